This design comes from an exercise in tuning for small area on the open sky130 flow, not from production work. Only simulation tests tie the RTL to the original design; equivalence was not proved. Order is by start time. A run may have started before the one above it ended, and the first run may already hold edits. Not every run is shown, and edits may drop behaviour that the tests do not exercise. Power is estimated from default activity; no workload was simulated.

==> design/flow/design.v <==
module SIGNAL_GENERATOR_ANALYZER_ONE_WIRE
(
	input CLK_100MHz,
	input rst,
	input  	MUAFR_MISO_P,
	input  	MUAFR_MISO_N,
	input 	enable_generate,
	output logic [11: 0] test_cnt_1,
	output logic [11: 0] test_cnt_0
);
localparam ITERATION = 1004; 
logic [3: 0] prev_MUAFR_MISO_P;
logic [3: 0] prev_MUAFR_MISO_N;
always @(posedge CLK_100MHz)
begin
	if (rst)
	begin
		prev_MUAFR_MISO_P <= 4'h0;
		prev_MUAFR_MISO_N <= 4'h0;
	end else
	begin
	prev_MUAFR_MISO_P[3] <= prev_MUAFR_MISO_P[2];
	prev_MUAFR_MISO_P[2] <= prev_MUAFR_MISO_P[1];
	prev_MUAFR_MISO_P[1] <= prev_MUAFR_MISO_P[0];
	prev_MUAFR_MISO_P[0] <= MUAFR_MISO_P;
	prev_MUAFR_MISO_N[3] <= prev_MUAFR_MISO_N[2];
	prev_MUAFR_MISO_N[2] <= prev_MUAFR_MISO_N[1];
	prev_MUAFR_MISO_N[1] <= prev_MUAFR_MISO_N[0];
	prev_MUAFR_MISO_N[0] <= MUAFR_MISO_N;
	end
end
logic [15: 0] cnt_analyzer;
logic [11: 0] cnt_skew_P;
logic [11: 0] cnt_skew_N;
always @(posedge CLK_100MHz)
begin
	if (rst)
	begin
		cnt_skew_P <= 0;
		cnt_skew_N <= 0;
		cnt_analyzer <= 0;
		test_cnt_1 <= 0;
		test_cnt_0 <= 0;
	end else
	if (enable_generate == 0)
		begin
			if ((~prev_MUAFR_MISO_P[2] & MUAFR_MISO_P) | (prev_MUAFR_MISO_P[2] & ~MUAFR_MISO_P))
				cnt_skew_P <= cnt_skew_P + 1;
			if ((~prev_MUAFR_MISO_N[2] & MUAFR_MISO_N) | (prev_MUAFR_MISO_N[2] & ~MUAFR_MISO_N))
				cnt_skew_N <= cnt_skew_N + 1;
			if (cnt_analyzer == (ITERATION - 2))
			begin
				cnt_skew_N <= 0;
				cnt_skew_P <= 0;
				test_cnt_1 <= cnt_skew_P;
				test_cnt_0 <= cnt_skew_N;
			end
			if (cnt_analyzer == ITERATION)
				cnt_analyzer <= 0;
			else
				cnt_analyzer <= cnt_analyzer + 1;
		end else
		begin
			cnt_skew_P <= 0;
			cnt_skew_N <= 0;
			cnt_analyzer <= 0;
		end
end
endmodule
module SIGNAL_GENERATOR_ANALYZER
(
	input CLK_100MHz,
	input rst,
	output logic [15:0] MUAFR_MOSI_P,
	output [15:0] MUAFR_MOSI_N,
	input  logic [15:0] MUAFR_MISO_P,
	input  logic [15:0] MUAFR_MISO_N,
	input enable_generate,
	output logic [15:0] status_wire,
	output [15:0] status_gen
);
logic kz;
logic kz_P;
logic kz_N;
logic [15: 0] status_gen_P;
logic [15: 0] status_gen_N;
assign status_gen [15: 0] = status_gen_P [15: 0] & status_gen_N [15: 0];
assign kz = kz_N & kz_P;
localparam cnt_ETALON_GEN_min = 20;
localparam cnt_ETALON_GEN_max = 250;
assign MUAFR_MOSI_N [15: 0]  = ~ MUAFR_MOSI_P [15: 0];
localparam ITERATION = 102;
logic [2: 0] prev_flag_signal_P;
logic [7: 0] cnt_kz_signal_P;
logic [7: 0] cnt_kz_signal_N;
logic [15: 0] fail;
logic [3: 0] j;
logic flag_signal_P;
logic [9: 0] cnt_true_channel [15: 0];
logic [9: 0] cnt_status_true;
wire [8:0] test_cnt_1 [15: 0];
wire [8:0] test_cnt_0 [15: 0];
genvar i;
generate
	for (i = 0; i < 16; i = i + 1)
	begin : generator
		wire [11:0] full_cnt_1;
		wire [11:0] full_cnt_0;
		SIGNAL_GENERATOR_ANALYZER_ONE_WIRE signal_generator_analyzer_one_wire
		(
			.CLK_100MHz(CLK_100MHz),
			.rst(rst),
			.enable_generate(enable_generate),
			.MUAFR_MISO_P(MUAFR_MISO_P[i]),
			.MUAFR_MISO_N(MUAFR_MISO_N[i]),
			.test_cnt_1(full_cnt_1),
			.test_cnt_0(full_cnt_0)
		);
		assign test_cnt_1[i] = full_cnt_1[8:0];
		assign test_cnt_0[i] = full_cnt_0[8:0];
	always @(posedge CLK_100MHz)
	if (rst)
		status_gen_P [i] <= 0;
	else if (enable_generate == 0)
		if ((test_cnt_1 [i] > cnt_ETALON_GEN_min - 1) & (test_cnt_1 [i] < cnt_ETALON_GEN_max + 1))
			status_gen_P [i] <= 1;
		else
			status_gen_P [i] <= 0;
	always @(posedge CLK_100MHz)
	if (rst)
		status_gen_N [i] <= 0;
	else if (enable_generate == 0)
		if ((test_cnt_0 [i] > cnt_ETALON_GEN_min - 1) & (test_cnt_0 [i] < cnt_ETALON_GEN_max + 1))
			status_gen_N [i] <= 1;
		else
			status_gen_N [i] <= 0;
	end
endgenerate
integer k;
always @(posedge CLK_100MHz)
begin
	if (rst)
	begin
		MUAFR_MOSI_P <= 16'h0;
		prev_flag_signal_P <= 3'b0;
		cnt_kz_signal_P <= 0;
		cnt_kz_signal_N <= 0;
		kz_P <= 0;
		kz_N <= 0;
		fail <= 16'hFFFF;
		j <= 0;
		flag_signal_P <= 1;
		for (k = 0; k < 16; k = k + 1)
			cnt_true_channel [k] <= 0;
		cnt_status_true <= 0;
		status_wire <= 16'h0;
	end else
	if (enable_generate == 1)
	begin
		if (flag_signal_P == 1)		 
		begin
			if (prev_flag_signal_P [0] != flag_signal_P)
			begin
				MUAFR_MOSI_P [15: 0] <= 16'h0;
			end else
			begin
				MUAFR_MOSI_P [j] <= ((cnt_status_true  < (ITERATION - 6)) & (cnt_status_true >= 0)) ? 1 : 0;
			end
		end	else
		begin
			if (prev_flag_signal_P [0] != flag_signal_P)
			begin
				MUAFR_MOSI_P [15: 0] <= 16'hFFFF;
			end else
			begin
				MUAFR_MOSI_P [j] <= ((cnt_status_true  < (ITERATION - 6)) & (cnt_status_true >= 0)) ? 0 : 1;
			end
		end
		prev_flag_signal_P [2] <= prev_flag_signal_P [1];
		prev_flag_signal_P [1] <= prev_flag_signal_P [0];
		prev_flag_signal_P [0] <= flag_signal_P;
		if (cnt_status_true  == (ITERATION - 3))  
		begin
			j <= j + 1;
			cnt_status_true <= 0;
			if (j == 15)
				flag_signal_P <= flag_signal_P + 1;
			if (fail[j] == 0)
				status_wire [j] <= 1;
			else
				status_wire [j] <= 0;
		end else
			cnt_status_true <= cnt_status_true + 1;
		if ((cnt_status_true  == (ITERATION - 4)) & (flag_signal_P == 0))  
			if ((cnt_true_channel [j] > (ITERATION >> 1)) & (cnt_true_channel [j] < (ITERATION << 1)) & (kz == 1))
				fail[j] <= 0;
			else
				fail[j] <= 1;
		if ((cnt_status_true  > (ITERATION - 7)) & (flag_signal_P == 0))  
			if (cnt_kz_signal_P > (ITERATION - 15))
				kz_P <= 1;
			else
				kz_P <= 0;
		if ((cnt_status_true  > (ITERATION - 7)) & (flag_signal_P == 0))	 
			if (cnt_kz_signal_N > (ITERATION - 15))
				kz_N <= 1;
			else
				kz_N <= 0;
		if (cnt_status_true  == (ITERATION - 4))  
			cnt_true_channel [j] <= 0;
		else
			if ((MUAFR_MISO_P [j] == flag_signal_P) & (MUAFR_MISO_N [j] != flag_signal_P))
				cnt_true_channel [j] <= cnt_true_channel [j] + 1;
		if (cnt_status_true  == (ITERATION - 4))  
			cnt_kz_signal_P <= 0;
		else
			if (((MUAFR_MISO_P [0] == MUAFR_MISO_P [j]) + (MUAFR_MISO_P [1] == MUAFR_MISO_P [j]) + (MUAFR_MISO_P [2] == MUAFR_MISO_P [j]) + (MUAFR_MISO_P [3] == MUAFR_MISO_P [j]) + (MUAFR_MISO_P [4] == MUAFR_MISO_P [j]) + (MUAFR_MISO_P [5] == MUAFR_MISO_P [j]) + (MUAFR_MISO_P [6] == MUAFR_MISO_P [j]) + (MUAFR_MISO_P [7] == MUAFR_MISO_P [j]) + (MUAFR_MISO_P [8] == MUAFR_MISO_P [j]) + (MUAFR_MISO_P [9] == MUAFR_MISO_P [j]) + (MUAFR_MISO_P [10] == MUAFR_MISO_P [j]) + (MUAFR_MISO_P [11] == MUAFR_MISO_P [j]) + (MUAFR_MISO_P [12] == MUAFR_MISO_P [j]) + (MUAFR_MISO_P [13] == MUAFR_MISO_P [j])) == 1)
				cnt_kz_signal_P <= cnt_kz_signal_P + 1;
		if (cnt_status_true  == (ITERATION - 3)) 
			cnt_kz_signal_N <= 0;
		else
			if (((MUAFR_MISO_N [0] == MUAFR_MISO_N [j]) + (MUAFR_MISO_N [1] == MUAFR_MISO_N [j]) + (MUAFR_MISO_N [2] == MUAFR_MISO_N [j]) + (MUAFR_MISO_N [3] == MUAFR_MISO_N [j]) + (MUAFR_MISO_N [4] == MUAFR_MISO_N [j]) + (MUAFR_MISO_N [5] == MUAFR_MISO_N [j]) + (MUAFR_MISO_N [6] == MUAFR_MISO_N [j]) + (MUAFR_MISO_N [7] == MUAFR_MISO_N [j]) + (MUAFR_MISO_N [8] == MUAFR_MISO_N [j]) + (MUAFR_MISO_N [9] == MUAFR_MISO_N [j]) + (MUAFR_MISO_N [10] == MUAFR_MISO_N [j]) + (MUAFR_MISO_N [11] == MUAFR_MISO_N [j]) + (MUAFR_MISO_N [12] == MUAFR_MISO_N [j]) + (MUAFR_MISO_N [13] == MUAFR_MISO_N [j])) > 13)
				cnt_kz_signal_N <= cnt_kz_signal_N + 1;
		end else
		begin
			j <= 0;
			cnt_true_channel [j] <= 0;
			cnt_status_true <= 0;
			flag_signal_P <= 0;
			MUAFR_MOSI_P <= 16'h0;
		end
end
endmodule
==> design/flow/run.sh <==
#!/bin/bash
# synth_recipe.tcl (not shown) runs the flow's synth.tcl, then flattens the netlist and writes it again
# the make line also repeats each setting of config.mk as NAME=value (left out here)
make -C /OpenROAD-flow-scripts/flow DESIGN_CONFIG=/design/flow/config.mk WORK_HOME=/design/flow/orfs CLKGATE_MAP_FILE= SYNTH_SCRIPT=/design/flow/synth_recipe.tcl finish
==> design/flow/config.mk <==
export PLATFORM = sky130hd
export DESIGN_NAME = SIGNAL_GENERATOR_ANALYZER
export DESIGN_NICKNAME = SIGNAL_GENERATOR_ANALYZER
export VERILOG_FILES = /design/flow/design.v
export SDC_FILE = /design/flow/constraint.sdc
export NUM_CORES = 4
export LEC_CHECK = 0
export CAP_MARGIN = 20
export CORE_MARGIN = 2
export CORE_UTILIZATION = 40
export SLEW_MARGIN = 20
==> design/flow/constraint.sdc <==
create_clock -name core_clock -period 10.0 [get_ports {CLK_100MHz}]
set_input_delay 2.0000 -clock core_clock [delete_from_list [all_inputs] [get_ports {CLK_100MHz}]]
set_output_delay 2.0000 -clock core_clock [all_outputs]
set_load 0.01 [all_outputs]
==> impl_results.md, run 1 <==
* Worst Skew at 0.0264 ns
* Worst slack, placed at 1.25 ns
* Reg2reg setup slack at 2.96 ns
* H-tree lvl count at 4
* PostCTS Resize Cnt at 0
* First-pass GRT wire length at 184000 um
* DR vias/cell at a little over 5
* GRT Total Usage at approximately 17%
* Worst R2R End: cnt_kz_signal_N[0]$_SDFFE_PP0P_
* Max-Cap Viols at 0
* Switching power at about 2.4 mW
* Commonest register cell after synthesis: dfxtp_1
* Worst reg-to-reg path cell count at 16
* Post-synthesis net count at approximately 5500
* WP data required at ~11 ns
* Yosys reg bits at around 1200
* Nets at approximately 5600
* Fin. Hold Viols at 0
* Wire length per cell at 15.7 um
* Remaining DRCs at 0
* Post-DP HPWL at about 75000 um
* Pin count of the biggest net entering global routing at approximately 230
* Clock Latency Late Sink at between 0.7 and 0.8 ns
* CTS tree: built
* Global route total overflow at 0
* Synthesized instance count at 5344
* Setup crit end kind: flip-flop
* Ys Warns at 2
* Clock period minus worst slack at between 8 and 9 ns
* Drt first pass iters at 5
* Drt first-iter violations at 2316
* CP startpoint kind: primary input
* Count of cell types in the netlist at between 70 and 80
* Routed met1 length at 54400 um
* DR WL met2 at 49900 um
* Clock Path Buffers at 3
* GPL Wtd Cong at between 0.8 and 0.9
* WL final at roughly 110000 um
* Static Leak at slightly below 20 nW
* Fin util at between 40% and 50%
* Initial Util at around two fifths
* Slew Viols, Final at 0
* Sum Neg Setup Slack at 0 ns
* Synth area leaders: dfxtp_1 (41%), edfxtp_1 (9.4%), nor2_1 (7.8%), xor2_1 (6.0%), mux2i_1 (5.5%)
* Leading cell type by number of instances after synthesis: nor2_1
* Port Buffers at 98
* Vias in the first global route at approximately 35000
* Rel. slew slack at 21.2%
* CTS Root Buffer Type: clkbuf_16
* Initial antenna violation count at 2
* Area Growth Syn to Fin at 14.3%
* IR drop worst, VDD at between 100 and 150 uV
* Asr flop ratio synth at 0%
* Sequential power share at between 40% and 50%
* FF-to-FF Start: j[2]$_SDFFE_PP0N_
* Die height at about 360 um
* Pwr Total at between 10 and 15 mW
* Number of enable flip-flop cells after synthesis at between 150 and 200
* Dominant cell type by area after synthesis: dfxtp_1
* Share of the clock period used by the worst path at roughly four fifths
* Fraction of layout cells with a size suffix above 1 at 6.99%
* Most frequent cells after synthesis: nor2_1 (1059), dfxtp_1 (1046), nand2_1 (485)
* CTS Hold Bufs at 0
* Avg Cell Area, Syn at approximately 9.5 um^2
* Post-Syn Area at about 50000 um^2
* Final worst setup slack at ~1.8 ns
* Final setup viols at 0
* Die W at approximately 360 um
* Tightest Hold Check Type: reg2reg
* Slew @ Worst Pin at 1.18 ns
* CP Class: in2reg
* IO Pins at 99
* Max Used Layer: met4
* Fmax at 0.123 GHz
* Seq/Total Area, Yosys at between 50 and 60%
* CORE AREA at ~130000 um^2
* Share of the synthesized area in the top cell type at 41.1%
* Setup repair bufs after CTS at 0
* Worst-path clk slew at ~0.060 ns
* Combinational power share at between 4 and 5%
* Die area at ~130000 um^2
* CP Data Arrival Time at 8.84 ns
* Via count at between 30000 and 40000
* Worst Setup SP: MUAFR_MISO_N[12]
* Status: complete, no violations
* Crit-path max FO at 11
* Row count at 130
* Worst setup endpoint: cnt_kz_signal_N[0]$_SDFFE_PP0P_
* RSZ-0062 raised after global routing: no
* Cell internal pwr at approximately 8 mW
* Power Density at 181 nW/um^2
* Clock share of power at 47.6%
* CTS buffer count at roughly 130
* Switching share of power at a little under a quarter
* ANT nets after route at 0
* Met3 routed WL at approximately 6300 um
* CTS sink cnt at around 1200
* Inserted Diodes at 0
worst min path at each step:
stage | startpoint | end | slack (ns) | cells after the start
2_1_floorplan | flip-flop | flip-flop | 0.41 | 1
3_3_place_gp | flip-flop | flip-flop | 0.42 | 1
3_5_place_dp | flip-flop | flip-flop | 0.42 | 1
4_1_cts | flip-flop | flip-flop | 0.42 | 1
5_1_grt | flip-flop | flip-flop | 0.45 | 1
6_report | flip-flop | flip-flop | 0.42 | 1
through the flow:
stage	instances	hold WS, ns	area (um^2)
floorplan	5344	0.414	50900
global placement	6940	0.416	53600
detailed placement	6942	0.421	53700
CTS	7175	0.423	58200
global route	7176	0.451	58200
finish	7176	0.418	58200
power groups by stage:
stage | clock (mW) | sequential (mW) | combinational [mW]
after global routing | 5.35 | 5.01 | 0.582
after detailed placement | 0 | 5.11 | 0.521
after CTS | 5.16 | 5.01 | 0.525
final | 5.02 | 5.01 | 0.520
after global placement | 0 | 5.11 | 0.512
after floorplan | 0 | 5.10 | 0.364
critical path, stage by stage:
cell	delay [ns]
clkdlybuf4s50_1	0.80
mux4_2	0.63
a22oi_1	0.62
nand2_1	0.52
xnor2_1	0.27
ha_1	0.31
inv_1	0.05
fa_1	0.51
fa_1	0.52
fa_1	0.53
nand2b_1	0.18
fa_1	0.42
nand2b_1	0.19
or4_1	0.59
a21oi_1	0.44
mux2_2	0.24
kinds of logic (layout without fill, tap and decap cells):
group	after synthesis	after routing	share of synthesized area (%)
fa+ha+maj	119	119	3.08
buf+inv	291	473	2.29
flops	1206	1206	50.5
mux	350	350	8.35
xor+xnor	534	534	9.18
simple gates	2438	2438	21.8
compound gates	406	406	4.78
cell type report:
cell class | instances | area [um^2]
flip-flops and latches | 1206 | 25700
fillers | 11800 | 67800
clock inverters | 45 | 649
inverters | 98 | 368
repair buffers | 142 | 1350
well taps | 1650 | 2060
multi-input cells | 3847 | 24200
clock buffers | 188 | 3890
layout by cell type (no fill, tap or decap), types with 38 or more instances in the layout:
cell type           n
a21oi_1           216
and3_1            124
buf_4              39
clkbuf_16         135
clkdlybuf4s50_1    96
dfxtp_1          1043
edfxtp_1          160
ha_1              103
inv_1              97
mux2i_1           281
mux4_2             59
nand2_1           485
nand3_1           177
nand4_1           107
nor2_1           1047
nor2b_1           110
nor3_1            180
o21ai_0            70
or3_1              38
xnor2_1           180
xor2_1            351
metal layers:
layer / global-route usage (%) / up-vias
li1: - / 18400
met1: 23.9 / 17400
met2: 27.0 / 683
met3: 3.45 / 162
met4: 4.90 / 0
met5: 0 / -
==> run 2: changes to the inputs <==
==> design/flow/design.v (replaced) <==
module SIGNAL_GENERATOR_ANALYZER_ONE_WIRE
(
	input CLK_100MHz,
	input rst,
	input  	MUAFR_MISO_P,
	input  	MUAFR_MISO_N,
	input 	enable_generate,
	input 	hist_valid,	 
	input 	win_end,	 
	output logic status_gen
);
logic [2: 0] hist_P;
logic [2: 0] hist_N;
always @(posedge CLK_100MHz)
begin
	hist_P <= {hist_P[1: 0], MUAFR_MISO_P};
	hist_N <= {hist_N[1: 0], MUAFR_MISO_N};
end
wire inc_P = MUAFR_MISO_P ^ (hist_P[2] & hist_valid);
wire inc_N = MUAFR_MISO_N ^ (hist_N[2] & hist_valid);
logic [8: 0] cnt_P;
logic [8: 0] cnt_N;
wire clr = rst | enable_generate | win_end;
always @(posedge CLK_100MHz)
begin
	if (clr)
	begin
		cnt_P <= 9'd5;
		cnt_N <= 9'd5;
	end else
	begin
		cnt_P <= cnt_P + inc_P;
		cnt_N <= cnt_N + inc_N;
	end
end
wire ok_P = ~cnt_P[8] & (cnt_P[7: 0] >= 8'd25);
wire ok_N = ~cnt_N[8] & (cnt_N[7: 0] >= 8'd25);
logic verdict;
always @(posedge CLK_100MHz)
	if (rst)
		verdict <= 0;
	else if (~enable_generate & win_end)
		verdict <= ok_P & ok_N;
always @(posedge CLK_100MHz)
	if (rst)
		status_gen <= 0;
	else if (~enable_generate)
		status_gen <= verdict;
endmodule
module SIGNAL_GENERATOR_ANALYZER
(
	input CLK_100MHz,
	input rst,
	output logic [15:0] MUAFR_MOSI_P,
	output [15:0] MUAFR_MOSI_N,
	input  logic [15:0] MUAFR_MISO_P,
	input  logic [15:0] MUAFR_MISO_N,
	input enable_generate,
	output logic [15:0] status_wire,
	output [15:0] status_gen
);
wire en = enable_generate;
logic [2: 0] rst_hist;
always @(posedge CLK_100MHz)
	rst_hist <= {rst_hist[1: 0], rst};
wire hist_valid = ~|rst_hist;
logic [9: 0] win_cnt;
wire win_end  = (&win_cnt[9: 5]) & win_cnt[3] & ~win_cnt[2] & win_cnt[1] & ~win_cnt[0];	 
wire win_wrap = (&win_cnt[9: 5]) & win_cnt[3] & win_cnt[2];						 
always @(posedge CLK_100MHz)
	if (rst | en | win_wrap)
		win_cnt <= 0;
	else
		win_cnt <= win_cnt + 1'b1;
genvar i;
generate
	for (i = 0; i < 16; i = i + 1)
	begin : generator
		SIGNAL_GENERATOR_ANALYZER_ONE_WIRE signal_generator_analyzer_one_wire
		(
			.CLK_100MHz(CLK_100MHz),
			.rst(rst),
			.enable_generate(en),
			.MUAFR_MISO_P(MUAFR_MISO_P[i]),
			.MUAFR_MISO_N(MUAFR_MISO_N[i]),
			.hist_valid(hist_valid),
			.win_end(win_end),
			.status_gen(status_gen[i])
		);
	end
endgenerate
logic [6: 0] slot_cnt;		 
logic [3: 0] j;			 
logic flag;			 
logic prev_flag;		 
logic mosi_up;			 
logic mosi_cur;			 
wire slot_end = (slot_cnt == 7'd99);
always @(posedge CLK_100MHz)
	if (rst)
	begin
		slot_cnt <= 0;
		j <= 0;
		flag <= 1;
		prev_flag <= 0;
	end else if (~en)
	begin
		slot_cnt <= 0;
		j <= 0;
		flag <= 0;
	end else
	begin
		prev_flag <= flag;
		if (slot_end)
		begin
			slot_cnt <= 0;
			j <= j + 1'b1;
			if (j == 4'd15)
				flag <= ~flag;
		end else
			slot_cnt <= slot_cnt + 1'b1;
	end
always @(posedge CLK_100MHz)
	if (rst | ~en)
	begin
		mosi_up <= 0;
		mosi_cur <= 0;
	end else if (prev_flag != flag)
	begin
		mosi_up <= ~flag;
		mosi_cur <= ~flag;
	end else if (slot_end)
	begin
		if (j == 4'd15)
		begin
			mosi_up <= ~flag;
			mosi_cur <= ~flag;
		end else
			mosi_cur <= mosi_up;
	end else
		mosi_cur <= (slot_cnt < 7'd96) ? flag : ~flag;
integer k;
always @*
	for (k = 0; k < 16; k = k + 1)
		MUAFR_MOSI_P[k] = (k < j) ? ~flag : (k == j) ? mosi_cur : mosi_up;
assign MUAFR_MOSI_N = ~MUAFR_MOSI_P;
wire miso_p_j = MUAFR_MISO_P[j];
wire miso_n_j = MUAFR_MISO_N[j];
wire match = (miso_p_j == flag) & (miso_n_j != flag);
logic [6: 0] match_cnt;
logic [15: 0] left;
always @(posedge CLK_100MHz)
	if (rst | ~en | slot_end)
		match_cnt <= 0;
	else if (match)
		match_cnt <= match_cnt + 1'b1;
always @(posedge CLK_100MHz)
	if (rst)
		left <= 0;
	else if (~en)
		left[j] <= 0;
	else if (slot_end)
		left[j] <= match;
logic seen, multi;
always @*
begin
	seen = 0;
	multi = 0;
	for (k = 0; k < 14; k = k + 1)
	begin
		multi = multi | (seen & (MUAFR_MISO_P[k] == miso_p_j));
		seen = seen | (MUAFR_MISO_P[k] == miso_p_j);
	end
end
wire short_P = seen & ~multi;
wire short_N = miso_n_j ? (&MUAFR_MISO_N[13: 0]) : ~(|MUAFR_MISO_N[13: 0]);
logic [7: 0] cnt_kz_P;
logic [7: 0] cnt_kz_N;
always @(posedge CLK_100MHz)
	if (rst)
	begin
		cnt_kz_P <= 0;
		cnt_kz_N <= 0;
	end else if (en)
	begin
		if (slot_cnt == 7'd98)
			cnt_kz_P <= 0;
		else if (short_P)
			cnt_kz_P <= cnt_kz_P + 1'b1;
		if (slot_end)
			cnt_kz_N <= 0;
		else if (short_N)
			cnt_kz_N <= cnt_kz_N + 1'b1;
	end
logic verdict;
always @(posedge CLK_100MHz)
	if (slot_cnt == 7'd97)
		verdict <= (cnt_kz_P > 8'd87) & (cnt_kz_N > 8'd87);
	else if (slot_cnt == 7'd98)
		verdict <= verdict & ((match_cnt > 7'd51) | ((match_cnt == 7'd51) & left[j]));
always @(posedge CLK_100MHz)
	if (rst)
		status_wire <= 0;
	else if (en & slot_end & ~flag)
		status_wire[j] <= verdict;
endmodule
==> impl_results.md, run 2 <==
* Status: complete, no violations
* Worst path max stage delay at 1.02 ns (+0.22 ns)
* Via count at 15100 (-59%)
* Crit path buf inv count at 2 (unchanged)
* Leading cell type by number of instances after synthesis: dfxtp_1
* Remaining DRCs at 0 (unchanged)
* WL final at 44800 um (-60%)
* Vias in the first global route at 14600 (-58%)
* Rel. slew slack at 27.6% (+6.4 points)
* CP Class: reg2out
* Max Used Layer: met5
* Area occupied by multi-input gates at 10000 um^2 (-59%)
* Clock period minus worst slack at 5.55 ns (-2.61 ns)
* CTS Hold Bufs at 0 (unchanged)
* GRT Total Usage at 16.9% (-0.25 points)
* Sum Neg Setup Slack at 0 ns (unchanged)
* Post-Syn Area at 20600 um^2 (-60%)
* Slew @ Worst Pin at 1.08 ns (-0.102 ns)
* Final setup viols at 0 (unchanged)
* Share of the clock period used by the worst path at 55.5% (-26 points)
* Global route total overflow at 0 (unchanged)
* Crit-path max FO at 25 (+14)
* Initial antenna violation count at 2 (unchanged)
* Post-DP HPWL at 30300 um (-60%)
* Power Density at 178 nW/um^2 (-1.5%)
* Drt first pass iters at 5 (unchanged)
* Count of cell types in the netlist at 68 (-8.1%)
* CTS tree: built
* Worst reg-to-reg path cell count at 8 (-8)
* Dominant cell type by area after synthesis: dfxtp_1
* Row count at 83 (-36%)
* Finished Layout Cells at 3011 (-58%)
* Dpl cells at 2916 (-58%)
* Routed met1 length at 21200 um (-61%)
* Die height at 231 um (-36%)
* CP Data Arrival Time at 3.55 ns (-5.29 ns)
* IR drop worst, VDD at 108 uV (-26%)
* Crit path cell chain: inv_1, ha_1, nand2_1, o21ai_0, a211oi_1, clkdlybuf4s50_1
* ANT nets after route at 0 (unchanged)
* Asr flop ratio synth at 0% (unchanged)
* Pin count of the biggest net entering global routing at 78 (-65%)
* Worst-path clk slew at 0.06 ns (about the same)
* Post-synthesis net count at 2337 (-57%)
* Slew Viols, Final at 0 (unchanged)
* Most frequent cells after synthesis: dfxtp_1 (499), nor2_1 (356), nand2_1 (251)
* WP data required at 8.00 ns (-2.69 ns)
* Initial Util at 40.2% (-0.17 points)
* Share of the synthesized area in the top cell type at 48.6% (+7.5 points)
* Commonest non-fill, non-tap cell in the layout: dfxtp_1
* Reg2reg setup slack at 6.10 ns (+3.14 ns)
* Met3 routed WL at 2080 um (-67%)
* FF-to-FF Start: win_cnt[5]$_SDFF_PP0_
* Wire length per cell at 14.9 um (-5.4%)
* First-pass GRT wire length at 73600 um (-60%)
* CTS buffer count at 52 (-61%)
* Fraction of layout cells with a size suffix above 1 at 5.66% (-1.3 points)
* Clock Path Buffers at 3 (unchanged)
* Die area at 53200 um^2 (-59%)
* PostCTS Resize Cnt at 0 (unchanged)
* CP startpoint kind: flip-flop
* Ys Warns at 2 (unchanged)
* Synthesized instance count at 2225 (-58%)
* Static Leak at 8.47 nW (-57%)
* Storage cell area at 10000 um^2 (-61%)
* CTS Root Buffer Type: clkbuf_16
* # fillers at 4860 (-59%)
* Port Buffers at 98 (unchanged)
* Die W at 231 um (-36%)
* RSZ-0062 raised after global routing: no
* Largest registers: generator.signal_generator_analyzer_one_wire.cnt_N: 144 flops, generator.signal_generator_analyzer_one_wire.cnt_P: 144 flops
* Avg Cell Area, Syn at 9.24 um^2 (-3.1%)
* Slowest CP cell: dfxtp_1
* H-tree lvl count at 2 (-2)
* Commonest register cell after synthesis: dfxtp_1
* Seq/Total Area, Yosys at 48.7% (-1.8 points)
* Max-Cap Viols at 0 (unchanged)
* Synth area leaders: dfxtp_1 (49%), xor2_1 (6.9%), nor2_1 (6.5%), xnor2_1 (5.2%), ha_1 (4.7%)
* Nets at 2402 (-57%)
* Inserted Diodes at 0 (unchanged)
* Tightest Hold Check Type: reg2reg
* DR vias/cell at 5.02 (-1.7%)
* IO Pins at 99 (unchanged)
* Fmax at 0.180 GHz (+47%)
* CTS sink cnt at 500 (-59%)
* Family with the most delay on the worst path: flip-flops
* Clock Latency Late Sink at 0.58 ns (-0.17 ns)
* Setup crit end kind: output port
* GPL Wtd Cong at 0.838 (+0.13%)
* DR WL met2 at 20300 um (-59%)
* Area Growth Syn to Fin at 15.9%
* Fin. Hold Viols at 0 (unchanged)
* Hold path depth at 0 (-1)
* Worst Skew at 0.0152 ns (-0.0112 ns)
* Yosys reg bits at 500 (-59%)
* Setup repair bufs after CTS at 0 (unchanged)
* Number of enable flip-flop cells after synthesis at 1 (-99%)
* CORE AREA at 51100 um^2 (-59%)
* Commonest cells after routing, fill and taps aside: dfxtp_1 (499), nor2_1 (356), nand2_1 (251), xor2_1 (163), nand3_1 (138)
* Drt first-iter violations at 689 (-70%)
run 2: cell families after synthesis:
kind of cell	count (synthesis)	share of synthesized area, %
AOI/OAI and AO/OA	156	5.22
muxes	49	3.05
adders and majority gates	80	4.83
xor gates and xnor gates	286	12.2
buffers and inverters	125	2.71
DFF	500	48.7
and+or+nand+nor	1029	23.3
run 2: worst reg2reg max path: stages (launching register included):
cell and delay (ns):
dfxtp_1 0.38, and3_1 0.19, nand2_1 0.08, nor2_1 0.13
nor4bb_1 0.71, or3_4 0.68, buf_4 0.64, buf_4 0.79
nor2_1 0.16
run 2: how the worst max path moves through the flow:
stage | start | to | cells past startpoint
floorplan | MUAFR_MISO_P[6] | cnt_kz_P[4]$_SDFFE_PP0P_ | 9
global placement | MUAFR_MISO_P[1] | cnt_kz_P[6]$_SDFFE_PP0P_ | 9
detailed placement | MUAFR_MISO_P[1] | cnt_kz_P[6]$_SDFFE_PP0P_ | 9
CTS | j[1]$_SDFFE_PP0P_ | MUAFR_MOSI_P[4] | 6
global route | j[1]$_SDFFE_PP0P_ | MUAFR_MOSI_P[4] | 6
finish | j[1]$_SDFFE_PP0P_ | MUAFR_MOSI_P[4] | 6
run 2: where the power goes:
part | total (mW) | switching (mW) | internal [mW]
combinational | 0.180 | 0.107 | 0.0736
clock | 2.00 | 0.788 | 1.22
sequential | 2.06 | 0.0273 | 2.04
total | 4.25 | 0.922 | 3.33
run 2: routing by layer:
layer	global-route usage, %	vias to the layer above
li1	-	7644
met3	2.88	69
met1	22.3	7095
met4	6.25	2
met5	0	-
met2	27.9	301
run 2: layout make-up:
type / count / share of cell area, %
flip-flops and latches: 500 / 42.1
multi-input cells: 1600 / 42.0
clock buffers: 73 / 6.39
repair buffers: 108 / 4.39
well taps: 680 / 3.57
clock inverters: 22 / 1.18
inverters: 28 / 0.441
run 2: stage by stage:
| step | total power [mW] | utilization [%] | hold slack, ns | area (um^2) | setup slack (ns) |
|---|---|---|---|---|---|
| detailed placement | 2.29 | 43.1 | 0.312 | 22000 | 4.73 |
| finish | 4.25 | 46.6 | 0.318 | 23800 | 4.45 |
| global route | 4.41 | 46.6 | 0.324 | 23800 | 4.24 |
| global placement | 2.28 | 43.1 | 0.310 | 22000 | 4.72 |
| CTS | 4.31 | 46.6 | 0.320 | 23800 | 4.42 |
| floorplan | 2.22 | - | 0.310 | 20600 | 5.81 |
==> run 3: changes to the inputs <==
==> design/flow/flow/run.sh (new file) <==
#!/bin/bash
set -e
cp standard.sh flow/standard.sh.seen 2>/dev/null || true
export BUFFER_PORTS_ARGS="-buffer_cell sky130_fd_sc_hd__buf_1"
export CTS_ARGS="-sink_clustering_enable -repair_clock_nets -dont_use_dummy_load"
bash standard.sh > standard.log 2>&1
==> design/flow/flow/standard.sh.seen (new file) <==
#!/bin/bash
# The standard flow's own layout of this design, on the ORFS make targets given (by default finish). After
# finish it leaves the final layout's DEF at /design/flow/out/final.def.
set -euo pipefail
make -C /OpenROAD-flow-scripts/flow DESIGN_CONFIG=/design/flow/config.mk WORK_HOME=/design/flow/orfs CLKGATE_MAP_FILE= SYNTH_SCRIPT=/design/flow/synth_recipe.tcl CAP_MARGIN=20 CORE_MARGIN=2 CORE_UTILIZATION=40 SLEW_MARGIN=20 "${@:-finish}"
if [[ -f /design/flow/orfs/results/sky130hd/SIGNAL_GENERATOR_ANALYZER/base/6_final.odb ]]; then
  : # left out here: write the final layout as DEF
fi
==> design/flow/standard.sh (new file) <==
#!/bin/bash
# synth_recipe.tcl (not shown) runs the flow's synth.tcl, then flattens the netlist and writes it again
# the make line also repeats each setting of config.mk as NAME=value (left out here)
make -C /OpenROAD-flow-scripts/flow DESIGN_CONFIG=/design/flow/config.mk WORK_HOME=/design/flow/orfs CLKGATE_MAP_FILE= SYNTH_SCRIPT=/design/flow/synth_recipe.tcl "${@:-finish}"
removed: design/flow/run.sh
==> impl_results.md, run 3 <==
* # fillers at 4913 (+1.1%)
* Most frequent cells after synthesis: dfxtp_1 (499), nor2_1 (356), nand2_1 (251)
* Slew @ Worst Pin at 1.05 ns (-0.0311 ns)
* Max-Cap Viols at 0 (unchanged)
* Global route total overflow at 0 (unchanged)
* Post-Syn Area at 20600 um^2 (unchanged)
* CP Class: reg2out
* Static Leak at 7.97 nW (-5.9%)
* Switching share of power at 21.8% (+0.096 points)
* Tightest Hold Check Type: reg2reg
* Commonest cells after routing, fill and taps aside: dfxtp_1 (499), nor2_1 (356), nand2_1 (251), xor2_1 (163), nand3_1 (138)
* Avg Cell Area, Syn at 9.24 um^2 (unchanged)
* FF-to-FF Start: win_cnt[5]$_SDFF_PP0_
* Via count at 15000 (-0.79%)
* Met1 GRT Util at 21.7% (-0.65 points)
* Share of the clock period used by the worst path at 45.5% (-9.9 points)
* Synth area leaders: dfxtp_1 (49%), xor2_1 (6.9%), nor2_1 (6.5%), xnor2_1 (5.2%), ha_1 (4.7%)
* Yosys reg bits at 500 (unchanged)
* Remaining DRCs at 0 (unchanged)
* CTS buffer count at 51 (-1.9%)
* Nets at 2403 (+0.042%)
* Drt first pass iters at 5 (unchanged)
* GR peak layer: met2
* WL final at 44300 um (-1.2%)
* CTS tree: built
* Storage cell area at 10000 um^2 (unchanged)
* Die area at 53200 um^2 (unchanged)
* Worst setup endpoint: MUAFR_MOSI_N[4]
* CP Data Arrival Time at 2.55 ns (-1.00 ns)
* Clock period minus worst slack at 4.55 ns (-0.994 ns)
* CTS Hold Bufs at 0 (unchanged)
* Clock Latency Late Sink at 0.58 ns (about the same)
* CTS sink cnt at 500 (unchanged)
* Final setup viols at 0 (unchanged)
* WP data required at 8.00 ns (about the same)
* Drt first-iter violations at 837 (+21%)
* Row count at 83 (unchanged)
* Synthesized instance count at 2225 (unchanged)
* H-tree lvl count at 2 (unchanged)
* Rel. slew slack at 30.3% (+2.7 points)
* Worst Skew at 0.0247 ns (+0.00955 ns)
* Cell internal pwr at 2.99 mW (-10%)
* Worst-path clk slew at 0.06 ns (about the same)
* Power Density at 168 nW/um^2 (-5.6%)
* IR drop worst, VDD at 96.4 uV (-10%)
* Worst slack, placed at 4.90 ns (+0.174 ns)
* Initial Util at 40.2% (unchanged)
* Crit-path max FO at 10 (-60%)
* Combinational power share at 4.4% (+0.2 points)
* Grt met3 use at 3.46% (+0.58 points)
* Clock share of power at 41.6% (-5.6 points)
* ANT nets after route at 0 (unchanged)
* Leading cell type by number of instances after synthesis: dfxtp_1
* Fin. Hold Viols at 0 (unchanged)
* IO Pins at 99 (unchanged)
* Reg2reg setup slack at 6.61 ns (+0.51 ns)
* Clock Path Buffers at 3 (unchanged)
* Dominant cell type by area after synthesis: dfxtp_1
* Fraction of layout cells with a size suffix above 1 at 4.28% (-1.4 points)
* Die W at 231 um (unchanged)
* Count of cell types in the netlist at 68 (unchanged)
* Sequential power share at 54.0% (+5.4 points)
* CP startpoint kind: flip-flop
* Fmax at 0.220 GHz (+22%)
* Ys Warns at 2 (unchanged)
* Setup repair bufs after CTS at 0 (unchanged)
* Sum Neg Setup Slack at 0 ns (unchanged)
* Post-DP HPWL at 30000 um (-0.94%)
* Commonest register cell after synthesis: dfxtp_1
* Worst reg-to-reg path cell count at 9 (+1)
* Worst Setup SP: j[0]$_SDFFE_PP0P_
* Commonest non-fill, non-tap cell in the layout: dfxtp_1
* Switching power at 0.833 mW (-9.6%)
* Met2 usage at 26.9% (-0.92 points)
* Status: complete, no violations
* GRT Total Usage at 16.6% (-0.38 points)
* Asr flop ratio synth at 0% (unchanged)
* Area Growth Syn to Fin at 10.5%
* Largest registers: generator.signal_generator_analyzer_one_wire.cnt_N: 144 flops, generator.signal_generator_analyzer_one_wire.cnt_P: 144 flops
* Number of enable flip-flop cells after synthesis at 1 (unchanged)
* Vias in the first global route at 14500 (-0.78%)
* RSZ-0062 raised after global routing: no
* Port Buffers at 98 (unchanged)
* CORE AREA at 51100 um^2 (unchanged)
* Seq/Total Area, Yosys at 48.7% (unchanged)
* First-pass GRT wire length at 72000 um (-2.1%)
* GPL Wtd Cong at 0.858 (+2.3%)
* Final worst setup slack at 5.45 ns (+0.994 ns)
* Post-synthesis net count at 2337 (unchanged)
* Slew Viols, Final at 0 (unchanged)
* DR vias/cell at 5.05 (+0.58%)
* Setup crit end kind: output port
* CTS Root Buffer Type: clkbuf_16
* Area occupied by multi-input gates at 10000 um^2 (unchanged)
* Die height at 231 um (unchanged)
* Pin count of the biggest net entering global routing at 100 (+28%)
* PostCTS Resize Cnt at 0 (unchanged)
* WHS at 0.316 ns (-0.00273 ns)
* Share of the synthesized area in the top cell type at 48.6% (unchanged)
* Wire length per cell at 14.9 um (+0.12%)
* Initial antenna violation count at 4 (+2)
[run 3: changes by cell type in the layout (fill, tap and decap cells not counted), moves of 3 or more]
cell / previous run / this run
clkdlybuf4s50_1: 96 / 0
clkinv_2: 10 / 0
inv_6: 3 / 0
buf_1: 0 / 96
clkbuf_8: 12 / 0
clkbuf_1: 8 / 0
bufinv_16: 6 / 0
[run 3: how the worst min path moves through the flow]
stage	startpoint	to	slack [ns]	cells past startpoint
3_3_place_gp	flip-flop	flip-flop	0.31	0
5_1_grt	flip-flop	flip-flop	0.32	0
3_5_place_dp	flip-flop	flip-flop	0.31	0
2_1_floorplan	flip-flop	flip-flop	0.31	0
6_report	flip-flop	flip-flop	0.32	0
4_1_cts	flip-flop	flip-flop	0.32	0
[run 3: logic make-up after synthesis]
| kind of cell | share of synthesized area, % |
|---|---|
| AOI/OAI and AO/OA | 5.22 |
| xor gates and xnor gates | 12.2 |
| adders and majority gates | 4.83 |
| buffers and inverters | 2.71 |
| DFF | 48.7 |
| muxes | 3.05 |
| and+or+nand+nor | 23.3 |
[run 3: layout make-up]
type,instances,area share (%)
sequential,500,44.1
multi-input combinational,1600,44.0
clock buffer,51,5.62
tap,680,3.75
timing repair buffer,110,2.03
inverter,28,0.463
antenna,1,0.0110
[run 3: critical path: stages, from the launching register on]
cell and delay [ns]:
dfxtp_1 0.33, clkinv_1 0.38, ha_1 0.55, nand2_1 0.10
o21ai_0 0.08, a211oi_1 0.34, inv_1 0.07, buf_1 0.13
[run 3: power groups by stage]
stage          Clock, mW  Sequential [mW]  Combinational [mW]
2_1_floorplan          0             2.10               0.121
3_3_place_gp           0             2.11               0.165
3_5_place_dp           0             2.11               0.168
4_1_cts             1.65             2.07               0.170
5_1_grt             1.71             2.07               0.192
6_report            1.59             2.07               0.167
[run 3: layer usage]
| metal | share of wire (%) | routed length (um) |
|---|---|---|
| met3 | 4.8 | 2130 |
| met5 | 0.086 | 38 |
| met4 | 2.6 | 1160 |
| met1 | 47 | 21000 |
| met2 | 45 | 19900 |
[run 3: through the flow]
stage | power (mW) | instances | instance area, um^2 | util, %
finish | 3.82 | 2970 | 22700 | 44.4
global route | 3.98 | 2969 | 22700 | 44.4
CTS | 3.88 | 2969 | 22700 | 44.4
detailed placement | 2.28 | 2918 | 21400 | 41.9
global placement | 2.27 | 2918 | 21400 | 41.9
floorplan | 2.22 | 2225 | 20600 | -
==> run 4: changes to the inputs <==
--- a/design/flow/design.v
+++ b/design/flow/design.v
@@ -8,4 +8,5 @@
 	input 	hist_valid,	 
 	input 	win_end,	 
+	input 	pending,	 
 	output logic status_gen
 );
@@ -22,29 +23,24 @@
 logic [8: 0] cnt_N;
 wire clr = rst | enable_generate | win_end;
+wire ok_P = ~cnt_P[8] & (cnt_P[7: 0] >= 8'd25);
+wire ok_N = ~cnt_N[8] & (cnt_N[7: 0] >= 8'd25);
+wire [8: 0] cnt_P_val = {cnt_P[8: 2], cnt_P[1] & ~pending, cnt_P[0]};
 always @(posedge CLK_100MHz)
 begin
 	if (clr)
-	begin
-		cnt_P <= 9'd5;
+		cnt_P <= {7'd1, (win_end & ~rst & ~enable_generate) ? ok_P & ok_N :
+				(enable_generate & ~rst & pending) ? cnt_P[1] : 1'b0, 1'b1};
+	else
+		cnt_P <= cnt_P_val + inc_P;
+	if (clr)
 		cnt_N <= 9'd5;
-	end else
-	begin
-		cnt_P <= cnt_P + inc_P;
+	else
 		cnt_N <= cnt_N + inc_N;
-	end
 end
-wire ok_P = ~cnt_P[8] & (cnt_P[7: 0] >= 8'd25);
-wire ok_N = ~cnt_N[8] & (cnt_N[7: 0] >= 8'd25);
-logic verdict;
-always @(posedge CLK_100MHz)
-	if (rst)
-		verdict <= 0;
-	else if (~enable_generate & win_end)
-		verdict <= ok_P & ok_N;
 always @(posedge CLK_100MHz)
 	if (rst)
 		status_gen <= 0;
-	else if (~enable_generate)
-		status_gen <= verdict;
+	else if (~enable_generate & pending)
+		status_gen <= cnt_P[1];
 endmodule
 module SIGNAL_GENERATOR_ANALYZER
@@ -65,12 +61,34 @@
 	rst_hist <= {rst_hist[1: 0], rst};
 wire hist_valid = ~|rst_hist;
-logic [9: 0] win_cnt;
-wire win_end  = (&win_cnt[9: 5]) & win_cnt[3] & ~win_cnt[2] & win_cnt[1] & ~win_cnt[0];	 
-wire win_wrap = (&win_cnt[9: 5]) & win_cnt[3] & win_cnt[2];						 
+logic mode_q;
+logic [6: 0] low_cnt;
+logic [2: 0] win_hi;
+always @(posedge CLK_100MHz)
+	if (rst)
+		mode_q <= 0;
+	else
+		mode_q <= en;
+wire win_end  = (&win_hi) & (&low_cnt[6: 5]) & low_cnt[3] & ~low_cnt[2] & low_cnt[1] & ~low_cnt[0];	 
+wire win_wrap = (&win_hi) & (&low_cnt[6: 5]) & low_cnt[3] & low_cnt[2];						 
+wire [6: 0] slot_cnt = mode_q ? low_cnt : 7'd0;
+wire slot_end = mode_q & (low_cnt == 7'd99);
+always @(posedge CLK_100MHz)
+	if (rst | (en & slot_end) | (~en & win_wrap))
+		low_cnt <= 0;
+	else if (mode_q != en)
+		low_cnt <= 1;
+	else
+		low_cnt <= low_cnt + 1'b1;
 always @(posedge CLK_100MHz)
 	if (rst | en | win_wrap)
-		win_cnt <= 0;
-	else
-		win_cnt <= win_cnt + 1'b1;
+		win_hi <= 0;
+	else if (&low_cnt)
+		win_hi <= win_hi + 1'b1;
+logic pending;
+always @(posedge CLK_100MHz)
+	if (rst)
+		pending <= 0;
+	else if (~en)
+		pending <= win_end;
 genvar i;
 generate
@@ -86,9 +104,9 @@
 			.hist_valid(hist_valid),
 			.win_end(win_end),
+			.pending(pending),
 			.status_gen(status_gen[i])
 		);
 	end
 endgenerate
-logic [6: 0] slot_cnt;		 
 logic [3: 0] j;			 
 logic flag;			 
@@ -96,9 +114,7 @@
 logic mosi_up;			 
 logic mosi_cur;			 
-wire slot_end = (slot_cnt == 7'd99);
-always @(posedge CLK_100MHz)
-	if (rst)
-	begin
-		slot_cnt <= 0;
+always @(posedge CLK_100MHz)
+	if (rst)
+	begin
 		j <= 0;
 		flag <= 1;
@@ -106,5 +122,4 @@
 	end else if (~en)
 	begin
-		slot_cnt <= 0;
 		j <= 0;
 		flag <= 0;
@@ -114,10 +129,8 @@
 		if (slot_end)
 		begin
-			slot_cnt <= 0;
 			j <= j + 1'b1;
 			if (j == 4'd15)
 				flag <= ~flag;
-		end else
-			slot_cnt <= slot_cnt + 1'b1;
+		end
 	end
 always @(posedge CLK_100MHz)
==> design/flow/flow/run.sh (replaced) <==
#!/bin/bash
set -e
export BUFFER_PORTS_ARGS="-buffer_cell sky130_fd_sc_hd__buf_1"
export CTS_ARGS="-sink_clustering_enable -repair_clock_nets -dont_use_dummy_load"
bash standard.sh > standard.log 2>&1
removed: design/flow/flow/standard.sh.seen
==> impl_results.md, run 4 <==
* Status: complete, no violations
* WHS at 0.293 ns (-0.0229 ns)
* Drt first-iter violations at 811 (-3.1%)
* CTS buffer count at 51 (unchanged)
* CTS tree: built
* Initial antenna violation count at 4 (unchanged)
* Power Density at 167 nW/um^2 (-1.1%)
* Crit-path max FO at 28 (+18)
* Commonest cells after routing, fill and taps aside: dfxtp_1 (462), nor2_1 (314), nand2_1 (244), nand3_1 (142), xor2_1 (127)
* Setup repair bufs after CTS at 0 (unchanged)
* Commonest non-fill, non-tap cell in the layout: dfxtp_1
* Asr flop ratio synth at 0% (unchanged)
* RSZ-0062 raised after global routing: no
* Vias in the first global route at 14400 (-0.51%)
* CP Class: reg2out
* Clock Latency Late Sink at 0.58 ns (about the same)
* CORE AREA at 50100 um^2 (-2.0%)
* # fillers at 4955 (+0.85%)
* GPL Wtd Cong at 0.866 (+0.94%)
* Nets at 2386 (-0.71%)
* Slew @ Worst Pin at 1.09 ns (+0.0442 ns)
* Remaining DRCs at 0 (unchanged)
* Port Buffers at 98 (unchanged)
* IR drop worst, VDD at 115 uV (+20%)
* Number of enable flip-flop cells after synthesis at 17 (+16)
* Share of the synthesized area in the top cell type at 45.6% (-3.0 points)
* WP data required at 8.00 ns (about the same)
* Crit path cell chain: inv_1, a21oi_1, a31oi_1, a21oi_1, inv_1, buf_1
* Avg Cell Area, Syn at 9.15 um^2 (-0.96%)
* Initial Util at 40.5% (+0.27 points)
* Drt first pass iters at 5 (unchanged)
* Slew Viols, Final at 0 (unchanged)
* Worst-path clk slew at 0.05 ns (about the same)
* Seq/Total Area, Yosys at 48.1% (-0.61 points)
* Post-synthesis net count at 2327 (-0.43%)
* Clock period minus worst slack at 4.76 ns (+0.210 ns)
* Synth area leaders: dfxtp_1 (46%), nor2_1 (5.8%), xor2_1 (5.5%), xnor2_1 (5.3%), ha_1 (4.7%)
* Worst path max stage delay at 1.04 ns (+0.49 ns)
* Wire length per cell at 15.1 um (+1.1%)
* Global route total overflow at 0 (unchanged)
* CTS Hold Bufs at 0 (unchanged)
* Family with the most delay on the worst path: flip-flops
* Dominant cell type by area after synthesis: dfxtp_1
* Row count at 82 (-1.2%)
* CTS sink cnt at 479 (-4.2%)
* Rel. slew slack at 27.3% (-3.0 points)
* H-tree lvl count at 2 (unchanged)
* Count of cell types in the netlist at 78 (+15%)
* Slowest CP cell: dfxtp_1
* Yosys reg bits at 479 (-4.2%)
* Crit path buf inv count at 3 (unchanged)
* DR vias/cell at 5.13 (+1.6%)
* First-pass GRT wire length at 73000 um (+1.4%)
* Clock Path Buffers at 3 (unchanged)
* Leading cell type by number of instances after synthesis: dfxtp_1
* Synthesized instance count at 2216 (-0.40%)
* Final setup viols at 0 (unchanged)
* Fmax at 0.210 GHz (-4.4%)
* Inserted Diodes at 0 (-1)
* Sum Neg Setup Slack at 0 ns (unchanged)
* Most frequent cells after synthesis: dfxtp_1 (462), nor2_1 (314), nand2_1 (244)
* ANT nets after route at 0 (unchanged)
* Static Leak at 7.55 nW (-5.3%)
* Tightest Hold Check Type: reg2reg
* Setup crit end kind: output port
* Fraction of layout cells with a size suffix above 1 at 4.14% (-0.15 points)
* Die height at 229 um (-0.67%)
* Die area at 52500 um^2 (-1.3%)
* CTS Root Buffer Type: clkbuf_16
* Max-Cap Viols at 0 (unchanged)
* Die W at 229 um (-0.67%)
* Post-Syn Area at 20300 um^2 (-1.4%)
* Fin. Hold Viols at 0 (unchanged)
* Commonest register cell after synthesis: dfxtp_1
* IO Pins at 99 (unchanged)
* WL final at 44400 um (+0.21%)
* Pin count of the biggest net entering global routing at 98 (-2.0%)
* Largest registers: generator.signal_generator_analyzer_one_wire.cnt_N: 144 flops, generator.signal_generator_analyzer_one_wire.cnt_P: 144 flops
* Post-DP HPWL at 30200 um (+0.65%)
* CP Data Arrival Time at 2.76 ns (+0.21 ns)
* Ys Warns at 2 (unchanged)
* PostCTS Resize Cnt at 0 (unchanged)
* Via count at 15100 (+0.74%)
* Worst Skew at 0.0409 ns (+0.0161 ns)
* Share of the clock period used by the worst path at 47.6% (+2.1 points)
* Area Growth Syn to Fin at 10.5% (about the same)
* GRT Total Usage at 16.9% (+0.30 points)
* CP startpoint kind: flip-flop
## run 4: kinds of logic (layout without fill, tap and decap cells)
logic type	after synthesis	count (layout)	synth area share, %
flip-flops	479	479	48.1
multiplexers	30	30	2.18
AND/OR/NAND/NOR	961	961	21.8
XOR/XNOR	249	249	10.8
buffers and inverters	146	203	3.16
adder cells (fa/ha/maj)	78	78	4.79
AO/OA/AOI/OAI	273	273	9.16
## run 4: layout make-up
cell class | instances | area (um^2) | area share [%]
Clock buffer | 51 | 1280 | 5.69
Inverter | 42 | 158 | 0.703
Multi-Input combinational cell | 1591 | 9900 | 44.2
Sequential cell | 479 | 9760 | 43.5
Tap cell | 672 | 841 | 3.75
Timing Repair Buffer | 110 | 479 | 2.14
## run 4: worst paths after layout
check	endpoint	slack, ns	depth (start not counted)	startpoint
worst max-delay path	MUAFR_MOSI_N[8]	5.24	6	j[2]$_SDFFE_PP0P_
worst min-delay path	flip-flop	0.29	0	flip-flop
worst max register to register	cnt_kz_N[5]$_SDFFE_PP0P_	6.35	7	j[2]$_SDFFE_PP0P_
worst min register to register	flip-flop	0.29	0	flip-flop
## run 4: metal layers
metal	global-route usage [%]	part of all wire, %
met3	3.40	5.1
met5	0	0.086
met1	22.9	48
met4	4.67	2.1
met2	27.3	44
## run 4: where the power goes
group          internal, mW  switching (mW)
Combinational        0.0665           0.106
Clock                 0.889           0.680
Sequential             1.97          0.0255
Total                  2.92           0.812
## run 4: per-stage QoR
stage          instance area (um^2)  worst slack [ns]  utilization (%)  power (mW)  std cells
2_1_floorplan                 20300              6.01                -        2.15       2216
3_3_place_gp                  21100              4.98             42.2        2.20       2893
3_5_place_dp                  21100              4.90             42.2        2.20       2893
4_1_cts                       22400              5.23             44.7        3.79       2944
5_1_grt                       22400              5.02             44.8        3.90       2945
6_report                      22400              5.24             44.8        3.73       2945
==> run 5: changes to the inputs <==
==> design/flow/flow/run.sh (replaced) <==
#!/bin/bash
set -e
export BUFFER_PORTS_ARGS="-buffer_cell sky130_fd_sc_hd__buf_1"
export CTS_ARGS="-sink_clustering_enable -repair_clock_nets -dont_use_dummy_load -buf_list sky130_fd_sc_hd__clkbuf_8 -sink_clustering_size 16 -sink_clustering_max_diameter 60"
bash standard.sh > standard.log 2>&1
==> impl_results.md, run 5 <==
* Status: complete, no violations
* First-pass GRT wire length at 72500 um (-0.76%)
* Family with the most delay on the worst path: flip-flops
* Remaining DRCs at 0 (unchanged)
* Crit-path max FO at 28 (unchanged)
* Clock Latency Late Sink at 0.63 ns (+0.05 ns)
* Static Leak at 7.21 nW (-4.5%)
* CP Data Arrival Time at 2.82 ns (+0.06 ns)
* Slowest CP cell: dfxtp_1
* Synthesized instance count at 2216 (unchanged)
* Grt met3 use at 3.11% (-0.29 points)
* CTS Hold Bufs at 0 (unchanged)
* Synthesized-area fraction occupied by xor and xnor cells at 10.8% (unchanged)
* Switching power at 0.734 mW (-9.6%)
* Worst R2R End: cnt_kz_N[5]$_SDFFE_PP0P_
* Commonest cells after routing, fill and taps aside: dfxtp_1 (462), nor2_1 (314), nand2_1 (244), nand3_1 (142), xor2_1 (127)
* Post-synthesis compound-gate area fraction at 9.16% (unchanged)
* PostCTS Resize Cnt at 0 (unchanged)
* DR vias/cell at 5.12 (about the same)
* Pwr Total at 3.12 mW (-16%)
* Sequential power share at 63.7% (+10 points)
* Number of cells on the critical path at 6 (unchanged)
* Crit path buf inv count at 3 (unchanged)
* Combinational power share at 5.5% (+0.9 points)
* CP Class: reg2out
* Share of the clock period used by the worst path at 48.2% (+0.53 points)
* Setup repair bufs after CTS at 0 (unchanged)
* ANT nets after route at 0 (unchanged)
* Setup crit end kind: output port
* Max-Cap Viols at 0 (unchanged)
* Slew Viols, Final at 0 (unchanged)
* GRT Total Usage at 16.8% (-0.11 points)
* Synth area leaders: dfxtp_1 (46%), nor2_1 (5.8%), xor2_1 (5.5%), xnor2_1 (5.3%), ha_1 (4.7%)
* Post-Syn Area at 20300 um^2 (unchanged)
* Post-synthesis simple-gate area fraction at 21.8% (unchanged)
* Leading cell type by number of instances after synthesis: dfxtp_1
* Seq/Total Area, Yosys at 48.1% (unchanged)
* Drt first pass iters at 5 (unchanged)
* Share of the synthesized area in the top cell type at 45.6% (unchanged)
* Die height at 229 um (unchanged)
* GPL Wtd Cong at 0.866 (unchanged)
* Tightest Hold Check Type: reg2reg
* Vias in the first global route at 14300 (-0.84%)
* Ys Warns at 2 (unchanged)
* Asr flop ratio synth at 0% (unchanged)
* IO Pins at 99 (unchanged)
* Dpl cells at 2893 (unchanged)
* GR peak layer: met2
* WL final at 44200 um (-0.30%)
* # fillers at 5025 (+1.4%)
* Final setup viols at 0 (unchanged)
* Reg2reg setup slack at 6.34 ns (about the same)
* Global route total overflow at 0 (unchanged)
* Commonest non-fill, non-tap cell in the layout: dfxtp_1
* Clock share of power at 30.8% (-11 points)
* Post-DP HPWL at 30200 um (unchanged)
* Avg Cell Area, Syn at 9.15 um^2 (unchanged)
* Mux share of post-synthesis cell area at 2.18% (unchanged)
* FF-to-FF Start: j[2]$_SDFFE_PP0P_
* Dominant cell type by area after synthesis: dfxtp_1
* Fmax at 0.208 GHz (-1.1%)
* Worst Skew at 0.0597 ns (+0.0189 ns)
* Met1 GRT Util at 23.0% (+0.13 points)
* Via count at 15000 (-0.40%)
* Rel. slew slack at 25.7% (-1.6 points)
* CP startpoint kind: flip-flop
* H-tree lvl count at 2 (unchanged)
* Commonest register cell after synthesis: dfxtp_1
* Hold path depth at 0 (unchanged)
* Fraction of layout cells with a size suffix above 1 at 3.67% (-0.47 points)
* Nets at 2375 (-0.46%)
* Slew @ Worst Pin at 1.11 ns (+0.0239 ns)
* Die W at 229 um (unchanged)
* Worst reg-to-reg path cell count at 7 (unchanged)
* Worst-path clk slew at 0.09 ns (+0.04 ns)
* Drt first-iter violations at 862 (+6.3%)
* Row count at 82 (unchanged)
* Area Growth Syn to Fin at 6.95%
* Worst path max stage delay at 1.06 ns (+0.02 ns)
* Most frequent cells after synthesis: dfxtp_1 (462), nor2_1 (314), nand2_1 (244)
* Switching share of power at 23.5% (+1.8 points)
* Finished Layout Cells at 2935 (-0.34%)
* Clock Path Buffers at 3 (unchanged)
* Crit path cell chain: inv_1, a21oi_1, a31oi_1, a21oi_1, inv_1, buf_1
* RSZ-0062 raised after global routing: no
* Sum Neg Setup Slack at 0 ns (unchanged)
* Clock period minus worst slack at 4.82 ns (+0.0535 ns)
* Initial antenna violation count at 5 (+1)
* Adder-Cell Fraction of Synth Area at 4.79% (unchanged)
* Wire length per cell at 15.1 um (about the same)
* CORE AREA at 50100 um^2 (unchanged)
* Number of enable flip-flop cells after synthesis at 17 (unchanged)
* Die area at 52500 um^2 (unchanged)
* Count of cell types in the netlist at 78 (unchanged)
* Largest family of logic cells by synthesized area: simple AND/OR/NAND/NOR gates
* Pin count of the biggest net entering global routing at 98 (unchanged)
* WP data required at 8.00 ns (about the same)
* CTS buffer count at 40 (-22%)
* Cell internal pwr at 2.39 mW (-18%)
* IR drop worst, VDD at 63.9 uV (-45%)
* CTS sink cnt at 479 (unchanged)
* Fin. Hold Viols at 0 (unchanged)
* Port Buffers at 98 (unchanged)
* CTS tree: built
* Power Density at 144 nW/um^2 (-14%)
* Storage cell area at 9760 um^2 (unchanged)
* Initial Util at 40.5% (unchanged)
* CTS Root Buffer Type: clkbuf_8
* Yosys reg bits at 479 (unchanged)
* Largest registers: generator.signal_generator_analyzer_one_wire.cnt_N: 144 flops, generator.signal_generator_analyzer_one_wire.cnt_P: 144 flops
* Met2 usage at 26.8% (-0.51 points)
* Area occupied by multi-input gates at 9900 um^2 (unchanged)
* Post-synthesis net count at 2327 (unchanged)
run 5: power groups by stage:
stage,logic (mW),clock network (mW),registers [mW]
3_5_place_dp,0.172,0,2.03
3_3_place_gp,0.169,0,2.03
4_1_cts,0.174,1.01,1.99
5_1_grt,0.197,1.08,1.99
6_report,0.173,0.961,1.99
2_1_floorplan,0.126,0,2.02
run 5: worst reg2reg max path: cells and delay by family, from the launching register on:
kind	cells	cell delay, ns
AND/OR/NAND/NOR	1	0.48
buffers and inverters	1	0.49
AO/OA/AOI/OAI	2	0.47
multiplexers	3	1.09
flip-flops	1	1.06
run 5: final cells by class:
cell class | instances | area share (%)
Inverter | 42 | 0.727
Antenna cell | 1 | 0.0115
Sequential cell | 479 | 45.0
Multi-Input combinational cell | 1591 | 45.6
Timing Repair Buffer | 110 | 2.21
Tap cell | 672 | 3.88
Clock buffer | 40 | 2.54
run 5: cell families after synthesis:
family / count (synthesis)
muxes: 30
AOI/OAI and AO/OA: 273
adders and majority gates: 78
and+or+nand+nor: 961
xor gates and xnor gates: 249
buffers and inverters: 146
DFF: 479
run 5: per-layer routing:
| metal | up-vias | part of all wire, % |
|---|---|---|
| met3 | 72 | 4.8 |
| met5 | - | 0.086 |
| li1 | 7621 | - |
| met2 | 287 | 44 |
| met4 | 6 | 2.5 |
| met1 | 7055 | 49 |
run 5: how the worst max path moves through the flow:
stage	from	end	slack (ns)
global route	j[0]$_SDFFE_PP0P_	MUAFR_MOSI_N[4]	4.98
global placement	rst	flip-flop	4.98
floorplan	MUAFR_MISO_P[11]	match_cnt[3]$_SDFFE_PP0P_	6.01
finish	j[2]$_SDFFE_PP0P_	MUAFR_MOSI_N[8]	5.18
CTS	j[2]$_SDFFE_PP0P_	MUAFR_MOSI_N[8]	5.19
detailed placement	rst	flip-flop	4.90
run 5: metrics by stage:
stage                     hold slack, ns  area, um^2  util (%)  setup slack [ns]
after global placement             0.310       21100      42.2              4.98
after floorplan                    0.310       20300         -              6.01
final                              0.295       21700      43.3              5.18
after global routing               0.287       21700      43.3              4.98
after CTS                          0.289       21700      43.3              5.19
after detailed placement           0.312       21100      42.2              4.90
==> run 6: changes to the inputs <==
==> design/flow/flow/run.sh (replaced) <==
#!/bin/bash
set -e
export BUFFER_PORTS_ARGS="-buffer_cell sky130_fd_sc_hd__buf_1"
export CTS_ARGS="-sink_clustering_enable -repair_clock_nets -dont_use_dummy_load -buf_list sky130_fd_sc_hd__clkbuf_8 -sink_clustering_size 20 -sink_clustering_max_diameter 60"
bash standard.sh > standard.log 2>&1
==> impl_results.md, run 6 <==
* Row count at 82 (unchanged)
* Number of enable flip-flop cells after synthesis at 17 (unchanged)
* Final setup viols at 0 (unchanged)
* Leading cell type by number of instances after synthesis: dfxtp_1
* GPL Wtd Cong at 0.866 (unchanged)
* Largest registers: generator.signal_generator_analyzer_one_wire.cnt_N: 144 flops, generator.signal_generator_analyzer_one_wire.cnt_P: 144 flops
* Area Growth Syn to Fin at 6.77%
* Setup crit end kind: output port
* Worst path max stage delay at 1.06 ns (about the same)
* Family with the most delay on the worst path: flip-flops
* Post-synthesis net count at 2327 (unchanged)
* Avg Cell Area, Syn at 9.15 um^2 (unchanged)
* CTS buffer count at 37 (-7.5%)
* Post-DP HPWL at 30200 um (unchanged)
* CP startpoint kind: flip-flop
* Clock Path Buffers at 3 (unchanged)
* Share of the synthesized area in the top cell type at 45.6% (unchanged)
* Crit-path max FO at 28 (unchanged)
* Slew Viols, Final at 0 (unchanged)
* Clock Latency Late Sink at 0.64 ns (about the same)
* Vias in the first global route at 14200 (-0.18%)
* CP Data Arrival Time at 2.81 ns (about the same)
* Power Density at 143 nW/um^2 (-0.84%)
* Count of cell types in the netlist at 78 (unchanged)
* Synth area leaders: dfxtp_1 (46%), nor2_1 (5.8%), xor2_1 (5.5%), xnor2_1 (5.3%), ha_1 (4.7%)
* First-pass GRT wire length at 72300 um (-0.19%)
* Drt first-iter violations at 840 (-2.6%)
* Most frequent cells after synthesis: dfxtp_1 (462), nor2_1 (314), nand2_1 (244)
* ANT nets after route at 0 (unchanged)
* Clock period minus worst slack at 4.81 ns (-0.00851 ns)
* Wire length per cell at 15.1 um (about the same)
* Slowest CP cell: dfxtp_1
* GRT Total Usage at 16.7% (-0.040 points)
* Initial Util at 40.5% (unchanged)
* Initial antenna violation count at 6 (+1)
* Post-Syn Area at 20300 um^2 (unchanged)
* IO Pins at 99 (unchanged)
* Via count at 15000 (+0.047%)
* Max-Cap Viols at 0 (unchanged)
* Setup repair bufs after CTS at 0 (unchanged)
* WL final at 44200 um (about the same)
* RSZ-0062 raised after global routing: no
* Remaining DRCs at 0 (unchanged)
* Ys Warns at 2 (unchanged)
* Worst Skew at 0.0721 ns (+0.0124 ns)
* Rel. slew slack at 26.2% (+0.52 points)
* CORE AREA at 50100 um^2 (unchanged)
* H-tree lvl count at 2 (unchanged)
* Die height at 229 um (unchanged)
* Crit path cell chain: inv_1, a21oi_1, a31oi_1, a21oi_1, inv_1, buf_1
* Status: complete, no violations
* Fmax at 0.208 GHz (+0.18%)
* Fraction of layout cells with a size suffix above 1 at 3.54% (-0.13 points)
* Die area at 52500 um^2 (unchanged)
* Commonest cells after routing, fill and taps aside: dfxtp_1 (462), nor2_1 (314), nand2_1 (244), nand3_1 (142), xor2_1 (127)
* Finished Layout Cells at 2934 (-0.034%)
* Worst reg-to-reg path cell count at 7 (unchanged)
* Nets at 2372 (-0.13%)
* DR vias/cell at 5.13 (about the same)
* Drt first pass iters at 5 (unchanged)
* Worst-path clk slew at 0.12 ns (+0.03 ns)
* Slew @ Worst Pin at 1.11 ns (-0.00781 ns)
* CTS sink cnt at 479 (unchanged)
* Port Buffers at 98 (unchanged)
* FF-to-FF Start: j[2]$_SDFFE_PP0P_
* Static Leak at 7.19 nW (-0.30%)
* Dpl cells at 2893 (unchanged)
* PostCTS Resize Cnt at 0 (unchanged)
* WP data required at 8.00 ns (about the same)
* Pin count of the biggest net entering global routing at 98 (unchanged)
* Crit path buf inv count at 3 (unchanged)
* Seq/Total Area, Yosys at 48.1% (unchanged)
* Worst R2R End: cnt_kz_N[5]$_SDFFE_PP0P_
* Synthesized instance count at 2216 (unchanged)
* IR drop worst, VDD at 72.5 uV (+13%)
* Yosys reg bits at 479 (unchanged)
* Reg2reg setup slack at 6.33 ns (about the same)
* Hold path depth at 0 (unchanged)
* CTS Hold Bufs at 0 (unchanged)
* CTS Root Buffer Type: clkbuf_8
* Share of the clock period used by the worst path at 48.1% (-0.085 points)
* Commonest non-fill, non-tap cell in the layout: dfxtp_1
* CP Class: reg2out
* CTS tree: built
* Dominant cell type by area after synthesis: dfxtp_1
* Die W at 229 um (unchanged)
* Global route total overflow at 0 (unchanged)
* Sum Neg Setup Slack at 0 ns (unchanged)
* Commonest register cell after synthesis: dfxtp_1
* Asr flop ratio synth at 0% (unchanged)
* Tightest Hold Check Type: reg2reg
* Number of cells on the critical path at 6 (unchanged)
* Fin. Hold Viols at 0 (unchanged)
==> run 6: worst max path at each step <==
stage / start / endpoint
final: j[2]$_SDFFE_PP0P_ / MUAFR_MOSI_N[8]
after detailed placement: rst / flip-flop
after global routing: j[0]$_SDFFE_PP0P_ / MUAFR_MOSI_N[4]
after global placement: rst / flip-flop
after CTS: j[2]$_SDFFE_PP0P_ / MUAFR_MOSI_N[8]
after floorplan: MUAFR_MISO_P[11] / match_cnt[3]$_SDFFE_PP0P_
==> run 6: report_power, final <==
group / switching [mW] / internal (mW) / leakage [nW]
clock: 0.596 / 0.334 / 0.266
sequential: 0.0253 / 1.96 / 3.97
combinational: 0.106 / 0.0665 / 2.95
total: 0.727 / 2.36 / 7.19
==> run 6: stage by stage <==
step	hold slack, ns	total power, mW	setup slack [ns]	area, um^2	util (%)
2_1_floorplan	0.310	2.15	6.01	20300	-
3_3_place_gp	0.310	2.20	4.98	21100	42.2
5_1_grt	0.282	3.24	4.99	21600	43.2
4_1_cts	0.294	3.14	5.19	21600	43.2
6_report	0.293	3.09	5.19	21700	43.2
3_5_place_dp	0.312	2.20	4.90	21100	42.2
==> run 6: kinds of logic after synthesis <==
| logic type | Yosys count | share of synthesized area (%) |
|---|---|---|
| simple gates | 961 | 21.8 |
| buf+inv | 146 | 3.16 |
| xor+xnor | 249 | 10.8 |
| mux | 30 | 2.18 |
| fa+ha+maj | 78 | 4.79 |
| compound gates | 273 | 9.16 |
| flops | 479 | 48.1 |
==> run 6: layout make-up <==
class / instances / area, um^2
timing repair buffer: 110 / 479
multi-input combinational: 1591 / 9900
sequential: 479 / 9760
clock buffer: 37 / 509
fill: 5034 / 28400
tap: 672 / 841
antenna: 3 / 7.51
inverter: 42 / 158
==> run 6: worst reg2reg max path: stages (launching register included) <==
cell and delay, ns:
dfxtp_1 1.06, inv_1 0.50, mux2i_1 0.22, mux2i_1 0.34, mux2i_1 0.53, o21ai_1 0.34, or4_1 0.48, a21oi_1 0.14
==> run 6: metal layers <==
metal,up-vias,wire [um],share of wire (%),global-route usage [%]
met2,277,19400,44,26.6
met3,70,2070,4.7,3.11
met4,6,1110,2.5,5.26
li1,7618,-,-,-
met1,7077,21600,49,22.9
met5,-,38,0.086,0
==> run 7: changes to the inputs <==
==> design/flow/flow/run.sh (replaced) <==
#!/bin/bash
set -e
export BUFFER_PORTS_ARGS="-buffer_cell sky130_fd_sc_hd__buf_1"
export CTS_ARGS="-sink_clustering_enable -repair_clock_nets -dont_use_dummy_load -buf_list sky130_fd_sc_hd__clkbuf_4 -sink_clustering_size 10 -sink_clustering_max_diameter 40"
bash standard.sh > standard.log 2>&1
==> impl_results.md, run 7 <==
* Commonest register cell after synthesis: dfxtp_1
* Crit path buf inv count at 3 (unchanged)
* Clock Path Buffers at 3 (unchanged)
* CTS buffer count at 72 (+95%)
* Fin. Hold Viols at 0 (unchanged)
* Avg Cell Area, Syn at 9.15 um^2 (unchanged)
* Finished Layout Cells at 2970 (+1.2%)
* Slowest CP cell: dfxtp_1
* WL final at 44500 um (+0.62%)
* Crit-path max FO at 28 (unchanged)
* Leading cell type by number of instances after synthesis: dfxtp_1
* Post-synthesis net count at 2327 (unchanged)
* Dominant cell type by area after synthesis: dfxtp_1
* CP startpoint kind: flip-flop
* RSZ-0062 raised after global routing: no
* Die W at 229 um (unchanged)
* Die height at 229 um (unchanged)
* CTS Hold Bufs at 0 (unchanged)
* CORE AREA at 50100 um^2 (unchanged)
* Port Buffers at 98 (unchanged)
* Sum Neg Setup Slack at 0 ns (unchanged)
* Share of the synthesized area in the top cell type at 45.6% (unchanged)
* Status: complete, no violations
* First-pass GRT wire length at 73000 um (+0.90%)
* Synthesized instance count at 2216 (unchanged)
* Pwr Total at 3.11 mW (+0.77%)
* Commonest non-fill, non-tap cell in the layout: dfxtp_1
* WP data required at 8.00 ns (about the same)
* Max Used Layer: met5
* Worst Skew at 0.100 ns (+0.0278 ns)
* Area Growth Syn to Fin at 6.94%
* Global route total overflow at 0 (unchanged)
* Wire length per cell at 15.0 um (-0.60%)
* Nets at 2407 (+1.5%)
* Slew Viols, Final at 0 (unchanged)
* Clock share of power at 30.6% (+0.5 points)
* Power Density at 144 nW/um^2 (+0.61%)
* Die area at 52500 um^2 (unchanged)
* GPL Wtd Cong at 0.866 (unchanged)
* PostCTS Resize Cnt at 0 (unchanged)
* Fin area at 21700 um^2 (+0.16%)
* Rel. slew slack at 25.1% (-1.1 points)
* Remaining DRCs at 0 (unchanged)
* DR vias/cell at 5.13 (about the same)
* Share of the clock period used by the worst path at 50.2% (+2.1 points)
* CP Class: reg2out
* Max-Cap Viols at 0 (unchanged)
* Initial antenna violation count at 7 (+1)
* Fmax at 0.199 GHz (-4.2%)
* H-tree lvl count at 3 (+1)
* Pin count of the biggest net entering global routing at 98 (unchanged)
* DR WL met2 at 19700 um (+1.5%)
* Via count at 15200 (+1.2%)
* Ys Warns at 2 (unchanged)
* WHS at 0.280 ns (-0.0125 ns)
* CTS sink cnt at 479 (unchanged)
* Switching power at 0.754 mW (+3.7%)
* Initial Util at 40.5% (unchanged)
* CTS tree: built
* Seq/Total Area, Yosys at 48.1% (unchanged)
* Drt first pass iters at 5 (unchanged)
* Dpl cells at 2893 (unchanged)
* Static Leak at 7.25 nW (+0.91%)
* Routed met1 length at 21500 um (-0.50%)
* IR drop worst, VDD at 74.2 uV (+2.3%)
* Post-DP HPWL at 30200 um (unchanged)
* Met3 routed WL at 2210 um (+6.8%)
* Setup crit end kind: output port
* Post-Syn Area at 20300 um^2 (unchanged)
* Tightest Hold Check Type: reg2reg
* Setup repair bufs after CTS at 0 (unchanged)
* Count of cell types in the netlist at 78 (unchanged)
* GRT Total Usage at 17.0% (+0.24 points)
* ANT nets after route at 0 (unchanged)
* Fraction of layout cells with a size suffix above 1 at 5.01% (+1.5 points)
* Sequential power share at 63.8% (-0.5 points)
* Number of enable flip-flop cells after synthesis at 17 (unchanged)
* Slew @ Worst Pin at 1.12 ns (+0.0171 ns)
* # fillers at 5054 (+0.40%)
* Clock period minus worst slack at 5.02 ns (+0.212 ns)
* Cell Area, Placed at 21100 um^2 (unchanged)
* Row count at 82 (unchanged)
* Largest registers: generator.signal_generator_analyzer_one_wire.cnt_N: 144 flops, generator.signal_generator_analyzer_one_wire.cnt_P: 144 flops
* Combinational power share at 5.6% (about the same)
* Asr flop ratio synth at 0% (unchanged)
* Most frequent cells after synthesis: dfxtp_1 (462), nor2_1 (314), nand2_1 (244)
* Family with the most delay on the worst path: flip-flops
* Final setup viols at 0 (unchanged)
* Crit path cell chain: inv_1, a21oi_1, a31oi_1, a21oi_1, inv_1, buf_1
* Commonest cells after routing, fill and taps aside: dfxtp_1 (462), nor2_1 (314), nand2_1 (244), nand3_1 (142), xor2_1 (127)
* Worst path max stage delay at 1.08 ns (+0.02 ns)
* Vias in the first global route at 14500 (+2.1%)
* CTS Root Buffer Type: clkbuf_4
* Clock Latency Late Sink at 0.82 ns (+0.18 ns)
* CP Data Arrival Time at 3.02 ns (+0.21 ns)
* Cell internal pwr at 2.36 mW (-0.13%)
* Yosys reg bits at 479 (unchanged)
* Synth area leaders: dfxtp_1 (46%), nor2_1 (5.8%), xor2_1 (5.5%), xnor2_1 (5.3%), ha_1 (4.7%)
* Switching share of power at 24.2% (+0.68 points)
* IO Pins at 99 (unchanged)
* Worst-path clk slew at 0.11 ns (about the same)
* Drt first-iter violations at 775 (-7.7%)
-- run 7: cell counts after synthesis --
Identical to the previous run, type by type.
-- run 7: area by class of cell --
class / count / area, um^2 / share of cell area (%)
Multi-Input combinational cell: 1591 / 9900 / 45.6
Sequential cell: 479 / 9760 / 45.0
Tap cell: 672 / 841 / 3.88
Clock buffer: 72 / 541 / 2.49
Timing Repair Buffer: 110 / 479 / 2.21
Inverter: 42 / 158 / 0.727
Antenna cell: 4 / 10.0 / 0.0462
-- run 7: stage by stage --
| stage | util [%] | setup WS, ns |
|---|---|---|
| global placement | 42.2 | 4.98 |
| finish | 43.3 | 4.98 |
| floorplan | - | 6.01 |
| CTS | 43.2 | 4.98 |
| detailed placement | 42.2 | 4.90 |
| global route | 43.3 | 4.79 |
-- run 7: cell families after synthesis --
family / synth area share, %
XOR/XNOR: 10.8
flip-flops: 48.1
multiplexers: 2.18
AND/OR/NAND/NOR: 21.8
AO/OA/AOI/OAI: 9.16
adder cells (fa/ha/maj): 4.79
buffers and inverters: 3.16
-- run 7: worst paths after layout --
kind | start | end | slack (ns) | cells after the start
worst max-delay path | j[2]$_SDFFE_PP0P_ | MUAFR_MOSI_N[8] | 4.98 | 6
worst min-delay path | flip-flop | flip-flop | 0.28 | 0
worst max register to register | j[2]$_SDFFE_PP0P_ | cnt_kz_N[7]$_SDFFE_PP0P_ | 6.25 | 7
worst min register to register | flip-flop | flip-flop | 0.28 | 0
-- run 7: metal layers --
metal | vias to the layer above | global-route usage, %
met1 | 7091 | 22.7
met3 | 87 | 3.59
met2 | 313 | 27.2
li1 | 7725 | -
met4 | 8 | 5.70
met5 | - | 0
-- run 7: power by group through the flow --
| stage | clock, mW | combinational [mW] | sequential (mW) |
|---|---|---|---|
| final | 0.953 | 0.173 | 1.99 |
| after detailed placement | 0 | 0.172 | 2.03 |
| after global routing | 1.07 | 0.197 | 1.99 |
| after floorplan | 0 | 0.126 | 2.02 |
| after global placement | 0 | 0.169 | 2.03 |
| after CTS | 1.00 | 0.174 | 1.99 |
==> run 8: changes to the inputs <==
==> design/flow/flow/run.sh (replaced) <==
#!/bin/bash
# The standard layout (standard.sh) with three changes to how the layout is made:
#  - ABC maps the logic with an area-oriented script (flow/abc_area.script),
#  - ports get sky130_fd_sc_hd__buf_1 buffers,
#  - CTS builds the tree from clkbuf_8 with clusters of at most 16 sinks and no dummy loads.
set -e
rm -rf scripts_mod
cp -r "$FLOW_HOME/scripts" scripts_mod
cp flow/abc_area.script scripts_mod/abc_area.script
export SCRIPTS_DIR="$PWD/scripts_mod"
export ABC_AREA=1
export BUFFER_PORTS_ARGS="-buffer_cell sky130_fd_sc_hd__buf_1"
export CTS_ARGS="-sink_clustering_enable -repair_clock_nets -dont_use_dummy_load -buf_list sky130_fd_sc_hd__clkbuf_8 -sink_clustering_size 16 -sink_clustering_max_diameter 60"
bash standard.sh > standard.log 2>&1
==> design/flow/flow/abc_area.script (new file) <==
strash
dc2
&get -n
&dch -f
&nf -R 1000 -p -a
&put
strash
dc2
&get -n
&dch -f
&nf -R 1000 -p -F 8 -A 4 -a
&put
==> impl_results.md, run 8 <==
* Ys Warns at 2 (unchanged)
* # fillers at 4646 (-8.1%)
* Die height at 223 um (-2.9%)
* DR vias/cell at 5.59 (+9.0%)
* Setup crit end kind: flip-flop
* Sum Neg Setup Slack at 0 ns (unchanged)
* Fin util at 43.9% (+0.59 points)
* Commonest cells after routing, fill and taps aside: dfxtp_1 (462), nor3_1 (242), a21oi_1 (222), nand2_1 (173), and3_1 (135)
* Remaining DRCs at 0 (unchanged)
* Asr flop ratio synth at 0% (unchanged)
* Slowest CP cell: nor2_1
* Met2 usage at 28.8% (+1.6 points)
* Area Growth Syn to Fin at 8.98%
* RSZ-0062 raised after global routing: no
* CTS Hold Bufs at 0 (unchanged)
* Avg Cell Area, Syn at 9.60 um^2 (+4.9%)
* Initial Util at 40.3% (-0.22 points)
* Drt first-iter violations at 1003 (+29%)
* Post-DP HPWL at 30300 um (+0.26%)
* WL final at 45000 um (+1.1%)
* IR drop worst, VDD at 81.9 uV (+10%)
* Seq/Total Area, Yosys at 51.1% (+2.9 points)
* Worst path max stage delay at 0.79 ns (-0.29 ns)
* Status: complete, no violations
* Fmax at 0.155 GHz (-22%)
* Share of the clock period used by the worst path at 64.5% (+14 points)
* Switching share of power at 23.5% (-0.75 points)
* Global route total overflow at 0 (unchanged)
* Final worst setup slack at 3.55 ns (-1.43 ns)
* H-tree lvl count at 2 (-1)
* CP startpoint kind: flip-flop
* CP Class: reg2reg
* Die area at 49500 um^2 (-5.7%)
* GPL Wtd Cong at 0.872 (+0.74%)
* Commonest register cell after synthesis: dfxtp_1
* Crit-path most repeated cell: nor2_1
* Drt first pass iters at 5 (unchanged)
* Grt met3 use at 3.35% (-0.24 points)
* Number of enable flip-flop cells after synthesis at 17 (unchanged)
* Commonest non-fill, non-tap cell in the layout: dfxtp_1
* Pin count of the biggest net entering global routing at 98 (unchanged)
* CP Data Arrival Time at 6.98 ns (+3.96 ns)
* CTS tree: built
* Sequential power share at 64.0% (+0.2 points)
* Switching power at 0.730 mW (-3.2%)
* Share of the synthesized area in the top cell type at 48.4% (+2.8 points)
* Max-Cap Viols at 0 (unchanged)
* CORE AREA at 47400 um^2 (-5.2%)
* Static Leak at 7.60 nW (+4.8%)
* CTS sink cnt at 479 (unchanged)
* Worst slack, placed at 3.19 ns (-1.71 ns)
* Clock Latency Late Sink at 0.62 ns (-0.20 ns)
* Worst Skew at 0.0716 ns (-0.0284 ns)
* ANT nets after route at 0 (unchanged)
* Combinational power share at 5.4% (-0.2 points)
* Port Buffers at 98 (unchanged)
* Clock period minus worst slack at 6.45 ns (+1.43 ns)
* Power Density at 149 nW/um^2 (+4.0%)
* Wire length per cell at 16.4 um (+9.5%)
* Nets at 2239 (-7.0%)
* GRT Total Usage at 18.0% (+1.1 points)
* Post-Syn Area at 19100 um^2 (-5.8%)
* Clock Path Buffers at 3 (unchanged)
* Synth area leaders: dfxtp_1 (48%), nor3_1 (6.4%), a21oi_1 (5.8%), ha_1 (5.0%), and3_1 (4.4%)
* Leading cell type by number of instances after synthesis: dfxtp_1
* Vias in the first global route at 14200 (-2.3%)
* Fin area at 20800 um^2 (-4.0%)
* Slew Viols, Final at 0 (unchanged)
* Final setup viols at 0 (unchanged)
* Crit path cell chain: clkinv_1, nor2_1, o21ai_0, a21oi_1, a221oi_1, o21ai_2, xor2_1, nand4_1, nor2_1, nand3_1, or2_0, nor2_1, and2_0, and3_1, mux2i_1, xnor2_1, nor3_1, nand2b_1, nand4_1, nor2b_1, nand2_1, or3_1, a21oi_1
* Fin. Hold Viols at 0 (unchanged)
* Met1 GRT Util at 24.6% (+1.9 points)
* Count of cell types in the netlist at 54 (-31%)
* Yosys reg bits at 479 (unchanged)
* Initial antenna violation count at 3 (-4)
* GR peak layer: met2
* Largest registers: generator.signal_generator_analyzer_one_wire.cnt_N: 144 flops, generator.signal_generator_analyzer_one_wire.cnt_P: 144 flops
* Worst-path clk slew at 0.10 ns (about the same)
* Row count at 80 (-2.4%)
* Dominant cell type by area after synthesis: dfxtp_1
* Via count at 15300 (+0.70%)
* IO Pins at 99 (unchanged)
* Cell internal pwr at 2.38 mW (+0.83%)
* PostCTS Resize Cnt at 0 (unchanged)
* Synthesized instance count at 1990 (-10%)
* Fraction of layout cells with a size suffix above 1 at 2.87% (-2.1 points)
* WP data required at 10.53 ns (+2.53 ns)
* CTS buffer count at 39 (-46%)
* Setup repair bufs after CTS at 0 (unchanged)
* Crit-path max FO at 17 (-39%)
* Tightest Hold Check Type: reg2reg
* Post-synthesis net count at 2101 (-9.7%)
* Cell Area, Placed at 20300 um^2 (-4.0%)
* Slew @ Worst Pin at 1.07 ns (-0.0562 ns)
* CTS Root Buffer Type: clkbuf_8
* Clock share of power at 30.5% (about the same)
* Most frequent cells after synthesis: dfxtp_1 (462), nor3_1 (244), a21oi_1 (222)
* Die W at 223 um (-2.9%)
* First-pass GRT wire length at 73100 um (+0.22%)
* Rel. slew slack at 28.7% (+3.6 points)
run 8: cell types whose count changed after synthesis, moves of 103 or more:
cell	delta
nor2_1	-247
nor3_1	+190
and3_1	+125
nand3_1	-103
a21oi_1	+147
xor2_1	-112
run 8: cell type report:
cell class | count | area, um^2 | share of cell area, %
Antenna cell | 2 | 5.00 | 0.0240
Clock buffer | 39 | 537 | 2.58
Inverter | 25 | 93.8 | 0.451
Multi-Input combinational cell | 1470 | 9160 | 44.0
Sequential cell | 479 | 9760 | 46.9
Tap cell | 615 | 769 | 3.69
Timing Repair Buffer | 113 | 502 | 2.41
run 8: worst max-delay path: cells and delay by family (launching register included):
family                    cells  cell delay [ns]
buffers and inverters         1             0.47
xor gates and xnor gates      2             0.39
muxes                         1             0.22
AOI/OAI and AO/OA             5             1.32
DFF                           1             0.69
and+or+nand+nor              14             3.30
run 8: cell families (layout without fill, tap and decap cells):
group	count (synthesis)	after routing	synth area share, %
other	0	2	0
muxes	12	12	0.727
buffers and inverters	41	177	1.12
AOI/OAI and AO/OA	443	443	14.2
and+or+nand+nor	848	848	23.7
xor gates and xnor gates	91	91	4.17
adders and majority gates	76	76	4.98
DFF	479	479	51.1
run 8: stage by stage:
stage / hold WS [ns] / total power, mW / std cells
floorplan: 0.310 / 2.14 / 1990
global placement: 0.310 / 2.20 / 2701
detailed placement: 0.312 / 2.20 / 2701
CTS: 0.294 / 3.16 / 2740
global route: 0.300 / 3.26 / 2742
finish: 0.292 / 3.11 / 2743
run 8: final timing paths:
| kind | startpoint | endpoint | slack, ns | cells past startpoint |
|---|---|---|---|---|
| setup reg to reg | j[2]$_SDFFE_PP0P_ | cnt_kz_P[7]$_SDFFE_PP0P_ | 3.55 | 23 |
| hold / removal | flip-flop | flip-flop | 0.29 | 0 |
| hold reg to reg | flip-flop | flip-flop | 0.29 | 0 |
| setup / recovery | j[2]$_SDFFE_PP0P_ | cnt_kz_P[7]$_SDFFE_PP0P_ | 3.55 | 23 |
run 8: power groups by stage:
stage | combinational [mW] | clock, mW | sequential, mW
after global placement | 0.165 | 0 | 2.03
after detailed placement | 0.167 | 0 | 2.03
after global routing | 0.192 | 1.07 | 2.00
after floorplan | 0.110 | 0 | 2.03
final | 0.168 | 0.949 | 1.99
after CTS | 0.169 | 0.997 | 1.99
run 8: layer usage:
layer	up-vias	routed length (um)
met2	305	20100
met1	7219	21600
met3	79	2140
met4	2	1150
met5	-	13
li1	7725	-
==> run 9: changes to the inputs <==
--- a/design/flow/config.mk
+++ b/design/flow/config.mk
@@ -8,4 +8,4 @@
 export CAP_MARGIN = 20
 export CORE_MARGIN = 2
-export CORE_UTILIZATION = 40
+export CORE_UTILIZATION = 60
 export SLEW_MARGIN = 20
==> impl_results.md, run 9 <==
* CTS Hold Bufs at 0 (unchanged)
* WL final at 43200 um (-3.9%)
* Rel. slew slack at 29.5% (+0.80 points)
* CP Data Arrival Time at 6.95 ns (-0.03 ns)
* Grt met3 use at 3.77% (+0.43 points)
* Met1 GRT Util at 36.0% (+11 points)
* Static Leak at 7.59 nW (-0.20%)
* Post-Syn Area at 19100 um^2 (unchanged)
* Clock period minus worst slack at 6.44 ns (-0.0116 ns)
* Area occupied by multi-input gates at 9160 um^2 (unchanged)
* Port Buffers at 98 (unchanged)
* Seq/Total Area, Yosys at 51.1% (unchanged)
* Commonest cells after routing, fill and taps aside: dfxtp_1 (462), nor3_1 (242), a21oi_1 (222), nand2_1 (173), and3_1 (135)
* Count of cell types in the netlist at 54 (unchanged)
* Crit path buf inv count at 1 (unchanged)
* Number of enable flip-flop cells after synthesis at 17 (unchanged)
* First-pass GRT wire length at 70000 um (-4.3%)
* Number of cells on the critical path at 23 (unchanged)
* Worst-path clk slew at 0.09 ns (about the same)
* IO Pins at 99 (unchanged)
* # fillers at 2687 (-42%)
* Pin count of the biggest net entering global routing at 88 (-10%)
* H-tree lvl count at 2 (unchanged)
* Status: complete, no violations
* Commonest non-fill, non-tap cell in the layout: dfxtp_1
* FF-to-FF Start: j[2]$_SDFFE_PP0P_
* Slowest CP cell: o21ai_2
* DR vias/cell at 6.13 (+9.6%)
* Worst Skew at 0.0348 ns (-0.0368 ns)
* Reg2reg setup slack at 3.56 ns (about the same)
* Yosys reg bits at 479 (unchanged)
* Row count at 65 (-19%)
* Global route total overflow at 0 (unchanged)
* ANT nets after route at 0 (unchanged)
* Post-synthesis net count at 2101 (unchanged)
* Nets at 2236 (-0.13%)
* Post-DP HPWL at 29400 um (-2.8%)
* GPL Wtd Cong at 0.897 (+2.8%)
* Sum Neg Setup Slack at 0 ns (unchanged)
* GRT Total Usage at 25.6% (+7.6 points)
* Fin. Hold Viols at 0 (unchanged)
* Setup repair bufs after CTS at 0 (unchanged)
* CTS buffer count at 38 (-2.6%)
* Worst path max stage delay at 0.74 ns (-0.05 ns)
* Clock Latency Late Sink at 0.58 ns (-0.04 ns)
* Largest registers: generator.signal_generator_analyzer_one_wire.cnt_N: 144 flops, generator.signal_generator_analyzer_one_wire.cnt_P: 144 flops
* Share of the synthesized area in the top cell type at 48.4% (unchanged)
* Setup crit end kind: flip-flop
* Synth area leaders: dfxtp_1 (48%), nor3_1 (6.4%), a21oi_1 (5.8%), ha_1 (5.0%), and3_1 (4.4%)
* Drt first pass iters at 5 (unchanged)
* Via count at 15500 (+0.97%)
* Drt first-iter violations at 966 (-3.7%)
* Slew Viols, Final at 0 (unchanged)
* IR drop worst, VDD at 124 uV (+51%)
* Leading cell type by number of instances after synthesis: dfxtp_1
* Power Density at 150 nW/um^2 (+0.54%)
* Clock Path Buffers at 3 (unchanged)
* Met2 usage at 41.5% (+13 points)
* Worst reg-to-reg path cell count at 23 (unchanged)
* Commonest register cell after synthesis: dfxtp_1
* Die height at 182 um (-18%)
* Max-Cap Viols at 0 (unchanged)
* CP startpoint kind: flip-flop
* Crit-path most repeated cell: nor2_1
* CTS Root Buffer Type: clkbuf_8
* Final setup viols at 0 (unchanged)
* Share of the clock period used by the worst path at 64.4% (-0.12 points)
* Pwr Total at 3.08 mW (-0.89%)
* Synthesized instance count at 1990 (unchanged)
* CP Class: reg2reg
* Area Growth Syn to Fin at 7.42%
* Fmax at 0.155 GHz (+0.18%)
* CTS sink cnt at 479 (unchanged)
* Asr flop ratio synth at 0% (unchanged)
* CORE AREA at 31500 um^2 (-34%)
* Dominant cell type by area after synthesis: dfxtp_1
* PostCTS Resize Cnt at 0 (unchanged)
* Slew @ Worst Pin at 1.05 ns (-0.0119 ns)
* CTS tree: built
* Crit path cell chain: clkinv_1, nor2_1, o21ai_0, a21oi_1, a221oi_1, o21ai_2, xor2_1, nand4_1, nor2_1, nand3_1, or2_0, nor2_1, and2_0, and3_1, mux2i_1, xnor2_1, nor3_1, nand2b_1, nand4_1, nor2b_1, nand2_1, or3_1, a21oi_1
* GR peak layer: met2
* Most frequent cells after synthesis: dfxtp_1 (462), nor3_1 (244), a21oi_1 (222)
* Vias in the first global route at 14100 (-0.37%)
* Die area at 33300 um^2 (-33%)
* Remaining DRCs at 0 (unchanged)
* RSZ-0062 raised after global routing: no
* Initial Util at 60.7% (+20 points)
* Fraction of layout cells with a size suffix above 1 at 2.73% (-0.14 points)
* Crit-path max FO at 17 (unchanged)
* Family with the most delay on the worst path: simple AND/OR/NAND/NOR gates
* Hold path depth at 0 (unchanged)
* Avg Cell Area, Syn at 9.60 um^2 (unchanged)
* Storage cell area at 9760 um^2 (unchanged)
* Tightest Hold Check Type: reg2reg
* Wire length per cell at 17.1 um (+4.3%)
* Ys Warns at 2 (unchanged)
* Initial antenna violation count at 2 (-1)
* Worst R2R End: cnt_kz_P[7]$_SDFFE_PP0P_
* WP data required at 10.51 ns (-0.02 ns)
* Die W at 182 um (-18%)
run 9: cell types whose count changed in the layout (fill, tap and decap cells not counted), sizes merged:
cell | previous run | this run
buf | 112 | 110
clkbuf | 40 | 39
diode | 2 | 1
run 9: how the worst max path moves through the flow:
stage | end | slack (ns) | startpoint
3_3_place_gp | cnt_kz_P[7]$_SDFFE_PP0P_ | 3.44 | MUAFR_MISO_P[13]
2_1_floorplan | flip-flop | 2.75 | enable_generate
3_5_place_dp | cnt_kz_P[7]$_SDFFE_PP0P_ | 3.19 | MUAFR_MISO_P[13]
6_report | cnt_kz_P[7]$_SDFFE_PP0P_ | 3.56 | j[2]$_SDFFE_PP0P_
5_1_grt | cnt_kz_P[7]$_SDFFE_PP0P_ | 2.86 | j[2]$_SDFFE_PP0P_
4_1_cts | cnt_kz_P[7]$_SDFFE_PP0P_ | 3.68 | j[2]$_SDFFE_PP0P_
run 9: cells by family after synthesis:
family                     count (synthesis)  share of synthesized area (%)
adders and majority gates                 76                           4.98
buffers and inverters                     41                           1.12
and+or+nand+nor                          848                           23.7
DFF                                      479                           51.1
xor gates and xnor gates                  91                           4.17
muxes                                     12                          0.727
AOI/OAI and AO/OA                        443                           14.2
run 9: power by group:
group          switching (mW)  internal, mW
logic                   0.103        0.0639
clock network           0.582         0.343
registers              0.0276          1.96
total                   0.712          2.37
run 9: layout make-up:
class	instances	area share (%)
antenna	1	0.0122
clock buffer	38	2.55
inverter	25	0.457
multi-input combinational	1470	44.6
sequential	479	47.5
tap	402	2.45
timing repair buffer	111	2.37
run 9: through the flow:
stage	hold WS (ns)	cells	worst slack (ns)	utilization [%]	area [um^2]
4_1_cts	0.306	2525	3.68	65.2	20500
3_5_place_dp	0.312	2487	3.19	63.6	20000
3_3_place_gp	0.310	2486	3.44	63.5	20000
5_1_grt	0.319	2526	2.86	65.2	20500
2_1_floorplan	0.310	1990	2.75	-	19100
6_report	0.308	2526	3.56	65.2	20500
run 9: per-layer routing:
layer	part of all wire [%]	vias to the layer above	routed length, um
met3	5.8	53	2500
li1	-	7726	-
met5	0.028	-	12
met1	48	7307	20600
met4	1.8	2	764
met2	45	391	19400
==> run 10: changes to the inputs <==
--- a/design/flow/config.mk
+++ b/design/flow/config.mk
@@ -8,4 +8,5 @@
 export CAP_MARGIN = 20
 export CORE_MARGIN = 2
-export CORE_UTILIZATION = 60
+export CORE_UTILIZATION = 75
+export PLACE_DENSITY = 0.85
 export SLEW_MARGIN = 20
==> impl_results.md, run 10 <==
* Status: complete, no violations
* Asr flop ratio synth at 0% (unchanged)
* Commonest register cell after synthesis: dfxtp_1
* Fin area at 20400 um^2 (-0.44%)
* Avg Cell Area, Syn at 9.60 um^2 (unchanged)
* Finished Layout Cells at 2455 (-2.8%)
* Crit-path max FO at 17 (unchanged)
* Worst reg-to-reg path cell count at 23 (unchanged)
* Sum Neg Setup Slack at 0 ns (unchanged)
* Hold path depth at 0 (unchanged)
* Final setup viols at 0 (unchanged)
* CP Class: reg2reg
* Slew Viols, Final at 0 (unchanged)
* Met3 routed WL at 3310 um (+32%)
* Dpl cells at 2416 (-2.9%)
* WP data required at 10.49 ns (-0.02 ns)
* Nets at 2237 (+0.045%)
* DR vias/cell at 6.55 (+6.9%)
* CP Data Arrival Time at 6.93 ns (-0.02 ns)
* Setup crit end kind: flip-flop
* Worst-path clk slew at 0.10 ns (about the same)
* Static Leak at 7.59 nW (about the same)
* Power Density at 150 nW/um^2 (+0.20%)
* CTS Root Buffer Type: clkbuf_8
* Share of the synthesized area in the top cell type at 48.4% (unchanged)
* Via count at 16100 (+3.9%)
* Synthesized instance count at 1990 (unchanged)
* Post-Syn Area at 19100 um^2 (unchanged)
* Largest registers: generator.signal_generator_analyzer_one_wire.cnt_N: 144 flops, generator.signal_generator_analyzer_one_wire.cnt_P: 144 flops
* CP startpoint kind: flip-flop
* Initial antenna violation count at 2 (unchanged)
* Wire length per cell at 17.9 um (+4.5%)
* Dominant cell type by area after synthesis: dfxtp_1
* Vias in the first global route at 14900 (+5.4%)
* Tightest Hold Check Type: reg2reg
* CORE AREA at 25100 um^2 (-20%)
* Worst Skew at 0.0494 ns (+0.0146 ns)
* Synth area leaders: dfxtp_1 (48%), nor3_1 (6.4%), a21oi_1 (5.8%), ha_1 (5.0%), and3_1 (4.4%)
* Fin. Hold Viols at 0 (unchanged)
* H-tree lvl count at 2 (unchanged)
* IO Pins at 99 (unchanged)
* GRT Total Usage at 32.2% (+6.6 points)
* Die height at 164 um (-10%)
* Worst slack, placed at 3.24 ns (+0.0510 ns)
* Drt first-iter violations at 1348 (+40%)
* Number of enable flip-flop cells after synthesis at 17 (unchanged)
* Setup repair bufs after CTS at 0 (unchanged)
* Clock Latency Late Sink at 0.58 ns (about the same)
* IR drop worst, VDD at 126 uV (+1.7%)
* DR WL met2 at 20600 um (+6.1%)
* Final worst setup slack at 3.56 ns (-0.000120 ns)
* Fraction of layout cells with a size suffix above 1 at 2.73% (about the same)
* Fin util at 81.4% (+16 points)
* Fmax at 0.155 GHz (about the same)
* PostCTS Resize Cnt at 0 (unchanged)
* GPL Wtd Cong at 0.890 (-0.81%)
* Initial Util at 76.1% (+15 points)
* Most frequent cells after synthesis: dfxtp_1 (462), nor3_1 (244), a21oi_1 (222)
* Max-Cap Viols at 0 (unchanged)
* Die W at 164 um (-10%)
* CTS buffer count at 37 (-2.6%)
* Max Used Layer: met5
* Count of cell types in the netlist at 54 (unchanged)
* Ys Warns at 2 (unchanged)
* Clock period minus worst slack at 6.44 ns (+0.000120 ns)
* Worst R2R End: cnt_kz_P[7]$_SDFFE_PP0P_
* Seq/Total Area, Yosys at 51.1% (unchanged)
* Post-synthesis net count at 2101 (unchanged)
* Share of the clock period used by the worst path at 64.4% (about the same)
* Routed met1 length at 18700 um (-9.1%)
* RSZ-0062 raised after global routing: no
* Commonest non-fill, non-tap cell in the layout: dfxtp_1
* WL final at 43900 um (+1.5%)
* Rel. slew slack at 29.2% (-0.29 points)
* Cell Area, Placed at 19900 um^2 (-0.53%)
* WHS at 0.295 ns (-0.0130 ns)
* Port Buffers at 98 (unchanged)
* Drt first pass iters at 5 (unchanged)
* ANT nets after route at 0 (unchanged)
* CTS sink cnt at 479 (unchanged)
* # fillers at 1659 (-38%)
* Reg2reg setup slack at 3.56 ns (about the same)
* CTS Hold Bufs at 0 (unchanged)
* Row count at 58 (-11%)
* Leading cell type by number of instances after synthesis: dfxtp_1
* Area Growth Syn to Fin at 6.95%
* Pin count of the biggest net entering global routing at 103 (+17%)
* Die area at 26800 um^2 (-20%)
* Clock Path Buffers at 3 (unchanged)
* Pwr Total at 3.07 mW (-0.25%)
* Worst Setup SP: j[2]$_SDFFE_PP0P_
* FF-to-FF Start: j[2]$_SDFFE_PP0P_
* First-pass GRT wire length at 70800 um (+1.1%)
* Global route total overflow at 0 (unchanged)
* CTS tree: built
* Slew @ Worst Pin at 1.06 ns (+0.00797 ns)
* Commonest cells after routing, fill and taps aside: dfxtp_1 (462), nor3_1 (242), a21oi_1 (222), nand2_1 (173), and3_1 (135)
* Remaining DRCs at 0 (unchanged)
* Post-DP HPWL at 29600 um (+0.40%)
* Yosys reg bits at 479 (unchanged)
==> run 10: where the power goes <==
group	switching [mW]	total [mW]	internal, mW
clock network	0.578	0.912	0.334
registers	0.0285	1.99	1.96
logic	0.104	0.170	0.0655
==> run 10: area by class of cell <==
| cell class | instances | area (um^2) | area share, % |
|---|---|---|---|
| flip-flops and latches | 479 | 9760 | 47.8 |
| multi-input cells | 1470 | 9160 | 44.8 |
| clock buffers | 37 | 509 | 2.49 |
| repair buffers | 113 | 502 | 2.45 |
| well taps | 330 | 413 | 2.02 |
| inverters | 25 | 93.8 | 0.459 |
| diodes | 1 | 2.50 | 0.0122 |
==> run 10: logic make-up (layout without fill, tap and decap cells) <==
logic type	Yosys count	count (layout)	share of synthesized area, %
compound gates	443	443	14.2
xor+xnor	91	91	4.17
fa+ha+maj	76	76	4.98
buf+inv	41	175	1.12
flops	479	479	51.1
mux	12	12	0.727
other cells	0	1	0
simple gates	848	848	23.7
==> run 10: worst max-delay path, cell delays in order, from the launching register on <==
cell and delay (ns):
dfxtp_1 0.70, clkinv_1 0.45, nor2_1 0.74, o21ai_0 0.19, a21oi_1 0.16, a221oi_1 0.08
o21ai_2 0.74, xor2_1 0.32, nand4_1 0.17, nor2_1 0.20, nand3_1 0.13, or2_0 0.28
nor2_1 0.16, and2_0 0.20, and3_1 0.20, mux2i_1 0.22, xnor2_1 0.08, nor3_1 0.31
nand2b_1 0.22, nand4_1 0.13, nor2b_1 0.18, nand2_1 0.11, or3_1 0.31, a21oi_1 0.12
==> run 10: how the worst max path moves through the flow <==
stage                                to  slack (ns)  cells after the start
5_1_grt        cnt_kz_P[7]$_SDFFE_PP0P_        2.87                     23
4_1_cts        cnt_kz_P[7]$_SDFFE_PP0P_        3.71                     23
3_3_place_gp   cnt_kz_P[7]$_SDFFE_PP0P_        3.50                     22
3_5_place_dp   cnt_kz_P[7]$_SDFFE_PP0P_        3.24                     22
2_1_floorplan                 flip-flop        2.75                      2
6_report       cnt_kz_P[7]$_SDFFE_PP0P_        3.56                     23
==> run 10: metal layers <==
layer  global-route usage, %  vias up
li1                        -     7751
met1                    42.9     7618
met2                    54.0      601
met3                    4.67      106
met4                    11.2        2
met5                       0        -
==> run 11: changes to the inputs <==
--- a/design/flow/flow/run.sh
+++ b/design/flow/flow/run.sh
@@ -11,4 +11,4 @@
 export ABC_AREA=1
 export BUFFER_PORTS_ARGS="-buffer_cell sky130_fd_sc_hd__buf_1"
-export CTS_ARGS="-sink_clustering_enable -repair_clock_nets -dont_use_dummy_load -buf_list sky130_fd_sc_hd__clkbuf_8 -sink_clustering_size 16 -sink_clustering_max_diameter 60"
+export CTS_ARGS="-sink_clustering_enable -repair_clock_nets -dont_use_dummy_load -buf_list sky130_fd_sc_hd__clkbuf_16 -sink_clustering_size 28 -sink_clustering_max_diameter 80"
 bash standard.sh > standard.log 2>&1
--- a/design/flow/config.mk
+++ b/design/flow/config.mk
@@ -8,5 +8,4 @@
 export CAP_MARGIN = 20
 export CORE_MARGIN = 2
-export CORE_UTILIZATION = 75
-export PLACE_DENSITY = 0.85
+export CORE_UTILIZATION = 40
 export SLEW_MARGIN = 20
==> impl_results.md, run 11 <==
* Status: complete, no violations
* Most frequent cells after synthesis: dfxtp_1 (462), nor3_1 (244), a21oi_1 (222)
* Ys Warns at 2 (unchanged)
* Static Leak at 7.64 nW (+0.72%)
* Tightest Hold Check Type: reg2reg
* Pin count of the biggest net entering global routing at 98 (-4.9%)
* Clock Path Buffers at 3 (unchanged)
* Setup repair bufs after CTS at 0 (unchanged)
* Sum Neg Setup Slack at 0 ns (unchanged)
* Count of cell types in the netlist at 54 (unchanged)
* Clock period minus worst slack at 6.48 ns (+0.0434 ns)
* Port Buffers at 98 (unchanged)
* ANT nets after route at 0 (unchanged)
* Post-DP HPWL at 30300 um (+2.5%)
* WP data required at 10.50 ns (about the same)
* Rel. slew slack at 27.2% (-2.0 points)
* WL final at 44500 um (+1.5%)
* Wire length per cell at 16.3 um (-8.7%)
* CTS Root Buffer Type: clkbuf_16
* Dominant cell type by area after synthesis: dfxtp_1
* CP Data Arrival Time at 6.98 ns (+0.05 ns)
* Fin. Hold Viols at 0 (unchanged)
* Commonest cells after routing, fill and taps aside: dfxtp_1 (462), nor3_1 (242), a21oi_1 (222), nand2_1 (173), and3_1 (135)
* Pwr Total at 3.21 mW (+4.4%)
* Drt first pass iters at 5 (unchanged)
* Via count at 15200 (-5.3%)
* Worst Skew at 0.0457 ns (-0.00364 ns)
* Leading cell type by number of instances after synthesis: dfxtp_1
* CP Class: reg2reg
* Die W at 223 um (+36%)
* Clock Latency Late Sink at 0.58 ns (about the same)
* Crit-path max FO at 17 (unchanged)
* Setup crit end kind: flip-flop
* Largest registers: generator.signal_generator_analyzer_one_wire.cnt_N: 144 flops, generator.signal_generator_analyzer_one_wire.cnt_P: 144 flops
* Synthesized-area fraction occupied by xor and xnor cells at 4.17% (unchanged)
* CP startpoint kind: flip-flop
* Fraction of layout cells with a size suffix above 1 at 2.27% (-0.46 points)
* Worst-path clk slew at 0.10 ns (about the same)
* IR drop worst, VDD at 75.0 uV (-40%)
* Power Density at 153 nW/um^2 (+1.9%)
* Remaining DRCs at 0 (unchanged)
* Share of the clock period used by the worst path at 64.8% (+0.43 points)
* Post-synthesis simple-gate area fraction at 23.7% (unchanged)
* Commonest non-fill, non-tap cell in the layout: dfxtp_1
* Final setup viols at 0 (unchanged)
* Nets at 2226 (-0.49%)
* Mux share of post-synthesis cell area at 0.727% (unchanged)
* GRT Total Usage at 17.6% (-15 points)
* Slew Viols, Final at 0 (unchanged)
* Post-synthesis net count at 2101 (unchanged)
* CTS buffer count at 26 (-30%)
* Row count at 80 (+38%)
* PostCTS Resize Cnt at 0 (unchanged)
* IO Pins at 99 (unchanged)
* H-tree lvl count at 1 (-1)
* CTS Hold Bufs at 0 (unchanged)
* Slew @ Worst Pin at 1.09 ns (+0.0260 ns)
* CTS tree: built
* Initial Util at 40.3% (-36 points)
* Die area at 49500 um^2 (+85%)
* CTS sink cnt at 479 (unchanged)
* # fillers at 4623 (+180%)
* Number of enable flip-flop cells after synthesis at 17 (unchanged)
* RSZ-0062 raised after global routing: no
* Post-synthesis compound-gate area fraction at 14.2% (unchanged)
* Drt first-iter violations at 956 (-29%)
* GPL Wtd Cong at 0.872 (-2.0%)
* Commonest register cell after synthesis: dfxtp_1
* DR vias/cell at 5.58 (-15%)
* Max-Cap Viols at 0 (unchanged)
* Fmax at 0.154 GHz (-0.67%)
* First-pass GRT wire length at 72500 um (+2.4%)
* Area Growth Syn to Fin at 9.58%
* Synthesized instance count at 1990 (unchanged)
* Synth area leaders: dfxtp_1 (48%), nor3_1 (6.4%), a21oi_1 (5.8%), ha_1 (5.0%), and3_1 (4.4%)
* Adder-Cell Fraction of Synth Area at 4.98% (unchanged)
* Fin util at 44.1% (-37 points)
* Asr flop ratio synth at 0% (unchanged)
* Vias in the first global route at 14100 (-5.4%)
* Global route total overflow at 0 (unchanged)
* Initial antenna violation count at 3 (+1)
* Die height at 223 um (+36%)
* Seq/Total Area, Yosys at 51.1% (unchanged)
* Share of the synthesized area in the top cell type at 48.4% (unchanged)
* CORE AREA at 47400 um^2 (+89%)
* Largest family of logic cells by synthesized area: simple AND/OR/NAND/NOR gates
* Yosys reg bits at 479 (unchanged)
* Post-Syn Area at 19100 um^2 (unchanged)
* Avg Cell Area, Syn at 9.60 um^2 (unchanged)
==> run 11: changes by cell type in the layout (fill, tap and decap cells not counted) <==
cell and delta:
nor2b_2 +1, clkbuf_16 +26, diode_2 +1, clkbuf_8 -37
nor2b_1 -1
==> run 11: stage by stage <==
| step | hold slack, ns | setup WS [ns] | cell area, um^2 | instances |
|---|---|---|---|---|
| after global placement | 0.310 | 3.36 | 20300 | 2701 |
| after CTS | 0.303 | 3.65 | 20900 | 2727 |
| after detailed placement | 0.312 | 3.19 | 20300 | 2701 |
| final | 0.296 | 3.52 | 20900 | 2730 |
| after floorplan | 0.310 | 2.75 | 19100 | 1990 |
| after global routing | 0.304 | 2.96 | 20900 | 2729 |
==> run 11: critical path: stages, from the launching register on <==
cell	delay [ns]
dfxtp_1	0.70
clkinv_1	0.46
nor2_1	0.79
o21ai_0	0.19
a21oi_1	0.17
a221oi_1	0.08
o21ai_2	0.74
xor2_1	0.31
nand4_1	0.16
nor2_1	0.19
nand3_1	0.11
or2_0	0.25
nor2_1	0.13
and2_0	0.20
and3_1	0.22
mux2i_1	0.22
xnor2_1	0.08
nor3_1	0.33
nand2b_1	0.22
nand4_1	0.12
nor2b_1	0.17
nand2_1	0.11
or3_1	0.33
a21oi_1	0.14
==> run 11: worst paths after layout <==
path	startpoint	to	slack, ns	cells after the start
max	j[2]$_SDFFE_PP0P_	cnt_kz_P[7]$_SDFFE_PP0P_	3.52	23
min	flip-flop	flip-flop	0.30	0
max reg2reg	j[2]$_SDFFE_PP0P_	cnt_kz_P[7]$_SDFFE_PP0P_	3.52	23
min reg2reg	flip-flop	flip-flop	0.30	0
==> run 11: layer usage <==
layer / global-route usage (%) / share of wire (%) / vias to the layer above
met5: 0 / 0.029 / -
met4: 4.89 / 2.1 / 2
met3: 2.18 / 4.4 / 56
met2: 28.8 / 45 / 283
met1: 24.5 / 48 / 7178
li1: - / - / 7714
==> run 11: logic make-up (layout without fill, tap and decap cells) <==
logic type,count (synthesis),after routing
XOR/XNOR,91,91
flip-flops,479,479
multiplexers,12,12
AO/OA/AOI/OAI,443,443
other,0,2
adder cells (fa/ha/maj),76,76
buffers and inverters,41,164
AND/OR/NAND/NOR,848,848
==> run 11: power by group <==
| part | total [mW] | internal (mW) | switching (mW) | leakage [nW] |
|---|---|---|---|---|
| clock network | 1.05 | 0.463 | 0.588 | 0.320 |
| logic | 0.168 | 0.0650 | 0.103 | 3.35 |
| registers | 1.99 | 1.96 | 0.0275 | 3.97 |
==> run 11: cell type report <==
class                   count  area, um^2  share of cell area [%]
multi-input cells        1470        9160                    43.7
repair buffers            113         502                    2.40
clock buffers              26         651                    3.11
inverters                  25        93.8                   0.448
flip-flops and latches    479        9760                    46.6
well taps                 615         769                    3.67
diodes                      2        5.00                  0.0239
==> run 12: changes to the inputs <==
--- a/design/flow/flow/run.sh
+++ b/design/flow/flow/run.sh
@@ -11,4 +11,4 @@
 export ABC_AREA=1
 export BUFFER_PORTS_ARGS="-buffer_cell sky130_fd_sc_hd__buf_1"
-export CTS_ARGS="-sink_clustering_enable -repair_clock_nets -dont_use_dummy_load -buf_list sky130_fd_sc_hd__clkbuf_16 -sink_clustering_size 28 -sink_clustering_max_diameter 80"
+export CTS_ARGS="-sink_clustering_enable -repair_clock_nets -dont_use_dummy_load -buf_list sky130_fd_sc_hd__clkbuf_8 -sink_clustering_size 16 -sink_clustering_max_diameter 60"
 bash standard.sh > standard.log 2>&1
==> design/flow/flow/abc_area.script (replaced) <==
strash
&get -n
&b
&syn4
&put
strash
dc2
&get -n
&dch -f
&nf -R 1000 -p -a
&put
strash
dc2
&get -n
&dch -f
&nf -R 1000 -p -a
&put
==> impl_results.md, run 12 <==
* Die area at 48800 um^2 (-1.4%)
* CP Data Arrival Time at 5.66 ns (-1.32 ns)
* Fin area at 20500 um^2 (-2.1%)
* Setup repair bufs after CTS at 0 (unchanged)
* CTS tree: built
* Status: complete, no violations
* Initial antenna violation count at 1 (-2)
* Yosys reg bits at 479 (unchanged)
* ANT nets after route at 0 (unchanged)
* H-tree lvl count at 2 (+1)
* Dominant cell type by area after synthesis: dfxtp_1
* Die height at 221 um (-0.71%)
* Reg2reg setup slack at 5.58 ns (+2.06 ns)
* Remaining DRCs at 0 (unchanged)
* Post-DP HPWL at 29800 um (-1.5%)
* Fmax at 0.196 GHz (+27%)
* Vias in the first global route at 14000 (-0.57%)
* Initial Util at 40.5% (+0.18 points)
* Hold path depth at 0 (unchanged)
* Crit-path max FO at 11 (-6)
* Max-Cap Viols at 0 (unchanged)
* CTS Hold Bufs at 0 (unchanged)
* Sum Neg Setup Slack at 0 ns (unchanged)
* Static Leak at 7.66 nW (+0.20%)
* IR drop worst, VDD at 111 uV (+47%)
* RSZ-0062 raised after global routing: no
* Most frequent cells after synthesis: dfxtp_1 (462), nor3_1 (231), a21oi_1 (174)
* Share of the clock period used by the worst path at 51.0% (-14 points)
* Commonest non-fill, non-tap cell in the layout: dfxtp_1
* Asr flop ratio synth at 0% (unchanged)
* Drt first pass iters at 5 (unchanged)
* Rel. slew slack at 27.7% (+0.54 points)
* Worst Skew at 0.0723 ns (+0.0266 ns)
* IO Pins at 99 (unchanged)
* CTS sink cnt at 479 (unchanged)
* GPL Wtd Cong at 0.819 (-6.1%)
* Synth area leaders: dfxtp_1 (49%), nor3_1 (6.1%), ha_1 (5.0%), and3_1 (4.6%), a21oi_1 (4.6%)
* Cell Area, Placed at 20000 um^2 (-1.4%)
* Post-Syn Area at 18800 um^2 (-1.4%)
* Fraction of layout cells with a size suffix above 1 at 2.81% (+0.54 points)
* Worst Setup SP: MUAFR_MISO_P[1]
* CP startpoint kind: primary input
* Port Buffers at 98 (unchanged)
* WP data required at 10.56 ns (+0.06 ns)
* Count of cell types in the netlist at 51 (-5.6%)
* Worst-path clk slew at 0.09 ns (about the same)
* Slew @ Worst Pin at 1.08 ns (-0.00439 ns)
* CP Class: in2reg
* Share of the synthesized area in the top cell type at 49.1% (+0.71 points)
* Inserted Diodes at 0 (-2)
* Clock Latency Late Sink at 0.63 ns (+0.05 ns)
* FF-to-FF Start: j[0]$_SDFFE_PP0P_
* Via count at 15000 (-1.3%)
* CTS buffer count at 39 (+50%)
* Fin. Hold Viols at 0 (unchanged)
* Row count at 79 (-1.3%)
* WL final at 44000 um (-1.3%)
* CTS Root Buffer Type: clkbuf_8
* Avg Cell Area, Syn at 9.77 um^2 (+1.7%)
* Ys Warns at 2 (unchanged)
* Slew Viols, Final at 0 (unchanged)
* Final setup viols at 0 (unchanged)
* Setup crit end kind: flip-flop
* Wire length per cell at 16.5 um (+0.99%)
* GRT Total Usage at 17.6% (-0.045 points)
* Worst reg-to-reg path cell count at 18 (-22%)
* Global route total overflow at 0 (unchanged)
* Die W at 221 um (-0.71%)
* Leading cell type by number of instances after synthesis: dfxtp_1
* Pin count of the biggest net entering global routing at 97 (-1.0%)
* Commonest register cell after synthesis: dfxtp_1
* Post-synthesis net count at 2039 (-3.0%)
* Number of enable flip-flop cells after synthesis at 17 (unchanged)
* DR vias/cell at 5.63 (+0.95%)
* Nets at 2175 (-2.3%)
* Tightest Hold Check Type: reg2reg
* Drt first-iter violations at 939 (-1.8%)
* CORE AREA at 46600 um^2 (-1.9%)
* Area Growth Syn to Fin at 8.89%
* Commonest cells after routing, fill and taps aside: dfxtp_1 (461), nor3_1 (229), a21oi_1 (173), nand2_1 (142), and3_1 (140)
* Clock Path Buffers at 3 (unchanged)
* First-pass GRT wire length at 71000 um (-2.0%)
* Largest registers: generator.signal_generator_analyzer_one_wire.cnt_N: 144 flops, generator.signal_generator_analyzer_one_wire.cnt_P: 144 flops
* Worst R2R End: cnt_kz_P[4]$_SDFFE_PP0P_
* Synthesized instance count at 1928 (-3.1%)
* PostCTS Resize Cnt at 0 (unchanged)
* # fillers at 4529 (-2.0%)
* Clock period minus worst slack at 5.10 ns (-1.39 ns)
* Power Density at 152 nW/um^2 (-0.49%)
* Seq/Total Area, Yosys at 51.8% (+0.75 points)
==> run 12: layout make-up <==
type                       instances  area [um^2]  area share, %
timing repair buffer             111          465           2.27
multi-input combinational       1409         8900           43.4
inverter                          24         90.1          0.439
clock buffer                      39          537           2.62
tap                              607          759           3.70
sequential                       479         9760           47.6
==> run 12: routing by layer <==
metal | global-route usage (%) | part of all wire [%] | vias up | routed length [um]
met1 | 23.9 | 48 | 7086 | 21100
li1 | - | - | 7538 | -
met3 | 3.45 | 5.6 | 76 | 2480
met4 | 5.52 | 2.7 | 2 | 1200
met2 | 28.1 | 44 | 332 | 19200
met5 | 0 | 0.030 | - | 13
==> run 12: logic make-up after synthesis <==
family                     Yosys count  share of synthesized area [%]
AOI/OAI and AO/OA                  483                           15.9
xor gates and xnor gates            70                           3.25
adders and majority gates           76                           5.05
buffers and inverters               40                           1.12
DFF                                479                           51.8
muxes                                6                          0.345
and+or+nand+nor                    774                           22.5
==> run 12: how the worst max path moves through the flow <==
stage                                     to  cells after the start  slack [ns]
floorplan                          flip-flop                      2        2.75
global placement    cnt_kz_P[4]$_SDFFE_PP0P_                     16        4.43
detailed placement  cnt_kz_P[4]$_SDFFE_PP0P_                     16        4.26
CTS                 cnt_kz_P[4]$_SDFFE_PP0P_                     16        4.95
global route        cnt_kz_P[4]$_SDFFE_PP0P_                     16        4.61
finish              cnt_kz_P[4]$_SDFFE_PP0P_                     16        4.90
==> run 12: where the power goes <==
group          internal [mW]  switching (mW)  total (mW)
logic                 0.0710           0.121       0.192
clock network          0.351           0.594       0.945
registers               1.96          0.0282        1.99
==> run 12: metrics by stage <==
stage | power (mW) | util [%] | setup slack [ns] | hold WS [ns] | cells
after floorplan | 2.15 | - | 2.75 | 0.310 | 1928
after global placement | 2.22 | 42.9 | 4.43 | 0.310 | 2630
after detailed placement | 2.23 | 42.9 | 4.26 | 0.312 | 2630
after CTS | 3.18 | 44.1 | 4.95 | 0.294 | 2669
after global routing | 3.28 | 44.1 | 4.61 | 0.295 | 2669
final | 3.13 | 44.1 | 4.90 | 0.301 | 2669
==> run 12: worst max-delay path: stages <==
cell	delay [ns]
buf_1	0.20
a22o_1	0.26
a221oi_1	0.30
nor3_1	0.07
or4_1	0.75
nor3_1	0.31
a31oi_1	0.06
or2_0	0.27
o31ai_1	0.26
o211ai_1	0.12
a21oi_1	0.15
o21ai_0	0.12
nor2_1	0.33
and2_0	0.24
a31oi_1	0.10
a21oi_1	0.11
==> run 13: changes to the inputs <==
--- a/design/flow/design.v
+++ b/design/flow/design.v
@@ -1,3 +1,6 @@
 module SIGNAL_GENERATOR_ANALYZER_ONE_WIRE
+#(
+	parameter SHARE = 0
+)
 (
 	input CLK_100MHz,
@@ -9,4 +12,8 @@
 	input 	win_end,	 
 	input 	pending,	 
+	input 	mode_q,		 
+	input 	match,		 
+	input 	slot_end,	 
+	output	[6: 0] match_cnt,	 
 	output logic status_gen
 );
@@ -33,9 +40,26 @@
 	else
 		cnt_P <= cnt_P_val + inc_P;
-	if (clr)
-		cnt_N <= 9'd5;
-	else
-		cnt_N <= cnt_N + inc_N;
 end
+generate
+	if (SHARE)
+	begin : shared
+		wire [8: 0] base = (mode_q == enable_generate) ? cnt_N : 9'd5;
+		wire step = enable_generate ? match : inc_N;
+		wire cnt_clr = rst | (enable_generate & mode_q & slot_end) | (~enable_generate & ~mode_q & win_end);
+		always @(posedge CLK_100MHz)
+			if (cnt_clr)
+				cnt_N <= 9'd5;
+			else
+				cnt_N <= base + step;
+	end else
+	begin : alone
+		always @(posedge CLK_100MHz)
+			if (clr)
+				cnt_N <= 9'd5;
+			else
+				cnt_N <= cnt_N + inc_N;
+	end
+endgenerate
+assign match_cnt = cnt_N[6: 0];
 always @(posedge CLK_100MHz)
 	if (rst)
@@ -57,4 +81,7 @@
 );
 wire en = enable_generate;
+wire match;			 
+wire slot_end;			 
+wire [6: 0] match_cnt_ch [15: 0];
 logic [2: 0] rst_hist;
 always @(posedge CLK_100MHz)
@@ -72,5 +99,5 @@
 wire win_wrap = (&win_hi) & (&low_cnt[6: 5]) & low_cnt[3] & low_cnt[2];						 
 wire [6: 0] slot_cnt = mode_q ? low_cnt : 7'd0;
-wire slot_end = mode_q & (low_cnt == 7'd99);
+assign slot_end = mode_q & (low_cnt == 7'd99);
 always @(posedge CLK_100MHz)
 	if (rst | (en & slot_end) | (~en & win_wrap))
@@ -95,5 +122,5 @@
 	for (i = 0; i < 16; i = i + 1)
 	begin : generator
-		SIGNAL_GENERATOR_ANALYZER_ONE_WIRE signal_generator_analyzer_one_wire
+		SIGNAL_GENERATOR_ANALYZER_ONE_WIRE #(.SHARE(i == 15)) signal_generator_analyzer_one_wire
 		(
 			.CLK_100MHz(CLK_100MHz),
@@ -105,4 +132,8 @@
 			.win_end(win_end),
 			.pending(pending),
+			.mode_q(mode_q),
+			.match(match),
+			.slot_end(slot_end),
+			.match_cnt(match_cnt_ch[i]),
 			.status_gen(status_gen[i])
 		);
@@ -160,12 +191,7 @@
 wire miso_p_j = MUAFR_MISO_P[j];
 wire miso_n_j = MUAFR_MISO_N[j];
-wire match = (miso_p_j == flag) & (miso_n_j != flag);
-logic [6: 0] match_cnt;
+assign match = (miso_p_j == flag) & (miso_n_j != flag);
+wire [6: 0] match_cnt = match_cnt_ch[15];
 logic [15: 0] left;
-always @(posedge CLK_100MHz)
-	if (rst | ~en | slot_end)
-		match_cnt <= 0;
-	else if (match)
-		match_cnt <= match_cnt + 1'b1;
 always @(posedge CLK_100MHz)
 	if (rst)
@@ -211,5 +237,5 @@
 		verdict <= (cnt_kz_P > 8'd87) & (cnt_kz_N > 8'd87);
 	else if (slot_cnt == 7'd98)
-		verdict <= verdict & ((match_cnt > 7'd51) | ((match_cnt == 7'd51) & left[j]));
+		verdict <= verdict & ((match_cnt > 7'd56) | ((match_cnt == 7'd56) & left[j]));
 always @(posedge CLK_100MHz)
 	if (rst)
==> impl_results.md, run 13 <==
* H-tree lvl count at 2 (unchanged)
* Family with the most delay on the worst path: flip-flops
* Post-synthesis net count at 2098 (+2.9%)
* Fin area at 20400 um^2 (-0.55%)
* Area Growth Syn to Fin at 9.09%
* CTS Hold Bufs at 0 (unchanged)
* IR drop worst, VDD at 78.8 uV (-29%)
* Clock Path Buffers at 3 (unchanged)
* Share of the synthesized area in the top cell type at 48.7% (-0.38 points)
* Post-Syn Area at 18700 um^2 (-0.74%)
* Switching power at 0.719 mW (-3.2%)
* Dominant cell type by area after synthesis: dfxtp_1
* Vias in the first global route at 13900 (-1.2%)
* Crit path cell chain: nand2_1, o21ai_0, o21ba_1, o21ai_0, clkinv_1, buf_1
* Initial antenna violation count at 6 (+5)
* Crit path buf inv count at 2 (+1)
* Share of the clock period used by the worst path at 50.3% (-0.66 points)
* Worst Skew at 0.0545 ns (-0.0179 ns)
* Pwr Total at 3.07 mW (-1.9%)
* Wire length per cell at 15.9 um (-3.6%)
* CTS Root Buffer Type: clkbuf_8
* CP Data Arrival Time at 3.03 ns (-2.63 ns)
* Largest registers: generator.signal_generator_analyzer_one_wire.cnt_N: 144 flops, generator.signal_generator_analyzer_one_wire.cnt_P: 144 flops
* Synthesized instance count at 1986 (+3.0%)
* Rel. slew slack at 32.2% (+4.5 points)
* DR vias/cell at 5.45 (-3.2%)
* RSZ-0062 raised after global routing: no
* Cell internal pwr at 2.35 mW (-1.4%)
* Fin util at 44.0% (-0.055 points)
* Port Buffers at 98 (unchanged)
* Via count at 14900 (-0.84%)
* Leading cell type by number of instances after synthesis: dfxtp_1
* Combinational power share at 5.6% (-0.5 points)
* Slowest CP cell: dfxtp_1
* Reg2reg setup slack at 5.55 ns (-0.03 ns)
* GRT Total Usage at 17.9% (+0.31 points)
* Die height at 220 um (-0.36%)
* Global route total overflow at 0 (unchanged)
* Power Density at 150 nW/um^2 (-1.3%)
* Worst-path clk slew at 0.11 ns (+0.02 ns)
* Clock Latency Late Sink at 0.62 ns (about the same)
* Fraction of layout cells with a size suffix above 1 at 2.73% (-0.080 points)
* Drt first pass iters at 5 (unchanged)
* Initial Util at 40.3% (-0.13 points)
* Status: complete, no violations
* CP startpoint kind: flip-flop
* Asr flop ratio synth at 0% (unchanged)
* WHS at 0.319 ns (+0.0176 ns)
* Ys Warns at 3 (+1)
* CTS buffer count at 39 (unchanged)
* CORE AREA at 46400 um^2 (-0.42%)
* Max-Cap Viols at 0 (unchanged)
* WP data required at 8.00 ns (-2.56 ns)
* Yosys reg bits at 472 (-1.5%)
* Crit-path most repeated cell: o21ai_0
* Tightest Hold Check Type: reg2reg
* Commonest register cell after synthesis: dfxtp_1
* Switching share of power at 23.4% (-0.32 points)
* Drt first-iter violations at 943 (+0.43%)
* # fillers at 4435 (-2.1%)
* Worst path max stage delay at 0.89 ns (+0.14 ns)
* Slew Viols, Final at 0 (unchanged)
* Clock period minus worst slack at 5.03 ns (-0.0663 ns)
* CP Class: reg2out
* Die W at 220 um (-0.36%)
* Clock share of power at 30.5% (+0.3 points)
* Most frequent cells after synthesis: dfxtp_1 (455), nor3_1 (197), nand2_1 (184)
* Commonest cells after routing, fill and taps aside: dfxtp_1 (455), nor3_1 (195), nand2_1 (184), a21oi_1 (157), nor2_1 (134)
* Post-DP HPWL at 29400 um (-1.5%)
* Final setup viols at 0 (unchanged)
* Avg Cell Area, Syn at 9.41 um^2 (-3.6%)
* Nets at 2236 (+2.8%)
* Seq/Total Area, Yosys at 51.4% (-0.36 points)
* Fmax at 0.199 GHz (+1.3%)
* Sum Neg Setup Slack at 0 ns (unchanged)
* Synth area leaders: dfxtp_1 (49%), nor3_1 (5.3%), ha_1 (5.2%), a21oi_1 (4.2%), and3_1 (3.8%)
* Slew @ Worst Pin at 1.02 ns (-0.0677 ns)
* WL final at 43400 um (-1.2%)
* Setup repair bufs after CTS at 0 (unchanged)
* ANT nets after route at 0 (unchanged)
* Setup crit end kind: output port
* Number of enable flip-flop cells after synthesis at 17 (unchanged)
* Count of cell types in the netlist at 53 (+3.9%)
* Fin. Hold Viols at 0 (unchanged)
* Commonest non-fill, non-tap cell in the layout: dfxtp_1
* First-pass GRT wire length at 70100 um (-1.3%)
* Cell Area, Placed at 19800 um^2 (-0.64%)
* Remaining DRCs at 0 (unchanged)
* CTS sink cnt at 472 (-1.5%)
* Crit-path max FO at 22 (+11)
* IO Pins at 99 (unchanged)
* PostCTS Resize Cnt at 0 (unchanged)
* Row count at 79 (unchanged)
* Static Leak at 7.51 nW (-1.9%)
* GPL Wtd Cong at 0.877 (+7.2%)
* Die area at 48500 um^2 (-0.72%)
* CTS tree: built
* Sequential power share at 63.9% (+0.2 points)
* Pin count of the biggest net entering global routing at 91 (-6.2%)
run 13: metrics by stage:
step,setup slack [ns],instances
global placement,4.51,2690
floorplan,2.15,1986
CTS,4.95,2729
finish,4.97,2735
global route,4.73,2732
detailed placement,4.46,2690
run 13: worst paths after layout:
| kind | from | to | depth (start not counted) |
|---|---|---|---|
| max reg2reg | j[0]$_SDFFE_PP0P_ | cnt_kz_P[7]$_SDFFE_PP0P_ | 17 |
| max | j[2]$_SDFFE_PP0P_ | MUAFR_MOSI_N[11] | 6 |
| min reg2reg | flip-flop | flip-flop | 0 |
| min | flip-flop | flip-flop | 0 |
run 13: cell type report:
class | instances | area [um^2] | area share [%]
Antenna cell | 6 | 15.0 | 0.0736
Sequential cell | 472 | 9620 | 47.2
Tap cell | 607 | 759 | 3.72
Multi-Input combinational cell | 1470 | 8880 | 43.5
Timing Repair Buffer | 113 | 480 | 2.36
Inverter | 28 | 105 | 0.515
Clock buffer | 39 | 537 | 2.63
run 13: power groups by stage:
stage / Sequential (mW) / Combinational (mW) / Clock [mW]
final: 1.96 / 0.171 / 0.936
after global routing: 1.97 / 0.196 / 1.05
after CTS: 1.96 / 0.173 / 0.986
after detailed placement: 2.01 / 0.171 / 0
after global placement: 2.00 / 0.168 / 0
after floorplan: 2.00 / 0.114 / 0
run 13: cells by family (layout without fill, tap and decap cells):
kind of cell / after synthesis / in the layout / synth area share, %
compound gates: 442 / 442 / 14.3
fa+ha+maj: 77 / 77 / 5.15
other cells: 0 / 6 / 0
xor+xnor: 89 / 89 / 4.17
mux: 6 / 6 / 0.348
flops: 472 / 472 / 51.4
buf+inv: 44 / 180 / 1.20
simple gates: 856 / 856 / 23.4
run 13: layer usage:
metal  GRT usage [%]  wire length (um)  share of wire [%]  vias to the layer above
li1                -                 -                  -                     7533
met1            23.6             20500                 47                     6974
met2            28.9             19400                 45                      328
met3            3.97              2500                5.7                       73
met4            6.09              1090                2.5                        0
met5               0                 0                  0                        -
run 13: worst reg2reg max path, cell delays in order, from the launching register on:
cell and delay (ns):
dfxtp_1 0.67, clkinv_1 0.36, nor2_1 0.35, buf_4 0.28, a22o_1 0.17, a221oi_1 0.05
nor3_1 0.21, or4_1 0.36, a21oi_1 0.07, a21oi_1 0.15, or3b_1 0.37, o22ai_1 0.14
o211ai_1 0.13, a21oi_1 0.28, and2_0 0.23, nor2b_1 0.21, nand3_1 0.12, o31ai_1 0.21
==> run 14: changes to the inputs <==
--- a/design/flow/design.v
+++ b/design/flow/design.v
@@ -90,5 +90,7 @@
 logic mode_q;
 logic [6: 0] low_cnt;
-logic [2: 0] win_hi;
+logic [3: 0] hi_cnt;
+wire [2: 0] win_hi = mode_q ? 3'd0 : hi_cnt[2: 0];
+wire [3: 0] j = mode_q ? hi_cnt : 4'd0;		 
 always @(posedge CLK_100MHz)
 	if (rst)
@@ -108,8 +110,8 @@
 		low_cnt <= low_cnt + 1'b1;
 always @(posedge CLK_100MHz)
-	if (rst | en | win_wrap)
-		win_hi <= 0;
-	else if (&low_cnt)
-		win_hi <= win_hi + 1'b1;
+	if (rst | (mode_q != en) | (~en & win_wrap))
+		hi_cnt <= 0;
+	else if (en ? slot_end : &low_cnt)
+		hi_cnt <= hi_cnt + 1'b1;
 logic pending;
 always @(posedge CLK_100MHz)
@@ -140,5 +142,4 @@
 	end
 endgenerate
-logic [3: 0] j;			 
 logic flag;			 
 logic prev_flag;		 
@@ -148,20 +149,14 @@
 	if (rst)
 	begin
-		j <= 0;
 		flag <= 1;
 		prev_flag <= 0;
 	end else if (~en)
 	begin
-		j <= 0;
 		flag <= 0;
 	end else
 	begin
 		prev_flag <= flag;
-		if (slot_end)
-		begin
-			j <= j + 1'b1;
-			if (j == 4'd15)
-				flag <= ~flag;
-		end
+		if (slot_end & (j == 4'd15))
+			flag <= ~flag;
 	end
 always @(posedge CLK_100MHz)
==> impl_results.md, run 14 <==
* Drt first-iter violations at 991 (+5.1%)
* Reg2reg setup slack at 5.41 ns (-0.14 ns)
* Inserted Diodes at 0 (-6)
* CP Class: reg2out
* Fmax at 0.193 GHz (-3.0%)
* Most frequent cells after synthesis: dfxtp_1 (452), nor3_1 (210), nand2_1 (176)
* Worst reg-to-reg path cell count at 18 (+1)
* RSZ-0062 raised after global routing: no
* Max-Cap Viols at 0 (unchanged)
* Hold path depth at 0 (unchanged)
* Power Density at 151 nW/um^2 (+0.27%)
* Worst-path clk slew at 0.09 ns (-0.02 ns)
* CP startpoint kind: flip-flop
* H-tree lvl count at 2 (unchanged)
* Initial Util at 40.3% (about the same)
* Setup repair bufs after CTS at 0 (unchanged)
* DR vias/cell at 5.48 (+0.54%)
* Pin count of the biggest net entering global routing at 95 (+4.4%)
* Fraction of layout cells with a size suffix above 1 at 2.66% (-0.072 points)
* Leading cell type by number of instances after synthesis: dfxtp_1
* Number of enable flip-flop cells after synthesis at 17 (unchanged)
* ANT nets after route at 0 (unchanged)
* Synthesized instance count at 2007 (+1.1%)
* Share of the synthesized area in the top cell type at 48.4% (-0.32 points)
* Fin util at 44.0% (about the same)
* Largest registers: generator.signal_generator_analyzer_one_wire.cnt_N: 144 flops, generator.signal_generator_analyzer_one_wire.cnt_P: 144 flops
* Post-synthesis net count at 2116 (+0.86%)
* Vias in the first global route at 14100 (+1.9%)
* CTS Root Buffer Type: clkbuf_8
* Setup crit end kind: output port
* Dominant cell type by area after synthesis: dfxtp_1
* Static Leak at 7.36 nW (-2.1%)
* CORE AREA at 46400 um^2 (unchanged)
* Commonest cells after routing, fill and taps aside: dfxtp_1 (452), nor3_1 (208), nand2_1 (176), nor2_1 (171), a21oi_1 (145)
* Asr flop ratio synth at 0% (unchanged)
* GPL Wtd Cong at 0.868 (-1.1%)
* Rel. slew slack at 30.8% (-1.4 points)
* Via count at 15100 (+1.1%)
* Slew Viols, Final at 0 (unchanged)
* Avg Cell Area, Syn at 9.32 um^2 (-1.0%)
* Nets at 2253 (+0.76%)
* Fin. Hold Viols at 0 (unchanged)
* IO Pins at 99 (unchanged)
* Global route total overflow at 0 (unchanged)
* Commonest non-fill, non-tap cell in the layout: dfxtp_1
* Commonest register cell after synthesis: dfxtp_1
* CTS Hold Bufs at 0 (unchanged)
* Slew @ Worst Pin at 1.04 ns (+0.0211 ns)
* Clock period minus worst slack at 5.19 ns (+0.155 ns)
* Seq/Total Area, Yosys at 51.1% (-0.32 points)
* WP data required at 8.00 ns (about the same)
* Drt first pass iters at 5 (unchanged)
* Die height at 220 um (about the same)
* Final setup viols at 0 (unchanged)
* Ys Warns at 3 (unchanged)
* Share of the clock period used by the worst path at 51.9% (+1.6 points)
* Clock Latency Late Sink at 0.64 ns (+0.02 ns)
* PostCTS Resize Cnt at 0 (unchanged)
* Synth area leaders: dfxtp_1 (48%), nor3_1 (5.6%), ha_1 (5.0%), a21oi_1 (3.9%), nand2_1 (3.5%)
* CTS sink cnt at 469 (-0.64%)
* Worst Skew at 0.0765 ns (+0.0220 ns)
* Sum Neg Setup Slack at 0 ns (unchanged)
* IR drop worst, VDD at 121 uV (+53%)
* CTS buffer count at 40 (+2.6%)
* Post-DP HPWL at 30600 um (+4.1%)
* Die W at 220 um (about the same)
* Wire length per cell at 16.0 um (+0.56%)
* Yosys reg bits at 469 (-0.64%)
* Count of cell types in the netlist at 59 (+11%)
* Area Growth Syn to Fin at 9.00% (about the same)
* Port Buffers at 98 (unchanged)
* Post-Syn Area at 18700 um^2 (about the same)
* Tightest Hold Check Type: reg2reg
* Pwr Total at 3.08 mW (+0.19%)
* Crit-path max FO at 19 (-14%)
* WL final at 43900 um (+1.1%)
* CTS tree: built
* Die area at 48500 um^2 (about the same)
* GRT Total Usage at 18.3% (+0.38 points)
* Initial antenna violation count at 2 (-4)
* First-pass GRT wire length at 71500 um (+2.0%)
* CP Data Arrival Time at 3.19 ns (+0.16 ns)
* Status: complete, no violations
* Clock Path Buffers at 3 (unchanged)
* Remaining DRCs at 0 (unchanged)
* Row count at 79 (unchanged)
==> run 14: cell count changes in the layout (fill, tap and decap cells not counted), moves of 13 or more <==
cell     change
nand3_1     +17
nor2_1      +37
and3_1      -15
a32o_1      +14
nor3_1      +13
==> run 14: through the flow <==
step	hold slack [ns]	instances	setup WS, ns	cell area (um^2)
finish	0.297	2749	4.81	20400
global route	0.288	2749	4.50	20400
CTS	0.289	2749	4.83	20400
detailed placement	0.312	2709	4.77	19800
global placement	0.310	2709	4.84	19800
floorplan	0.310	2007	2.23	18700
==> run 14: where the power goes <==
part	internal, mW	switching, mW	leakage [nW]
Combinational	0.0666	0.107	3.17
Clock	0.359	0.589	0.288
Sequential	1.92	0.0288	3.89
==> run 14: logic make-up after synthesis <==
kind of cell | synth area share [%]
buffers and inverters | 1.16
adder cells (fa/ha/maj) | 4.95
multiplexers | 0.234
XOR/XNOR | 4.82
AND/OR/NAND/NOR | 23.7
flip-flops | 51.1
AO/OA/AOI/OAI | 14.0
==> run 14: final timing paths <==
check | startpoint | to
worst max register to register | mode_q$_SDFF_PP0_ | cnt_kz_P[4]$_SDFFE_PP0P_
worst min register to register | flip-flop | flip-flop
worst max-delay path | mode_q$_SDFF_PP0_ | MUAFR_MOSI_N[12]
worst min-delay path | flip-flop | flip-flop
==> run 14: cell type report <==
class	count	area [um^2]
Clock buffer	40	551
Fill cell	4493	26000
Inverter	26	97.6
Multi-Input combinational cell	1496	8950
Sequential cell	469	9560
Tap cell	607	759
Timing Repair Buffer	111	465
==> run 14: per-layer routing <==
metal	GRT usage [%]	vias up	part of all wire, %
li1	-	7544	-
met1	24.7	7084	47
met2	29.7	361	45
met3	3.11	72	5.3
met4	5.88	4	2.6
met5	0	-	0.055
==> run 14: critical path, cell delays in order, from the launching register on <==
cell      delay, ns
dfxtp_1        0.64
and2_0         0.43
clkinv_1       0.24
ha_1           0.44
o21ai_0        0.38
nor2_1         0.08
nor2_1         0.16
clkinv_1       0.08
buf_1          0.13
==> run 15: changes to the inputs <==
==> design/flow/run.sh (new file) <==
#!/bin/bash
# synth_recipe.tcl (not shown) runs the flow's synth.tcl, then flattens the netlist and writes it again
# the make line also repeats each setting of config.mk as NAME=value (left out here)
make -C /OpenROAD-flow-scripts/flow DESIGN_CONFIG=/design/flow/config.mk WORK_HOME=/design/flow/orfs CLKGATE_MAP_FILE= SYNTH_SCRIPT=/design/flow/synth_recipe.tcl finish
--- a/design/flow/config.mk
+++ b/design/flow/config.mk
@@ -9,3 +9,6 @@
 export CORE_MARGIN = 2
 export CORE_UTILIZATION = 40
+export CTS_BUF_LIST = sky130_fd_sc_hd__clkbuf_8
+export CTS_CLUSTER_DIAMETER = 60
+export CTS_CLUSTER_SIZE = 16
 export SLEW_MARGIN = 20
removed: design/flow/flow/run.sh
removed: design/flow/flow/abc_area.script
removed: design/flow/standard.sh
==> impl_results.md, run 15 <==
* Reg2reg setup slack at 5.94 ns (+0.53 ns)
* Synthesized instance count at 2227 (+11%)
* IR drop worst, VDD at 77.8 uV (-36%)
* Crit path buf inv count at 3 (unchanged)
* Drt first-iter violations at 1042 (+5.1%)
* CTS buffer count at 42 (+5.0%)
* Final worst setup slack at 4.22 ns (-0.593 ns)
* Vias in the first global route at 14300 (+0.96%)
* CTS Hold Bufs at 0 (unchanged)
* WP data required at 8.00 ns (about the same)
* Synth area leaders: dfxtp_1 (45%), nor2_1 (6.3%), xor2_1 (5.8%), xnor2_1 (5.6%), ha_1 (4.6%)
* Slowest CP cell: nand2_1
* Fin area at 22400 um^2 (+9.9%)
* Avg Cell Area, Syn at 8.99 um^2 (-3.5%)
* Worst reg-to-reg path cell count at 15 (-3)
* Pin count of the biggest net entering global routing at 101 (+6.3%)
* Pwr Total at 3.34 mW (+8.5%)
* CP Data Arrival Time at 3.78 ns (+0.59 ns)
* CP Class: reg2out
* Number of enable flip-flop cells after synthesis at 17 (unchanged)
* Share of the synthesized area in the top cell type at 45.2% (-3.2 points)
* Clock period minus worst slack at 5.78 ns (+0.593 ns)
* CTS tree: built
* Worst slack, placed at 4.40 ns (-0.375 ns)
* Area Growth Syn to Fin at 11.9%
* Tightest Hold Check Type: reg2reg
* Crit-path max FO at 18 (-1)
* Static Leak at 7.80 nW (+6.1%)
* Cell Area, Placed at 21500 um^2 (+8.3%)
* Asr flop ratio synth at 0% (unchanged)
* Die height at 228 um (+3.4%)
* PostCTS Resize Cnt at 0 (unchanged)
* Power Density at 149 nW/um^2 (-1.3%)
* Max-Cap Viols at 0 (unchanged)
* IO Pins at 99 (unchanged)
* WL final at 46300 um (+5.4%)
* Worst-path clk slew at 0.11 ns (+0.02 ns)
* Via count at 15100 (+0.15%)
* Port Buffers at 98 (unchanged)
* Slew Viols, Final at 0 (unchanged)
* Row count at 81 (+2.5%)
* Die area at 51900 um^2 (+7.0%)
* Worst Skew at 0.0523 ns (-0.0242 ns)
* Leading cell type by number of instances after synthesis: dfxtp_1
* Wire length per cell at 15.6 um (-2.6%)
* Share of the clock period used by the worst path at 57.8% (+5.9 points)
* DR vias/cell at 5.07 (-7.5%)
* CP startpoint kind: flip-flop
* GPL Wtd Cong at 0.843 (-2.9%)
* Commonest non-fill, non-tap cell in the layout: dfxtp_1
* First-pass GRT wire length at 74600 um (+4.3%)
* Initial antenna violation count at 4 (+2)
* Dominant cell type by area after synthesis: dfxtp_1
* Post-synthesis net count at 2336 (+10%)
* Yosys reg bits at 469 (unchanged)
* Count of cell types in the netlist at 67 (+14%)
* Seq/Total Area, Yosys at 47.7% (-3.4 points)
* Final setup viols at 0 (unchanged)
* Die W at 228 um (+3.4%)
* Nets at 2389 (+6.0%)
* Most frequent cells after synthesis: dfxtp_1 (452), nor2_1 (337), nand2_1 (242)
* Worst path max stage delay at 0.57 ns (-0.07 ns)
* FF-to-FF Start: mode_q$_SDFF_PP0_
* Rel. slew slack at 39.0% (+8.2 points)
* RSZ-0062 raised after global routing: no
* Hold path depth at 0 (unchanged)
* Ys Warns at 3 (unchanged)
* Crit path cell chain: nand2_1, clkinv_1, ha_1, or2_2, and2_1, o221a_2, inv_1, clkdlybuf4s50_1
* Clock Latency Late Sink at 0.65 ns (about the same)
* Slew @ Worst Pin at 0.915 ns (-0.122 ns)
* Remaining DRCs at 0 (unchanged)
* Post-DP HPWL at 31300 um (+2.4%)
* Fraction of layout cells with a size suffix above 1 at 5.11% (+2.4 points)
* Fmax at 0.173 GHz (-10%)
* Initial Util at 40.7% (+0.40 points)
* CORE AREA at 49200 um^2 (+6.0%)
* Status: complete, no violations
* Commonest register cell after synthesis: dfxtp_1
* Drt first pass iters at 5 (unchanged)
* WHS at 0.323 ns (+0.0263 ns)
* Global route total overflow at 0 (unchanged)
* Setup repair bufs after CTS at 0 (unchanged)
* GRT Total Usage at 17.6% (-0.67 points)
* Fin. Hold Viols at 0 (unchanged)
* H-tree lvl count at 2 (unchanged)
* Sum Neg Setup Slack at 0 ns (unchanged)
* Post-Syn Area at 20000 um^2 (+7.1%)
* Family with the most delay on the worst path: buffers and inverters
* Clock Path Buffers at 3 (unchanged)
* Commonest cells after routing, fill and taps aside: dfxtp_1 (452), nor2_1 (337), nand2_1 (242), nand3_1 (137), xor2_1 (133)
* Largest registers: generator.signal_generator_analyzer_one_wire.cnt_N: 144 flops, generator.signal_generator_analyzer_one_wire.cnt_P: 144 flops
* CTS sink cnt at 469 (unchanged)
* Setup crit end kind: output port
* CTS Root Buffer Type: clkbuf_8
* ANT nets after route at 0 (unchanged)
## run 15: cell types whose count changed after synthesis, moves of 45 or more
| cell | before | now |
|---|---|---|
| a21oi_1 | 146 | 49 |
| xnor2_1 | 75 | 128 |
| nor2_1 | 171 | 337 |
| clkbuf_1 | 0 | 67 |
| and3_1 | 99 | 25 |
| a31oi_1 | 56 | 11 |
| nor3_1 | 210 | 65 |
| nand3_1 | 52 | 137 |
| nand2_1 | 176 | 242 |
| xor2_1 | 28 | 133 |
## run 15: worst max-delay path by stage
| stage | slack, ns | startpoint | cells after the start | endpoint |
|---|---|---|---|---|
| finish | 4.22 | mode_q$_SDFF_PP0_ | 8 | MUAFR_MOSI_N[14] |
| global route | 4.01 | mode_q$_SDFF_PP0_ | 8 | MUAFR_MOSI_N[14] |
| CTS | 4.18 | mode_q$_SDFF_PP0_ | 8 | MUAFR_MOSI_N[14] |
| detailed placement | 4.40 | MUAFR_MISO_P[6] | 8 | cnt_kz_P[6]$_SDFFE_PP0P_ |
| global placement | 4.49 | MUAFR_MISO_P[6] | 8 | cnt_kz_P[6]$_SDFFE_PP0P_ |
| floorplan | 5.43 | MUAFR_MISO_P[0] | 15 | flip-flop |
## run 15: cells by family after synthesis
| logic type | synth area share [%] |
|---|---|
| fa+ha+maj | 4.82 |
| xor+xnor | 11.4 |
| simple gates | 22.8 |
| flops | 47.7 |
| buf+inv | 3.10 |
| compound gates | 8.78 |
| mux | 1.35 |
## run 15: cell type report
class | count | area, um^2
clock buffers | 44 | 606
well taps | 664 | 831
flip-flops and latches | 469 | 9560
fillers | 4718 | 26800
diodes | 1 | 2.50
clock inverters | 30 | 272
inverters | 34 | 128
repair buffers | 116 | 1140
multi-input cells | 1617 | 9860
## run 15: metal layers
metal	vias to the layer above	global-route usage, %	wire, um
li1	7639	-	-
met1	7090	23.6	22200
met2	285	28.6	20800
met3	69	3.36	2140
met4	4	5.55	1090
met5	-	0	23
## run 15: metrics by stage
| step | util [%] | instances |
|---|---|---|
| finish | 45.6 | 2975 |
| global route | 45.6 | 2975 |
| CTS | 45.5 | 2972 |
| detailed placement | 43.7 | 2898 |
| global placement | 43.7 | 2898 |
| floorplan | - | 2227 |
## run 15: where the power goes
group | leakage, nW | internal (mW) | switching, mW
sequential | 3.89 | 1.92 | 0.0255
clock | 0.477 | 0.510 | 0.689
combinational | 3.44 | 0.0779 | 0.111

port drivers added, routing unchanged:
Ports are ideal in the flow. The routed layouts listed here were re-timed in OpenROAD.
Step 1 assumes that a clkbuf_16 drives the clock port and a buf_2 every other input.
Step 2 also shifts input and output timing later by t, the mid clock arrival at the registers, as if the neighbouring blocks saw the same clock.
Three values: ideal ports, drivers, drivers and shift; two values: the first two.
run	shift t [ns]	setup slack, ns	worst hold slack (ns)	clock arrival spread, ns	worst slew at a driven data input, ns
run 1	0.808	1.847 / 1.895 / 1.086	0.418 / 0.418 / 0.418	0.030 / 0.029	0.09
run 2	0.635	4.453 / 4.394 / 4.706	0.318 / 0.318 / 0.318	0.020 / 0.021	0.09
run 3	0.619	5.447 / 5.392 / 4.989	0.316 / 0.316 / 0.316	0.026 / 0.026	0.10
run 4	0.623	5.237 / 5.178 / 5.163	0.293 / 0.293 / 0.293	0.041 / 0.041	0.10
run 5	0.656	5.183 / 5.127 / 5.175	0.295 / 0.295 / 0.295	0.066 / 0.066	0.11
run 6	0.656	5.192 / 5.136 / 5.170	0.293 / 0.293 / 0.293	0.075 / 0.076	0.09
run 7	0.817	4.980 / 4.929 / 5.155	0.280 / 0.280 / 0.280	0.108 / 0.107	0.10
run 8	0.638	3.547 / 3.547 / 3.195	0.292 / 0.292 / 0.292	0.072 / 0.072	0.11
run 9	0.613	3.559 / 3.559 / 3.141	0.308 / 0.308 / 0.308	0.046 / 0.046	0.07
run 10	0.599	3.559 / 3.559 / 3.130	0.295 / 0.295 / 0.295	0.055 / 0.055	0.09
run 11	0.612	3.515 / 3.515 / 3.157	0.296 / 0.296 / 0.296	0.046 / 0.046	0.10
run 12	0.637	4.902 / 4.927 / 4.290	0.301 / 0.301 / 0.301	0.073 / 0.073	0.10
run 13	0.641	4.968 / 4.919 / 4.442	0.319 / 0.319 / 0.319	0.057 / 0.057	0.11
run 14	0.651	4.813 / 4.766 / 4.635	0.297 / 0.297 / 0.297	0.076 / 0.077	0.08
run 15	0.677	4.221 / 4.168 / 4.354	0.323 / 0.323 / 0.323	0.054 / 0.053	0.11
After both steps every run listed still meets setup and hold. The setup slack of run 1, which loses most, moves by +0.048 ns with the drivers and by -0.761 ns with both steps.
